Background: an optimization exercise with open tools, aiming at small area. Do not read the settings as production practice.
At most, simulation tests tie the RTL to the original design; equivalence was not proved.
Order is by start time. A run may have started before the one above it ended, and the first run may already hold edits.
Some runs may be left out. An edit can pass the tests and still lose a function that they never use.
Only the layout flow was run in runs 4 to 8; the RTL was not checked for function there.
The clock port is modelled as an ideal driver; clocking choices that lean on that would not hold on a real chip.

==> design.v <==
module task2 #(parameter x=32)			 
  ( output reg [15:0]r,
   output reg [25:0]data_out,
   output reg done,
             input  data,start,clk);
  reg [7:0]b;
  always@(posedge clk or posedge start)
    begin
      if(start) begin r<=16'hFFFF;b<=1'b0;done<=1'b0;end
      else if(~done) begin
        r[0]<=data+r[15];
        r[1]<=r[0];
        r[2]<=data+r[1]+r[15];
        r[14:3]<=r[13:2];
        r[15]<=r[14]+r[15]+data;
        b<=b+1;
        if(b>=23)
          begin
            data_out[(x-b+2)*2]<=r[5]^r[4]^r[3]^r[2];
            data_out[(x-b+2)*2+1]<=r[5]^r[4]^r[2];
          end
        if(b==x-1) 
          begin
            done<=1'b1;                       
          end
      end
      else
        begin
          data_out[25]<=r[15]^r[14]^r[12];
          data_out[24]<=r[15]^r[14]^r[13]^r[12];
          data_out[5]<=r[5]^r[4]^r[2];
          data_out[4]<=r[5]^r[4]^r[3]^r[2];
          data_out[3]<=r[4]^r[3]^r[1];
          data_out[2]<=r[4]^r[3]^r[2]^r[1];
          data_out[1]<=r[3]^r[2]^r[0];
          data_out[0]<=r[3]^r[2]^r[1]^r[0];
        end
    end
endmodule
module task3#(parameter x =32, k=4)(output reg [2*x-1:0]fec,
                                    output reg done,
                                    output reg [3:0]r,
                              input data,start,clk);
  reg [7:0] b;
  always@(posedge clk or posedge start)
    begin
      if(start) begin r<=0;b<=2*x+2;done<=1'b0;fec<=0;end
      else if(~done)
        begin
          if(b!=2)begin r[0]<=data;
            r[3:1]<=r[2:0];end
          fec[b-2]<=r[3]^r[2]^r[1]^r[0];
          fec[b-1]<=r[3]^r[2]^r[0];
          b<=b-2;
          if(b==2) done<=1'b1;
        end
    end
endmodule
module interleaver_4byte (
  input [7:0] byte0,		
  input [7:0] byte1,
  input [7:0] byte2,
  input [7:0] byte3, 
  output [7:0] out0,
  output [7:0] out1,
  output [7:0] out2,
  output [7:0] out3
  );
  assign out3 = {byte3[7:6],byte2[7:6],byte1[7:6],byte0[7:6]};
  assign out2 = {byte3[5:4],byte2[5:4],byte1[5:4],byte0[5:4]};
  assign out1 = {byte3[3:2],byte2[3:2],byte1[3:2],byte0[3:2]};
  assign out0 = {byte3[1:0],byte2[1:0],byte1[1:0],byte0[1:0]};
endmodule
module interleaver (output [95:0] data_out,
             input [95:0] data_in);
  interleaver_4byte IL1 (data_in[31:24],data_in[23:16],data_in[15:8],data_in[7:0],data_out[31:24],data_out[23:16],data_out[15:8],data_out[7:0]);
  interleaver_4byte IL2 (data_in[63:56],data_in[55:48],data_in[47:40],data_in[39:32],data_out[63:56],data_out[55:48],data_out[47:40],data_out[39:32]);
  interleaver_4byte IL3 (data_in[95:88],data_in[87:80],data_in[79:72],data_in[71:64],data_out[95:88],data_out[87:80],data_out[79:72],data_out[71:64]);
endmodule
module task4_2(output [95:0] yout,  
               output done,
              input data,start,clk);
  wire [15:0]r;
  wire [3:0] last4_data;
  wire [25:0] data_out;
  wire [63:0] fec1;
  wire [95:0] fec2;
  wire done1;
  wire [5:0]b;
  task2 T2_2(r,data_out,done1,data,start,clk);
  task3 T3_2(fec1,done,last4_data,data,start,clk);
  interleaver I1(yout,fec2);
  assign b[5]=r[15]^last4_data[2]^last4_data[1];
  assign b[4]=r[15]^last4_data[2]^last4_data[1]^last4_data[0];
  assign b[3]=r[14]^last4_data[1]^last4_data[0];
  assign b[2]=r[15]^r[14]^last4_data[1]^last4_data[0];
  assign b[1]=r[15]^r[13]^last4_data[0];
  assign b[0]=r[15]^r[14]^r[13]^last4_data[0];  
  assign fec2={fec1,b,data_out};
endmodule
==> run.sh <==
#!/bin/bash
# synth_recipe.tcl (not shown) runs the flow's synth.tcl, then flattens the netlist and writes it again
# the make line also repeats each setting of config.mk as NAME=value (left out here)
make -C /OpenROAD-flow-scripts/flow DESIGN_CONFIG=/design/flow/config.mk WORK_HOME=/design/flow/orfs CLKGATE_MAP_FILE= SYNTH_SCRIPT=/design/flow/synth_recipe.tcl finish
==> config.mk <==
export PLATFORM = sky130hd
export DESIGN_NAME = task4_2
export DESIGN_NICKNAME = task4_2
export VERILOG_FILES = /design/flow/design.v
export SDC_FILE = /design/flow/constraint.sdc
export NUM_CORES = 4
export LEC_CHECK = 0
export CAP_MARGIN = 20
export CORE_MARGIN = 2
export CORE_UTILIZATION = 40
export SLEW_MARGIN = 20
==> constraint.sdc <==
create_clock -name core_clock -period 7.0 [get_ports {clk}]
set_input_delay 1.4000 -clock core_clock [delete_from_list [all_inputs] [get_ports {clk}]]
set_output_delay 1.4000 -clock core_clock [all_outputs]
set_load 0.01 [all_outputs]
==> results.py, run 1 <==
metrics = {
    "worst_hold_path": {
        "hp-start": "T3_2.b[7]$_DFFE_PP0N_",
        "hold_class": "reg2reg",
    },
    "placed_design": {
        "portBuffers": 99,
        "hpwl_um": 14000,
        "routabilityCongestion": 0.863,
    },
    "floorplanning": {
        "dieArea_um2": 21300,
        "row_count": 51,
        "io_pins": 100,
        "start_util_pct": 41.0,
        "dieHeight_um": 146,
        "die_w_um": 146,
        "design.core.area_um2": 19600,
    },
    "clock_network": {
        "clock_tree.root_cell": "clkbuf_16",
        "clk_path_buf_depth": 2,
        "cts-htree-levels": 4,
        "ctsResizeCount": 0,
        "clock-sinks": 127,
        "clk_latency_ns": 0.42,
        "cts_buffers": 17,
        "cts_hold_buf": 0,
        "clkTransAtPathRegs_ns": 0.06,
        "cts_tree": "done",
        "post_cts_buffers": 0,
    },
    "yosys": {
        "synth_area_leader_cell": "dfrtp_1",
        "synthMuxAreaShare_pct": 15.3,
        "ys.warnings.count": 2,
        "synthSimpleGateAreaFrac_pct": 20.6,
        "synth_seq_cells": 127,
        "async_flop_share_pct": 79.5,
        "synth_enable_flop_cells": 26,
        "synth_fp_nets": 840,
        "yosysSeqAreaShare_pct": 41.4,
        "synth_compound_area_share_pct": 8.45,
        "yosys-top-cells-area": "dfrtp_1, mux2_2, edfxtp_1",
        "synth-main-ff-cell": "dfrtp_1",
        "avgSynthCellArea_um2": 9.90,
        "synth_area_um2": 8040,
        "synth_top_family_by_area": "simple AND/OR/NAND/NOR gates",
        "synth_top_area_share_pct": 25.8,
        "syn_inst": 812,
        "synth_fa_ha_area_share_pct": 3.89,
        "ys_types": 75,
        "synth_xor_area_share_pct": 7.39,
    },
    "finish": {
        "antenna_cells": 0,
        "syn_to_final_growth_pct": 22.8,
        "layout_common_cells": "mux2_2, clkdlybuf4s50_1, nand2_1",
        "final_core_util_pct": 50.4,
        "nets": 928,
        "drive_gt1_share_pct": 19.4,
    },
    "outcome": {
        "status": "finished clean",
    },
    "worst_setup_path": {
        "cp_top_family": "simple AND/OR/NAND/NOR gates",
        "cp.required_ns": 7.17,
        "crit_path_end_kind": "register",
        "critical_path.max_stage_delay_ns": 0.63,
        "worst_ep_arrival_time_ns": 6.33,
        "path_common_cell": "ha_1",
        "crit_buf_inv": 2,
        "crit_start": "T2_2.b[1]$_DFFE_PP0N_",
        "critical_path_class": "reg2reg",
        "slowest_stage": "or4b_2",
        "start_kind": "register",
        "rr_startpoint": "T2_2.b[1]$_DFFE_PP0N_",
        "crit_chain": "inv_1, ha_1, ha_1, nor3b_1, a21o_1, and3_1, inv_1, ha_1, nand3_1, nor3_1, nand2b_1, nor2_1, o311a_1, a31oi_1, or4b_2, o41ai_1, nand4_1, nor4_1, mux2_1",
        "path_max_fanout": 13,
    },
    "global_routing": {
        "grt_use_total_pct": 18.6,
        "grt_pass1_wl_um": 32600,
        "grt-ovfl-total": 0,
        "grt_max_degree": 58,
        "first_global_vias": 6154,
        "antenna_found_initial": 0,
    },
    "routing": {
        "antenna_left": 0,
        "viasPerCell": 5.42,
        "vias": 6385,
        "drt-wirelength-per-cell_um": 16.5,
        "first_iter_violations": 328,
        "first_pass_iters": 5,
        "wl_um": 19500,
        "post-route-drc-count": 0,
    },
    "sta": {
        "fin_skew_ns": 0.0101,
        "fmax_ghz": 0.162,
        "slew_headroom_pct": 35.1,
        "fin_hold_ws_ns": 0.499,
        "fin_crit_ns": 6.16,
        "finalSetupViolCount": 0,
        "rsz0062_at_grt": "no",
        "hold_violations": 0,
        "slew_violations": 0,
        "setup_tns_ns": 0,
        "period_share_pct": 88.0,
        "worst_pin_slew_ns": 0.961,
    },
    "run": {
        "cap_violations": 0,
    },
}
cells by family (layout without fill, tap and decap cells):
family / after synthesis / in the layout
adder cells (fa/ha/maj): 25 / 25
flip-flops: 127 / 127
AO/OA/AOI/OAI: 94 / 94
multiplexers: 110 / 110
buffers and inverters: 60 / 161
AND/OR/NAND/NOR: 329 / 329
XOR/XNOR: 67 / 67
cell type report:
cell class	instances	area, um^2
clock buffer	19	453
multi-input combinational	625	4500
inverter	22	85.1
timing repair buffer	107	1050
clock inverter	13	119
fill	1812	9720
tap	265	332
sequential	127	3330
cells in the mapped netlist (all sizes together) (16+ instances only):
cell type	instances
mux2	101
nand2	90
dfrtp	83
nor2	79
xnor2	42
clkbuf	31
nand3	28
edfxtp	26
ha	25
xor2	25
inv	21
nor4	21
o21ai	21
nor3	19
dfstp	18
nand4	16
flip-flops by register name, summed over array words and instances, names as in the netlist:
register and count:
T2_2.r 16, T2_2.data_out 26, T3_2.fec 64, T3_2.r 4, T2_2.b 8, T3_2.b 7
T2_2.done 1, T3_2.done 1
metrics by stage:
| step | std cells | setup slack [ns] | area (um^2) |
|---|---|---|---|
| after global placement | 1146 | 1.11 | 9290 |
| after detailed placement | 1146 | 0.938 | 9290 |
| after CTS | 1178 | 0.935 | 9860 |
| final | 1178 | 0.841 | 9870 |
| after floorplan | 812 | 1.47 | 8040 |
| after global routing | 1178 | 0.292 | 9870 |
metal layers:
metal | track usage [%] | up-vias | share of wire (%)
li1 | - | 3133 | -
met1 | 25.1 | 3079 | 47
met2 | 30.3 | 153 | 47
met3 | 4.48 | 20 | 4.7
met4 | 4.17 | 0 | 1.1
met5 | 0 | - | 0
final timing paths:
check / end / slack (ns) / depth (start not counted)
hold reg to reg: T3_2.b[7]$_DFFE_PP0N_ / 0.50 / 1
setup / recovery: T2_2.data_out[20]$_DFFE_PP_ / 0.84 / 19
min in group asynchronous: T3_2.fec[30]$_DFFE_PP0N_ / 1.46 / 2
max in group asynchronous: T2_2.b[3]$_DFFE_PP0N_ / 4.39 / 3
hold / removal: T3_2.b[7]$_DFFE_PP0N_ / 0.50 / 1
setup reg to reg: T2_2.data_out[20]$_DFFE_PP_ / 0.84 / 19
worst register-to-register path: stages (launching register included):
cell,delay [ns]
dfrtp_1,0.52
inv_1,0.08
ha_1,0.53
ha_1,0.35
nor3b_1,0.29
a21o_1,0.25
and3_1,0.29
inv_1,0.07
ha_1,0.33
nand3_1,0.19
nor3_1,0.40
nand2b_1,0.12
nor2_1,0.12
o311a_1,0.31
a31oi_1,0.13
or4b_2,0.63
o41ai_1,0.21
nand4_1,0.38
nor4_1,0.38
mux2_1,0.35
Power of run 1 is not shown: the default activity estimate is doubtful for this run.
==> run 2, diff against run 1 <==
==> design.v (replaced) <==
module task4_2(output [95:0] yout,
               output done,
               input data, start, clk);
  reg  [5:0]  cnt;      
  reg  [31:0] d;        
  reg  [15:0] r;        
  wire        run = ~cnt[5];    
  wire        fb  = data ^ r[15];
  assign done = cnt[5] & cnt[0];
  always @(posedge clk or posedge start)
    if (start)      cnt <= 6'd0;
    else if (!done) cnt <= cnt + 6'd1;
  always @(posedge clk)
    if (run) d <= {data, d[31:1]};
  always @(posedge clk or posedge start)
    if (start)    r <= 16'hFFFF;
    else if (run) r <= {r[14] ^ fb, r[13:2], r[1] ^ fb, r[0], fb};
  wire [34:0] dz = {d, 3'b000};           
  wire [95:0] f;
  genvar j;
  generate
    for (j = 0; j < 32; j = j + 1) begin : g_fec
      assign f[94 - 2*j] = dz[j+3] ^ dz[j+2] ^ dz[j+1] ^ dz[j];
      assign f[95 - 2*j] = dz[j+3] ^ dz[j+1] ^ dz[j];
    end
  endgenerate
  wire [18:0] q = {d[29], d[30], d[31], r};
  generate
    for (j = 0; j < 16; j = j + 1) begin : g_crc
      assign f[2*j]     = q[j] ^ q[j+1] ^ q[j+2] ^ q[j+3];
      assign f[2*j + 1] = q[j] ^ q[j+2] ^ q[j+3];
    end
  endgenerate
  genvar w, k, b;
  generate
    for (w = 0; w < 3; w = w + 1) begin : g_w
      for (k = 0; k < 4; k = k + 1) begin : g_k
        for (b = 0; b < 4; b = b + 1) begin : g_b
          assign yout[32*w + 8*(3-k) + 2*b +: 2] = f[32*w + 8*(3-b) + 2*k +: 2];
        end
      end
    end
  endgenerate
endmodule
==> run 2 against run 1 <==
  * Final cell count down 62%
  * Still clean
  * Die area shrank 59%
  * Worst setup slack gained 2.6 ns
  * Synthesized cell count is 70% lower
  * Worst hold slack lost 0.025 ns
  * Utilization rose by 5.4 points
  * Cell area fell by 57%
  * Clock skew is 0.0046 ns lower
==> results.py, run 2 <==
metrics = {
    "outcome": {
        "status": "finished clean",
    },
    "sta": {
        "setup_tns_ns": 0,
        "rsz0062_at_grt": "no",
        "hold_violations": 0,
        "fin_crit_ns": 3.52,
        "slew_headroom_pct": 45.5,
        "fin_hold_ws_ns": 0.474,
        "slew_violations": 0,
        "worst_pin_slew_ns": 0.816,
        "period_share_pct": 50.2,
        "finalSetupViolCount": 0,
        "setup_ws_ns": 3.48,
        "fin_skew_ns": 0.00550,
        "fmax_ghz": 0.284,
    },
    "worst_setup_path": {
        "crit_buf_inv": 1,
        "cp.required_ns": 5.60,
        "start_kind": "register",
        "worst_ep_arrival_time_ns": 2.12,
        "slowest_stage": "dfstp_2",
        "crit_chain": "xor2_1, xnor2_1, clkdlybuf4s50_1",
        "critical_path.max_stage_delay_ns": 0.60,
        "crit_path_end_kind": "primary output",
        "cp_top_family": "XOR/XNOR gates",
        "critical_path_class": "reg2out",
        "path_max_fanout": 5,
    },
    "clock_network": {
        "ctsResizeCount": 0,
        "cts-htree-levels": 2,
        "clkTransAtPathRegs_ns": 0.08,
        "post_cts_buffers": 0,
        "clk_latency_ns": 0.30,
        "clock_tree.root_cell": "clkbuf_8",
        "cts_tree": "done",
        "cts_buffers": 5,
        "clk_path_buf_depth": 2,
        "cts_hold_buf": 0,
        "clock-sinks": 54,
    },
    "floorplanning": {
        "io_pins": 100,
        "design.core.area_um2": 7690,
        "dieArea_um2": 8620,
        "row_count": 32,
        "die_w_um": 92.9,
        "start_util_pct": 41.1,
        "dieHeight_um": 92.9,
    },
    "yosys": {
        "yosysSeqAreaShare_pct": 48.5,
        "synth_fp_nets": 250,
        "synthTopCellsByCount": "xnor2_1, xor2_1, edfxtp_1",
        "synth_seq_cells": 54,
        "avgSynthCellArea_um2": 12.8,
        "synth_area_um2": 3160,
        "syn_inst": 246,
        "synth_top_area_share_pct": 30.4,
        "ys.warnings.count": 1,
        "async_flop_share_pct": 40.7,
        "synth_most_common_cell": "xnor2_1",
        "synth-main-ff-cell": "edfxtp_1",
        "synth_enable_flop_cells": 32,
        "synth_area_leader_cell": "edfxtp_1",
        "ys_types": 19,
        "yosys-top-cells-area": "edfxtp_1, xnor2_1, dfstp_2",
    },
    "routing": {
        "wl_um": 5570,
        "viasPerCell": 4.45,
        "antenna_left": 0,
        "post-route-drc-count": 0,
        "vias": 1965,
        "first_pass_iters": 3,
        "drt-wirelength-per-cell_um": 12.6,
        "first_iter_violations": 43,
    },
    "placed_design": {
        "dpl_cell_area_um2": 4210,
        "portBuffers": 99,
        "pre_cts_slack_ns": 3.79,
        "hpwl_um": 4210,
        "routabilityCongestion": 0.684,
    },
    "finish": {
        "syn_to_final_growth_pct": 35.7,
        "layout_top_registers": "d: 32 flops, r: 16 flops, cnt: 6 flops",
        "antenna_cells": 0,
        "layout_common_cells": "xnor2_1, clkdlybuf4s50_1, xor2_1",
        "largest_reg_flops": 32,
        "drive_gt1_share_pct": 11.5,
        "n_fill_cell": 703,
        "largest_register": "d",
        "final_common_cell": "xnor2_1",
        "nets": 343,
        "fin_area_um2": 4290,
    },
    "global_routing": {
        "antenna_found_initial": 0,
        "grt_pass1_wl_um": 9390,
        "grt_max_degree": 37,
        "grt-ovfl-total": 0,
        "grt_use_total_pct": 13.5,
        "first_global_vias": 1994,
    },
    "run": {
        "cap_violations": 0,
    },
    "worst_hold_path": {
        "hold_class": "reg2reg",
    },
}
## run 2: cell types whose count changed after synthesis, moves of 24 or more
cell / delta
clkbuf_1: -24
dfrtp_1: -77
ha_1: -24
mux2_2: -84
nand2_1: -84
nand3_1: -27
nor2_1: -79
xnor2_1: +61
## run 2: layout make-up
| class | instances | area (um^2) | share of cell area, % |
|---|---|---|---|
| Clock buffer | 8 | 80.1 | 1.87 |
| Timing Repair Buffer | 100 | 998 | 23.3 |
| Multi-Input combinational cell | 174 | 1540 | 35.8 |
| Sequential cell | 54 | 1530 | 35.7 |
| Inverter | 4 | 15.0 | 0.350 |
| Tap cell | 102 | 128 | 2.98 |
## run 2: cells by family (layout without fill, tap and decap cells)
family | after synthesis | in the layout | share of synthesized area (%)
AOI/OAI and AO/OA | 1 | 1 | 0.158
xor gates and xnor gates | 147 | 147 | 41.2
adders and majority gates | 1 | 1 | 0.396
buffers and inverters | 18 | 112 | 2.93
DFF | 54 | 54 | 48.5
muxes | 15 | 15 | 5.35
and+or+nand+nor | 10 | 10 | 1.47
## run 2: routing by layer
| layer | up-vias | share of wire [%] | global-route usage [%] | wire (um) |
|---|---|---|---|---|
| li1 | 961 | - | - | - |
| met1 | 944 | 46 | 18.6 | 2560 |
| met3 | 6 | 5.6 | 3.58 | 310 |
| met2 | 54 | 47 | 21.3 | 2640 |
| met4 | 0 | 1.1 | 3.31 | 59 |
| met5 | - | 0 | 0 | 0 |
## run 2: path summary, 6_finish.rpt
path / start / to / slack, ns / depth (start not counted)
min: cnt[4]$_DFFE_PP0N_ / cnt[4]$_DFFE_PP0N_ / 0.47 / 1
max reg2reg: cnt[5]$_DFFE_PP0N_ / cnt[3]$_DFFE_PP0N_ / 5.29 / 4
max in group asynchronous: start / cnt[2]$_DFFE_PP0N_ / 4.93 / 2
max: r[13]$_DFFE_PP1N_ / yout[24] / 3.48 / 3
min in group asynchronous: start / cnt[4]$_DFFE_PP0N_ / 1.57 / 2
min reg2reg: cnt[4]$_DFFE_PP0N_ / cnt[4]$_DFFE_PP0N_ / 0.47 / 1
## run 2: through the flow
stage,instances,utilization [%]
after floorplan,246,-
after global placement,434,54.7
after detailed placement,434,54.7
after CTS,442,55.8
after global routing,442,55.8
final,442,55.8
Power of run 2 is not shown: the default activity estimate is doubtful for this run.
==> run 3, diff against run 2 <==
==> flow/run.sh (new file) <==
#!/bin/bash
set -uo pipefail
bash standard.sh "BUFFER_PORTS_ARGS=-buffer_cell sky130_fd_sc_hd__buf_1" finish > standard.log 2>&1
rc=$?
tail -n 30 standard.log
exit $rc
==> standard.sh (new file) <==
#!/bin/bash
# synth_recipe.tcl (not shown) runs the flow's synth.tcl, then flattens the netlist and writes it again
# the make line also repeats each setting of config.mk as NAME=value (left out here)
make -C /OpenROAD-flow-scripts/flow DESIGN_CONFIG=/design/flow/config.mk WORK_HOME=/design/flow/orfs CLKGATE_MAP_FILE= SYNTH_SCRIPT=/design/flow/synth_recipe.tcl "${@:-finish}"
removed: run.sh
==> run 3 against run 2 <==
  * Still clean
  * Area after synthesis is the same
  * Worst hold slack better by 0.0094 ns
  * Non-clock buffer count is the same
  * Critical path depth is the same
  * Count of clock-buffer cells in the layout fell by 3
  * Worst setup slack better by 0.34 ns
  * Maximum frequency rose by 11%
  * Final cell count is the same
  * Sequential cell count stayed put
  * Critical path type unchanged
  * Critical endpoint is now yout[11]
==> results.py, run 3 <==
metrics = {
    "yosys": {
        "async_flop_share_pct": 40.7,
        "yosys-top-cells-area": "edfxtp_1, xnor2_1, dfstp_2",
        "synthTopCellsByCount": "xnor2_1, xor2_1, edfxtp_1",
        "synth_seq_cells": 54,
        "synth_area_leader_cell": "edfxtp_1",
        "synth_area_um2": 3160,
        "ys.warnings.count": 1,
        "avgSynthCellArea_um2": 12.8,
        "synth_top_area_share_pct": 30.4,
        "synth_enable_flop_cells": 32,
        "synth_most_common_cell": "xnor2_1",
        "syn_inst": 246,
        "ys_types": 19,
        "synth_fp_nets": 250,
        "synth-main-ff-cell": "edfxtp_1",
        "yosysSeqAreaShare_pct": 48.5,
    },
    "clock_network": {
        "cts_buffers": 5,
        "clock-sinks": 54,
        "clk_latency_ns": 0.30,
        "clk_path_buf_depth": 2,
        "clock_tree.root_cell": "clkbuf_8",
        "cts_hold_buf": 0,
        "clkTransAtPathRegs_ns": 0.09,
        "cts_tree": "done",
        "cts-htree-levels": 2,
        "ctsResizeCount": 0,
        "post_cts_buffers": 0,
    },
    "worst_hold_path": {
        "hold_class": "reg2reg",
        "hp-start": "cnt[0]$_DFFE_PP0N_",
        "hold-path-endpoint": "cnt[0]$_DFFE_PP0N_",
        "whs_path_depth": 1,
    },
    "finish": {
        "layout_common_cells": "xnor2_1, buf_1, xor2_1",
        "largest_register": "d",
        "final_common_cell": "xnor2_1",
        "largest_reg_flops": 32,
        "nets": 343,
        "syn_to_final_growth_pct": 17.8,
        "layout_top_registers": "d: 32 flops, r: 16 flops, cnt: 6 flops",
        "stdcell_count": 442,
        "antenna_cells": 0,
        "drive_gt1_share_pct": 12.1,
    },
    "sta": {
        "worst_pin_slew_ns": 0.807,
        "finalSetupViolCount": 0,
        "fin_crit_ns": 3.18,
        "fin_skew_ns": 0.00770,
        "hold_violations": 0,
        "rsz0062_at_grt": "no",
        "period_share_pct": 45.4,
        "slew_headroom_pct": 46.1,
        "fmax_ghz": 0.315,
        "slew_violations": 0,
        "setup_tns_ns": 0,
    },
    "floorplanning": {
        "start_util_pct": 41.1,
        "io_pins": 100,
        "die_w_um": 92.9,
        "dieArea_um2": 8620,
        "dieHeight_um": 92.9,
        "row_count": 32,
        "design.core.area_um2": 7690,
    },
    "routing": {
        "first_pass_iters": 4,
        "drt-wirelength-per-cell_um": 11.6,
        "viasPerCell": 4.37,
        "antenna_left": 0,
        "post-route-drc-count": 0,
        "first_iter_violations": 65,
        "vias": 1932,
        "wl_um": 5130,
    },
    "worst_setup_path": {
        "timing.rr.end": "cnt[3]$_DFFE_PP0N_",
        "rr_startpoint": "cnt[5]$_DFFE_PP0N_",
        "path_max_fanout": 5,
        "crit_chain": "xor2_1, xor2_1, buf_1",
        "path_common_cell": "xor2_1",
        "regToRegSetupSlack_ns": 5.34,
        "reg2regPathDepth": 4,
        "slowest_stage": "dfstp_2",
        "critical_path.max_stage_delay_ns": 0.60,
        "cp.required_ns": 5.60,
        "start_kind": "register",
        "worst_ep_arrival_time_ns": 1.78,
        "crit_path_end_kind": "primary output",
        "critical_path_class": "reg2out",
    },
    "run": {
        "cap_violations": 0,
    },
    "global_routing": {
        "antenna_found_initial": 0,
        "grt_pass1_wl_um": 8310,
        "grt-ovfl-total": 0,
        "first_global_vias": 1762,
        "grt_max_degree": 37,
        "grt_use_total_pct": 11.9,
    },
    "placed_design": {
        "place_inst": 434,
        "routabilityCongestion": 0.666,
        "hpwl_um": 3770,
        "portBuffers": 99,
    },
    "outcome": {
        "status": "finished clean",
    },
}
## run 3: cell counts after synthesis
Identical to the previous run, type by type.
## run 3: logic make-up (layout without fill, tap and decap cells)
logic type | Yosys count | in the layout | synth area share [%]
adders and majority gates | 1 | 1 | 0.396
AOI/OAI and AO/OA | 1 | 1 | 0.158
muxes | 15 | 15 | 5.35
buffers and inverters | 18 | 112 | 2.93
and+or+nand+nor | 10 | 10 | 1.47
DFF | 54 | 54 | 48.5
xor gates and xnor gates | 147 | 147 | 41.2
## run 3: stage by stage
| stage | cell area (um^2) | worst slack [ns] | util, % | hold WS (ns) |
|---|---|---|---|---|
| CTS | 3720 | 3.80 | 48.4 | 0.490 |
| finish | 3720 | 3.82 | 48.4 | 0.483 |
| global route | 3720 | 3.71 | 48.4 | 0.523 |
| floorplan | 3160 | 4.26 | - | 0.446 |
| global placement | 3590 | 4.18 | 46.7 | 0.469 |
| detailed placement | 3590 | 4.15 | 46.7 | 0.475 |
## run 3: worst max path at each step
stage,start,end,slack [ns],depth (start not counted)
6_report,r[13]$_DFFE_PP1N_,yout[11],3.82,3
5_1_grt,r[12]$_DFFE_PP1N_,yout[11],3.71,3
4_1_cts,r[13]$_DFFE_PP1N_,yout[11],3.80,3
3_5_place_dp,r[13]$_DFFE_PP1N_,yout[11],4.15,3
3_3_place_gp,r[13]$_DFFE_PP1N_,yout[24],4.18,3
2_1_floorplan,r[4]$_DFFE_PP1N_,yout[14],4.26,4
## run 3: area by class of cell
type | count | area [um^2]
repair buffers | 100 | 379
multi-input cells | 174 | 1540
clock buffers | 5 | 68.8
flip-flops and latches | 54 | 1530
fillers | 747 | 3970
well taps | 102 | 128
inverters | 4 | 15.0
clock inverters | 3 | 63.8
## run 3: worst max-delay path, delay by kind of cell, from the launching register on
family	cells	cell delay, ns
xor gates and xnor gates	2	0.70
buffers and inverters	1	0.17
DFF	1	0.60
## run 3: metal layers
metal / GRT usage (%) / wire, um / vias to the layer above
li1: - / - / 964
met1: 16.7 / 2460 / 909
met2: 18.4 / 2350 / 54
met3: 2.60 / 264 / 5
met4: 3.68 / 51 / 0
met5: 0 / 0 / -
Power of run 3 is not shown: the default activity estimate is doubtful for this run.
==> run 4, diff against run 3 <==
==> design.v (replaced) <==
module task4_2(output [95:0] yout,
               output done,
               input data, start, clk);
  reg  [5:0]  cnt;      
  reg  [31:0] d;        
  reg  [15:0] g;        
  wire        run = ~cnt[5];    
  assign done = cnt[5] & cnt[0];
  always @(posedge clk or posedge start)
    if (start)      cnt <= 6'd0;
    else if (!done) cnt <= cnt + 6'd1;
  always @(posedge clk)
    if (run) d <= {data, d[31:1]};
  wire x = data ^ g[15];        
  always @(posedge clk)
    if (run) begin
      if (start) g <= 16'h0000;
      else       g <= {g[14] ^ x, ~g[13:2], g[1] ^ x, ~g[0], ~x};
    end
  wire [15:0] r = g ^ 16'h2AB5;
  wire [34:0] dz = {d, 3'b000};           
  wire [33:0] tz = dz[34:1] ^ dz[33:0];   
  wire [95:0] f;
  genvar j;
  generate
    for (j = 0; j < 32; j = j + 1) begin : g_fec
      assign f[95 - 2*j] = dz[j+3] ^ tz[j];
      assign f[94 - 2*j] = f[95 - 2*j] ^ dz[j+2];
    end
  endgenerate
  wire [18:0] q = {d[29], d[30], d[31], r};
  wire [17:0] tq = q[18:1] ^ q[17:0];
  generate
    for (j = 0; j < 16; j = j + 1) begin : g_crc
      assign f[2*j + 1] = q[j] ^ tq[j+2];
      assign f[2*j]     = f[2*j + 1] ^ q[j+1];
    end
  endgenerate
  genvar w, k, b;
  generate
    for (w = 0; w < 3; w = w + 1) begin : g_w
      for (k = 0; k < 4; k = k + 1) begin : g_k
        for (b = 0; b < 4; b = b + 1) begin : g_b
          assign yout[32*w + 8*(3-k) + 2*b +: 2] = f[32*w + 8*(3-b) + 2*k +: 2];
        end
      end
    end
  endgenerate
endmodule
==> flow/run.sh (replaced) <==
#!/bin/bash
set -uo pipefail
bash standard.sh "BUFFER_PORTS_ARGS=-buffer_cell sky130_fd_sc_hd__buf_1" \
  "CTS_ARGS=-sink_clustering_enable -repair_clock_nets -dont_use_dummy_load" \
  finish > standard.log 2>&1
rc=$?
tail -n 30 standard.log
exit $rc
==> run 4 against run 3 <==
  * Still clean on timing, DRC and antenna
  * Non-clock buffer count is 1 lower
  * Worst setup slack better by 0.083 ns
  * Worst hold slack improved by 0.0094 ns
  * Final cell count is 2.3% lower
  * Synthesized cell count is 3.3% lower
  * Via count fell by 2.0%
  * Register-to-register slack better by 0.05 ns
==> results.py, run 4 <==
metrics = {
    "outcome": {
        "status": "finished clean",
    },
    "worst_setup_path": {
        "start_kind": "register",
        "worst_ep_arrival_time_ns": 1.69,
        "critical_path.max_stage_delay_ns": 0.48,
        "crit_buf_inv": 1,
        "path_max_fanout": 4,
        "crit_path_end_kind": "primary output",
        "critical_path_class": "reg2out",
        "slowest_stage": "edfxtp_1",
        "cp_top_family": "XOR/XNOR gates",
        "crit_chain": "xnor2_1, xnor2_1, xor2_1, buf_1",
        "path_common_cell": "xnor2_1",
        "cp.required_ns": 5.60,
    },
    "routing": {
        "post-route-drc-count": 0,
        "first_pass_iters": 4,
        "wl_um": 5440,
        "antenna_left": 0,
        "viasPerCell": 4.38,
        "vias": 1893,
        "first_iter_violations": 91,
        "drt-wirelength-per-cell_um": 12.6,
    },
    "finish": {
        "multi_input_area_um2": 1400,
        "antenna_cells": 0,
        "layout_common_cells": "buf_1, xnor2_1, edfxtp_1",
        "nets": 339,
        "largest_register": "d",
        "seqCellArea_um2": 1590,
        "drive_gt1_share_pct": 2.70,
        "largest_reg_flops": 32,
        "n_fill_cell": 690,
        "syn_to_final_growth_pct": 16.9,
        "final_common_cell": "buf_1",
        "layout_top_registers": "d: 32 flops, g: 16 flops, cnt: 6 flops",
    },
    "clock_network": {
        "post_cts_buffers": 0,
        "cts_buffers": 5,
        "cts-htree-levels": 2,
        "clk_path_buf_depth": 2,
        "clkTransAtPathRegs_ns": 0.09,
        "clock_tree.root_cell": "clkbuf_8",
        "cts_hold_buf": 0,
        "clock-sinks": 54,
        "ctsResizeCount": 0,
        "clk_latency_ns": 0.29,
        "cts_tree": "done",
    },
    "sta": {
        "finalSetupViolCount": 0,
        "setup_tns_ns": 0,
        "slew_headroom_pct": 44.0,
        "fmax_ghz": 0.323,
        "slew_violations": 0,
        "fin_crit_ns": 3.09,
        "rsz0062_at_grt": "no",
        "hold_violations": 0,
        "period_share_pct": 44.2,
        "fin_skew_ns": 0.00470,
        "worst_pin_slew_ns": 0.839,
    },
    "floorplanning": {
        "design.core.area_um2": 7330,
        "row_count": 31,
        "dieArea_um2": 8360,
        "die_w_um": 91.4,
        "start_util_pct": 41.7,
        "dieHeight_um": 91.4,
        "io_pins": 100,
    },
    "placed_design": {
        "portBuffers": 99,
        "routabilityCongestion": 0.742,
        "hpwl_um": 4130,
    },
    "yosys": {
        "async_flop_share_pct": 11.1,
        "yosys-top-cells-area": "edfxtp_1, xnor2_1, xor2_1",
        "synth_fa_ha_area_share_pct": 0.409,
        "synth_area_um2": 3060,
        "synth_xor_area_share_pct": 41.5,
        "synth_enable_flop_cells": 48,
        "synth_seq_cells": 54,
        "synth_top_family_by_area": "XOR/XNOR gates",
        "syn_inst": 238,
        "ys.warnings.count": 1,
        "synth_fp_nets": 242,
        "ys_types": 19,
        "avgSynthCellArea_um2": 12.8,
        "synthSimpleGateAreaFrac_pct": 3.23,
        "synthMuxAreaShare_pct": 0.368,
        "synthTopCellsByCount": "xnor2_1, edfxtp_1, xor2_1",
        "synth-main-ff-cell": "edfxtp_1",
        "synth_most_common_cell": "xnor2_1",
        "synth_compound_area_share_pct": 0.327,
        "synth_top_area_share_pct": 47.2,
        "yosysSeqAreaShare_pct": 52.1,
        "synth_area_leader_cell": "edfxtp_1",
    },
    "global_routing": {
        "grt_use_total_pct": 13.1,
        "grt-ovfl-total": 0,
        "grt_pass1_wl_um": 8730,
        "first_global_vias": 1795,
        "grt_max_degree": 52,
        "antenna_found_initial": 0,
    },
    "run": {
        "cap_violations": 0,
    },
    "worst_hold_path": {
        "hold_class": "reg2reg",
    },
}
-- run 4: path summary, 6_finish.rpt --
check	slack (ns)	cells past startpoint	startpoint	to
worst min-delay path	0.49	1	cnt[4]$_DFFE_PP0N_	cnt[4]$_DFFE_PP0N_
worst max-delay path	3.91	4	d[27]$_DFFE_PN_	yout[54]
worst min register to register	0.49	1	cnt[4]$_DFFE_PP0N_	cnt[4]$_DFFE_PP0N_
min in group asynchronous	1.33	2	start	cnt[1]$_DFFE_PP0N_
worst max register to register	5.39	3	cnt[5]$_DFFE_PP0N_	cnt[3]$_DFFE_PP0N_
max in group asynchronous	5.47	2	start	cnt[3]$_DFFE_PP0N_
-- run 4: layout make-up --
| type | instances | area share (%) |
|---|---|---|
| repair buffers | 99 | 10.4 |
| well taps | 99 | 3.47 |
| flip-flops and latches | 54 | 44.6 |
| multi-input cells | 171 | 39.2 |
| clock buffers | 5 | 1.93 |
| inverters | 4 | 0.455 |
-- run 4: per-stage QoR --
stage | util, % | instances | cell area [um^2] | hold WS, ns | setup WS, ns
6_report | 48.7 | 432 | 3570 | 0.493 | 3.91
5_1_grt | 48.7 | 432 | 3570 | 0.524 | 3.81
4_1_cts | 48.7 | 432 | 3570 | 0.495 | 3.91
3_5_place_dp | 47.8 | 427 | 3500 | 0.479 | 4.24
3_3_place_gp | 47.8 | 427 | 3500 | 0.464 | 4.22
2_1_floorplan | - | 238 | 3060 | 0.445 | 4.36
-- run 4: logic make-up after synthesis --
logic type / after synthesis
xor gates and xnor gates: 143
AOI/OAI and AO/OA: 2
DFF: 54
adders and majority gates: 1
buffers and inverters: 13
muxes: 1
and+or+nand+nor: 24
-- run 4: per-layer routing --
layer / routed length [um] / GRT usage, % / share of wire (%)
met3: 307 / 3.40 / 5.6
met5: 0 / 0 / 0
met2: 2520 / 20.5 / 46
met4: 76 / 4.17 / 1.4
met1: 2540 / 17.7 / 47
Power of run 4 is not shown: the default activity estimate is doubtful for this run.
==> run 5, diff against run 4 <==
==> flow/run.sh (replaced) <==
#!/bin/bash
set -uo pipefail
bash standard.sh "BUFFER_PORTS_ARGS=-buffer_cell sky130_fd_sc_hd__buf_1" finish > standard.log 2>&1
rc=$?
tail -n 30 standard.log
exit $rc
==> run 5 against run 4 <==
  * Clock skew rose by 0.00054 ns
  * Register-to-register slack got worse by 0.09 ns
  * Sequential share of layout area fell by 0.14 points
  * Routed wire length rose by 0.70%
  * Worst setup slack improved by 0.0054 ns
  * Via count rose by 1.3%
  * Final cell count rose by 0.69%
  * Maximum frequency rose by 0.17%
  * Utilization rose by 0.15 points
  * Largest cell class unchanged
==> results.py, run 5 <==
metrics = {
    "yosys": {
        "ys.warnings.count": 1,
        "yosys-top-cells-area": "edfxtp_1, xnor2_1, xor2_1",
        "synth_area_um2": 3060,
        "synth_enable_flop_cells": 48,
        "synth_area_leader_cell": "edfxtp_1",
        "synth_top_area_share_pct": 47.2,
        "synthTopCellsByCount": "xnor2_1, edfxtp_1, xor2_1",
        "syn_inst": 238,
        "synth_fp_nets": 242,
        "synth_seq_cells": 54,
        "synth_most_common_cell": "xnor2_1",
        "async_flop_share_pct": 11.1,
        "avgSynthCellArea_um2": 12.8,
        "synth-main-ff-cell": "edfxtp_1",
        "yosysSeqAreaShare_pct": 52.1,
        "ys_types": 19,
    },
    "sta": {
        "fin_skew_ns": 0.00524,
        "period_share_pct": 44.1,
        "slew_violations": 0,
        "fin_crit_ns": 3.09,
        "finalSetupViolCount": 0,
        "worst_pin_slew_ns": 1.02,
        "hold_violations": 0,
        "slew_headroom_pct": 31.8,
        "fin_hold_ws_ns": 0.494,
        "rsz0062_at_grt": "no",
        "setup_tns_ns": 0,
        "fmax_ghz": 0.324,
    },
    "worst_setup_path": {
        "cp.required_ns": 5.60,
        "critical_path.max_stage_delay_ns": 0.49,
        "path_max_fanout": 4,
        "crit_chain": "xnor2_1, xnor2_1, xor2_1, buf_1",
        "crit_path_end_kind": "primary output",
        "path_common_cell": "xnor2_1",
        "critical_path_class": "reg2out",
        "worst_ep_arrival_time_ns": 1.69,
        "regToRegSetupSlack_ns": 5.30,
        "slowest_stage": "edfxtp_1",
        "start_kind": "register",
    },
    "floorplanning": {
        "die_w_um": 91.4,
        "design.core.area_um2": 7330,
        "start_util_pct": 41.7,
        "io_pins": 100,
        "dieArea_um2": 8360,
        "dieHeight_um": 91.4,
        "row_count": 31,
    },
    "clock_network": {
        "post_cts_buffers": 0,
        "clk_path_buf_depth": 2,
        "cts_buffers": 5,
        "clock-sinks": 54,
        "ctsResizeCount": 0,
        "clkTransAtPathRegs_ns": 0.09,
        "cts_hold_buf": 0,
        "clock_tree.root_cell": "clkbuf_8",
        "clk_latency_ns": 0.30,
        "cts_tree": "done",
        "cts-htree-levels": 2,
    },
    "global_routing": {
        "grt_use_total_pct": 13.1,
        "grt_pass1_wl_um": 8740,
        "antenna_found_initial": 0,
        "first_global_vias": 1803,
        "grt_max_degree": 52,
        "grt-ovfl-total": 0,
    },
    "placed_design": {
        "routabilityCongestion": 0.742,
        "hpwl_um": 4130,
        "portBuffers": 99,
    },
    "finish": {
        "layout_top_registers": "d: 32 flops, g: 16 flops, cnt: 6 flops",
        "syn_to_final_growth_pct": 17.2,
        "largest_register": "d",
        "nets": 339,
        "antenna_cells": 0,
        "largest_reg_flops": 32,
        "drive_gt1_share_pct": 2.98,
        "layout_common_cells": "buf_1, xnor2_1, edfxtp_1",
        "final_common_cell": "buf_1",
    },
    "routing": {
        "post-route-drc-count": 0,
        "wl_um": 5480,
        "antenna_left": 0,
        "first_pass_iters": 4,
        "vias": 1917,
        "drt-wirelength-per-cell_um": 12.6,
        "first_iter_violations": 84,
        "viasPerCell": 4.41,
    },
    "run": {
        "cap_violations": 0,
    },
    "outcome": {
        "status": "finished clean",
    },
    "worst_hold_path": {
        "hold_class": "reg2reg",
    },
}
==> run 5: stage by stage <==
step           setup WS (ns)  util [%]  cell area (um^2)  cells
4_1_cts                 3.89      48.9              3580    435
2_1_floorplan           4.36         -              3060    238
6_report                3.91      48.9              3580    435
3_5_place_dp            4.24      47.8              3500    427
5_1_grt                 3.80      48.9              3580    435
3_3_place_gp            4.22      47.8              3500    427
==> run 5: layout make-up <==
cell class	instances	area, um^2
Clock inverter	2	8.76
Tap cell	99	124
Multi-Input combinational cell	171	1400
Inverter	4	15.0
Sequential cell	54	1590
Fill cell	689	3750
Timing Repair Buffer	99	372
Clock buffer	6	72.6
==> run 5: per-layer routing <==
metal	wire length [um]	GRT usage (%)	up-vias
li1	-	-	960
met1	2510	17.4	895
met2	2580	20.8	55
met3	312	3.40	7
met4	76	4.17	0
met5	0	0	-
==> run 5: path summary, 6_finish.rpt <==
| path | start | end | depth (start not counted) |
|---|---|---|---|
| min in group asynchronous | start | cnt[1]$_DFFE_PP0N_ | 2 |
| setup reg to reg | cnt[5]$_DFFE_PP0N_ | cnt[3]$_DFFE_PP0N_ | 3 |
| hold reg to reg | cnt[4]$_DFFE_PP0N_ | cnt[4]$_DFFE_PP0N_ | 1 |
| max in group asynchronous | start | cnt[2]$_DFFE_PP0N_ | 2 |
| setup / recovery | d[27]$_DFFE_PN_ | yout[54] | 4 |
| hold / removal | cnt[4]$_DFFE_PP0N_ | cnt[4]$_DFFE_PP0N_ | 1 |
==> run 5: worst max-delay path, delay by kind of cell (launching register included) <==
| family | cells | cell delay, ns |
|---|---|---|
| buffers and inverters | 1 | 0.20 |
| xor gates and xnor gates | 3 | 0.70 |
| DFF | 1 | 0.49 |
==> run 5: logic make-up (layout without fill, tap and decap cells) <==
logic type,Yosys count,after routing,synth area share [%]
compound gates,2,2,0.327
xor+xnor,143,143,41.5
fa+ha+maj,1,1,0.409
buf+inv,13,111,2.13
flops,54,54,52.1
mux,1,1,0.368
simple gates,24,24,3.23
Power of run 5 is not shown: the default activity estimate is doubtful for this run.
==> run 6, diff against run 5 <==
==> flow/run.sh (replaced) <==
#!/bin/bash
set -uo pipefail
bash standard.sh "BUFFER_PORTS_ARGS=-buffer_cell sky130_fd_sc_hd__buf_1" \
  "CTS_ARGS=-sink_clustering_enable -repair_clock_nets -dont_use_dummy_load -buf_list {sky130_fd_sc_hd__clkbuf_4 sky130_fd_sc_hd__clkbuf_8} -sink_clustering_size 30 -sink_clustering_max_diameter 100" \
  finish > standard.log 2>&1
rc=$?
tail -n 30 standard.log
exit $rc
==> run 6 against run 5 <==
  * Still clean
  * Final cell count down 0.69%
  * Worst setup slack worse by 0.0054 ns
  * Global-route usage about the same
  * Maximum frequency down 0.17%
  * Count of clock-buffer cells in the layout down 1
  * Area after synthesis unchanged
  * Utilization down 0.15 points
  * Synthesized cell count unchanged
  * Register-to-register slack better by 0.09 ns
==> results.py, run 6 <==
metrics = {
    "sta": {
        "hold_violations": 0,
        "rsz0062_at_grt": "no",
        "fin_crit_ns": 3.09,
        "fmax_ghz": 0.323,
        "slew_violations": 0,
        "finalSetupViolCount": 0,
        "setup_tns_ns": 0,
        "period_share_pct": 44.2,
        "slew_headroom_pct": 44.0,
        "fin_skew_ns": 0.00470,
        "worst_pin_slew_ns": 0.839,
    },
    "routing": {
        "wl_um": 5440,
        "drt-wirelength-per-cell_um": 12.6,
        "viasPerCell": 4.38,
        "post-route-drc-count": 0,
        "first_pass_iters": 4,
        "vias": 1893,
        "antenna_left": 0,
        "first_iter_violations": 91,
    },
    "worst_setup_path": {
        "worst_ep_arrival_time_ns": 1.69,
        "crit_path_end_kind": "primary output",
        "start_kind": "register",
        "slowest_stage": "edfxtp_1",
        "critical_path.max_stage_delay_ns": 0.48,
        "crit_chain": "xnor2_1, xnor2_1, xor2_1, buf_1",
        "path_max_fanout": 4,
        "critical_path_class": "reg2out",
        "path_common_cell": "xnor2_1",
        "reg2regPathDepth": 3,
        "cp.required_ns": 5.60,
    },
    "yosys": {
        "syn_inst": 238,
        "yosysSeqAreaShare_pct": 52.1,
        "synth_enable_flop_cells": 48,
        "avgSynthCellArea_um2": 12.8,
        "ys_types": 19,
        "synth-main-ff-cell": "edfxtp_1",
        "ys.warnings.count": 1,
        "async_flop_share_pct": 11.1,
        "synth_area_um2": 3060,
        "synth_top_area_share_pct": 47.2,
        "synth_most_common_cell": "xnor2_1",
        "synth_seq_cells": 54,
        "synth_area_leader_cell": "edfxtp_1",
        "synth_fp_nets": 242,
        "yosys-top-cells-area": "edfxtp_1, xnor2_1, xor2_1",
        "synthTopCellsByCount": "xnor2_1, edfxtp_1, xor2_1",
    },
    "worst_hold_path": {
        "hold_class": "reg2reg",
        "whs_path_depth": 1,
    },
    "placed_design": {
        "portBuffers": 99,
        "hpwl_um": 4130,
        "routabilityCongestion": 0.742,
        "place_inst": 427,
    },
    "floorplanning": {
        "die_w_um": 91.4,
        "design.core.area_um2": 7330,
        "io_pins": 100,
        "row_count": 31,
        "dieArea_um2": 8360,
        "dieHeight_um": 91.4,
        "start_util_pct": 41.7,
    },
    "clock_network": {
        "cts_buffers": 5,
        "clock_tree.root_cell": "clkbuf_8",
        "clkTransAtPathRegs_ns": 0.09,
        "cts_tree": "done",
        "cts-htree-levels": 2,
        "clk_latency_ns": 0.29,
        "ctsResizeCount": 0,
        "cts_hold_buf": 0,
        "post_cts_buffers": 0,
        "clock-sinks": 54,
        "clk_path_buf_depth": 2,
    },
    "outcome": {
        "status": "finished clean",
    },
    "finish": {
        "layout_common_cells": "buf_1, xnor2_1, edfxtp_1",
        "largest_reg_flops": 32,
        "layout_top_registers": "d: 32 flops, g: 16 flops, cnt: 6 flops",
        "antenna_cells": 0,
        "nets": 339,
        "final_common_cell": "buf_1",
        "n_fill_cell": 690,
        "stdcell_count": 432,
        "drive_gt1_share_pct": 2.70,
        "largest_register": "d",
        "syn_to_final_growth_pct": 16.9,
    },
    "global_routing": {
        "grt-ovfl-total": 0,
        "antenna_found_initial": 0,
        "grt_max_degree": 52,
        "first_global_vias": 1795,
        "grt_use_total_pct": 13.1,
        "grt_pass1_wl_um": 8730,
    },
    "run": {
        "cap_violations": 0,
    },
}
## run 6: final timing paths
| path | start | end | slack, ns |
|---|---|---|---|
| max | d[27]$_DFFE_PN_ | yout[54] | 3.91 |
| min | cnt[4]$_DFFE_PP0N_ | cnt[4]$_DFFE_PP0N_ | 0.49 |
| max reg2reg | cnt[5]$_DFFE_PP0N_ | cnt[3]$_DFFE_PP0N_ | 5.39 |
| min reg2reg | cnt[4]$_DFFE_PP0N_ | cnt[4]$_DFFE_PP0N_ | 0.49 |
| max in group asynchronous | start | cnt[3]$_DFFE_PP0N_ | 5.47 |
| min in group asynchronous | start | cnt[1]$_DFFE_PP0N_ | 1.33 |
## run 6: logic make-up (layout without fill, tap and decap cells)
family,count (synthesis),after routing,synth area share (%)
XOR/XNOR,143,143,41.5
flip-flops,54,54,52.1
AND/OR/NAND/NOR,24,24,3.23
buffers and inverters,13,108,2.13
AO/OA/AOI/OAI,2,2,0.327
adder cells (fa/ha/maj),1,1,0.409
multiplexers,1,1,0.368
## run 6: area by class of cell
class,count,area (um^2),area share (%)
multi-input cells,171,1400,39.2
flip-flops and latches,54,1590,44.6
inverters,4,16.3,0.455
clock buffers,5,68.8,1.93
repair buffers,99,372,10.4
well taps,99,124,3.47
## run 6: stage by stage
step | hold slack, ns | area, um^2 | util, % | setup slack [ns]
finish | 0.493 | 3570 | 48.7 | 3.91
global route | 0.524 | 3570 | 48.7 | 3.81
CTS | 0.495 | 3570 | 48.7 | 3.91
detailed placement | 0.479 | 3500 | 47.8 | 4.24
global placement | 0.464 | 3500 | 47.8 | 4.22
floorplan | 0.445 | 3060 | - | 4.36
## run 6: critical path, delay by kind of cell (launching register included)
family                 cells  cell delay (ns)
XOR/XNOR                   3             0.72
buffers and inverters      1             0.20
flip-flops                 1             0.48
## run 6: per-layer routing
metal	routed length [um]	GRT usage, %	share of wire (%)	up-vias
li1	-	-	-	956
met1	2540	17.7	47	874
met2	2520	20.5	46	56
met3	307	3.40	5.6	7
met4	76	4.17	1.4	0
met5	0	0	0	-
Power of run 6 is not shown: the default activity estimate is doubtful for this run.
==> run 7, diff against run 6 <==
==> flow/run.sh (replaced) <==
#!/bin/bash
set -uo pipefail
bash standard.sh "BUFFER_PORTS_ARGS=-buffer_cell sky130_fd_sc_hd__buf_1" \
  "CTS_ARGS=-sink_clustering_enable -repair_clock_nets -dont_use_dummy_load -buf_list sky130_fd_sc_hd__clkbuf_16 -sink_clustering_size 64 -sink_clustering_max_diameter 300" \
  finish > standard.log 2>&1
rc=$?
tail -n 30 standard.log
exit $rc
==> run 7 against run 6 <==
  * Utilization increased by 0.77 points
  * Global-route usage increased by 0.11 points
  * Clock skew about the same
  * Die area unchanged
  * Critical path depth unchanged
  * Maximum frequency increased by 1.1%
==> results.py, run 7 <==
metrics = {
    "finish": {
        "final_common_cell": "buf_1",
        "syn_to_final_growth_pct": 18.7,
        "layout_top_registers": "d: 32 flops, g: 16 flops, cnt: 6 flops",
        "n_fill_cell": 685,
        "layout_common_cells": "buf_1, xnor2_1, edfxtp_1",
        "largest_register": "d",
        "nets": 339,
        "drive_gt1_share_pct": 2.70,
        "antenna_cells": 0,
        "largest_reg_flops": 32,
    },
    "yosys": {
        "ys_types": 19,
        "synth_enable_flop_cells": 48,
        "yosys-top-cells-area": "edfxtp_1, xnor2_1, xor2_1",
        "avgSynthCellArea_um2": 12.8,
        "synth_area_leader_cell": "edfxtp_1",
        "synth_top_area_share_pct": 47.2,
        "synth_most_common_cell": "xnor2_1",
        "yosysSeqAreaShare_pct": 52.1,
        "synthTopCellsByCount": "xnor2_1, edfxtp_1, xor2_1",
        "async_flop_share_pct": 11.1,
        "synth_fp_nets": 242,
        "synth_seq_cells": 54,
        "synth_area_um2": 3060,
        "ys.warnings.count": 1,
        "syn_inst": 238,
        "synth-main-ff-cell": "edfxtp_1",
    },
    "routing": {
        "vias": 1903,
        "met2_length_um": 2510,
        "highest_layer": "met4",
        "wirelength_met1_um": 2510,
        "drt-wirelength-per-cell_um": 12.5,
        "antenna_left": 0,
        "post-route-drc-count": 0,
        "viasPerCell": 4.41,
        "first_pass_iters": 4,
        "first_iter_violations": 73,
        "wl_um": 5420,
        "dr_wl_met3_um": 322,
    },
    "clock_network": {
        "cts_buffers": 5,
        "cts-htree-levels": 2,
        "cts_tree": "done",
        "post_cts_buffers": 0,
        "cts_hold_buf": 0,
        "clk_path_buf_depth": 2,
        "ctsResizeCount": 0,
        "clk_latency_ns": 0.28,
        "clock-sinks": 54,
        "clock_tree.root_cell": "clkbuf_16",
        "clkTransAtPathRegs_ns": 0.06,
    },
    "global_routing": {
        "grt-ovfl-total": 0,
        "antenna_found_initial": 0,
        "first_global_vias": 1789,
        "grt_use_total_pct": 13.2,
        "grt_max_degree": 52,
        "grt_pass1_wl_um": 8740,
    },
    "worst_setup_path": {
        "slowest_stage": "edfxtp_1",
        "path_common_cell": "xnor2_1",
        "regToRegSetupSlack_ns": 5.41,
        "worst_ep_arrival_time_ns": 1.66,
        "critical_path.max_stage_delay_ns": 0.48,
        "crit_chain": "xnor2_1, xnor2_1, xor2_1, buf_1",
        "path_max_fanout": 4,
        "start_kind": "register",
        "critical_path_class": "reg2out",
        "cp.required_ns": 5.60,
        "crit_path_end_kind": "primary output",
    },
    "placed_design": {
        "portBuffers": 99,
        "routabilityCongestion": 0.742,
        "hpwl_um": 4130,
    },
    "floorplanning": {
        "dieHeight_um": 91.4,
        "start_util_pct": 41.7,
        "dieArea_um2": 8360,
        "io_pins": 100,
        "die_w_um": 91.4,
        "row_count": 31,
        "design.core.area_um2": 7330,
    },
    "run": {
        "cap_violations": 0,
    },
    "outcome": {
        "status": "finished clean",
    },
    "sta": {
        "fin_crit_ns": 3.06,
        "worst_pin_slew_ns": 0.827,
        "slew_headroom_pct": 44.8,
        "rsz0062_at_grt": "no",
        "hold_violations": 0,
        "fmax_ghz": 0.327,
        "setup_tns_ns": 0,
        "finalSetupViolCount": 0,
        "period_share_pct": 43.7,
        "fin_skew_ns": 0.00480,
        "slew_violations": 0,
    },
    "worst_hold_path": {
        "hold_class": "reg2reg",
    },
}
-- run 7: cell counts after synthesis --
No cell type changed its count.
-- run 7: kinds of logic after synthesis --
logic type / share of synthesized area [%]
buf+inv: 2.13
simple gates: 3.23
xor+xnor: 41.5
fa+ha+maj: 0.409
mux: 0.368
compound gates: 0.327
flops: 52.1
-- run 7: routing by layer --
metal,vias to the layer above,track usage [%]
met5,-,0
met4,0,4.55
met3,7,3.40
met2,58,20.2
met1,880,18.1
li1,958,-
-- run 7: critical path, delay by kind of cell (launching register included) --
kind,cells,cell delay [ns]
DFF,1,0.48
buffers and inverters,1,0.20
xor gates and xnor gates,3,0.70
-- run 7: cell type report --
| cell class | count | area (um^2) | area share [%] |
|---|---|---|---|
| sequential | 54 | 1590 | 43.9 |
| multi-input combinational | 171 | 1400 | 38.6 |
| timing repair buffer | 99 | 372 | 10.2 |
| clock buffer | 5 | 125 | 3.45 |
| tap | 99 | 124 | 3.41 |
| inverter | 4 | 16.3 | 0.448 |
-- run 7: worst paths after layout --
path	cells after the start	to	startpoint
setup reg to reg	3	cnt[3]$_DFFE_PP0N_	cnt[5]$_DFFE_PP0N_
min in group asynchronous	2	cnt[1]$_DFFE_PP0N_	start
max in group asynchronous	2	cnt[2]$_DFFE_PP0N_	start
hold / removal	1	cnt[4]$_DFFE_PP0N_	cnt[4]$_DFFE_PP0N_
hold reg to reg	1	cnt[4]$_DFFE_PP0N_	cnt[4]$_DFFE_PP0N_
setup / recovery	4	yout[54]	d[27]$_DFFE_PN_
-- run 7: metrics by stage --
stage	setup WS, ns	instance area, um^2	instances	hold slack [ns]	utilization, %
after floorplan	4.36	3060	238	0.445	-
after global placement	4.22	3500	427	0.464	47.8
after detailed placement	4.24	3500	427	0.479	47.8
after CTS	3.93	3630	432	0.491	49.5
after global routing	3.84	3630	432	0.520	49.5
final	3.94	3630	432	0.489	49.5
Power of run 7 is not shown: the default activity estimate is doubtful for this run.
==> run 8, diff against run 7 <==
==> flow/run.sh (replaced) <==
#!/bin/bash
set -uo pipefail
bash standard.sh "BUFFER_PORTS_ARGS=-buffer_cell sky130_fd_sc_hd__buf_1" \
  "CTS_ARGS=-sink_clustering_enable -repair_clock_nets -dont_use_dummy_load -buf_list sky130_fd_sc_hd__clkbuf_4 -root_buf sky130_fd_sc_hd__clkbuf_8 -tree_buf sky130_fd_sc_hd__clkbuf_4" \
  finish > standard.log 2>&1
rc=$?
tail -n 30 standard.log
exit $rc
==> run 8 against run 7 <==
  * Still clean on timing, DRC and antenna
  * Utilization down 0.77 points
  * Maximum frequency down 1.1%
  * Register-to-register slack worse by 0.02 ns
  * Cell area down 1.6%
  * Clock skew about the same
  * Final cell count unchanged
  * Sequential cell count unchanged
  * Count of clock-buffer cells in the layout unchanged
  * Area after synthesis unchanged
  * Non-clock buffer count unchanged
  * Synthesized cell count unchanged
  * Global-route usage down 0.11 points
  * Critical path type unchanged
  * Largest cell class unchanged
==> results.py, run 8 <==
metrics = {
    "outcome": {
        "status": "finished clean",
    },
    "clock_network": {
        "cts_hold_buf": 0,
        "cts_tree": "done",
        "ctsResizeCount": 0,
        "clk_path_buf_depth": 2,
        "cts-htree-levels": 2,
        "clock_tree.root_cell": "clkbuf_8",
        "post_cts_buffers": 0,
        "clkTransAtPathRegs_ns": 0.09,
        "clock-sinks": 54,
        "clk_latency_ns": 0.29,
        "cts_buffers": 5,
    },
    "sta": {
        "finalSetupViolCount": 0,
        "fin_crit_ns": 3.09,
        "worst_pin_slew_ns": 0.839,
        "fin_skew_ns": 0.00470,
        "setup_tns_ns": 0,
        "slew_headroom_pct": 44.0,
        "hold_violations": 0,
        "rsz0062_at_grt": "no",
        "period_share_pct": 44.2,
        "slew_violations": 0,
        "fmax_ghz": 0.323,
    },
    "routing": {
        "antenna_left": 0,
        "first_pass_iters": 4,
        "drt-wirelength-per-cell_um": 12.6,
        "wl_um": 5440,
        "vias": 1893,
        "first_iter_violations": 91,
        "viasPerCell": 4.38,
        "post-route-drc-count": 0,
    },
    "global_routing": {
        "first_global_vias": 1795,
        "grt-ovfl-total": 0,
        "grt_max_degree": 52,
        "grt_use_total_pct": 13.1,
        "grt_pass1_wl_um": 8730,
        "antenna_found_initial": 0,
    },
    "yosys": {
        "synthTopCellsByCount": "xnor2_1, edfxtp_1, xor2_1",
        "synthMuxAreaShare_pct": 0.368,
        "synthSimpleGateAreaFrac_pct": 3.23,
        "syn_inst": 238,
        "synth_fa_ha_area_share_pct": 0.409,
        "synth_fp_nets": 242,
        "yosys-top-cells-area": "edfxtp_1, xnor2_1, xor2_1",
        "synth_top_area_share_pct": 47.2,
        "synth_area_leader_cell": "edfxtp_1",
        "async_flop_share_pct": 11.1,
        "synth_compound_area_share_pct": 0.327,
        "yosysSeqAreaShare_pct": 52.1,
        "synth_most_common_cell": "xnor2_1",
        "synth_xor_area_share_pct": 41.5,
        "synth_seq_cells": 54,
        "ys.warnings.count": 1,
        "avgSynthCellArea_um2": 12.8,
        "synth_top_family_by_area": "XOR/XNOR gates",
        "synth_area_um2": 3060,
        "ys_types": 19,
        "synth-main-ff-cell": "edfxtp_1",
        "synth_enable_flop_cells": 48,
    },
    "worst_setup_path": {
        "worst_ep_arrival_time_ns": 1.69,
        "path_max_fanout": 4,
        "start_kind": "register",
        "critical_path_class": "reg2out",
        "path_common_cell": "xnor2_1",
        "crit_path_end_kind": "primary output",
        "slowest_stage": "edfxtp_1",
        "critical_path.max_stage_delay_ns": 0.48,
        "path_depth": 4,
        "cp_top_family": "XOR/XNOR gates",
        "reg2regPathDepth": 3,
        "rr_startpoint": "cnt[5]$_DFFE_PP0N_",
        "cp.required_ns": 5.60,
        "crit_chain": "xnor2_1, xnor2_1, xor2_1, buf_1",
        "crit_start": "d[27]$_DFFE_PN_",
        "crit_buf_inv": 1,
    },
    "floorplanning": {
        "dieArea_um2": 8360,
        "die_w_um": 91.4,
        "dieHeight_um": 91.4,
        "io_pins": 100,
        "start_util_pct": 41.7,
        "row_count": 31,
        "design.core.area_um2": 7330,
    },
    "finish": {
        "layout_top_registers": "d: 32 flops, g: 16 flops, cnt: 6 flops",
        "final_common_cell": "buf_1",
        "nets": 339,
        "antenna_cells": 0,
        "largest_reg_flops": 32,
        "layout_common_cells": "buf_1, xnor2_1, edfxtp_1",
        "largest_register": "d",
        "syn_to_final_growth_pct": 16.9,
        "drive_gt1_share_pct": 2.70,
    },
    "run": {
        "cap_violations": 0,
    },
    "placed_design": {
        "hpwl_um": 4130,
        "routabilityCongestion": 0.742,
        "portBuffers": 99,
    },
    "worst_hold_path": {
        "hp-start": "cnt[4]$_DFFE_PP0N_",
        "whs_path_depth": 1,
        "hold_class": "reg2reg",
    },
}
## run 8: cell types whose count changed in the layout (fill, tap and decap cells not counted)
cell       delta
clkbuf_8      +5
clkbuf_16     -5
## run 8: area by class of cell
class                   count  area [um^2]
fillers                   690         3760
flip-flops and latches     54         1590
multi-input cells         171         1400
repair buffers             99          372
well taps                  99          124
clock buffers               5         68.8
inverters                   4         16.3
## run 8: worst paths after layout
path	endpoint	slack (ns)
worst max-delay path	yout[54]	3.91
worst min-delay path	cnt[4]$_DFFE_PP0N_	0.49
worst max register to register	cnt[3]$_DFFE_PP0N_	5.39
worst min register to register	cnt[4]$_DFFE_PP0N_	0.49
max in group asynchronous	cnt[3]$_DFFE_PP0N_	5.47
min in group asynchronous	cnt[1]$_DFFE_PP0N_	1.33
## run 8: worst reg2reg max path, cell delays in order, from the launching register on
cell      delay, ns
dfrtp_1        0.39
clkinv_2       0.66
nand4_1        0.34
xnor2_1        0.14
## run 8: cell families after synthesis
kind of cell	Yosys count
compound gates	2
xor+xnor	143
fa+ha+maj	1
buf+inv	13
flops	54
mux	1
simple gates	24
## run 8: routing by layer
metal | up-vias | GRT usage, % | wire length (um)
met5 | - | 0 | 0
met3 | 7 | 3.40 | 307
li1 | 956 | - | -
met1 | 874 | 17.7 | 2540
met2 | 56 | 20.5 | 2520
met4 | 0 | 4.17 | 76
## run 8: through the flow
stage	utilization [%]	hold slack [ns]	instances	cell area (um^2)	setup slack, ns
after floorplan	-	0.445	238	3060	4.36
after global placement	47.8	0.464	427	3500	4.22
after detailed placement	47.8	0.479	427	3500	4.24
after CTS	48.7	0.495	432	3570	3.91
after global routing	48.7	0.524	432	3570	3.81
final	48.7	0.493	432	3570	3.91
Power of run 8 is not shown: the default activity estimate is doubtful for this run.
==> run 9, diff against run 8 <==
==> design.v (replaced) <==
module task4_2(output [95:0] yout,
               output done,
               input data, start, clk);
  reg  [5:0]  cnt;      
  reg  [31:0] d;        
  reg  [15:0] g;        
  wire        run = ~cnt[5];    
  assign done = cnt[5] & cnt[0];
  always @(posedge clk or posedge start)
    if (start)      cnt <= 6'd0;
    else if (!done) cnt <= cnt + 6'd1;
  always @(posedge clk)
    if (run) d <= {data, d[31:1]};
  wire first = (cnt == 6'd0);
  wire x = d[31] ^ g[15];       
  always @(posedge clk)
    if (!done) begin
      if (first) g <= 16'h0000;
      else       g <= {g[14] ^ x, ~g[13:2], g[1] ^ x, ~g[0], ~x};
    end
  wire [15:0] r = g ^ 16'h2AB5;
  wire [34:0] dz = {d, 3'b000};            
  wire [31:0] tz = dz[32:1] ^ dz[31:0];    
  wire [31:0] fo = dz[34:3] ^ tz;
  wire [31:0] fe = fo ^ dz[33:2];
  wire [18:0] q  = {d[29], d[30], d[31], r};
  wire [15:0] tq = q[18:3] ^ q[17:2];      
  wire [15:0] co = q[15:0] ^ tq;
  wire [15:0] ce = co ^ q[16:1];
  assign yout = {fo[15], fe[15], fo[11], fe[11], fo[7], fe[7], fo[3], fe[3],
                 fo[14], fe[14], fo[10], fe[10], fo[6], fe[6], fo[2], fe[2],
                 fo[13], fe[13], fo[9], fe[9], fo[5], fe[5], fo[1], fe[1],
                 fo[12], fe[12], fo[8], fe[8], fo[4], fe[4], fo[0], fe[0],
                 fo[31], fe[31], fo[27], fe[27], fo[23], fe[23], fo[19], fe[19],
                 fo[30], fe[30], fo[26], fe[26], fo[22], fe[22], fo[18], fe[18],
                 fo[29], fe[29], fo[25], fe[25], fo[21], fe[21], fo[17], fe[17],
                 fo[28], fe[28], fo[24], fe[24], fo[20], fe[20], fo[16], fe[16],
                 co[0], ce[0], co[4], ce[4], co[8], ce[8], co[12], ce[12],
                 co[1], ce[1], co[5], ce[5], co[9], ce[9], co[13], ce[13],
                 co[2], ce[2], co[6], ce[6], co[10], ce[10], co[14], ce[14],
                 co[3], ce[3], co[7], ce[7], co[11], ce[11], co[15], ce[15]};
endmodule
==> flow/run.sh (replaced) <==
#!/bin/bash
set -uo pipefail
bash standard.sh "BUFFER_PORTS_ARGS=-buffer_cell sky130_fd_sc_hd__buf_1" \
  "CTS_ARGS=-sink_clustering_enable -repair_clock_nets -dont_use_dummy_load" \
  finish > standard.log 2>&1
rc=$?
tail -n 30 standard.log
exit $rc
==> run 9 against run 8 <==
  * Utilization fell by 0.82 points
  * Register-to-register slack improved by 0.03 ns
  * Routed wire length rose by 3.4%
  * First-iteration DRC count fell by 5.5%
==> results.py, run 9 <==
metrics = {
    "outcome": {
        "status": "finished clean",
    },
    "sta": {
        "hold_violations": 0,
        "fin_crit_ns": 3.18,
        "fin_hold_ws_ns": 0.515,
        "slew_violations": 0,
        "fmax_ghz": 0.315,
        "setup_tns_ns": 0,
        "rsz0062_at_grt": "no",
        "slew_headroom_pct": 45.5,
        "worst_pin_slew_ns": 0.816,
        "finalSetupViolCount": 0,
        "fin_skew_ns": 0.0210,
        "period_share_pct": 45.4,
    },
    "routing": {
        "drt-wirelength-per-cell_um": 12.5,
        "vias": 1961,
        "first_iter_violations": 86,
        "wl_um": 5630,
        "first_pass_iters": 4,
        "viasPerCell": 4.37,
        "post-route-drc-count": 0,
        "antenna_left": 0,
    },
    "floorplanning": {
        "row_count": 32,
        "dieHeight_um": 93.1,
        "start_util_pct": 41.1,
        "design.core.area_um2": 7730,
        "dieArea_um2": 8670,
        "die_w_um": 93.1,
        "io_pins": 100,
    },
    "yosys": {
        "synth_most_common_cell": "xnor2_1",
        "yosys-top-cells-area": "edfxtp_1, xnor2_1, xor2_1",
        "ys.warnings.count": 1,
        "synth_enable_flop_cells": 48,
        "synth_area_leader_cell": "edfxtp_1",
        "ys_types": 19,
        "avgSynthCellArea_um2": 12.7,
        "synth_seq_cells": 54,
        "synth_area_um2": 3180,
        "synth_top_area_share_pct": 45.4,
        "synth_fp_nets": 256,
        "synthTopCellsByCount": "xnor2_1, edfxtp_1, xor2_1",
        "syn_inst": 251,
        "async_flop_share_pct": 11.1,
        "synth-main-ff-cell": "edfxtp_1",
        "yosysSeqAreaShare_pct": 50.1,
    },
    "finish": {
        "syn_to_final_growth_pct": 16.6,
        "nets": 354,
        "antenna_cells": 0,
        "largest_register": "d",
        "layout_common_cells": "xnor2_1, buf_1, edfxtp_1",
        "final_common_cell": "xnor2_1",
        "layout_top_registers": "d: 32 flops, g: 16 flops, cnt: 6 flops",
        "largest_reg_flops": 32,
        "drive_gt1_share_pct": 3.17,
    },
    "placed_design": {
        "hpwl_um": 4320,
        "portBuffers": 99,
        "routabilityCongestion": 0.784,
    },
    "clock_network": {
        "cts-htree-levels": 2,
        "clock-sinks": 54,
        "ctsResizeCount": 0,
        "cts_buffers": 5,
        "clkTransAtPathRegs_ns": 0.09,
        "clk_latency_ns": 0.30,
        "clock_tree.root_cell": "clkbuf_8",
        "cts_tree": "done",
        "cts_hold_buf": 0,
        "clk_path_buf_depth": 2,
        "post_cts_buffers": 0,
    },
    "run": {
        "cap_violations": 0,
    },
    "worst_setup_path": {
        "cp.required_ns": 5.60,
        "worst_ep_arrival_time_ns": 1.78,
        "path_max_fanout": 3,
        "critical_path.max_stage_delay_ns": 0.48,
        "crit_path_end_kind": "primary output",
        "crit_buf_inv": 1,
        "cp_top_family": "XOR/XNOR gates",
        "crit_chain": "xnor2_2, xor2_1, xnor2_1, buf_1",
        "start_kind": "register",
        "critical_path_class": "reg2out",
        "slowest_stage": "edfxtp_1",
    },
    "global_routing": {
        "grt_pass1_wl_um": 9000,
        "grt-ovfl-total": 0,
        "grt_use_total_pct": 13.3,
        "first_global_vias": 1799,
        "grt_max_degree": 36,
        "antenna_found_initial": 0,
    },
    "worst_hold_path": {
        "hold_class": "reg2reg",
    },
}
[run 9: cell types whose count changed after synthesis, sizes merged, moves of 2 or more]
cell	delta
xor2	-11
xnor2	+20
clkbuf	+2
inv	+2
buf	-2
[run 9: routing by layer]
metal,part of all wire [%],vias to the layer above,GRT usage [%]
met5,0,-,0
met4,1.3,0,4.41
met3,5.4,8,3.14
met2,45,54,19.7
met1,49,911,19.3
li1,-,988,-
[run 9: through the flow]
step	cell area, um^2	instances	setup slack, ns	utilization, %
finish	3700	449	3.82	47.9
global route	3700	449	3.68	47.9
CTS	3700	449	3.79	47.9
detailed placement	3630	444	4.15	47.0
global placement	3630	444	4.18	47.0
floorplan	3180	251	4.35	-
[run 9: area by class of cell]
cell class                      count  area [um^2]
Fill cell                         752         4030
Sequential cell                    54         1590
Multi-Input combinational cell    182         1510
Timing Repair Buffer              100          379
Tap cell                          102          128
Clock buffer                        5         68.8
Inverter                            6         22.5
[run 9: worst paths after layout]
| check | from | end | slack (ns) | depth (start not counted) |
|---|---|---|---|---|
| max | g[14]$_SDFFCE_PN0N_ | yout[8] | 3.82 | 4 |
| min | cnt[4]$_DFFE_PP0N_ | cnt[4]$_DFFE_PP0N_ | 0.52 | 1 |
| max reg2reg | cnt[3]$_DFFE_PP0N_ | g[2]$_SDFFCE_PN0N_ | 5.42 | 3 |
| min reg2reg | cnt[4]$_DFFE_PP0N_ | cnt[4]$_DFFE_PP0N_ | 0.52 | 1 |
| max in group asynchronous | start | cnt[5]$_DFFE_PP0N_ | 5.85 | 2 |
| min in group asynchronous | start | cnt[1]$_DFFE_PP0N_ | 0.96 | 2 |
[run 9: logic make-up after synthesis]
kind of cell	after synthesis	share of synthesized area [%]
fa+ha+maj	2	0.788
flops	54	50.1
buf+inv	15	2.25
simple gates	26	3.43
compound gates	2	0.315
xor+xnor	152	43.1
Power of run 9 is not shown: the default activity estimate is doubtful for this run.
==> run 10, diff against run 9 <==
==> flow/run.sh (replaced) <==
#!/bin/bash
# The standard layout with three changes:
#  - after the standard synthesis, flow/xorsyn.py rebuilds the netlist's
#    XOR network (the convolutional-code outputs) with fewer gates; the
#    registers and all other cells are kept as synthesised;
#  - the port buffers are the smallest buffer cell;
#  - clock tree synthesis adds no dummy load cells.
set -uo pipefail
R=orfs/results/${FLOW_PLATFORM}/task4_2/base
KNOBS=("BUFFER_PORTS_ARGS=-buffer_cell sky130_fd_sc_hd__buf_1"
       "CTS_ARGS=-sink_clustering_enable -repair_clock_nets -dont_use_dummy_load")
bash standard.sh "${KNOBS[@]}" synth > synth.log 2>&1 || { tail -n 30 synth.log; exit 1; }
cp "$R/1_2_yosys.v" "$R/1_2_yosys_abc.v"
python3 flow/xorsyn.py "$R/1_2_yosys_abc.v" "$R/1_2_yosys.v" > xorsyn.log 2>&1 || { cat xorsyn.log; exit 1; }
cat xorsyn.log
rm -f "$R/1_synth.odb" "$R/1_synth.sdc"
bash standard.sh "${KNOBS[@]}" finish > standard.log 2>&1
rc=$?
tail -n 30 standard.log
exit $rc
==> flow/xorsyn.py (new file) <==
#!/usr/bin/env python3
"""Re-synthesise the XOR network of a flat Yosys netlist for least area.

Usage: xorsyn.py IN.v OUT.v

Every xor2/xnor2/inv/buf cell of the netlist ("linear" cells) is removed. Each
net that such a cell drives and that a module output or another cell reads is
a target: an XOR of source nets (register outputs, inputs, outputs of other
cells) plus a constant. The targets are rebuilt from two-input XOR/XNOR gates
by Paar's greedy common-pair elimination (best of several tie-breaking runs);
a gate's choice between XOR and XNOR absorbs the constants, so inverters are
only needed where one node must be used in both polarities. All other cells,
and so all registers with their names, are kept as they are.
"""
import collections
import itertools
import random
import re
import sys

LIN = re.compile(r'sky130_fd_sc_hd__(xor2|xnor2|inv|clkinv|buf|clkbuf)_\d+$')


def parse(text):
    m = re.search(r'\bmodule\s+(\S+)\s*\((.*?)\);', text, re.S)
    top, body_start = m.group(1), m.end()
    body_end = text.rindex('endmodule')
    body = text[body_start:body_end]
    items = []          # ('decl', text) or ('cell', type, name, pins, text)
    pos = 0
    stmt = re.compile(r'\s*((?:\(\*.*?\*\)\s*)*)(input|output|inout|wire|reg)\b(.*?);'
                      r'|\s*((?:\(\*.*?\*\)\s*)*)(\S+)\s+(\\\S+|\S+)\s*\((.*?)\)\s*;', re.S)
    while True:
        mm = stmt.match(body, pos)
        if not mm:
            rest = body[pos:].strip()
            assert rest == '', rest[:200]
            break
        pos = mm.end()
        if mm.group(2):
            items.append(('decl', mm.group(2), mm.group(3).strip()))
        else:
            pins = {}
            for pm in re.finditer(r'\.(\w+)\s*\(\s*(.*?)\s*\)\s*(?:,|$)', mm.group(7).strip(), re.S):
                pins[pm.group(1)] = pm.group(2).strip()
            items.append(('cell', mm.group(5), mm.group(6), pins))
    return top, m.group(2), items


def norm(n):
    return n.strip()


def esc(n):
    """Escaped identifiers need a space before the next token."""
    return n + ' ' if n.startswith('\\') else n


def main(src, dst, tries=400):
    text = open(src).read()
    top, ports, items = parse(text)
    outs = set()
    for it in items:
        if it[0] == 'decl' and it[1] == 'output':
            d = it[2]
            mm = re.match(r'\[(\d+):(\d+)\]\s*(\S+)', d)
            if mm:
                hi, lo, nm = int(mm.group(1)), int(mm.group(2)), mm.group(3)
                for i in range(min(hi, lo), max(hi, lo) + 1):
                    outs.add(f'{nm}[{i}]')
            else:
                outs.add(d.split()[-1])
    cells = [it for it in items if it[0] == 'cell']
    lin = [c for c in cells if LIN.match(c[1])]
    other = [c for c in cells if not LIN.match(c[1])]
    drv = {}
    for c in lin:
        o = c[3].get('X', c[3].get('Y'))
        drv[norm(o)] = c
    memo = {}

    def fn(net):
        net = norm(net)
        if net in memo:
            return memo[net]
        c = drv.get(net)
        if c is None:
            r = (frozenset([net]), 0)
        else:
            kind = LIN.match(c[1]).group(1)
            p = c[3]
            if kind in ('xor2', 'xnor2'):
                a, b = fn(p['A']), fn(p['B'])
                r = (a[0] ^ b[0], a[1] ^ b[1] ^ (kind == 'xnor2'))
            elif kind in ('inv', 'clkinv'):
                a = fn(p['A'])
                r = (a[0], a[1] ^ 1)
            else:
                r = fn(p['A'])
        memo[net] = r
        return r

    # sinks: linear nets read by other cells or that are outputs
    read_by_other = set()
    for c in other:
        for k, v in c[3].items():
            read_by_other.add(norm(v))
    sinks = [n for n in drv if n in outs or n in read_by_other]
    tgt = {n: fn(n) for n in sinks}
    for n, (s, p) in tgt.items():
        assert len(s) > 0 or True
    sets = sorted({s for s, p in tgt.values() if len(s) > 1}, key=lambda s: sorted(s))

    def paar(rng):
        T = [set(s) for s in sets]
        nodes = []
        while True:
            cnt = collections.Counter()
            for t in T:
                for a, b in itertools.combinations(sorted(t), 2):
                    cnt[(a, b)] += 1
            if not cnt:
                break
            best = max(cnt.values())
            cands = sorted(p for p, v in cnt.items() if v == best)
            a, b = rng.choice(cands) if rng else cands[0]
            new = f'@{len(nodes)}'
            nodes.append((a, b))
            for t in T:
                if a in t and b in t:
                    t.discard(a); t.discard(b); t.add(new)
        return nodes, [next(iter(t)) for t in T]

    best = paar(None)
    rng = random.Random(12345)
    for _ in range(tries):
        r = paar(rng)
        if len(r[0]) < len(best[0]):
            best = r
    nodes, roots = best
    root_of = dict(zip(sets, roots))
    # which sinks need which (root, parity)
    want = collections.defaultdict(list)     # root -> list of (sink, parity)
    for n in sinks:
        s, p = tgt[n]
        if len(s) == 1:
            want[next(iter(s))].append((n, p))
        else:
            want[root_of[s]].append((n, p))
    # node polarity: choose from its sinks (port sinks first), default 0
    pol = {}
    name = {}
    newcells = []
    newwires = []
    uid = [0]

    def fresh():
        uid[0] += 1
        w = f'_xs{uid[0]}_'
        newwires.append(w)
        return w
    for i, (a, b) in enumerate(nodes):
        nd = f'@{i}'
        ws = want.get(nd, [])
        ws.sort(key=lambda x: (x[0] not in outs, x[0]))
        if ws:
            pol[nd] = ws[0][1]
            name[nd] = ws[0][0]
        else:
            pol[nd] = 0
            name[nd] = fresh()
        pa = pol.get(a, 0); pb = pol.get(b, 0)
        na = name.get(a, a); nb = name.get(b, b)
        kind = 'xor2' if (pa ^ pb) == pol[nd] else 'xnor2'
        pin = 'X' if kind == 'xor2' else 'Y'
        newcells.append((f'sky130_fd_sc_hd__{kind}_1', {'A': na, 'B': nb, pin: name[nd]}))
    # remaining sinks
    rename = {}
    for root, ws in want.items():
        rp = pol.get(root, 0)
        rn = name.get(root, root)
        for sink, p in ws:
            if sink == rn:
                continue
            if p == rp and sink not in outs:
                rename[sink] = rn
                continue
            if p == rp:
                newcells.append(('sky130_fd_sc_hd__buf_1', {'A': rn, 'X': sink}))
            else:
                newcells.append(('sky130_fd_sc_hd__inv_1', {'A': rn, 'Y': sink}))
    # emit
    removed = set(drv) - set(sinks)
    out = [f'module {top}({ports});']
    for it in items:
        if it[0] == 'decl':
            nm = it[2].split()[-1]
            if it[1] == 'wire' and (nm in removed or nm in rename):
                continue
            out.append(f'  {it[1]} {esc(it[2])};')
    for w in newwires:
        out.append(f'  wire {w};')
    k = 0
    for c in other:
        pins = ', '.join(f'.{p}({esc(rename.get(norm(v), norm(v)))})' for p, v in c[3].items())
        out.append(f'  {c[1]} {esc(c[2])} ({pins});')
    for t, p in newcells:
        k += 1
        pins = ', '.join(f'.{a}({esc(b)})' for a, b in p.items())
        out.append(f'  {t} _xsc{k}_ ({pins});')
    out.append('endmodule')
    open(dst, 'w').write('\n'.join(out) + '\n')
    nx = sum(1 for t, p in newcells if 'xor' in t)
    print(f'xorsyn: {len(lin)} linear cells ({sum(1 for c in lin if "xor" in c[1])} xor) -> '
          f'{len(newcells)} ({nx} xor), {len(sinks)} targets')


if __name__ == '__main__':
    main(sys.argv[1], sys.argv[2])
==> run 10 against run 9 <==
  * Still clean
  * Non-clock buffer count did not move
  * Die area decreased by 5.0%
  * First-iteration DRC count decreased by 34%
  * Critical endpoint is now yout[17]
==> results.py, run 10 <==
metrics = {
    "clock_network": {
        "cts_buffers": 5,
        "cts-htree-levels": 2,
        "ctsResizeCount": 0,
        "clock-sinks": 54,
        "clk_latency_ns": 0.30,
        "clkTransAtPathRegs_ns": 0.10,
        "clk_path_buf_depth": 2,
        "post_cts_buffers": 0,
        "cts_hold_buf": 0,
        "clock_tree.root_cell": "clkbuf_8",
        "cts_tree": "done",
    },
    "routing": {
        "first_pass_iters": 4,
        "vias": 1895,
        "first_iter_violations": 57,
        "drt-wirelength-per-cell_um": 12.5,
        "antenna_left": 0,
        "post-route-drc-count": 0,
        "wl_um": 5450,
        "viasPerCell": 4.36,
    },
    "floorplanning": {
        "dieArea_um2": 8230,
        "die_w_um": 90.7,
        "io_pins": 100,
        "design.core.area_um2": 7250,
        "dieHeight_um": 90.7,
        "start_util_pct": 41.5,
        "row_count": 31,
    },
    "worst_hold_path": {
        "hold-path-endpoint": "cnt[4]$_DFFE_PP0N_",
        "whs_path_depth": 1,
        "hold_class": "reg2reg",
        "hp-start": "cnt[4]$_DFFE_PP0N_",
    },
    "placed_design": {
        "hpwl_um": 4140,
        "portBuffers": 99,
        "routabilityCongestion": 0.769,
    },
    "sta": {
        "fin_crit_ns": 3.22,
        "fin_hold_ws_ns": 0.517,
        "worst_pin_slew_ns": 0.820,
        "period_share_pct": 45.9,
        "slew_violations": 0,
        "slew_headroom_pct": 45.2,
        "finalSetupViolCount": 0,
        "fmax_ghz": 0.311,
        "rsz0062_at_grt": "no",
        "fin_skew_ns": 0.0185,
        "hold_violations": 0,
        "setup_tns_ns": 0,
    },
    "worst_setup_path": {
        "rr_startpoint": "d[31]$_DFFE_PN_",
        "reg2regPathDepth": 3,
        "worst_ep_arrival_time_ns": 1.82,
        "cp.required_ns": 5.60,
        "path_max_fanout": 7,
        "crit_path_end_kind": "primary output",
        "critical_path_class": "reg2out",
        "timing.rr.end": "g[2]$_SDFFCE_PN0N_",
        "start_kind": "register",
        "regToRegSetupSlack_ns": 5.34,
    },
    "yosys": {
        "synth_area_um2": 3010,
        "synth_fp_nets": 239,
        "avgSynthCellArea_um2": 12.9,
        "ys.warnings.count": 1,
        "syn_inst": 234,
    },
    "global_routing": {
        "grt_max_degree": 36,
        "antenna_found_initial": 0,
        "grt_use_total_pct": 13.1,
        "grt_pass1_wl_um": 8870,
        "first_global_vias": 1853,
        "grt-ovfl-total": 0,
    },
    "finish": {
        "n_fill_cell": 694,
        "final_core_util_pct": 49.2,
        "largest_register": "d",
        "layout_common_cells": "xor2_1, buf_1, edfxtp_1",
        "final_common_cell": "xor2_1",
        "syn_to_final_growth_pct": 18.6,
        "nets": 343,
        "multi_input_area_um2": 1390,
        "drive_gt1_share_pct": 1.79,
        "antenna_cells": 0,
        "seqCellArea_um2": 1590,
        "layout_top_registers": "d: 32 flops, g: 16 flops, cnt: 6 flops",
        "largest_reg_flops": 32,
    },
    "outcome": {
        "status": "finished clean",
    },
    "run": {
        "cap_violations": 0,
    },
}
==> run 10: worst max-delay path by stage <==
stage	to	depth (start not counted)	startpoint
2_1_floorplan	yout[18]	3	g[11]$_SDFFCE_PN0N_
3_3_place_gp	yout[17]	3	d[31]$_DFFE_PN_
3_5_place_dp	yout[17]	3	d[31]$_DFFE_PN_
4_1_cts	yout[17]	3	d[31]$_DFFE_PN_
5_1_grt	yout[16]	3	d[31]$_DFFE_PN_
6_report	yout[17]	3	d[31]$_DFFE_PN_
==> run 10: metal layers <==
metal / track usage, % / wire length, um
met2: 21.0 / 2560
met5: 0 / 0
met3: 3.26 / 286
met4: 3.85 / 29
met1: 17.8 / 2570
==> run 10: layout make-up <==
cell class / instances / share of cell area [%]
sequential: 54 / 44.6
multi-input combinational: 172 / 38.9
timing repair buffer: 100 / 10.6
tap: 99 / 3.47
clock buffer: 5 / 1.93
inverter: 5 / 0.526
==> run 10: metrics by stage <==
stage	area, um^2	instances	worst slack (ns)
2_1_floorplan	3010	234	4.25
3_3_place_gp	3500	430	4.11
3_5_place_dp	3500	430	4.08
4_1_cts	3570	435	3.73
5_1_grt	3570	435	3.63
6_report	3570	435	3.78
==> run 10: worst max-delay path, stage by stage (launching register included) <==
cell      delay (ns)
edfxtp_1        0.47
xor2_1          0.66
xnor2_1         0.21
buf_1           0.17
Power of run 10 is not shown: the default activity estimate is doubtful for this run.
==> run 11, diff against run 10 <==
--- a/flow/run.sh
+++ b/flow/run.sh
@@ -13,6 +13,9 @@
 cp "$R/1_2_yosys.v" "$R/1_2_yosys_abc.v"
 python3 flow/xorsyn.py "$R/1_2_yosys_abc.v" "$R/1_2_yosys.v" > xorsyn.log 2>&1 || { cat xorsyn.log; exit 1; }
 cat xorsyn.log
+mv "$R/1_2_yosys.v" "$R/1_2_yosys_xs.v"
+python3 flow/clkbuf.py "$R/1_2_yosys_xs.v" "$R/1_2_yosys.v" clk sky130_fd_sc_hd__clkbuf_16 > clkbuf.log 2>&1 || { cat clkbuf.log; exit 1; }
+cat clkbuf.log
 rm -f "$R/1_synth.odb" "$R/1_synth.sdc"
 bash standard.sh "${KNOBS[@]}" finish > standard.log 2>&1
 rc=$?
==> flow/clkbuf.py (new file) <==
#!/usr/bin/env python3
"""Put one clock buffer between the clock port and every clock pin.

Usage: clkbuf.py IN.v OUT.v PORT CELL
"""
import re
import sys

src, dst, port, cell = sys.argv[1:5]
text = open(src).read()
net = f'{port}_buf'
n = len(re.findall(r'\.CLK\(\s*' + re.escape(port) + r'\s*\)', text))
text = re.sub(r'\.CLK\(\s*' + re.escape(port) + r'\s*\)', f'.CLK({net})', text)
i = text.rindex('endmodule')
text = (text[:i] + f'  wire {net};\n  {cell} _clkroot_ (.A({port}), .X({net}));\n'
        + text[i:])
open(dst, 'w').write(text)
print(f'clkbuf: {n} clock pins now on {cell}')
==> run 11 against run 10 <==
  * Still clean on timing, DRC and antenna
  * Area after synthesis increased by 0.83%
  * Utilization is 0.26 points lower
  * First-iteration DRC count up 40%
  * Final cell count unchanged
  * Routed wire length increased by 1.5%
  * Synthesized cell count grew 0.43%
  * Sequential cell count stayed put
  * Critical path depth unchanged
  * Die area increased by 0.80%
  * Critical path type unchanged
  * Critical endpoint is now yout[0]
==> results.py, run 11 <==
metrics = {
    "clock_network": {
        "cts-htree-levels": 2,
        "clkTransAtPathRegs_ns": 0.09,
        "ctsResizeCount": 0,
        "cts_buffers": 5,
        "post_cts_buffers": 0,
        "clk_path_buf_depth": 2,
        "clock-sinks": 54,
        "cts_tree": "done",
        "clk_latency_ns": 0.30,
        "cts_hold_buf": 0,
        "clock_tree.root_cell": "clkbuf_8",
    },
    "worst_setup_path": {
        "regToRegSetupSlack_ns": 5.33,
        "critical_path_class": "reg2out",
        "cp_top_family": "XOR/XNOR gates",
        "slowest_stage": "xor2_1",
        "path_max_fanout": 7,
        "worst_ep_arrival_time_ns": 1.82,
        "critical_path.max_stage_delay_ns": 0.67,
        "crit_buf_inv": 1,
        "crit_chain": "xor2_1, xor2_1, buf_1",
        "start_kind": "register",
        "crit_start": "d[31]$_DFFE_PN_",
        "reg2regPathDepth": 3,
        "cp.required_ns": 5.60,
        "timing.rr.end": "g[2]$_SDFFCE_PN0N_",
        "path_common_cell": "xor2_1",
        "rr_startpoint": "d[31]$_DFFE_PN_",
        "crit_path_end_kind": "primary output",
    },
    "yosys": {
        "synth_area_um2": 3030,
        "synth_fp_nets": 240,
        "syn_inst": 235,
        "avgSynthCellArea_um2": 12.9,
        "ys.warnings.count": 1,
    },
    "routing": {
        "drt-wirelength-per-cell_um": 12.7,
        "antenna_left": 0,
        "wl_um": 5530,
        "dr_wl_met3_um": 274,
        "post-route-drc-count": 0,
        "first_pass_iters": 4,
        "wirelength_met1_um": 2650,
        "vias": 1940,
        "first_iter_violations": 80,
        "met2_length_um": 2570,
        "highest_layer": "met4",
        "viasPerCell": 4.46,
    },
    "run": {
        "cap_violations": 0,
    },
    "global_routing": {
        "grt_use_total_pct": 13.0,
        "grt_pass1_wl_um": 8830,
        "grt-ovfl-total": 0,
        "grt_max_degree": 36,
        "first_global_vias": 1804,
        "antenna_found_initial": 0,
    },
    "sta": {
        "rsz0062_at_grt": "no",
        "setup_tns_ns": 0,
        "fmax_ghz": 0.310,
        "worst_pin_slew_ns": 0.794,
        "fin_skew_ns": 0.0130,
        "fin_crit_ns": 3.22,
        "period_share_pct": 46.0,
        "hold_violations": 0,
        "slew_violations": 0,
        "finalSetupViolCount": 0,
        "slew_headroom_pct": 46.9,
    },
    "finish": {
        "final_common_cell": "xor2_1",
        "largest_reg_flops": 32,
        "layout_common_cells": "xor2_1, buf_1, edfxtp_1",
        "multi_input_area_um2": 1390,
        "syn_to_final_growth_pct": 17.6,
        "largest_register": "d",
        "n_fill_cell": 697,
        "layout_top_registers": "d: 32 flops, g: 16 flops, cnt: 6 flops",
        "drive_gt1_share_pct": 1.79,
        "seqCellArea_um2": 1590,
        "nets": 343,
        "antenna_cells": 0,
    },
    "outcome": {
        "status": "finished clean",
    },
    "floorplanning": {
        "dieArea_um2": 8300,
        "row_count": 31,
        "io_pins": 100,
        "design.core.area_um2": 7290,
        "dieHeight_um": 91.1,
        "die_w_um": 91.1,
        "start_util_pct": 41.6,
    },
    "worst_hold_path": {
        "hold_class": "reg2reg",
        "hp-start": "cnt[4]$_DFFE_PP0N_",
        "hold-path-endpoint": "cnt[4]$_DFFE_PP0N_",
        "whs_path_depth": 1,
    },
    "placed_design": {
        "portBuffers": 99,
        "hpwl_um": 4100,
        "routabilityCongestion": 0.792,
    },
}
## run 11: final cells by class
class | count | area share, %
Sequential cell | 54 | 44.6
Multi-Input combinational cell | 172 | 38.9
Timing Repair Buffer | 100 | 10.6
Tap cell | 99 | 3.47
Clock buffer | 5 | 1.93
Inverter | 5 | 0.526
## run 11: worst max-delay path by stage
stage,endpoint,slack (ns),depth (start not counted)
final,yout[0],3.78,3
after global routing,yout[8],3.64,3
after CTS,yout[17],3.74,3
after detailed placement,yout[17],4.08,3
after global placement,yout[17],4.11,3
after floorplan,yout[18],4.25,3
## run 11: layer usage
layer  global-route usage [%]  vias up
li1                         -      961
met1                     17.9      926
met2                     20.6       48
met3                     3.82        5
met4                     2.27        0
met5                        0        -
## run 11: per-stage QoR
| step | util, % | cells | worst slack [ns] | hold WS [ns] | cell area (um^2) |
|---|---|---|---|---|---|
| 2_1_floorplan | - | 235 | 4.25 | 0.468 | 3030 |
| 5_1_grt | 49.0 | 435 | 3.64 | 0.548 | 3570 |
| 4_1_cts | 49.0 | 435 | 3.74 | 0.517 | 3570 |
| 3_5_place_dp | 48.0 | 430 | 4.08 | 0.498 | 3500 |
| 6_report | 49.0 | 435 | 3.78 | 0.517 | 3570 |
| 3_3_place_gp | 48.0 | 430 | 4.11 | 0.497 | 3500 |
Power of run 11 is not shown: the default activity estimate is doubtful for this run.
==> run 12, diff against run 11 <==
--- a/flow/run.sh
+++ b/flow/run.sh
@@ -13,9 +13,6 @@
 cp "$R/1_2_yosys.v" "$R/1_2_yosys_abc.v"
 python3 flow/xorsyn.py "$R/1_2_yosys_abc.v" "$R/1_2_yosys.v" > xorsyn.log 2>&1 || { cat xorsyn.log; exit 1; }
 cat xorsyn.log
-mv "$R/1_2_yosys.v" "$R/1_2_yosys_xs.v"
-python3 flow/clkbuf.py "$R/1_2_yosys_xs.v" "$R/1_2_yosys.v" clk sky130_fd_sc_hd__clkbuf_16 > clkbuf.log 2>&1 || { cat clkbuf.log; exit 1; }
-cat clkbuf.log
 rm -f "$R/1_synth.odb" "$R/1_synth.sdc"
 bash standard.sh "${KNOBS[@]}" finish > standard.log 2>&1
 rc=$?
==> run 12 against run 11 <==
  * Still clean on timing, DRC and antenna
  * Die area decreased by 0.79%
  * Non-clock buffer count unchanged
  * Synthesized cell count is 0.43% lower
  * Highest routed layer unchanged
==> results.py, run 12 <==
metrics = {
    "finish": {
        "layout_top_registers": "d: 32 flops, g: 16 flops, cnt: 6 flops",
        "antenna_cells": 0,
        "layout_common_cells": "xor2_1, buf_1, edfxtp_1",
        "n_fill_cell": 694,
        "final_common_cell": "xor2_1",
        "nets": 343,
        "syn_to_final_growth_pct": 18.6,
        "largest_register": "d",
        "largest_reg_flops": 32,
        "drive_gt1_share_pct": 1.79,
    },
    "worst_setup_path": {
        "crit_path_end_kind": "primary output",
        "timing.rr.end": "g[2]$_SDFFCE_PN0N_",
        "start_kind": "register",
        "regToRegSetupSlack_ns": 5.34,
        "worst_ep_arrival_time_ns": 1.82,
        "path_max_fanout": 7,
        "critical_path_class": "reg2out",
        "reg2regPathDepth": 3,
        "rr_startpoint": "d[31]$_DFFE_PN_",
        "cp.required_ns": 5.60,
    },
    "outcome": {
        "status": "finished clean",
    },
    "floorplanning": {
        "start_util_pct": 41.5,
        "dieHeight_um": 90.7,
        "row_count": 31,
        "design.core.area_um2": 7250,
        "io_pins": 100,
        "die_w_um": 90.7,
        "dieArea_um2": 8230,
    },
    "sta": {
        "fin_crit_ns": 3.22,
        "slew_violations": 0,
        "rsz0062_at_grt": "no",
        "hold_violations": 0,
        "slew_headroom_pct": 45.2,
        "period_share_pct": 45.9,
        "setup_tns_ns": 0,
        "fmax_ghz": 0.311,
        "finalSetupViolCount": 0,
        "worst_pin_slew_ns": 0.820,
        "fin_skew_ns": 0.0185,
    },
    "clock_network": {
        "ctsResizeCount": 0,
        "cts_tree": "done",
        "clk_latency_ns": 0.30,
        "cts_buffers": 5,
        "cts_hold_buf": 0,
        "clock-sinks": 54,
        "cts-htree-levels": 2,
        "clkTransAtPathRegs_ns": 0.10,
        "clock_tree.root_cell": "clkbuf_8",
        "clk_path_buf_depth": 2,
        "post_cts_buffers": 0,
    },
    "yosys": {
        "synth_fp_nets": 239,
        "ys.warnings.count": 1,
        "avgSynthCellArea_um2": 12.9,
        "synth_area_um2": 3010,
        "syn_inst": 234,
    },
    "routing": {
        "post-route-drc-count": 0,
        "antenna_left": 0,
        "drt-wirelength-per-cell_um": 12.5,
        "first_pass_iters": 4,
        "first_iter_violations": 57,
        "viasPerCell": 4.36,
        "wl_um": 5450,
        "vias": 1895,
    },
    "global_routing": {
        "grt_pass1_wl_um": 8870,
        "grt_max_degree": 36,
        "grt_use_total_pct": 13.1,
        "first_global_vias": 1853,
        "grt-ovfl-total": 0,
        "antenna_found_initial": 0,
    },
    "worst_hold_path": {
        "hp-start": "cnt[4]$_DFFE_PP0N_",
        "hold-path-endpoint": "cnt[4]$_DFFE_PP0N_",
        "hold_class": "reg2reg",
        "whs_path_depth": 1,
    },
    "placed_design": {
        "portBuffers": 99,
        "routabilityCongestion": 0.769,
        "hpwl_um": 4140,
    },
    "run": {
        "cap_violations": 0,
    },
}
[run 12: cell counts in the layout (fill, tap and decap cells not counted)]
Identical to the previous run, type by type.
[run 12: area by class of cell]
class                           count  area [um^2]  area share (%)
Multi-Input combinational cell    172         1390            38.9
Tap cell                           99          124            3.47
Clock buffer                        5         68.8            1.93
Timing Repair Buffer              100          379            10.6
Inverter                            5         18.8           0.526
Sequential cell                    54         1590            44.6
[run 12: worst max-delay path by stage]
stage / start / endpoint / slack (ns) / cells after the start
4_1_cts: d[31]$_DFFE_PN_ / yout[17] / 3.73 / 3
6_report: d[31]$_DFFE_PN_ / yout[17] / 3.78 / 3
2_1_floorplan: g[11]$_SDFFCE_PN0N_ / yout[18] / 4.25 / 3
5_1_grt: d[31]$_DFFE_PN_ / yout[16] / 3.63 / 3
3_5_place_dp: d[31]$_DFFE_PN_ / yout[17] / 4.08 / 3
3_3_place_gp: d[31]$_DFFE_PN_ / yout[17] / 4.11 / 3
[run 12: routing by layer]
layer	share of wire, %	track usage (%)	vias up
li1	-	-	959
met1	47	17.8	887
met2	47	21.0	47
met3	5.2	3.26	2
met4	0.53	3.85	0
met5	0	0	-
[run 12: worst max-delay path, cell delays in order, from the launching register on]
cell,delay (ns)
edfxtp_1,0.47
xor2_1,0.66
xnor2_1,0.21
buf_1,0.17
[run 12: through the flow]
| stage | hold WS [ns] | area, um^2 | utilization (%) | setup slack [ns] | std cells |
|---|---|---|---|---|---|
| 2_1_floorplan | 0.468 | 3010 | - | 4.25 | 234 |
| 3_3_place_gp | 0.496 | 3500 | 48.3 | 4.11 | 430 |
| 3_5_place_dp | 0.501 | 3500 | 48.3 | 4.08 | 430 |
| 4_1_cts | 0.517 | 3570 | 49.2 | 3.73 | 435 |
| 5_1_grt | 0.540 | 3570 | 49.2 | 3.63 | 435 |
| 6_report | 0.517 | 3570 | 49.2 | 3.78 | 435 |
Power of run 12 is not shown: the default activity estimate is doubtful for this run.
==> run 13, diff against run 12 <==
--- a/design.v
+++ b/design.v
@@ -1,17 +1,18 @@
 module task4_2(output [95:0] yout,
                output done,
                input data, start, clk);
-  reg  [5:0]  cnt;      
+  reg  [5:0]  s;        
   reg  [31:0] d;        
   reg  [15:0] g;        
-  wire        run = ~cnt[5];    
-  assign done = cnt[5] & cnt[0];
+  wire all5  = &s[4:0];
+  wire run   = ~all5;
+  wire first = ~s[5] & s[3] & ~s[2] & s[0];
+  assign done = all5 & s[5];
   always @(posedge clk or posedge start)
-    if (start)      cnt <= 6'd0;
-    else if (!done) cnt <= cnt + 6'd1;
+    if (start) s <= 6'b011011;
+    else       s <= {s[4:0], ~(s[5] ^ s[0]) | all5};
   always @(posedge clk)
     if (run) d <= {data, d[31:1]};
-  wire first = (cnt == 6'd0);
   wire x = d[31] ^ g[15];       
   always @(posedge clk)
     if (!done) begin
--- a/flow/xorsyn.py
+++ b/flow/xorsyn.py
@@ -3,7 +3,7 @@
 
 Usage: xorsyn.py IN.v OUT.v
 
-Every xor2/xnor2/inv/buf cell of the netlist ("linear" cells) is removed. Each
+Every xor2/xnor2/xor3/xnor3/inv/buf cell of the netlist ("linear" cells) is removed. Each
 net that such a cell drives and that a module output or another cell reads is
 a target: an XOR of source nets (register outputs, inputs, outputs of other
 cells) plus a constant. The targets are rebuilt from two-input XOR/XNOR gates
@@ -18,7 +18,7 @@
 import re
 import sys
 
-LIN = re.compile(r'sky130_fd_sc_hd__(xor2|xnor2|inv|clkinv|buf|clkbuf)_\d+$')
+LIN = re.compile(r'sky130_fd_sc_hd__(xor2|xnor2|xor3|xnor3|inv|clkinv|buf|clkbuf)_\d+$')
 
 
 def parse(text):
@@ -92,6 +92,9 @@
             if kind in ('xor2', 'xnor2'):
                 a, b = fn(p['A']), fn(p['B'])
                 r = (a[0] ^ b[0], a[1] ^ b[1] ^ (kind == 'xnor2'))
+            elif kind in ('xor3', 'xnor3'):
+                a, b, c3 = fn(p['A']), fn(p['B']), fn(p['C'])
+                r = (a[0] ^ b[0] ^ c3[0], a[1] ^ b[1] ^ c3[1] ^ (kind == 'xnor3'))
             elif kind in ('inv', 'clkinv'):
                 a = fn(p['A'])
                 r = (a[0], a[1] ^ 1)
==> run 13 against run 12 <==
  * Worst hold slack lost 0.14 ns
  * Synthesized cell count fell by 6.0%
  * First-iteration DRC count shrank 11%
  * Area after synthesis fell by 2.3%
  * Final cell count down 3.2%
  * Via count is 3.0% lower
  * Global-route usage decreased by 0.88 points
  * Sequential cell count stayed put
  * Die area down 2.2%
  * Critical path depth is 1 higher
  * Sequential share of layout area grew 0.84 points
  * Highest routed layer unchanged
==> results.py, run 13 <==
metrics = {
    "outcome": {
        "status": "finished clean",
    },
    "global_routing": {
        "grt_pass1_wl_um": 8200,
        "grt_max_degree": 33,
        "gr-usage-met3_pct": 3.27,
        "grt-ovfl-total": 0,
        "antenna_found_initial": 0,
        "grt_use_total_pct": 12.3,
        "grt_use_met2_pct": 19.1,
        "use_met1_pct": 17.3,
        "busiest_layer": "met2",
        "first_global_vias": 1698,
    },
    "yosys": {
        "avgSynthCellArea_um2": 13.4,
        "synth_fp_nets": 223,
        "syn_inst": 220,
        "synth_area_um2": 2940,
        "ys.warnings.count": 1,
    },
    "worst_hold_path": {
        "hp-start": "s[3]$_DFF_PP1_",
        "hold-path-endpoint": "s[4]$_DFF_PP1_",
        "hold_class": "reg2reg",
        "whs_path_depth": 0,
    },
    "worst_setup_path": {
        "crit_path_end_kind": "primary output",
        "critical_path_class": "reg2out",
        "timing.rr.end": "g[10]$_SDFFCE_PP0N_",
        "rr_startpoint": "s[0]$_DFF_PP1_",
        "regToRegSetupSlack_ns": 5.10,
        "start_kind": "register",
        "worst_ep_arrival_time_ns": 1.86,
        "cp.required_ns": 5.60,
        "reg2regPathDepth": 2,
        "path_max_fanout": 5,
    },
    "sta": {
        "fin_skew_ns": 0.0252,
        "fin_crit_ns": 3.26,
        "slew_headroom_pct": 45.7,
        "fmax_ghz": 0.307,
        "finalSetupViolCount": 0,
        "rsz0062_at_grt": "no",
        "setup_tns_ns": 0,
        "hold_violations": 0,
        "fin_hold_ws_ns": 0.382,
        "period_share_pct": 46.6,
        "slew_violations": 0,
        "worst_pin_slew_ns": 0.814,
    },
    "finish": {
        "nets": 327,
        "multi_input_area_um2": 1340,
        "seqCellArea_um2": 1600,
        "syn_to_final_growth_pct": 19.6,
        "drive_gt1_share_pct": 3.42,
        "largest_reg_flops": 32,
        "antenna_cells": 0,
        "layout_common_cells": "xor2_1, buf_1, edfxtp_1",
        "final_common_cell": "xor2_1",
        "layout_top_registers": "d: 32 flops, g: 16 flops, s: 6 flops",
        "n_fill_cell": 697,
        "largest_register": "d",
    },
    "clock_network": {
        "ctsResizeCount": 0,
        "clkTransAtPathRegs_ns": 0.09,
        "clock-sinks": 54,
        "post_cts_buffers": 0,
        "clk_path_buf_depth": 2,
        "cts_buffers": 5,
        "cts-htree-levels": 2,
        "clk_latency_ns": 0.29,
        "cts_tree": "done",
        "cts_hold_buf": 0,
        "clock_tree.root_cell": "clkbuf_8",
    },
    "floorplanning": {
        "dieHeight_um": 89.7,
        "design.core.area_um2": 7180,
        "io_pins": 100,
        "row_count": 31,
        "die_w_um": 89.7,
        "dieArea_um2": 8050,
        "start_util_pct": 41.0,
    },
    "routing": {
        "wl_um": 5060,
        "post-route-drc-count": 0,
        "first_pass_iters": 4,
        "viasPerCell": 4.37,
        "antenna_left": 0,
        "first_iter_violations": 51,
        "vias": 1838,
        "drt-wirelength-per-cell_um": 12.0,
    },
    "placed_design": {
        "routabilityCongestion": 0.733,
        "hpwl_um": 3810,
        "portBuffers": 99,
    },
    "run": {
        "cap_violations": 0,
    },
}
-- run 13: worst max-delay path by stage --
| stage | start | slack (ns) | endpoint | cells past startpoint |
|---|---|---|---|---|
| 2_1_floorplan | d[31]$_DFFE_PN_ | 4.25 | yout[16] | 3 |
| 3_3_place_gp | d[31]$_DFFE_PN_ | 4.10 | yout[16] | 4 |
| 3_5_place_dp | d[31]$_DFFE_PN_ | 4.04 | yout[16] | 4 |
| 4_1_cts | d[31]$_DFFE_PN_ | 3.70 | yout[16] | 4 |
| 5_1_grt | d[31]$_DFFE_PN_ | 3.56 | yout[16] | 4 |
| 6_report | d[31]$_DFFE_PN_ | 3.74 | yout[16] | 4 |
-- run 13: metrics by stage --
stage / utilization (%) / std cells / cell area [um^2] / setup WS [ns]
finish: 49.0 / 421 / 3510 / 3.74
global placement: 48.0 / 416 / 3450 / 4.10
floorplan: - / 220 / 2940 / 4.25
CTS: 49.0 / 421 / 3510 / 3.70
global route: 49.0 / 421 / 3510 / 3.56
detailed placement: 48.0 / 416 / 3450 / 4.04
-- run 13: critical path: stages, from the launching register on --
cell and delay, ns:
edfxtp_1 0.47, xor2_1 0.49, xnor2_1 0.27, xor2_1 0.19, buf_1 0.16
-- run 13: metal layers --
metal	vias up	wire [um]
met5	-	0
met4	0	44
li1	923	-
met2	55	2330
met1	855	2400
met3	5	290
-- run 13: cell type report --
class	count	area share (%)
repair buffers	100	10.8
flip-flops and latches	54	45.4
clock buffers	5	1.96
well taps	99	3.52
inverters	1	0.107
multi-input cells	162	38.2
Power of run 13 is not shown: the default activity estimate is doubtful for this run.
==> run 14, diff against run 13 <==
--- a/flow/run.sh
+++ b/flow/run.sh
@@ -8,7 +8,8 @@
 set -uo pipefail
 R=orfs/results/${FLOW_PLATFORM}/task4_2/base
 KNOBS=("BUFFER_PORTS_ARGS=-buffer_cell sky130_fd_sc_hd__buf_1"
-       "CTS_ARGS=-sink_clustering_enable -repair_clock_nets -dont_use_dummy_load")
+       "CTS_ARGS=-sink_clustering_enable -repair_clock_nets -dont_use_dummy_load -clk_nets clk"
+       "PRE_CTS_TCL=$PWD/flow/pre_cts.tcl")
 bash standard.sh "${KNOBS[@]}" synth > synth.log 2>&1 || { tail -n 30 synth.log; exit 1; }
 cp "$R/1_2_yosys.v" "$R/1_2_yosys_abc.v"
 python3 flow/xorsyn.py "$R/1_2_yosys_abc.v" "$R/1_2_yosys.v" > xorsyn.log 2>&1 || { cat xorsyn.log; exit 1; }
==> flow/pre_cts.tcl (new file) <==
# The clock port drives a few clock buffers directly; each buffer drives the
# clock pins of one group of registers (groups by k-means on the register
# positions) and sits at its group's centre. Clock tree synthesis then only
# sees the port's net, whose sinks are these buffers.
set cell sky130_fd_sc_hd__clkbuf_8
set k 4
set block [ord::get_db_block]
set dbu [$block getDbUnitsPerMicron]
set net [$block findNet clk]
set pins {}
foreach it [$net getITerms] {
  set box [[$it getInst] getBBox]
  lappend pins [list [$it getInst] [$it getMTerm] \
    [expr {([$box xMin] + [$box xMax]) / 2.0 / $dbu}] \
    [expr {([$box yMin] + [$box yMax]) / 2.0 / $dbu}]]
}
# k-means, started from points spread along x
set sorted [lsort -real -index 2 $pins]
set n [llength $sorted]
set cx {}
set cy {}
for {set i 0} {$i < $k} {incr i} {
  set p [lindex $sorted [expr {int(($i + 0.5) * $n / $k)}]]
  lappend cx [lindex $p 2]
  lappend cy [lindex $p 3]
}
for {set iter 0} {$iter < 50} {incr iter} {
  set groups {}
  for {set i 0} {$i < $k} {incr i} { lappend groups {} }
  foreach p $pins {
    set best 0
    set bd 1e30
    for {set i 0} {$i < $k} {incr i} {
      set d [expr {abs([lindex $p 2] - [lindex $cx $i]) + abs([lindex $p 3] - [lindex $cy $i])}]
      if {$d < $bd} { set bd $d; set best $i }
    }
    lset groups $best [concat [lindex $groups $best] [list $p]]
  }
  for {set i 0} {$i < $k} {incr i} {
    set g [lindex $groups $i]
    if {[llength $g] == 0} continue
    set sx 0.0; set sy 0.0
    foreach p $g { set sx [expr {$sx + [lindex $p 2]}]; set sy [expr {$sy + [lindex $p 3]}] }
    lset cx $i [expr {$sx / [llength $g]}]
    lset cy $i [expr {$sy / [llength $g]}]
  }
}
for {set i 0} {$i < $k} {incr i} {
  set g [lindex $groups $i]
  if {[llength $g] == 0} continue
  set loads {}
  foreach p $g {
    lappend loads [get_pins "[[lindex $p 0] getName]/[[lindex $p 1] getName]"]
  }
  puts "pre_cts: clock buffer $i for [llength $g] clock pins at ([lindex $cx $i], [lindex $cy $i])"
  insert_buffer -buffer_cell $cell -net clk -load_pins $loads \
    -location [list [lindex $cx $i] [lindex $cy $i]] \
    -buffer_name clkleaf$i -net_name clk_leaf$i
}
==> run 14 against run 13 <==
  * Still clean on timing, DRC and antenna
  * Register-to-register slack improved by 0.04 ns
  * First-iteration DRC count rose by 29%
  * Worst setup slack improved by 0.14 ns
  * Clock skew down 0.020 ns
  * Cell area fell by 0.39%
  * Critical endpoint unchanged
  * Largest cell class unchanged
==> results.py, run 14 <==
metrics = {
    "worst_hold_path": {
        "hold_class": "reg2reg",
    },
    "global_routing": {
        "grt-ovfl-total": 0,
        "first_global_vias": 1690,
        "grt_pass1_wl_um": 8200,
        "grt_use_total_pct": 11.7,
        "antenna_found_initial": 0,
        "grt_max_degree": 33,
    },
    "finish": {
        "final_core_util_pct": 48.8,
        "largest_reg_flops": 32,
        "final_common_cell": "xor2_1",
        "syn_to_final_growth_pct": 19.1,
        "layout_common_cells": "xor2_1, buf_1, edfxtp_1",
        "layout_top_registers": "d: 32 flops, g: 16 flops, s: 6 flops",
        "largest_register": "d",
        "nets": 326,
        "antenna_cells": 0,
        "drive_gt1_share_pct": 3.12,
    },
    "placed_design": {
        "hpwl_um": 3810,
        "routabilityCongestion": 0.733,
        "portBuffers": 99,
    },
    "sta": {
        "slew_headroom_pct": 45.0,
        "setup_tns_ns": 0,
        "hold_violations": 0,
        "slew_violations": 0,
        "fin_crit_ns": 3.12,
        "worst_pin_slew_ns": 0.823,
        "period_share_pct": 44.6,
        "fmax_ghz": 0.320,
        "fin_skew_ns": 0.00531,
        "finalSetupViolCount": 0,
        "rsz0062_at_grt": "no",
    },
    "worst_setup_path": {
        "start_kind": "register",
        "critical_path_class": "reg2out",
        "path_max_fanout": 5,
        "crit_buf_inv": 1,
        "worst_ep_arrival_time_ns": 1.72,
        "crit_chain": "xor2_1, xnor2_1, xor2_1, buf_1",
        "cp_top_family": "XOR/XNOR gates",
        "slowest_stage": "xor2_1",
        "crit_path_end_kind": "primary output",
        "path_common_cell": "xor2_1",
        "cp.required_ns": 5.60,
        "critical_path.max_stage_delay_ns": 0.49,
    },
    "routing": {
        "first_iter_violations": 66,
        "first_pass_iters": 4,
        "post-route-drc-count": 0,
        "vias": 1831,
        "antenna_left": 0,
        "wl_um": 5060,
        "viasPerCell": 4.36,
        "drt-wirelength-per-cell_um": 12.1,
    },
    "floorplanning": {
        "io_pins": 100,
        "dieArea_um2": 8050,
        "row_count": 31,
        "die_w_um": 89.7,
        "design.core.area_um2": 7180,
        "dieHeight_um": 89.7,
        "start_util_pct": 41.0,
    },
    "clock_network": {
        "clkTransAtPathRegs_ns": 0.08,
        "clk_latency_ns": 0.14,
        "ctsResizeCount": 0,
        "post_cts_buffers": 0,
        "cts_hold_buf": 0,
    },
    "yosys": {
        "synth_fp_nets": 223,
        "ys.warnings.count": 1,
        "synth_area_um2": 2940,
        "avgSynthCellArea_um2": 13.4,
        "syn_inst": 220,
    },
    "run": {
        "cap_violations": 0,
    },
    "outcome": {
        "status": "finished clean",
    },
}
[run 14: cell types whose count changed in the layout (fill, tap and decap cells not counted)]
cell      change
clkbuf_8      -1
[run 14: path summary, 6_finish.rpt]
path                                  from            endpoint  slack, ns  depth (start not counted)
min reg2reg                 s[3]$_DFF_PP1_      s[4]$_DFF_PP1_       0.38                          0
max                        d[31]$_DFFE_PN_            yout[16]       3.88                          4
max reg2reg                 s[0]$_DFF_PP1_  g[1]$_SDFFCE_PP0N_       5.14                          2
max in group asynchronous            start      s[3]$_DFF_PP1_       5.63                          2
min                         s[3]$_DFF_PP1_      s[4]$_DFF_PP1_       0.38                          0
min in group asynchronous            start      s[5]$_DFF_PP0_       1.12                          2
[run 14: stage by stage]
| stage | std cells | cell area, um^2 | hold slack [ns] | setup slack [ns] |
|---|---|---|---|---|
| 3_5_place_dp | 416 | 3450 | 0.369 | 4.04 |
| 4_1_cts | 420 | 3500 | 0.370 | 4.03 |
| 2_1_floorplan | 220 | 2940 | 0.356 | 4.25 |
| 6_report | 420 | 3500 | 0.383 | 3.88 |
| 3_3_place_gp | 416 | 3450 | 0.369 | 4.10 |
| 5_1_grt | 420 | 3500 | 0.395 | 3.71 |
[run 14: worst reg2reg max path, cell delays in order, from the launching register on]
cell and delay (ns):
dfstp_2 0.56, and4_1 0.25, nand3_1 0.58
[run 14: area by class of cell, clock buffers not listed]
class	count	area, um^2
Timing Repair Buffer	100	379
Tap cell	99	124
Sequential cell	54	1600
Multi-Input combinational cell	162	1340
Fill cell	698	3670
Inverter	1	3.75
[run 14: per-layer routing]
layer	global-route usage, %	vias up	part of all wire, %
met5	0	-	0
met4	1.03	0	0.93
met3	2.10	5	6.2
met2	19.1	54	46
met1	17.0	855	47
li1	-	917	-
Power of run 14 is not shown: the default activity estimate is doubtful for this run.
==> run 15, diff against run 14 <==
--- a/design.v
+++ b/design.v
@@ -13,13 +13,12 @@
     else       s <= {s[4:0], ~(s[5] ^ s[0]) | all5};
   always @(posedge clk)
     if (run) d <= {data, d[31:1]};
-  wire x = d[31] ^ g[15];       
+  wire x   = d[31] ^ g[15];     
+  wire upd = ~done & ~first;    
+  wire [15:0] gn = {~(g[14] ^ x), g[13:2], ~(g[1] ^ x), g[0], x};
   always @(posedge clk)
-    if (!done) begin
-      if (first) g <= 16'h0000;
-      else       g <= {g[14] ^ x, ~g[13:2], g[1] ^ x, ~g[0], ~x};
-    end
-  wire [15:0] r = g ^ 16'h2AB5;
+    g <= ({16{done}} & g) | ({16{upd}} & gn);
+  wire [15:0] r = ~g;
   wire [34:0] dz = {d, 3'b000};            
   wire [31:0] tz = dz[32:1] ^ dz[31:0];    
   wire [31:0] fo = dz[34:3] ^ tz;
--- a/flow/pre_cts.tcl
+++ b/flow/pre_cts.tcl
@@ -3,7 +3,7 @@
 # positions) and sits at its group's centre. Clock tree synthesis then only
 # sees the port's net, whose sinks are these buffers.
 set cell sky130_fd_sc_hd__clkbuf_8
-set k 4
+set k 3
 set block [ord::get_db_block]
 set dbu [$block getDbUnitsPerMicron]
 set net [$block findNet clk]
==> run 15 against run 14 <==
  * Sequential cell count unchanged
  * Clock skew up 0.0088 ns
  * Maximum frequency down 2.0%
  * Area after synthesis down 1.5%
  * Highest routed layer unchanged
  * Largest cell class unchanged
  * First-iteration DRC count down 6.1%
==> results.py, run 15 <==
metrics = {
    "finish": {
        "layout_top_registers": "d: 32 flops, g: 16 flops, s: 6 flops",
        "final_common_cell": "xor2_1",
        "drive_gt1_share_pct": 2.76,
        "nets": 331,
        "largest_register": "d",
        "layout_common_cells": "xor2_1, buf_1, edfxtp_1",
        "antenna_cells": 0,
        "syn_to_final_growth_pct": 18.3,
        "largest_reg_flops": 32,
    },
    "sta": {
        "setup_tns_ns": 0,
        "slew_violations": 0,
        "fin_skew_ns": 0.0142,
        "slew_headroom_pct": 32.5,
        "hold_violations": 0,
        "finalSetupViolCount": 0,
        "rsz0062_at_grt": "no",
        "period_share_pct": 45.6,
        "fin_crit_ns": 3.19,
        "fmax_ghz": 0.314,
        "worst_pin_slew_ns": 1.01,
    },
    "worst_setup_path": {
        "start_kind": "register",
        "critical_path_class": "reg2out",
        "path_common_cell": "xor2_1",
        "crit_path_end_kind": "primary output",
        "crit_chain": "xor2_1, xor2_1, xnor2_1, buf_1",
        "path_max_fanout": 5,
        "cp.required_ns": 5.60,
        "worst_ep_arrival_time_ns": 1.79,
        "crit_buf_inv": 1,
        "slowest_stage": "edfxtp_1",
        "critical_path.max_stage_delay_ns": 0.51,
        "cp_top_family": "XOR/XNOR gates",
    },
    "global_routing": {
        "busiest_layer": "met2",
        "grt_use_met2_pct": 19.6,
        "grt_pass1_wl_um": 8070,
        "grt-ovfl-total": 0,
        "use_met1_pct": 18.8,
        "grt_use_total_pct": 12.3,
        "antenna_found_initial": 0,
        "first_global_vias": 1641,
        "grt_max_degree": 33,
        "gr-usage-met3_pct": 1.29,
    },
    "yosys": {
        "ys.warnings.count": 1,
        "syn_inst": 227,
        "avgSynthCellArea_um2": 12.8,
        "synth_area_um2": 2900,
        "synth_fp_nets": 230,
    },
    "clock_network": {
        "clkTransAtPathRegs_ns": 0.12,
        "post_cts_buffers": 0,
        "clk_latency_ns": 0.17,
        "ctsResizeCount": 0,
        "cts_hold_buf": 0,
    },
    "routing": {
        "viasPerCell": 4.44,
        "vias": 1886,
        "antenna_left": 0,
        "first_iter_violations": 62,
        "wl_um": 5120,
        "first_pass_iters": 4,
        "drt-wirelength-per-cell_um": 12.0,
        "post-route-drc-count": 0,
    },
    "floorplanning": {
        "dieArea_um2": 7930,
        "dieHeight_um": 89.1,
        "design.core.area_um2": 7140,
        "die_w_um": 89.1,
        "row_count": 31,
        "start_util_pct": 40.6,
        "io_pins": 100,
    },
    "worst_hold_path": {
        "hold_class": "reg2reg",
    },
    "placed_design": {
        "portBuffers": 99,
        "hpwl_um": 3910,
        "routabilityCongestion": 0.713,
    },
    "outcome": {
        "status": "finished clean",
    },
    "run": {
        "cap_violations": 0,
    },
}
## run 15: cell count changes in the layout (fill, tap and decap cells not counted), moves of 2 or more
cell / change
a21oi_1: +2
a22o_1: +15
xor2_1: -6
xnor2_1: +5
nor2_1: -15
dfxtp_1: +16
edfxtp_1: -16
## run 15: metal layers
layer / share of wire, % / up-vias
li1: - / 955
met1: 47 / 864
met2: 45 / 64
met3: 6.5 / 3
met4: 1.0 / 0
met5: 0 / -
## run 15: cell type report, clock buffers not listed
| class | count | area, um^2 |
|---|---|---|
| tap | 99 | 124 |
| multi-input combinational | 167 | 1440 |
| inverter | 2 | 7.51 |
| sequential | 54 | 1440 |
| fill | 687 | 3710 |
| timing repair buffer | 100 | 379 |
## run 15: worst paths after layout
kind | cells after the start | end | slack [ns] | start
max | 4 | yout[16] | 3.81 | d[31]$_DFFE_PN_
min | 0 | s[4]$_DFF_PP1_ | 0.36 | s[3]$_DFF_PP1_
max reg2reg | 3 | g[1]$_DFF_P_ | 5.22 | s[5]$_DFF_PP0_
min reg2reg | 0 | s[4]$_DFF_PP1_ | 0.36 | s[3]$_DFF_PP1_
max in group asynchronous | 2 | s[3]$_DFF_PP1_ | 5.65 | start
min in group asynchronous | 2 | s[2]$_DFF_PP0_ | 1.09 | start
## run 15: metrics by stage
step	hold slack (ns)	util (%)	worst slack [ns]	std cells	instance area, um^2
5_1_grt	0.366	48.0	3.62	425	3420
4_1_cts	0.363	48.0	4.02	425	3420
2_1_floorplan	0.357	-	4.17	227	2900
3_5_place_dp	0.365	47.4	4.03	422	3380
3_3_place_gp	0.358	47.4	4.05	422	3380
6_report	0.360	48.0	3.81	425	3420
Power of run 15 is not shown: the default activity estimate is doubtful for this run.
==> run 16, diff against run 15 <==
--- a/flow/pre_cts.tcl
+++ b/flow/pre_cts.tcl
@@ -3,7 +3,7 @@
 # positions) and sits at its group's centre. Clock tree synthesis then only
 # sees the port's net, whose sinks are these buffers.
 set cell sky130_fd_sc_hd__clkbuf_8
-set k 3
+set k 4
 set block [ord::get_db_block]
 set dbu [$block getDbUnitsPerMicron]
 set net [$block findNet clk]
==> run 16 against run 15 <==
  * Cell area up 0.40%
  * Critical endpoint unchanged
  * Clock skew is 0.0072 ns higher
  * Critical path depth unchanged
  * Final cell count increased by 0.24%
  * Maximum frequency is 1.0% higher
  * Synthesized cell count unchanged
  * Worst setup slack gained 0.033 ns
  * Global-route usage up 0.058 points
==> results.py, run 16 <==
metrics = {
    "routing": {
        "viasPerCell": 4.44,
        "met2_length_um": 2290,
        "highest_layer": "met4",
        "post-route-drc-count": 0,
        "wl_um": 5160,
        "first_pass_iters": 4,
        "drt-wirelength-per-cell_um": 12.1,
        "dr_wl_met3_um": 372,
        "first_iter_violations": 58,
        "antenna_left": 0,
        "wirelength_met1_um": 2440,
        "vias": 1893,
    },
    "floorplanning": {
        "dieArea_um2": 7930,
        "dieHeight_um": 89.1,
        "io_pins": 100,
        "die_w_um": 89.1,
        "row_count": 31,
        "design.core.area_um2": 7140,
        "start_util_pct": 40.6,
    },
    "worst_setup_path": {
        "crit_path_end_kind": "primary output",
        "slowest_stage": "edfxtp_1",
        "reg2regPathDepth": 3,
        "rr_startpoint": "s[5]$_DFF_PP0_",
        "cp.required_ns": 5.60,
        "critical_path.max_stage_delay_ns": 0.50,
        "crit_chain": "xor2_1, xor2_1, xnor2_1, buf_1",
        "critical_path_class": "reg2out",
        "path_max_fanout": 5,
        "start_kind": "register",
        "worst_ep_arrival_time_ns": 1.76,
        "path_common_cell": "xor2_1",
        "crit_start": "d[31]$_DFFE_PN_",
    },
    "finish": {
        "layout_top_registers": "d: 32 flops, g: 16 flops, s: 6 flops",
        "syn_to_final_growth_pct": 18.8,
        "fin_area_um2": 3440,
        "nets": 332,
        "final_common_cell": "xor2_1",
        "antenna_cells": 0,
        "largest_reg_flops": 32,
        "drive_gt1_share_pct": 3.06,
        "largest_register": "d",
        "layout_common_cells": "xor2_1, buf_1, edfxtp_1",
    },
    "placed_design": {
        "hpwl_um": 3910,
        "portBuffers": 99,
        "dpl_cell_area_um2": 3380,
        "routabilityCongestion": 0.713,
    },
    "clock_network": {
        "post_cts_buffers": 0,
        "clkTransAtPathRegs_ns": 0.10,
        "cts_hold_buf": 0,
        "clk_latency_ns": 0.16,
        "ctsResizeCount": 0,
    },
    "worst_hold_path": {
        "hold_class": "reg2reg",
        "hp-start": "s[3]$_DFF_PP1_",
        "whs_path_depth": 0,
    },
    "outcome": {
        "status": "finished clean",
    },
    "sta": {
        "slew_headroom_pct": 32.3,
        "fin_skew_ns": 0.0213,
        "fmax_ghz": 0.317,
        "period_share_pct": 45.1,
        "hold_violations": 0,
        "slew_violations": 0,
        "finalSetupViolCount": 0,
        "fin_hold_ws_ns": 0.376,
        "fin_crit_ns": 3.16,
        "setup_tns_ns": 0,
        "rsz0062_at_grt": "no",
        "worst_pin_slew_ns": 1.01,
    },
    "yosys": {
        "avgSynthCellArea_um2": 12.8,
        "synth_fp_nets": 230,
        "syn_inst": 227,
        "synth_area_um2": 2900,
        "ys.warnings.count": 1,
    },
    "global_routing": {
        "grt-ovfl-total": 0,
        "grt_max_degree": 33,
        "first_global_vias": 1640,
        "grt_use_total_pct": 12.4,
        "antenna_found_initial": 0,
        "grt_pass1_wl_um": 8110,
    },
    "run": {
        "cap_violations": 0,
    },
}
==> run 16: path summary, 6_finish.rpt <==
kind                             endpoint  slack, ns
hold / removal             s[4]$_DFF_PP1_       0.38
setup reg to reg             g[8]$_DFF_P_       5.23
hold reg to reg            s[4]$_DFF_PP1_       0.38
min in group asynchronous  s[5]$_DFF_PP0_       1.11
max in group asynchronous  s[4]$_DFF_PP1_       5.64
setup / recovery                 yout[16]       3.84
==> run 16: through the flow <==
stage / utilization, % / std cells / setup WS, ns
detailed placement: 47.4 / 422 / 4.03
finish: 48.2 / 426 / 3.84
global route: 48.2 / 426 / 3.64
floorplan: - / 227 / 4.17
global placement: 47.4 / 422 / 4.05
CTS: 48.2 / 426 / 4.02
==> run 16: per-layer routing <==
layer | vias up | GRT usage (%)
met4 | 0 | 1.22
met3 | 5 | 1.57
met1 | 864 | 18.8
met2 | 65 | 19.7
met5 | - | 0
li1 | 959 | -
==> run 16: critical path: cells and delay by family, from the launching register on <==
kind	cells	cell delay [ns]
buffers and inverters	1	0.17
flip-flops	1	0.50
XOR/XNOR	3	0.93
==> run 16: cell type report, clock buffers not listed <==
class	instances	area [um^2]
Fill cell	690	3700
Multi-Input combinational cell	167	1440
Timing Repair Buffer	100	379
Sequential cell	54	1440
Inverter	2	7.51
Tap cell	99	124
Power of run 16 is not shown: the default activity estimate is doubtful for this run.
==> run 17, diff against run 16 <==
--- a/flow/run.sh
+++ b/flow/run.sh
@@ -1,10 +1,12 @@
 #!/bin/bash
-# The standard layout with three changes:
+# The standard layout with these changes:
 #  - after the standard synthesis, flow/xorsyn.py rebuilds the netlist's
 #    XOR network (the convolutional-code outputs) with fewer gates; the
 #    registers and all other cells are kept as synthesised;
 #  - the port buffers are the smallest buffer cell;
-#  - clock tree synthesis adds no dummy load cells.
+#  - before clock tree synthesis, flow/pre_cts.tcl lets the clock port drive
+#    three clock buffers, one per group of nearby registers; clock tree
+#    synthesis then has nothing to add and adds no dummy loads.
 set -uo pipefail
 R=orfs/results/${FLOW_PLATFORM}/task4_2/base
 KNOBS=("BUFFER_PORTS_ARGS=-buffer_cell sky130_fd_sc_hd__buf_1"
--- a/flow/pre_cts.tcl
+++ b/flow/pre_cts.tcl
@@ -3,7 +3,7 @@
 # positions) and sits at its group's centre. Clock tree synthesis then only
 # sees the port's net, whose sinks are these buffers.
 set cell sky130_fd_sc_hd__clkbuf_8
-set k 4
+set k 3
 set block [ord::get_db_block]
 set dbu [$block getDbUnitsPerMicron]
 set net [$block findNet clk]
==> run 17 against run 16 <==
  * First-iteration DRC count rose by 6.9%
  * Utilization fell by 0.19 points
  * Sequential cell count did not move
  * Critical path type unchanged
  * Area after synthesis did not move
  * Global-route usage fell by 0.058 points
  * Routed wire length fell by 0.89%
  * Register-to-register slack barely moved
  * Maximum frequency fell by 1.0%
  * Final cell count fell by 0.23%
  * Clock skew fell by 0.0072 ns
  * Die area did not move
  * Via count fell by 0.37%
==> results.py, run 17 <==
metrics = {
    "worst_setup_path": {
        "crit_path_end_kind": "primary output",
        "start_kind": "register",
        "worst_ep_arrival_time_ns": 1.79,
        "path_max_fanout": 5,
        "cp.required_ns": 5.60,
        "critical_path_class": "reg2out",
    },
    "sta": {
        "worst_pin_slew_ns": 1.01,
        "fin_skew_ns": 0.0142,
        "setup_tns_ns": 0,
        "finalSetupViolCount": 0,
        "fin_crit_ns": 3.19,
        "period_share_pct": 45.6,
        "rsz0062_at_grt": "no",
        "hold_violations": 0,
        "slew_headroom_pct": 32.5,
        "fmax_ghz": 0.314,
        "slew_violations": 0,
    },
    "clock_network": {
        "post_cts_buffers": 0,
        "clk_latency_ns": 0.17,
        "clkTransAtPathRegs_ns": 0.12,
        "cts_hold_buf": 0,
        "ctsResizeCount": 0,
    },
    "placed_design": {
        "routabilityCongestion": 0.713,
        "hpwl_um": 3910,
        "portBuffers": 99,
        "dpl_cell_area_um2": 3380,
    },
    "finish": {
        "drive_gt1_share_pct": 2.76,
        "largest_register": "d",
        "multi_input_area_um2": 1440,
        "final_common_cell": "xor2_1",
        "seqCellArea_um2": 1440,
        "n_fill_cell": 687,
        "largest_reg_flops": 32,
        "layout_common_cells": "xor2_1, buf_1, edfxtp_1",
        "fin_area_um2": 3420,
        "layout_top_registers": "d: 32 flops, g: 16 flops, s: 6 flops",
        "syn_to_final_growth_pct": 18.3,
        "nets": 331,
        "antenna_cells": 0,
    },
    "yosys": {
        "synth_fp_nets": 230,
        "avgSynthCellArea_um2": 12.8,
        "ys.warnings.count": 1,
        "synth_area_um2": 2900,
        "syn_inst": 227,
    },
    "floorplanning": {
        "start_util_pct": 40.6,
        "dieArea_um2": 7930,
        "die_w_um": 89.1,
        "dieHeight_um": 89.1,
        "design.core.area_um2": 7140,
        "io_pins": 100,
        "row_count": 31,
    },
    "routing": {
        "drt-wirelength-per-cell_um": 12.0,
        "wl_um": 5120,
        "first_iter_violations": 62,
        "post-route-drc-count": 0,
        "viasPerCell": 4.44,
        "first_pass_iters": 4,
        "vias": 1886,
        "antenna_left": 0,
    },
    "global_routing": {
        "first_global_vias": 1641,
        "grt_max_degree": 33,
        "grt-ovfl-total": 0,
        "antenna_found_initial": 0,
        "grt_use_total_pct": 12.3,
        "grt_pass1_wl_um": 8070,
    },
    "run": {
        "cap_violations": 0,
    },
    "worst_hold_path": {
        "hold_class": "reg2reg",
    },
    "outcome": {
        "status": "finished clean",
    },
}
==> run 17: layer usage <==
metal,vias up,global-route usage (%),routed length [um]
met5,-,0,0
li1,955,-,-
met2,64,19.6,2300
met3,3,1.29,334
met4,0,1.22,51
met1,864,18.8,2430
==> run 17: area by class of cell, clock buffers not listed <==
class,instances,area share (%)
timing repair buffer,100,11.1
inverter,2,0.219
sequential,54,41.9
tap,99,3.62
multi-input combinational,167,41.9
==> run 17: per-stage QoR <==
step	utilization, %	hold slack [ns]	cells	setup WS, ns
2_1_floorplan	-	0.357	227	4.17
3_3_place_gp	47.4	0.358	422	4.05
3_5_place_dp	47.4	0.365	422	4.03
4_1_cts	48.0	0.363	425	4.02
5_1_grt	48.0	0.366	425	3.62
6_report	48.0	0.360	425	3.81
==> run 17: path summary, 6_finish.rpt <==
check                                 from              to  slack [ns]  cells past startpoint
hold reg to reg             s[3]$_DFF_PP1_  s[4]$_DFF_PP1_        0.36                      0
max in group asynchronous            start  s[3]$_DFF_PP1_        5.65                      2
min in group asynchronous            start  s[2]$_DFF_PP0_        1.09                      2
hold / removal              s[3]$_DFF_PP1_  s[4]$_DFF_PP1_        0.36                      0
setup reg to reg            s[5]$_DFF_PP0_    g[1]$_DFF_P_        5.22                      3
setup / recovery           d[31]$_DFFE_PN_        yout[16]        3.81                      4
==> run 17: worst max-delay path: stages, from the launching register on <==
cell and delay [ns]:
edfxtp_1 0.51, xor2_1 0.50, xor2_1 0.29, xnor2_1 0.15, buf_1 0.17
Power of run 17 is not shown: the default activity estimate is doubtful for this run.
==> run 18, diff against run 17 <==
--- a/config.mk
+++ b/config.mk
@@ -7,5 +7,6 @@
 export LEC_CHECK = 0
 export CAP_MARGIN = 20
 export CORE_MARGIN = 2
-export CORE_UTILIZATION = 40
+export CORE_UTILIZATION = 55
+export PLACE_DENSITY = 0.75
 export SLEW_MARGIN = 20
removed: flow/clkbuf.py
==> run 18 against run 17 <==
  * Critical path type unchanged
  * First-iteration DRC count is 16% lower
  * Synthesized cell count stayed put
  * Cell area is 1.1% lower
  * Via count is 0.64% higher
  * Clock skew is 0.011 ns higher
  * Global-route usage is 4.7 points higher
  * Critical path depth stayed put
  * Utilization is 18 points higher
  * Maximum frequency is 0.46% higher
==> results.py, run 18 <==
metrics = {
    "worst_hold_path": {
        "hold_class": "reg2reg",
    },
    "floorplanning": {
        "die_w_um": 76.6,
        "row_count": 26,
        "design.core.area_um2": 5110,
        "dieArea_um2": 5860,
        "dieHeight_um": 76.6,
        "start_util_pct": 56.7,
        "io_pins": 100,
    },
    "global_routing": {
        "grt_pass1_wl_um": 8580,
        "grt_use_total_pct": 17.0,
        "antenna_found_initial": 0,
        "grt_max_degree": 33,
        "first_global_vias": 1781,
        "grt-ovfl-total": 0,
    },
    "finish": {
        "largest_register": "d",
        "n_fill_cell": 437,
        "final_common_cell": "xor2_1",
        "layout_common_cells": "xor2_1, buf_1, edfxtp_1",
        "syn_to_final_growth_pct": 17.0,
        "largest_reg_flops": 32,
        "antenna_cells": 0,
        "final_core_util_pct": 66.3,
        "layout_top_registers": "d: 32 flops, g: 16 flops, s: 6 flops",
        "nets": 331,
        "drive_gt1_share_pct": 2.76,
    },
    "sta": {
        "fmax_ghz": 0.315,
        "rsz0062_at_grt": "no",
        "hold_violations": 0,
        "worst_pin_slew_ns": 1.04,
        "finalSetupViolCount": 0,
        "fin_crit_ns": 3.17,
        "slew_violations": 0,
        "slew_headroom_pct": 30.0,
        "setup_ws_ns": 3.83,
        "fin_skew_ns": 0.0247,
        "setup_tns_ns": 0,
        "period_share_pct": 45.3,
    },
    "clock_network": {
        "ctsResizeCount": 0,
        "clkTransAtPathRegs_ns": 0.12,
        "clk_latency_ns": 0.17,
        "post_cts_buffers": 0,
        "cts_hold_buf": 0,
    },
    "worst_setup_path": {
        "worst_ep_arrival_time_ns": 1.77,
        "critical_path_class": "reg2out",
        "cp.required_ns": 5.60,
        "start_kind": "register",
        "crit_path_end_kind": "primary output",
        "path_max_fanout": 5,
    },
    "routing": {
        "antenna_left": 0,
        "drt-wirelength-per-cell_um": 12.8,
        "first_pass_iters": 4,
        "wl_um": 5060,
        "viasPerCell": 4.79,
        "post-route-drc-count": 0,
        "first_iter_violations": 52,
        "vias": 1898,
    },
    "yosys": {
        "synth_fp_nets": 230,
        "synth_area_um2": 2900,
        "ys.warnings.count": 1,
        "avgSynthCellArea_um2": 12.8,
        "syn_inst": 227,
    },
    "run": {
        "cap_violations": 0,
    },
    "outcome": {
        "status": "finished clean",
    },
    "placed_design": {
        "hpwl_um": 3740,
        "portBuffers": 99,
        "pre_cts_slack_ns": 4.02,
        "routabilityCongestion": 0.787,
    },
}
==> run 18: cell counts in the layout (fill, tap and decap cells not counted) <==
No cell type changed its count.
==> run 18: layer usage <==
metal,global-route usage [%],routed length [um],vias to the layer above
met3,1.66,247,3
met1,23.7,2310,879
met2,30.3,2470,58
met5,0,0,-
li1,-,-,958
met4,0.909,32,0
==> run 18: final cells by class, clock buffers not listed <==
type / instances / area, um^2 / area share [%]
flip-flops and latches: 54 / 1440 / 42.4
multi-input cells: 167 / 1440 / 42.4
repair buffers: 100 / 379 / 11.2
well taps: 70 / 87.6 / 2.58
inverters: 2 / 7.51 / 0.222
==> run 18: through the flow <==
stage	hold slack, ns	area (um^2)	instances
3_5_place_dp	0.363	3350	393
2_1_floorplan	0.357	2900	227
4_1_cts	0.362	3390	396
3_3_place_gp	0.360	3350	393
6_report	0.379	3390	396
5_1_grt	0.386	3390	396
==> run 18: worst max-delay path, stage by stage, from the launching register on <==
cell,delay [ns]
edfxtp_1,0.50
xor2_1,0.51
xor2_1,0.30
xnor2_1,0.15
buf_1,0.16
==> run 18: worst paths after layout <==
check	from	end	slack [ns]	cells after the start
setup / recovery	d[31]$_DFFE_PN_	yout[16]	3.83	4
hold / removal	s[3]$_DFF_PP1_	s[4]$_DFF_PP1_	0.38	0
setup reg to reg	s[5]$_DFF_PP0_	g[14]$_DFF_P_	5.21	3
hold reg to reg	s[3]$_DFF_PP1_	s[4]$_DFF_PP1_	0.38	0
max in group asynchronous	start	s[1]$_DFF_PP1_	5.66	2
min in group asynchronous	start	s[5]$_DFF_PP0_	1.09	2
Power of run 18 is not shown: the default activity estimate is doubtful for this run.
==> run 19, diff against run 18 <==
==> config.mk (replaced) <==
export PLATFORM = sky130hd
export DESIGN_NAME = task4_2
export DESIGN_NICKNAME = task4_2
export VERILOG_FILES = /design/flow/design.v
export SDC_FILE = /design/flow/constraint.sdc
export NUM_CORES = 4
export LEC_CHECK = 0
export CAP_MARGIN = 0
export CORE_MARGIN = 2
export CORE_UTILIZATION = 40
export SLEW_MARGIN = 0
==> run 19 against run 18 <==
  * Still clean on timing, DRC and antenna
  * Area after synthesis stayed put
  * Cell area is 1.1% higher
  * Maximum frequency down 0.46%
  * Global-route usage is 4.7 points lower
  * Worst hold slack got worse by 0.020 ns
  * Critical path depth unchanged
  * Sequential share of layout area down 0.45 points
  * Register-to-register slack hardly changed
  * Critical path type unchanged
  * Highest routed layer unchanged
==> results.py, run 19 <==
metrics = {
    "routing": {
        "first_iter_violations": 62,
        "drt-wirelength-per-cell_um": 12.0,
        "first_pass_iters": 4,
        "viasPerCell": 4.44,
        "antenna_left": 0,
        "vias": 1886,
        "post-route-drc-count": 0,
        "wl_um": 5120,
    },
    "finish": {
        "drive_gt1_share_pct": 2.76,
        "largest_register": "d",
        "nets": 331,
        "antenna_cells": 0,
        "layout_common_cells": "xor2_1, buf_1, edfxtp_1",
        "fin_area_um2": 3420,
        "n_fill_cell": 687,
        "seqCellArea_um2": 1440,
        "multi_input_area_um2": 1440,
        "final_common_cell": "xor2_1",
        "syn_to_final_growth_pct": 18.3,
        "largest_reg_flops": 32,
        "layout_top_registers": "d: 32 flops, g: 16 flops, s: 6 flops",
    },
    "sta": {
        "finalSetupViolCount": 0,
        "rsz0062_at_grt": "no",
        "fin_crit_ns": 3.19,
        "setup_tns_ns": 0,
        "slew_violations": 0,
        "fmax_ghz": 0.314,
        "hold_violations": 0,
        "period_share_pct": 45.6,
        "slew_headroom_pct": 32.5,
        "fin_skew_ns": 0.0142,
        "worst_pin_slew_ns": 1.01,
    },
    "clock_network": {
        "cts_hold_buf": 0,
        "post_cts_buffers": 0,
        "clk_latency_ns": 0.17,
        "clkTransAtPathRegs_ns": 0.12,
        "ctsResizeCount": 0,
    },
    "placed_design": {
        "hpwl_um": 3910,
        "dpl_cell_area_um2": 3380,
        "routabilityCongestion": 0.713,
        "portBuffers": 99,
    },
    "worst_setup_path": {
        "regToRegSetupSlack_ns": 5.22,
        "start_kind": "register",
        "worst_ep_arrival_time_ns": 1.79,
        "cp.required_ns": 5.60,
        "critical_path_class": "reg2out",
        "reg2regPathDepth": 3,
        "crit_start": "d[31]$_DFFE_PN_",
        "timing.rr.end": "g[1]$_DFF_P_",
        "path_max_fanout": 5,
        "crit_path_end": "yout[16]",
        "rr_startpoint": "s[5]$_DFF_PP0_",
        "crit_path_end_kind": "primary output",
    },
    "global_routing": {
        "antenna_found_initial": 0,
        "grt_use_total_pct": 12.3,
        "grt_pass1_wl_um": 8070,
        "grt_max_degree": 33,
        "first_global_vias": 1641,
        "grt-ovfl-total": 0,
    },
    "floorplanning": {
        "dieHeight_um": 89.1,
        "row_count": 31,
        "io_pins": 100,
        "start_util_pct": 40.6,
        "dieArea_um2": 7930,
        "die_w_um": 89.1,
        "design.core.area_um2": 7140,
    },
    "yosys": {
        "synth_area_um2": 2900,
        "ys.warnings.count": 1,
        "syn_inst": 227,
        "synth_fp_nets": 230,
        "avgSynthCellArea_um2": 12.8,
    },
    "worst_hold_path": {
        "whs_path_depth": 0,
        "hold_class": "reg2reg",
    },
    "outcome": {
        "status": "finished clean",
    },
    "run": {
        "cap_violations": 0,
    },
}
## run 19: critical path, cell delays in order, from the launching register on
cell and delay (ns):
edfxtp_1 0.51, xor2_1 0.50, xor2_1 0.29, xnor2_1 0.15
buf_1 0.17
## run 19: final cells by class, clock buffers not listed
cell class	count	area share, %
multi-input cells	167	41.9
inverters	2	0.219
repair buffers	100	11.1
flip-flops and latches	54	41.9
well taps	99	3.62
## run 19: per-stage QoR
stage / hold WS (ns) / instances / setup slack, ns / utilization, %
final: 0.360 / 425 / 3.81 / 48.0
after global routing: 0.366 / 425 / 3.62 / 48.0
after CTS: 0.363 / 425 / 4.02 / 48.0
after detailed placement: 0.365 / 422 / 4.03 / 47.4
after global placement: 0.358 / 422 / 4.05 / 47.4
after floorplan: 0.357 / 227 / 4.17 / -
## run 19: metal layers
layer  track usage [%]  vias up  share of wire [%]
li1                  -      955                  -
met1              18.8      864                 47
met3              1.29        3                6.5
met4              1.22        0                1.0
met5                 0        -                  0
met2              19.6       64                 45
## run 19: worst min-delay path by stage
stage	from	endpoint	slack, ns
final	s[3]$_DFF_PP1_	s[4]$_DFF_PP1_	0.36
after global routing	s[3]$_DFF_PP1_	s[4]$_DFF_PP1_	0.37
after CTS	s[3]$_DFF_PP1_	s[4]$_DFF_PP1_	0.36
after detailed placement	s[0]$_DFF_PP1_	s[1]$_DFF_PP1_	0.36
after global placement	s[3]$_DFF_PP1_	s[4]$_DFF_PP1_	0.36
after floorplan	s[3]$_DFF_PP1_	s[4]$_DFF_PP1_	0.36
Power of run 19 is not shown: the default activity estimate is doubtful for this run.
==> run 20, diff against run 19 <==
--- a/config.mk
+++ b/config.mk
@@ -5,7 +5,7 @@
 export SDC_FILE = /design/flow/constraint.sdc
 export NUM_CORES = 4
 export LEC_CHECK = 0
-export CAP_MARGIN = 0
+export CAP_MARGIN = 20
 export CORE_MARGIN = 2
 export CORE_UTILIZATION = 40
-export SLEW_MARGIN = 0
+export SLEW_MARGIN = 20
==> run 20 against run 19 <==
  * Still clean on timing, DRC and antenna
  * Utilization unchanged
  * First-iteration DRC count unchanged
  * Clock skew unchanged
  * Synthesized cell count unchanged
  * Register-to-register slack about the same
  * Global-route usage unchanged
  * Final cell count unchanged
  * Sequential cell count unchanged
  * Area after synthesis unchanged
  * Critical endpoint unchanged
  * Highest routed layer unchanged
==> results.py, run 20 <==
metrics = {
    "floorplanning": {
        "row_count": 31,
        "design.core.area_um2": 7140,
        "start_util_pct": 40.6,
        "dieHeight_um": 89.1,
        "dieArea_um2": 7930,
        "die_w_um": 89.1,
        "io_pins": 100,
    },
    "finish": {
        "largest_register": "d",
        "syn_to_final_growth_pct": 18.3,
        "layout_common_cells": "xor2_1, buf_1, edfxtp_1",
        "n_fill_cell": 687,
        "final_core_util_pct": 48.0,
        "final_common_cell": "xor2_1",
        "drive_gt1_share_pct": 2.76,
        "layout_top_registers": "d: 32 flops, g: 16 flops, s: 6 flops",
        "antenna_cells": 0,
        "largest_reg_flops": 32,
        "nets": 331,
    },
    "sta": {
        "fmax_ghz": 0.314,
        "slew_violations": 0,
        "setup_tns_ns": 0,
        "worst_pin_slew_ns": 1.01,
        "fin_crit_ns": 3.19,
        "period_share_pct": 45.6,
        "finalSetupViolCount": 0,
        "rsz0062_at_grt": "no",
        "fin_skew_ns": 0.0142,
        "slew_headroom_pct": 32.5,
        "hold_violations": 0,
    },
    "clock_network": {
        "clk_latency_ns": 0.17,
        "post_cts_buffers": 0,
        "clkTransAtPathRegs_ns": 0.12,
        "cts_hold_buf": 0,
        "ctsResizeCount": 0,
    },
    "routing": {
        "met2_length_um": 2300,
        "drt-wirelength-per-cell_um": 12.0,
        "wirelength_met1_um": 2430,
        "highest_layer": "met4",
        "viasPerCell": 4.44,
        "wl_um": 5120,
        "post-route-drc-count": 0,
        "antenna_left": 0,
        "vias": 1886,
        "first_iter_violations": 62,
        "first_pass_iters": 4,
        "dr_wl_met3_um": 334,
    },
    "placed_design": {
        "portBuffers": 99,
        "routabilityCongestion": 0.713,
        "hpwl_um": 3910,
    },
    "worst_setup_path": {
        "critical_path_class": "reg2out",
        "reg2regPathDepth": 3,
        "timing.rr.end": "g[1]$_DFF_P_",
        "start_kind": "register",
        "rr_startpoint": "s[5]$_DFF_PP0_",
        "crit_path_end_kind": "primary output",
        "path_max_fanout": 5,
        "regToRegSetupSlack_ns": 5.22,
        "cp.required_ns": 5.60,
        "worst_ep_arrival_time_ns": 1.79,
    },
    "global_routing": {
        "grt-ovfl-total": 0,
        "antenna_found_initial": 0,
        "grt_max_degree": 33,
        "first_global_vias": 1641,
        "grt_pass1_wl_um": 8070,
        "grt_use_total_pct": 12.3,
    },
    "yosys": {
        "synth_area_um2": 2900,
        "avgSynthCellArea_um2": 12.8,
        "syn_inst": 227,
        "synth_fp_nets": 230,
        "ys.warnings.count": 1,
    },
    "worst_hold_path": {
        "hold_class": "reg2reg",
        "hp-start": "s[3]$_DFF_PP1_",
        "hold-path-endpoint": "s[4]$_DFF_PP1_",
        "whs_path_depth": 0,
    },
    "outcome": {
        "status": "finished clean",
    },
    "run": {
        "cap_violations": 0,
    },
}
[run 20: worst max-delay path, cell delays in order, from the launching register on]
cell and delay (ns):
edfxtp_1 0.51, xor2_1 0.50, xor2_1 0.29, xnor2_1 0.15
buf_1 0.17
[run 20: worst max-delay path by stage]
| stage | startpoint | end | slack, ns | cells after the start |
|---|---|---|---|---|
| final | d[31]$_DFFE_PN_ | yout[16] | 3.81 | 4 |
| after CTS | d[31]$_DFFE_PN_ | yout[16] | 4.02 | 4 |
| after global placement | d[31]$_DFFE_PN_ | yout[16] | 4.05 | 4 |
| after floorplan | d[31]$_DFFE_PN_ | yout[16] | 4.17 | 3 |
| after detailed placement | d[31]$_DFFE_PN_ | yout[16] | 4.03 | 4 |
| after global routing | d[31]$_DFFE_PN_ | yout[16] | 3.62 | 4 |
[run 20: metrics by stage]
stage	hold WS, ns	worst slack (ns)	std cells	area (um^2)
3_5_place_dp	0.365	4.03	422	3380
2_1_floorplan	0.357	4.17	227	2900
5_1_grt	0.366	3.62	425	3420
3_3_place_gp	0.358	4.05	422	3380
4_1_cts	0.363	4.02	425	3420
6_report	0.360	3.81	425	3420
[run 20: metal layers]
metal	vias to the layer above	GRT usage, %
met5	-	0
met2	64	19.6
met3	3	1.29
li1	955	-
met4	0	1.22
met1	864	18.8
[run 20: final cells by class, clock buffers not listed]
class	count	area, um^2	area share (%)
inverter	2	7.51	0.219
timing repair buffer	100	379	11.1
sequential	54	1440	41.9
tap	99	124	3.62
multi-input combinational	167	1440	41.9
Power of run 20 is not shown: the default activity estimate is doubtful for this run.

==> separate check: timing with driven ports <==
The results above use ideal ports. As a check the final layouts listed here were re-extracted and re-timed, cells and wires unchanged.
Step 1 (the two cells are an assumption about what drives the block):
set clk [get_ports {clk}]
set_driving_cell -lib_cell sky130_fd_sc_hd__clkbuf_16 $clk
set_driving_cell -lib_cell sky130_fd_sc_hd__buf_2 [delete_from_list [all_inputs] $clk]
Step 2 adds t to the input delays and takes it off the output delays; t is the mean of the earliest and latest rising clock arrival at the registers after step 1. Input paths then give back, and output paths get back, about the clock's delay inside the block.
a / b / c = ideal / step 1 / step 2; a / b = the first two.
run	shift t [ns]	setup WS [ns]	worst setup path after step 2	clock arrival spread, ns	pins driven straight from the clock port
run 1	0.458	0.841 / 0.841 / 0.841	register to register	0.010 / 0.011	1
run 2	0.324	3.483 / 3.455 / 3.779	register to output	0.006 / 0.006	1
run 3	0.324	3.823 / 3.793 / 4.117	register to output	0.008 / 0.009	1
run 4	0.320	3.906 / 3.879 / 4.198	register to output	0.007 / 0.007	1
run 5	0.324	3.911 / 3.884 / 4.208	register to output	0.007 / 0.007	1
run 6	0.320	3.906 / 3.879 / 4.198	register to output	0.007 / 0.007	1
run 7	0.311	3.939 / 3.907 / 4.218	register to output	0.006 / 0.006	1
run 8	0.320	3.906 / 3.879 / 4.198	register to output	0.007 / 0.007	1
run 9	0.318	3.820 / 3.792 / 4.110	register to output	0.022 / 0.022	1
run 10	0.320	3.784 / 3.756 / 4.076	register to output	0.019 / 0.018	1
run 11	0.321	3.778 / 3.754 / 4.075	register to output	0.015 / 0.014	1
run 12	0.320	3.784 / 3.756 / 4.076	register to output	0.019 / 0.018	1
run 13	0.310	3.741 / 3.712 / 4.023	register to output	0.025 / 0.025	1
run 14	0.196	3.876 / 3.821 / 4.017	register to output	0.006 / 0.006	4
run 15	0.211	3.811 / 3.761 / 3.972	register to output	0.014 / 0.014	3
run 16	0.205	3.844 / 3.784 / 3.989	register to output	0.022 / 0.022	4
run 17	0.211	3.811 / 3.761 / 3.972	register to output	0.014 / 0.014	3
run 18	0.201	3.826 / 3.781 / 3.981	register to output	0.025 / 0.025	3
run 19	0.211	3.811 / 3.761 / 3.972	register to output	0.014 / 0.014	3
run 20	0.211	3.811 / 3.761 / 3.972	register to output	0.014 / 0.014	3
After both steps setup and hold are still met in every run listed.
